Source: an optimization exercise on an open RTL-to-GDS flow (aim: small area). Production flows keep margins and buffers that such runs may drop.
Where RTL was checked, it was by simulation tests only, not by an equivalence proof against the original.
The runs stand in the order in which they began. Some may have run side by side, so a run need not build on the results above it, and the first need not be the original design.
Some runs may be left out. An edit can pass the tests and still lose a function that they never use.
For runs 1 and 2, only the layout was checked, not whether the RTL still works.
Power figures rest on the tool's default switching activity, not on a simulated workload. The flow treats the clock pin as an ideal source, which a real chip does not have.

`design/flow/config.mk`:
```
export PLATFORM = sky130hd
export DESIGN_NAME = tpuv1
export DESIGN_NICKNAME = tpuv1
export VERILOG_FILES = /design/flow/design.v
export SDC_FILE = /design/flow/constraint.sdc
export NUM_CORES = 4
export LEC_CHECK = 0
export CAP_MARGIN = 20
export CORE_MARGIN = 2
export CORE_UTILIZATION = 35
export PLACE_DENSITY = 0.45
export SLEW_MARGIN = 30
```
`design/flow/constraint.sdc`:
```
create_clock -name core_clock -period 10.0 [get_ports {clk}]
set_input_delay 2.0000 -clock core_clock [delete_from_list [all_inputs] [get_ports {clk}]]
set_output_delay 2.0000 -clock core_clock [all_outputs]
set_load 0.01 [all_outputs]
```
`design/flow/design.v`:
```
module tpuv1
  (
    input clk, rst_n, r_w,  
    input [63:0] dataIn,
    output [63:0] dataOut,
    input [15:0] addr
  );
wire wrA   = r_w & (addr[15:6] == 10'h004);             
wire wrB   = r_w & (addr[15:6] == 10'h008);             
wire wrCl  = r_w & (addr[15:7] == 9'h006) & ~addr[3];  
wire wrCh  = r_w & (addr[15:7] == 9'h006) &  addr[3];  
wire start = r_w & (addr == 16'h0400);
reg        busy;
reg  [2:0] row;
reg  [1:0] step;
wire last = busy & (row == 3'd7) & (step == 2'd2);
always @(posedge clk) begin
  if (!rst_n) begin
    busy <= 1'b0;
    row  <= 3'd0;
    step <= 2'd0;
  end else if (busy) begin
    if (step == 2'd2) begin
      step <= 2'd0;
      row  <= row + 3'd1;
      if (row == 3'd7) busy <= 1'b0;
    end else
      step <= step + 2'd1;
  end else if (start) begin
    busy <= 1'b1;
    row  <= 3'd0;
    step <= 2'd0;
  end
end
wire [63:0] din = (rst_n & ~busy) ? dataIn : 64'd0;
reg [63:0] A [0:7];
integer ia;
always @(posedge clk)
  for (ia = 0; ia < 8; ia = ia + 1)
    if (!rst_n || last || (wrA && addr[5:3] == ia[2:0]))
      A[ia] <= din;
reg [63:0] B [0:7];
reg [7:0]  bval;
integer ib;
always @(posedge clk)
  if (wrB) begin
    for (ib = 0; ib < 7; ib = ib + 1)
      B[ib] <= B[ib+1];
    B[7] <= dataIn;
  end
always @(posedge clk)
  if (!rst_n || last) bval <= 8'd0;
  else if (wrB)       bval <= {1'b1, bval[7:1]};
reg [63:0] Cin_lo;
always @(posedge clk)
  if (!rst_n || wrCl) Cin_lo <= din;
reg  [127:0] C [0:7];
wire [2:0]   crow = busy ? row : addr[6:4];
wire [127:0] Crd  = C[crow];
assign dataOut = addr[3] ? Crd[127:64] : Crd[63:0];
wire [63:0] Arow = A[row];
reg  [63:0] Bcol [0:2];
reg  [15:0] Cel  [0:2];
integer u, m;
always @* begin
  for (u = 0; u < 3; u = u + 1) begin
    for (m = 0; m < 8; m = m + 1)
      Bcol[u][8*m +: 8] = bval[m] ? B[m][8*(3*step+u) +: 8] : 8'd0;
    Cel[u] = Crd[16*(3*step+u) +: 16];
  end
end
reg [15:0] res [0:2];
reg signed [15:0] pa, pb;
integer k;
always @* begin
  for (u = 0; u < 3; u = u + 1) begin
    res[u] = Cel[u];
    for (k = 0; k < 8; k = k + 1) begin
      pa = {{8{Arow[8*k+7]}}, Arow[8*k +: 8]};
      pb = {{8{Bcol[u][8*k+7]}}, Bcol[u][8*k +: 8]};
      res[u] = res[u] + pa * pb;
    end
  end
end
wire [127:0] wdata = rst_n ? {din, Cin_lo} : 128'd0;
integer ic, jc;
always @(posedge clk)
  for (ic = 0; ic < 8; ic = ic + 1)
    for (jc = 0; jc < 8; jc = jc + 1)
      if (!rst_n || (wrCh && addr[6:4] == ic[2:0]))
        C[ic][16*jc +: 16] <= wdata[16*jc +: 16];
      else if (busy && row == ic[2:0] && step == jc / 3)
        C[ic][16*jc +: 16] <= res[jc % 3];
endmodule
```
`design/flow/run.sh`:
```
#!/bin/bash
# synth_recipe.tcl (not shown) runs the flow's synth.tcl, then flattens the netlist and writes it again
# the make line also repeats each setting of config.mk as NAME=value (left out here)
make -C /OpenROAD-flow-scripts/flow DESIGN_CONFIG=/design/flow/config.mk WORK_HOME=/design/flow/orfs CLKGATE_MAP_FILE= SYNTH_SCRIPT=/design/flow/synth_recipe.tcl finish
```
==> metrics.yaml, run 1 <==
clockBufferDepth: 4
clock_skew_ns: 0.153
drt_iter0_drc: 14900
pin_count: 147
vias: 122000
num-fill-cells: 42800
crit_path_max_fanout: 8
dpl.hpwl_mm: 567
grt_pass1_vias: 121000
cpMostUsedCell: "fa_1"
start_kind: "flop"
grt_max_degree: 198
hold_path_class: "reg2reg"
required_ns: 10.68
worstSkewPairLatency_ns: 1.05
synth_cells: 14700
port_buffers: 146
end_kind: "flop"
antenna_found_initial: 49
final-setup-viol-count: 358
htree_levels: 4
final_nets: 18700
max_cap_viol_count: 0
cts_buffers: 240
regArea_um2: 63700
crit_slowest_cell: "fa_2"
die_w_um: 676
cellPowerDensity_nw_per_um2: 121
synth_ff_type: "edfxtp_1"
cts_sinks: 2126
rsz0062_at_grt: "yes"
synth_seq_cells: 2126
avgSynthCellArea_um2: 10.8
synth-edff-count: 2112
grt_pass1_wl_mm: 1010
drc: 0
yosysSeqAreaShare_pct: 40.3
track_usage_pct: 32.2
ys_async_sr_fraction_pct: 0
p_leak_uw: 0.0801
grt_overflow: 0
multi_input_area_um2: 86200
tns_ns: -46.79
start_util_pct: 35.2
netlist_area_um2: 158000
area_delta_synth_final_pct: 23.0
antenna_left: 0
ir_worst_vdd_uv: 168
yosys_warnings: 7
die_h_um: 676
setup_slack_ns: -0.349
slew_viol_final: 0
drt_first_pass_iters: 8
max_slew_margin_pct: 21.2
path_clk_slew_ns: 0.08
vias_per_cell: 5.47
die-area_um2: 456000
path_delay_family: "adder cells"
cts_root_buf: "clkbuf_16"
rows: 246
finalCritPeriodShare_pct: 103
worstMarginPinSlew_ns: 1.18
crit_buf_inv: 13
cts_tree: "built"
place_congestion: 0.997
final-hold-violation-count: 0
drive_above_1_share_pct: 19.9
crit_type: "reg2reg"
check.faults: "negative setup slack"
fmax_mhz: 96.6
core_area_um2: 449000
outcome: "finished with violations"
wire_per_inst_um: 33.2
dp_slack_ns: -2.33
routed_wl_mm: 741
min_period_ns: 10.35
power_uw: 23600
slowest_delay_ns: 0.68
crit_arrival_ns: 11.03
synth.distinct_cells: 84
cells in the final DEF (no fill, tap or decap), types with 249 or more instances in the layout:
cell type / Yosys / routed
nand3_1: 348 / 338
clkbuf_16: 0 / 249
edfxtp_1: 2112 / 2112
nor2_1: 1347 / 1297
a21oi_1: 678 / 642
ha_1: 591 / 550
buf_4: 29 / 1576
o21ai_0: 666 / 567
buf_12: 0 / 313
nand2_1: 2221 / 2191
inv_1: 2023 / 1953
fa_1: 1873 / 1783
state kept, by name, indices dropped and copies added, names as in the netlist:
name and count:
row 3, bval 8, B 512, A 512
C 1024, busy 1, Cin_lo 64, step 2
where the power goes:
part	switching (uW)	internal, uW	leakage [uW]
sequential	232	10400	0.0207
combinational	2600	1430	0.0556
clock	4000	4900	0.00370
total	6830	16700	0.0801
Yosys cell counts (36+ instances only):
library cell | count | area [um^2]
mux2i_1 | 144 | 1440
a21oi_1 | 678 | 3390
nor2_1 | 1347 | 5060
nand3_1 | 348 | 1740
ha_1 | 591 | 7390
o22ai_1 | 50 | 313
xnor2_1 | 198 | 1730
nor3_1 | 45 | 225
buf_1 | 109 | 409
a211oi_1 | 69 | 518
nor2b_1 | 48 | 300
a222oi_1 | 65 | 651
nand4_1 | 45 | 282
fa_1 | 1873 | 37500
o211ai_1 | 51 | 383
edfxtp_1 | 2112 | 63400
a22oi_1 | 128 | 961
o22a_1 | 36 | 315
mux2_2 | 158 | 1780
o21ai_0 | 666 | 3330
inv_1 | 2023 | 7590
clkbuf_1 | 655 | 2460
mux4_2 | 58 | 1310
and2_1 | 162 | 1010
o21a_1 | 89 | 668
or2_2 | 49 | 307
o21ai_1 | 38 | 190
buf_2 | 95 | 475
a31oi_1 | 49 | 307
nand2b_1 | 52 | 325
a221oi_1 | 53 | 464
nand2_1 | 2221 | 8340
per-stage QoR:
stage	instances	hold slack (ns)	cell area (um^2)	utilization (%)
2_1_floorplan	14700	0.417	159000	-
3_3_place_gp	21700	0.428	181000	40.4
3_5_place_dp	21700	0.429	182000	40.4
4_1_cts	22300	0.422	192000	42.8
5_1_grt	22300	0.430	194000	43.2
6_report	22300	0.418	194000	43.2
area by class of cell:
cell class                      count  share of cell area (%)
Inverter                         2029                    3.94
Sequential cell                  2126                    32.8
Antenna cell                       27                  0.0348
Clock inverter                    142                   0.672
Multi-Input combinational cell   9599                    44.4
Clock buffer                      296                    3.24
Tap cell                         5952                    3.84
Timing Repair Buffer             2164                    11.1
cells by family (layout without fill, tap and decap cells):
kind of cell | after synthesis | in the layout | synth area share (%)
AO/OA/AOI/OAI | 2148 | 2148 | 8.29
XOR/XNOR | 241 | 241 | 1.42
adder cells (fa/ha/maj) | 2464 | 2464 | 28.4
buffers and inverters | 2938 | 4631 | 7.15
flip-flops | 2126 | 2126 | 40.3
multiplexers | 365 | 365 | 2.93
other | 0 | 27 | 0
AND/OR/NAND/NOR | 4381 | 4381 | 11.4
what timing repair did:
action | CTS | global route
setup endpoints to repair | 680 | 612
resized for setup | 349 | 348
setup buffers | 143 | 55
hold buffers | 0 | 0
pin swaps | 154 | 170
cloned | 11 | 6
metal layers:
layer / vias up / GRT usage, % / share of wire (%)
met1: 62800 / 41.7 / 39
met2: 6310 / 50.3 / 45
met3: 1539 / 5.16 / 8.1
met5: - / 0 / 0.010
met4: 12 / 20.4 / 7.9
li1: 51400 / - / -
worst paths after layout:
check	from	endpoint	slack [ns]	depth (start not counted)
max	row[0]$_SDFFE_PN0P_	C[7][45]$_DFFE_PP_	-0.35	38
min	B[6][28]$_DFFE_PP_	B[5][28]$_DFFE_PP_	0.42	0
max reg2reg	row[0]$_SDFFE_PN0P_	C[7][45]$_DFFE_PP_	-0.35	38
min reg2reg	B[6][28]$_DFFE_PP_	B[5][28]$_DFFE_PP_	0.42	0
==> run 2, diff against run 1 <==
==> design/flow/design.v (replaced) <==
module dot8 (input [63:0] a, input [63:0] b, input [15:0] c, output [15:0] r);
wire pp1;
wire pp2;
wire pp3;
wire pp4;
wire pp5;
wire pp6;
wire pp7;
wire pp8;
wire pp9;
wire pp10;
wire pp11;
wire pp12;
wire pp13;
wire pp14;
wire pp15;
wire pp16;
wire pp17;
wire pp18;
wire pp19;
wire pp20;
wire pp21;
wire pp22;
wire pp23;
wire pp24;
wire pp25;
wire pp26;
wire pp27;
wire pp28;
wire pp29;
wire pp30;
wire pp31;
wire pp32;
wire pp33;
wire pp34;
wire pp35;
wire pp36;
wire pp37;
wire pp38;
wire pp39;
wire pp40;
wire pp41;
wire pp42;
wire pp43;
wire pp44;
wire pp45;
wire pp46;
wire pp47;
wire pp48;
wire pp49;
wire pp50;
wire pp51;
wire pp52;
wire pp53;
wire pp54;
wire pp55;
wire pp56;
wire pp57;
wire pp58;
wire pp59;
wire pp60;
wire pp61;
wire pp62;
wire pp63;
wire pp64;
wire pp65;
wire pp66;
wire pp67;
wire pp68;
wire pp69;
wire pp70;
wire pp71;
wire pp72;
wire pp73;
wire pp74;
wire pp75;
wire pp76;
wire pp77;
wire pp78;
wire pp79;
wire pp80;
wire pp81;
wire pp82;
wire pp83;
wire pp84;
wire pp85;
wire pp86;
wire pp87;
wire pp88;
wire pp89;
wire pp90;
wire pp91;
wire pp92;
wire pp93;
wire pp94;
wire pp95;
wire pp96;
wire pp97;
wire pp98;
wire pp99;
wire pp100;
wire pp101;
wire pp102;
wire pp103;
wire pp104;
wire pp105;
wire pp106;
wire pp107;
wire pp108;
wire pp109;
wire pp110;
wire pp111;
wire pp112;
wire pp113;
wire pp114;
wire pp115;
wire pp116;
wire pp117;
wire pp118;
wire pp119;
wire pp120;
wire pp121;
wire pp122;
wire pp123;
wire pp124;
wire pp125;
wire pp126;
wire pp127;
wire pp128;
wire pp129;
wire pp130;
wire pp131;
wire pp132;
wire pp133;
wire pp134;
wire pp135;
wire pp136;
wire pp137;
wire pp138;
wire pp139;
wire pp140;
wire pp141;
wire pp142;
wire pp143;
wire pp144;
wire pp145;
wire pp146;
wire pp147;
wire pp148;
wire pp149;
wire pp150;
wire pp151;
wire pp152;
wire pp153;
wire pp154;
wire pp155;
wire pp156;
wire pp157;
wire pp158;
wire pp159;
wire pp160;
wire pp161;
wire pp162;
wire pp163;
wire pp164;
wire pp165;
wire pp166;
wire pp167;
wire pp168;
wire pp169;
wire pp170;
wire pp171;
wire pp172;
wire pp173;
wire pp174;
wire pp175;
wire pp176;
wire pp177;
wire pp178;
wire pp179;
wire pp180;
wire pp181;
wire pp182;
wire pp183;
wire pp184;
wire pp185;
wire pp186;
wire pp187;
wire pp188;
wire pp189;
wire pp190;
wire pp191;
wire pp192;
wire pp193;
wire pp194;
wire pp195;
wire pp196;
wire pp197;
wire pp198;
wire pp199;
wire pp200;
wire pp201;
wire pp202;
wire pp203;
wire pp204;
wire pp205;
wire pp206;
wire pp207;
wire pp208;
wire pp209;
wire pp210;
wire pp211;
wire pp212;
wire pp213;
wire pp214;
wire pp215;
wire pp216;
wire pp217;
wire pp218;
wire pp219;
wire pp220;
wire pp221;
wire pp222;
wire pp223;
wire pp224;
wire pp225;
wire pp226;
wire pp227;
wire pp228;
wire pp229;
wire pp230;
wire pp231;
wire pp232;
wire pp233;
wire pp234;
wire pp235;
wire pp236;
wire pp237;
wire pp238;
wire pp239;
wire pp240;
wire pp241;
wire pp242;
wire pp243;
wire pp244;
wire pp245;
wire pp246;
wire pp247;
wire pp248;
wire pp249;
wire pp250;
wire pp251;
wire pp252;
wire pp253;
wire pp254;
wire pp255;
wire pp256;
wire pp257;
wire pp258;
wire pp259;
wire pp260;
wire pp261;
wire pp262;
wire pp263;
wire pp264;
wire pp265;
wire pp266;
wire pp267;
wire pp268;
wire pp269;
wire pp270;
wire pp271;
wire pp272;
wire pp273;
wire pp274;
wire pp275;
wire pp276;
wire pp277;
wire pp278;
wire pp279;
wire pp280;
wire pp281;
wire pp282;
wire pp283;
wire pp284;
wire pp285;
wire pp286;
wire pp287;
wire pp288;
wire pp289;
wire pp290;
wire pp291;
wire pp292;
wire pp293;
wire pp294;
wire pp295;
wire pp296;
wire pp297;
wire pp298;
wire pp299;
wire pp300;
wire pp301;
wire pp302;
wire pp303;
wire pp304;
wire pp305;
wire pp306;
wire pp307;
wire pp308;
wire pp309;
wire pp310;
wire pp311;
wire pp312;
wire pp313;
wire pp314;
wire pp315;
wire pp316;
wire pp317;
wire pp318;
wire pp319;
wire pp320;
wire pp321;
wire pp322;
wire pp323;
wire pp324;
wire pp325;
wire pp326;
wire pp327;
wire pp328;
wire pp329;
wire pp330;
wire pp331;
wire pp332;
wire pp333;
wire pp334;
wire pp335;
wire pp336;
wire pp337;
wire pp338;
wire pp339;
wire pp340;
wire pp341;
wire pp342;
wire pp343;
wire pp344;
wire pp345;
wire pp346;
wire pp347;
wire pp348;
wire pp349;
wire pp350;
wire pp351;
wire pp352;
wire pp353;
wire pp354;
wire pp355;
wire pp356;
wire pp357;
wire pp358;
wire pp359;
wire pp360;
wire pp361;
wire pp362;
wire pp363;
wire pp364;
wire pp365;
wire pp366;
wire pp367;
wire pp368;
wire pp369;
wire pp370;
wire pp371;
wire pp372;
wire pp373;
wire pp374;
wire pp375;
wire pp376;
wire pp377;
wire pp378;
wire pp379;
wire pp380;
wire pp381;
wire pp382;
wire pp383;
wire pp384;
wire pp385;
wire pp386;
wire pp387;
wire pp388;
wire pp389;
wire pp390;
wire pp391;
wire pp392;
wire pp393;
wire pp394;
wire pp395;
wire pp396;
wire pp397;
wire pp398;
wire pp399;
wire pp400;
wire pp401;
wire pp402;
wire pp403;
wire pp404;
wire pp405;
wire pp406;
wire pp407;
wire pp408;
wire pp409;
wire pp410;
wire pp411;
wire pp412;
wire pp413;
wire pp414;
wire pp415;
wire pp416;
wire pp417;
wire pp418;
wire pp419;
wire pp420;
wire pp421;
wire pp422;
wire pp423;
wire pp424;
wire pp425;
wire pp426;
wire pp427;
wire pp428;
wire pp429;
wire pp430;
wire pp431;
wire pp432;
wire pp433;
wire pp434;
wire pp435;
wire pp436;
wire pp437;
wire pp438;
wire pp439;
wire pp440;
wire pp441;
wire pp442;
wire pp443;
wire pp444;
wire pp445;
wire pp446;
wire pp447;
wire pp448;
wire pp449;
wire pp450;
wire pp451;
wire pp452;
wire pp453;
wire pp454;
wire pp455;
wire pp456;
wire pp457;
wire pp458;
wire pp459;
wire pp460;
wire pp461;
wire pp462;
wire pp463;
wire pp464;
wire pp465;
wire pp466;
wire pp467;
wire pp468;
wire pp469;
wire pp470;
wire pp471;
wire pp472;
wire pp473;
wire pp474;
wire pp475;
wire pp476;
wire pp477;
wire pp478;
wire pp479;
wire pp480;
wire pp481;
wire pp482;
wire pp483;
wire pp484;
wire pp485;
wire pp486;
wire pp487;
wire pp488;
wire pp489;
wire pp490;
wire pp491;
wire pp492;
wire pp493;
wire pp494;
wire pp495;
wire pp496;
wire pp497;
wire pp498;
wire pp499;
wire pp500;
wire pp501;
wire pp502;
wire pp503;
wire pp504;
wire pp505;
wire pp506;
wire pp507;
wire pp508;
wire pp509;
wire pp510;
wire pp511;
wire pp512;
wire s513;
wire co514;
wire s515;
wire co516;
wire s517;
wire co518;
wire s519;
wire co520;
wire s521;
wire co522;
wire s523;
wire co524;
wire s525;
wire co526;
wire s527;
wire co528;
wire s529;
wire co530;
wire s531;
wire co532;
wire s533;
wire co534;
wire s535;
wire co536;
wire s537;
wire co538;
wire s539;
wire co540;
wire s541;
wire co542;
wire s543;
wire co544;
wire s545;
wire co546;
wire s547;
wire co548;
wire s549;
wire co550;
wire s551;
wire co552;
wire s553;
wire co554;
wire s555;
wire co556;
wire s557;
wire co558;
wire s559;
wire co560;
wire s561;
wire co562;
wire s563;
wire co564;
wire s565;
wire co566;
wire s567;
wire co568;
wire s569;
wire co570;
wire s571;
wire co572;
wire s573;
wire co574;
wire s575;
wire co576;
wire s577;
wire co578;
wire s579;
wire co580;
wire s581;
wire co582;
wire s583;
wire co584;
wire s585;
wire co586;
wire s587;
wire co588;
wire s589;
wire co590;
wire s591;
wire co592;
wire s593;
wire co594;
wire s595;
wire co596;
wire s597;
wire co598;
wire s599;
wire co600;
wire s601;
wire co602;
wire s603;
wire co604;
wire s605;
wire co606;
wire s607;
wire co608;
wire s609;
wire co610;
wire s611;
wire co612;
wire s613;
wire co614;
wire s615;
wire co616;
wire s617;
wire co618;
wire s619;
wire co620;
wire s621;
wire co622;
wire s623;
wire co624;
wire s625;
wire co626;
wire s627;
wire co628;
wire s629;
wire co630;
wire s631;
wire co632;
wire s633;
wire co634;
wire s635;
wire co636;
wire s637;
wire co638;
wire s639;
wire co640;
wire s641;
wire co642;
wire s643;
wire co644;
wire s645;
wire co646;
wire s647;
wire co648;
wire s649;
wire co650;
wire s651;
wire co652;
wire s653;
wire co654;
wire s655;
wire co656;
wire s657;
wire co658;
wire s659;
wire co660;
wire s661;
wire co662;
wire s663;
wire co664;
wire s665;
wire co666;
wire s667;
wire co668;
wire s669;
wire co670;
wire s671;
wire co672;
wire s673;
wire co674;
wire s675;
wire co676;
wire s677;
wire co678;
wire s679;
wire co680;
wire s681;
wire co682;
wire s683;
wire co684;
wire s685;
wire co686;
wire s687;
wire co688;
wire s689;
wire co690;
wire s691;
wire co692;
wire s693;
wire co694;
wire s695;
wire co696;
wire s697;
wire co698;
wire s699;
wire co700;
wire s701;
wire co702;
wire s703;
wire co704;
wire s705;
wire co706;
wire s707;
wire co708;
wire s709;
wire co710;
wire s711;
wire co712;
wire s713;
wire co714;
wire s715;
wire co716;
wire s717;
wire co718;
wire s719;
wire co720;
wire s721;
wire co722;
wire s723;
wire co724;
wire s725;
wire co726;
wire s727;
wire co728;
wire s729;
wire co730;
wire s731;
wire co732;
wire s733;
wire co734;
wire s735;
wire co736;
wire s737;
wire co738;
wire s739;
wire co740;
wire s741;
wire co742;
wire s743;
wire co744;
wire s745;
wire co746;
wire s747;
wire co748;
wire s749;
wire co750;
wire s751;
wire co752;
wire s753;
wire co754;
wire s755;
wire co756;
wire s757;
wire co758;
wire s759;
wire co760;
wire s761;
wire co762;
wire s763;
wire co764;
wire s765;
wire co766;
wire s767;
wire co768;
wire s769;
wire co770;
wire s771;
wire co772;
wire s773;
wire co774;
wire s775;
wire co776;
wire s777;
wire co778;
wire s779;
wire co780;
wire s781;
wire co782;
wire s783;
wire co784;
wire s785;
wire co786;
wire s787;
wire co788;
wire s789;
wire co790;
wire s791;
wire co792;
wire s793;
wire co794;
wire s795;
wire co796;
wire s797;
wire co798;
wire s799;
wire co800;
wire s801;
wire co802;
wire s803;
wire co804;
wire s805;
wire co806;
wire s807;
wire co808;
wire s809;
wire co810;
wire s811;
wire co812;
wire s813;
wire co814;
wire s815;
wire co816;
wire s817;
wire co818;
wire s819;
wire co820;
wire s821;
wire co822;
wire s823;
wire co824;
wire s825;
wire co826;
wire s827;
wire co828;
wire s829;
wire co830;
wire s831;
wire co832;
wire s833;
wire co834;
wire s835;
wire co836;
wire s837;
wire co838;
wire s839;
wire co840;
wire s841;
wire co842;
wire s843;
wire co844;
wire s845;
wire co846;
wire s847;
wire co848;
wire s849;
wire co850;
wire s851;
wire co852;
wire s853;
wire co854;
wire s855;
wire co856;
wire s857;
wire co858;
wire s859;
wire co860;
wire s861;
wire co862;
wire s863;
wire co864;
wire s865;
wire co866;
wire s867;
wire co868;
wire s869;
wire co870;
wire s871;
wire co872;
wire s873;
wire co874;
wire s875;
wire co876;
wire s877;
wire co878;
wire s879;
wire co880;
wire s881;
wire co882;
wire s883;
wire co884;
wire s885;
wire co886;
wire s887;
wire co888;
wire s889;
wire co890;
wire s891;
wire co892;
wire s893;
wire co894;
wire s895;
wire co896;
wire s897;
wire co898;
wire s899;
wire co900;
wire s901;
wire co902;
wire s903;
wire co904;
wire s905;
wire co906;
wire s907;
wire co908;
wire s909;
wire co910;
wire s911;
wire co912;
wire s913;
wire co914;
wire s915;
wire co916;
wire s917;
wire co918;
wire s919;
wire co920;
wire s921;
wire co922;
wire s923;
wire co924;
wire s925;
wire co926;
wire s927;
wire co928;
wire s929;
wire co930;
wire s931;
wire co932;
wire s933;
wire co934;
wire s935;
wire co936;
wire s937;
wire co938;
wire s939;
wire co940;
wire s941;
wire co942;
wire s943;
wire co944;
wire s945;
wire co946;
wire s947;
wire co948;
wire s949;
wire co950;
wire s951;
wire co952;
wire s953;
wire co954;
wire s955;
wire co956;
wire s957;
wire co958;
wire s959;
wire co960;
wire s961;
wire co962;
wire s963;
wire co964;
wire s965;
wire co966;
wire s967;
wire co968;
wire s969;
wire co970;
wire s971;
wire co972;
wire s973;
wire co974;
wire s975;
wire co976;
wire s977;
wire co978;
wire s979;
wire co980;
wire s981;
wire co982;
wire s983;
wire co984;
wire s985;
wire co986;
wire s987;
wire co988;
wire s989;
wire co990;
wire s991;
wire co992;
wire s993;
wire co994;
wire s995;
wire co996;
wire s997;
wire co998;
wire s999;
wire co1000;
wire s1001;
wire co1002;
wire s1003;
wire co1004;
wire s1005;
wire co1006;
wire s1007;
wire co1008;
wire s1009;
wire co1010;
wire s1011;
wire co1012;
wire s1013;
wire co1014;
wire s1015;
wire co1016;
wire s1017;
wire co1018;
wire s1019;
wire co1020;
wire s1021;
wire co1022;
wire s1023;
wire co1024;
wire s1025;
wire co1026;
wire s1027;
wire co1028;
wire s1029;
wire co1030;
wire s1031;
wire co1032;
wire s1033;
wire co1034;
wire s1035;
wire co1036;
wire s1037;
wire co1038;
wire s1039;
wire co1040;
wire s1041;
wire co1042;
wire s1043;
wire co1044;
wire s1045;
wire co1046;
wire s1047;
wire co1048;
wire s1049;
wire co1050;
wire s1051;
wire co1052;
wire s1053;
wire co1054;
wire s1055;
wire co1056;
wire s1057;
wire co1058;
wire s1059;
wire co1060;
wire s1061;
wire co1062;
wire s1063;
wire co1064;
wire s1065;
wire co1066;
wire s1067;
wire co1068;
wire s1069;
wire co1070;
wire s1071;
wire co1072;
wire s1073;
wire co1074;
wire s1075;
wire co1076;
wire s1077;
wire co1078;
wire s1079;
wire co1080;
wire s1081;
wire co1082;
wire s1083;
wire co1084;
wire s1085;
wire co1086;
wire s1087;
wire co1088;
wire s1089;
wire co1090;
wire s1091;
wire co1092;
wire s1093;
wire co1094;
wire s1095;
wire co1096;
wire s1097;
wire co1098;
wire s1099;
wire co1100;
wire s1101;
wire co1102;
wire s1103;
wire co1104;
wire s1105;
wire co1106;
wire s1107;
wire co1108;
wire s1109;
wire co1110;
wire s1111;
wire co1112;
wire s1113;
wire co1114;
wire s1115;
wire co1116;
wire s1117;
wire co1118;
wire s1119;
wire co1120;
wire s1121;
wire co1122;
wire s1123;
wire co1124;
wire s1125;
wire co1126;
wire s1127;
wire co1128;
wire s1129;
wire co1130;
wire s1131;
wire co1132;
wire s1133;
wire co1134;
wire s1135;
wire co1136;
wire s1137;
wire co1138;
wire s1139;
wire co1140;
wire s1141;
wire co1142;
wire s1143;
wire co1144;
wire s1145;
wire co1146;
wire s1147;
wire co1148;
wire s1149;
wire co1150;
wire s1151;
wire co1152;
wire s1153;
wire co1154;
wire s1155;
wire co1156;
wire s1157;
wire co1158;
wire s1159;
wire co1160;
wire s1161;
wire co1162;
wire s1163;
wire co1164;
wire s1165;
wire co1166;
wire s1167;
wire co1168;
wire s1169;
wire co1170;
wire s1171;
wire co1172;
wire s1173;
wire co1174;
wire s1175;
wire co1176;
wire s1177;
wire co1178;
wire s1179;
wire co1180;
wire s1181;
wire co1182;
wire s1183;
wire co1184;
wire s1185;
wire co1186;
wire s1187;
wire co1188;
wire s1189;
wire co1190;
wire s1191;
wire co1192;
wire s1193;
wire co1194;
wire s1195;
wire co1196;
wire s1197;
wire co1198;
wire s1199;
wire co1200;
wire s1201;
wire co1202;
wire s1203;
wire co1204;
wire s1205;
wire co1206;
wire s1207;
wire co1208;
wire s1209;
wire co1210;
wire s1211;
wire co1212;
wire s1213;
wire co1214;
wire s1215;
wire co1216;
wire s1217;
wire co1218;
wire s1219;
wire co1220;
wire s1221;
wire co1222;
wire s1223;
wire co1224;
wire s1225;
wire co1226;
wire s1227;
wire co1228;
wire s1229;
wire co1230;
wire s1231;
wire co1232;
wire s1233;
wire co1234;
wire s1235;
wire co1236;
wire s1237;
wire co1238;
wire s1239;
wire co1240;
wire s1241;
wire co1242;
wire s1243;
wire co1244;
wire s1245;
wire co1246;
wire s1247;
wire co1248;
wire s1249;
wire co1250;
wire s1251;
wire co1252;
wire s1253;
wire co1254;
wire s1255;
wire co1256;
wire s1257;
wire co1258;
wire s1259;
wire co1260;
wire s1261;
wire co1262;
wire s1263;
wire co1264;
wire s1265;
wire co1266;
wire s1267;
wire co1268;
wire s1269;
wire co1270;
wire s1271;
wire co1272;
wire s1273;
wire co1274;
wire s1275;
wire co1276;
wire s1277;
wire co1278;
wire s1279;
wire co1280;
wire s1281;
wire co1282;
wire s1283;
wire co1284;
wire s1285;
wire co1286;
wire s1287;
wire co1288;
wire s1289;
wire co1290;
wire s1291;
wire co1292;
wire s1293;
wire co1294;
wire s1295;
wire co1296;
wire s1297;
wire co1298;
wire s1299;
wire co1300;
wire s1301;
wire co1302;
wire s1303;
wire co1304;
wire s1305;
wire co1306;
wire s1307;
wire co1308;
wire s1309;
wire co1310;
wire s1311;
wire co1312;
wire s1313;
wire co1314;
wire s1315;
wire co1316;
wire s1317;
wire co1318;
wire s1319;
wire co1320;
wire s1321;
wire co1322;
wire s1323;
wire co1324;
wire s1325;
wire co1326;
wire s1327;
wire co1328;
wire s1329;
wire co1330;
wire s1331;
wire co1332;
wire s1333;
wire co1334;
wire s1335;
wire co1336;
wire s1337;
wire co1338;
wire s1339;
wire co1340;
wire s1341;
wire co1342;
wire s1343;
wire co1344;
wire s1345;
wire co1346;
wire s1347;
wire co1348;
wire s1349;
wire co1350;
wire s1351;
wire co1352;
wire s1353;
wire co1354;
wire s1355;
wire co1356;
wire s1357;
wire co1358;
wire s1359;
wire co1360;
wire s1361;
wire co1362;
wire s1363;
wire co1364;
wire s1365;
wire co1366;
wire s1367;
wire co1368;
wire s1369;
wire co1370;
wire s1371;
wire co1372;
wire s1373;
wire co1374;
wire s1375;
wire co1376;
wire s1377;
wire co1378;
wire s1379;
wire co1380;
wire s1381;
wire co1382;
wire s1383;
wire co1384;
wire s1385;
wire co1386;
wire s1387;
wire co1388;
wire s1389;
wire co1390;
wire s1391;
wire co1392;
wire s1393;
wire co1394;
wire s1395;
wire co1396;
wire s1397;
wire co1398;
wire s1399;
wire co1400;
wire s1401;
wire co1402;
wire s1403;
wire co1404;
wire s1405;
wire co1406;
wire s1407;
wire co1408;
wire s1409;
wire co1410;
wire s1411;
wire co1412;
wire s1413;
wire co1414;
wire s1415;
wire co1416;
wire s1417;
wire co1418;
wire s1419;
wire co1420;
wire s1421;
wire co1422;
wire s1423;
wire co1424;
wire s1425;
wire co1426;
wire s1427;
wire co1428;
wire s1429;
wire co1430;
wire s1431;
wire co1432;
wire s1433;
wire co1434;
wire s1435;
wire co1436;
wire s1437;
wire co1438;
wire s1439;
wire co1440;
wire s1441;
wire co1442;
wire s1443;
wire co1444;
wire s1445;
wire co1446;
wire s1447;
wire co1448;
wire s1449;
wire co1450;
wire s1451;
wire co1452;
wire s1453;
wire co1454;
wire s1455;
wire co1456;
wire s1457;
wire co1458;
wire s1459;
wire co1460;
wire s1461;
wire co1462;
wire s1463;
wire co1464;
wire s1465;
wire co1466;
wire s1467;
wire co1468;
wire s1469;
wire co1470;
wire s1471;
wire co1472;
wire s1473;
wire co1474;
wire s1475;
wire co1476;
wire s1477;
wire co1478;
wire s1479;
wire co1480;
wire s1481;
wire co1482;
wire s1483;
wire co1484;
wire s1485;
wire co1486;
wire s1487;
wire co1488;
wire s1489;
wire co1490;
wire s1491;
wire co1492;
wire s1493;
wire co1494;
wire s1495;
wire co1496;
wire s1497;
wire co1498;
wire s1499;
wire co1500;
wire s1501;
wire co1502;
wire s1503;
wire co1504;
wire s1505;
wire co1506;
wire s1507;
wire co1508;
wire s1509;
wire co1510;
wire s1511;
wire co1512;
wire s1513;
wire co1514;
wire s1515;
wire co1516;
wire s1517;
wire co1518;
wire s1519;
wire co1520;
wire s1521;
wire co1522;
wire s1523;
wire co1524;
wire s1525;
wire co1526;
assign pp1 = ~(a[0] & b[0]);
assign pp2 = ~(a[0] & b[1]);
assign pp3 = ~(a[0] & b[2]);
assign pp4 = ~(a[0] & b[3]);
assign pp5 = ~(a[0] & b[4]);
assign pp6 = ~(a[0] & b[5]);
assign pp7 = ~(a[0] & b[6]);
assign pp8 = a[0] & b[7];
assign pp9 = ~(a[1] & b[0]);
assign pp10 = ~(a[1] & b[1]);
assign pp11 = ~(a[1] & b[2]);
assign pp12 = ~(a[1] & b[3]);
assign pp13 = ~(a[1] & b[4]);
assign pp14 = ~(a[1] & b[5]);
assign pp15 = ~(a[1] & b[6]);
assign pp16 = a[1] & b[7];
assign pp17 = ~(a[2] & b[0]);
assign pp18 = ~(a[2] & b[1]);
assign pp19 = ~(a[2] & b[2]);
assign pp20 = ~(a[2] & b[3]);
assign pp21 = ~(a[2] & b[4]);
assign pp22 = ~(a[2] & b[5]);
assign pp23 = ~(a[2] & b[6]);
assign pp24 = a[2] & b[7];
assign pp25 = ~(a[3] & b[0]);
assign pp26 = ~(a[3] & b[1]);
assign pp27 = ~(a[3] & b[2]);
assign pp28 = ~(a[3] & b[3]);
assign pp29 = ~(a[3] & b[4]);
assign pp30 = ~(a[3] & b[5]);
assign pp31 = ~(a[3] & b[6]);
assign pp32 = a[3] & b[7];
assign pp33 = ~(a[4] & b[0]);
assign pp34 = ~(a[4] & b[1]);
assign pp35 = ~(a[4] & b[2]);
assign pp36 = ~(a[4] & b[3]);
assign pp37 = ~(a[4] & b[4]);
assign pp38 = ~(a[4] & b[5]);
assign pp39 = ~(a[4] & b[6]);
assign pp40 = a[4] & b[7];
assign pp41 = ~(a[5] & b[0]);
assign pp42 = ~(a[5] & b[1]);
assign pp43 = ~(a[5] & b[2]);
assign pp44 = ~(a[5] & b[3]);
assign pp45 = ~(a[5] & b[4]);
assign pp46 = ~(a[5] & b[5]);
assign pp47 = ~(a[5] & b[6]);
assign pp48 = a[5] & b[7];
assign pp49 = ~(a[6] & b[0]);
assign pp50 = ~(a[6] & b[1]);
assign pp51 = ~(a[6] & b[2]);
assign pp52 = ~(a[6] & b[3]);
assign pp53 = ~(a[6] & b[4]);
assign pp54 = ~(a[6] & b[5]);
assign pp55 = ~(a[6] & b[6]);
assign pp56 = a[6] & b[7];
assign pp57 = a[7] & b[0];
assign pp58 = a[7] & b[1];
assign pp59 = a[7] & b[2];
assign pp60 = a[7] & b[3];
assign pp61 = a[7] & b[4];
assign pp62 = a[7] & b[5];
assign pp63 = a[7] & b[6];
assign pp64 = ~(a[7] & b[7]);
assign pp65 = ~(a[8] & b[8]);
assign pp66 = ~(a[8] & b[9]);
assign pp67 = ~(a[8] & b[10]);
assign pp68 = ~(a[8] & b[11]);
assign pp69 = ~(a[8] & b[12]);
assign pp70 = ~(a[8] & b[13]);
assign pp71 = ~(a[8] & b[14]);
assign pp72 = a[8] & b[15];
assign pp73 = ~(a[9] & b[8]);
assign pp74 = ~(a[9] & b[9]);
assign pp75 = ~(a[9] & b[10]);
assign pp76 = ~(a[9] & b[11]);
assign pp77 = ~(a[9] & b[12]);
assign pp78 = ~(a[9] & b[13]);
assign pp79 = ~(a[9] & b[14]);
assign pp80 = a[9] & b[15];
assign pp81 = ~(a[10] & b[8]);
assign pp82 = ~(a[10] & b[9]);
assign pp83 = ~(a[10] & b[10]);
assign pp84 = ~(a[10] & b[11]);
assign pp85 = ~(a[10] & b[12]);
assign pp86 = ~(a[10] & b[13]);
assign pp87 = ~(a[10] & b[14]);
assign pp88 = a[10] & b[15];
assign pp89 = ~(a[11] & b[8]);
assign pp90 = ~(a[11] & b[9]);
assign pp91 = ~(a[11] & b[10]);
assign pp92 = ~(a[11] & b[11]);
assign pp93 = ~(a[11] & b[12]);
assign pp94 = ~(a[11] & b[13]);
assign pp95 = ~(a[11] & b[14]);
assign pp96 = a[11] & b[15];
assign pp97 = ~(a[12] & b[8]);
assign pp98 = ~(a[12] & b[9]);
assign pp99 = ~(a[12] & b[10]);
assign pp100 = ~(a[12] & b[11]);
assign pp101 = ~(a[12] & b[12]);
assign pp102 = ~(a[12] & b[13]);
assign pp103 = ~(a[12] & b[14]);
assign pp104 = a[12] & b[15];
assign pp105 = ~(a[13] & b[8]);
assign pp106 = ~(a[13] & b[9]);
assign pp107 = ~(a[13] & b[10]);
assign pp108 = ~(a[13] & b[11]);
assign pp109 = ~(a[13] & b[12]);
assign pp110 = ~(a[13] & b[13]);
assign pp111 = ~(a[13] & b[14]);
assign pp112 = a[13] & b[15];
assign pp113 = ~(a[14] & b[8]);
assign pp114 = ~(a[14] & b[9]);
assign pp115 = ~(a[14] & b[10]);
assign pp116 = ~(a[14] & b[11]);
assign pp117 = ~(a[14] & b[12]);
assign pp118 = ~(a[14] & b[13]);
assign pp119 = ~(a[14] & b[14]);
assign pp120 = a[14] & b[15];
assign pp121 = a[15] & b[8];
assign pp122 = a[15] & b[9];
assign pp123 = a[15] & b[10];
assign pp124 = a[15] & b[11];
assign pp125 = a[15] & b[12];
assign pp126 = a[15] & b[13];
assign pp127 = a[15] & b[14];
assign pp128 = ~(a[15] & b[15]);
assign pp129 = ~(a[16] & b[16]);
assign pp130 = ~(a[16] & b[17]);
assign pp131 = ~(a[16] & b[18]);
assign pp132 = ~(a[16] & b[19]);
assign pp133 = ~(a[16] & b[20]);
assign pp134 = ~(a[16] & b[21]);
assign pp135 = ~(a[16] & b[22]);
assign pp136 = a[16] & b[23];
assign pp137 = ~(a[17] & b[16]);
assign pp138 = ~(a[17] & b[17]);
assign pp139 = ~(a[17] & b[18]);
assign pp140 = ~(a[17] & b[19]);
assign pp141 = ~(a[17] & b[20]);
assign pp142 = ~(a[17] & b[21]);
assign pp143 = ~(a[17] & b[22]);
assign pp144 = a[17] & b[23];
assign pp145 = ~(a[18] & b[16]);
assign pp146 = ~(a[18] & b[17]);
assign pp147 = ~(a[18] & b[18]);
assign pp148 = ~(a[18] & b[19]);
assign pp149 = ~(a[18] & b[20]);
assign pp150 = ~(a[18] & b[21]);
assign pp151 = ~(a[18] & b[22]);
assign pp152 = a[18] & b[23];
assign pp153 = ~(a[19] & b[16]);
assign pp154 = ~(a[19] & b[17]);
assign pp155 = ~(a[19] & b[18]);
assign pp156 = ~(a[19] & b[19]);
assign pp157 = ~(a[19] & b[20]);
assign pp158 = ~(a[19] & b[21]);
assign pp159 = ~(a[19] & b[22]);
assign pp160 = a[19] & b[23];
assign pp161 = ~(a[20] & b[16]);
assign pp162 = ~(a[20] & b[17]);
assign pp163 = ~(a[20] & b[18]);
assign pp164 = ~(a[20] & b[19]);
assign pp165 = ~(a[20] & b[20]);
assign pp166 = ~(a[20] & b[21]);
assign pp167 = ~(a[20] & b[22]);
assign pp168 = a[20] & b[23];
assign pp169 = ~(a[21] & b[16]);
assign pp170 = ~(a[21] & b[17]);
assign pp171 = ~(a[21] & b[18]);
assign pp172 = ~(a[21] & b[19]);
assign pp173 = ~(a[21] & b[20]);
assign pp174 = ~(a[21] & b[21]);
assign pp175 = ~(a[21] & b[22]);
assign pp176 = a[21] & b[23];
assign pp177 = ~(a[22] & b[16]);
assign pp178 = ~(a[22] & b[17]);
assign pp179 = ~(a[22] & b[18]);
assign pp180 = ~(a[22] & b[19]);
assign pp181 = ~(a[22] & b[20]);
assign pp182 = ~(a[22] & b[21]);
assign pp183 = ~(a[22] & b[22]);
assign pp184 = a[22] & b[23];
assign pp185 = a[23] & b[16];
assign pp186 = a[23] & b[17];
assign pp187 = a[23] & b[18];
assign pp188 = a[23] & b[19];
assign pp189 = a[23] & b[20];
assign pp190 = a[23] & b[21];
assign pp191 = a[23] & b[22];
assign pp192 = ~(a[23] & b[23]);
assign pp193 = ~(a[24] & b[24]);
assign pp194 = ~(a[24] & b[25]);
assign pp195 = ~(a[24] & b[26]);
assign pp196 = ~(a[24] & b[27]);
assign pp197 = ~(a[24] & b[28]);
assign pp198 = ~(a[24] & b[29]);
assign pp199 = ~(a[24] & b[30]);
assign pp200 = a[24] & b[31];
assign pp201 = ~(a[25] & b[24]);
assign pp202 = ~(a[25] & b[25]);
assign pp203 = ~(a[25] & b[26]);
assign pp204 = ~(a[25] & b[27]);
assign pp205 = ~(a[25] & b[28]);
assign pp206 = ~(a[25] & b[29]);
assign pp207 = ~(a[25] & b[30]);
assign pp208 = a[25] & b[31];
assign pp209 = ~(a[26] & b[24]);
assign pp210 = ~(a[26] & b[25]);
assign pp211 = ~(a[26] & b[26]);
assign pp212 = ~(a[26] & b[27]);
assign pp213 = ~(a[26] & b[28]);
assign pp214 = ~(a[26] & b[29]);
assign pp215 = ~(a[26] & b[30]);
assign pp216 = a[26] & b[31];
assign pp217 = ~(a[27] & b[24]);
assign pp218 = ~(a[27] & b[25]);
assign pp219 = ~(a[27] & b[26]);
assign pp220 = ~(a[27] & b[27]);
assign pp221 = ~(a[27] & b[28]);
assign pp222 = ~(a[27] & b[29]);
assign pp223 = ~(a[27] & b[30]);
assign pp224 = a[27] & b[31];
assign pp225 = ~(a[28] & b[24]);
assign pp226 = ~(a[28] & b[25]);
assign pp227 = ~(a[28] & b[26]);
assign pp228 = ~(a[28] & b[27]);
assign pp229 = ~(a[28] & b[28]);
assign pp230 = ~(a[28] & b[29]);
assign pp231 = ~(a[28] & b[30]);
assign pp232 = a[28] & b[31];
assign pp233 = ~(a[29] & b[24]);
assign pp234 = ~(a[29] & b[25]);
assign pp235 = ~(a[29] & b[26]);
assign pp236 = ~(a[29] & b[27]);
assign pp237 = ~(a[29] & b[28]);
assign pp238 = ~(a[29] & b[29]);
assign pp239 = ~(a[29] & b[30]);
assign pp240 = a[29] & b[31];
assign pp241 = ~(a[30] & b[24]);
assign pp242 = ~(a[30] & b[25]);
assign pp243 = ~(a[30] & b[26]);
assign pp244 = ~(a[30] & b[27]);
assign pp245 = ~(a[30] & b[28]);
assign pp246 = ~(a[30] & b[29]);
assign pp247 = ~(a[30] & b[30]);
assign pp248 = a[30] & b[31];
assign pp249 = a[31] & b[24];
assign pp250 = a[31] & b[25];
assign pp251 = a[31] & b[26];
assign pp252 = a[31] & b[27];
assign pp253 = a[31] & b[28];
assign pp254 = a[31] & b[29];
assign pp255 = a[31] & b[30];
assign pp256 = ~(a[31] & b[31]);
assign pp257 = ~(a[32] & b[32]);
assign pp258 = ~(a[32] & b[33]);
assign pp259 = ~(a[32] & b[34]);
assign pp260 = ~(a[32] & b[35]);
assign pp261 = ~(a[32] & b[36]);
assign pp262 = ~(a[32] & b[37]);
assign pp263 = ~(a[32] & b[38]);
assign pp264 = a[32] & b[39];
assign pp265 = ~(a[33] & b[32]);
assign pp266 = ~(a[33] & b[33]);
assign pp267 = ~(a[33] & b[34]);
assign pp268 = ~(a[33] & b[35]);
assign pp269 = ~(a[33] & b[36]);
assign pp270 = ~(a[33] & b[37]);
assign pp271 = ~(a[33] & b[38]);
assign pp272 = a[33] & b[39];
assign pp273 = ~(a[34] & b[32]);
assign pp274 = ~(a[34] & b[33]);
assign pp275 = ~(a[34] & b[34]);
assign pp276 = ~(a[34] & b[35]);
assign pp277 = ~(a[34] & b[36]);
assign pp278 = ~(a[34] & b[37]);
assign pp279 = ~(a[34] & b[38]);
assign pp280 = a[34] & b[39];
assign pp281 = ~(a[35] & b[32]);
assign pp282 = ~(a[35] & b[33]);
assign pp283 = ~(a[35] & b[34]);
assign pp284 = ~(a[35] & b[35]);
assign pp285 = ~(a[35] & b[36]);
assign pp286 = ~(a[35] & b[37]);
assign pp287 = ~(a[35] & b[38]);
assign pp288 = a[35] & b[39];
assign pp289 = ~(a[36] & b[32]);
assign pp290 = ~(a[36] & b[33]);
assign pp291 = ~(a[36] & b[34]);
assign pp292 = ~(a[36] & b[35]);
assign pp293 = ~(a[36] & b[36]);
assign pp294 = ~(a[36] & b[37]);
assign pp295 = ~(a[36] & b[38]);
assign pp296 = a[36] & b[39];
assign pp297 = ~(a[37] & b[32]);
assign pp298 = ~(a[37] & b[33]);
assign pp299 = ~(a[37] & b[34]);
assign pp300 = ~(a[37] & b[35]);
assign pp301 = ~(a[37] & b[36]);
assign pp302 = ~(a[37] & b[37]);
assign pp303 = ~(a[37] & b[38]);
assign pp304 = a[37] & b[39];
assign pp305 = ~(a[38] & b[32]);
assign pp306 = ~(a[38] & b[33]);
assign pp307 = ~(a[38] & b[34]);
assign pp308 = ~(a[38] & b[35]);
assign pp309 = ~(a[38] & b[36]);
assign pp310 = ~(a[38] & b[37]);
assign pp311 = ~(a[38] & b[38]);
assign pp312 = a[38] & b[39];
assign pp313 = a[39] & b[32];
assign pp314 = a[39] & b[33];
assign pp315 = a[39] & b[34];
assign pp316 = a[39] & b[35];
assign pp317 = a[39] & b[36];
assign pp318 = a[39] & b[37];
assign pp319 = a[39] & b[38];
assign pp320 = ~(a[39] & b[39]);
assign pp321 = ~(a[40] & b[40]);
assign pp322 = ~(a[40] & b[41]);
assign pp323 = ~(a[40] & b[42]);
assign pp324 = ~(a[40] & b[43]);
assign pp325 = ~(a[40] & b[44]);
assign pp326 = ~(a[40] & b[45]);
assign pp327 = ~(a[40] & b[46]);
assign pp328 = a[40] & b[47];
assign pp329 = ~(a[41] & b[40]);
assign pp330 = ~(a[41] & b[41]);
assign pp331 = ~(a[41] & b[42]);
assign pp332 = ~(a[41] & b[43]);
assign pp333 = ~(a[41] & b[44]);
assign pp334 = ~(a[41] & b[45]);
assign pp335 = ~(a[41] & b[46]);
assign pp336 = a[41] & b[47];
assign pp337 = ~(a[42] & b[40]);
assign pp338 = ~(a[42] & b[41]);
assign pp339 = ~(a[42] & b[42]);
assign pp340 = ~(a[42] & b[43]);
assign pp341 = ~(a[42] & b[44]);
assign pp342 = ~(a[42] & b[45]);
assign pp343 = ~(a[42] & b[46]);
assign pp344 = a[42] & b[47];
assign pp345 = ~(a[43] & b[40]);
assign pp346 = ~(a[43] & b[41]);
assign pp347 = ~(a[43] & b[42]);
assign pp348 = ~(a[43] & b[43]);
assign pp349 = ~(a[43] & b[44]);
assign pp350 = ~(a[43] & b[45]);
assign pp351 = ~(a[43] & b[46]);
assign pp352 = a[43] & b[47];
assign pp353 = ~(a[44] & b[40]);
assign pp354 = ~(a[44] & b[41]);
assign pp355 = ~(a[44] & b[42]);
assign pp356 = ~(a[44] & b[43]);
assign pp357 = ~(a[44] & b[44]);
assign pp358 = ~(a[44] & b[45]);
assign pp359 = ~(a[44] & b[46]);
assign pp360 = a[44] & b[47];
assign pp361 = ~(a[45] & b[40]);
assign pp362 = ~(a[45] & b[41]);
assign pp363 = ~(a[45] & b[42]);
assign pp364 = ~(a[45] & b[43]);
assign pp365 = ~(a[45] & b[44]);
assign pp366 = ~(a[45] & b[45]);
assign pp367 = ~(a[45] & b[46]);
assign pp368 = a[45] & b[47];
assign pp369 = ~(a[46] & b[40]);
assign pp370 = ~(a[46] & b[41]);
assign pp371 = ~(a[46] & b[42]);
assign pp372 = ~(a[46] & b[43]);
assign pp373 = ~(a[46] & b[44]);
assign pp374 = ~(a[46] & b[45]);
assign pp375 = ~(a[46] & b[46]);
assign pp376 = a[46] & b[47];
assign pp377 = a[47] & b[40];
assign pp378 = a[47] & b[41];
assign pp379 = a[47] & b[42];
assign pp380 = a[47] & b[43];
assign pp381 = a[47] & b[44];
assign pp382 = a[47] & b[45];
assign pp383 = a[47] & b[46];
assign pp384 = ~(a[47] & b[47]);
assign pp385 = ~(a[48] & b[48]);
assign pp386 = ~(a[48] & b[49]);
assign pp387 = ~(a[48] & b[50]);
assign pp388 = ~(a[48] & b[51]);
assign pp389 = ~(a[48] & b[52]);
assign pp390 = ~(a[48] & b[53]);
assign pp391 = ~(a[48] & b[54]);
assign pp392 = a[48] & b[55];
assign pp393 = ~(a[49] & b[48]);
assign pp394 = ~(a[49] & b[49]);
assign pp395 = ~(a[49] & b[50]);
assign pp396 = ~(a[49] & b[51]);
assign pp397 = ~(a[49] & b[52]);
assign pp398 = ~(a[49] & b[53]);
assign pp399 = ~(a[49] & b[54]);
assign pp400 = a[49] & b[55];
assign pp401 = ~(a[50] & b[48]);
assign pp402 = ~(a[50] & b[49]);
assign pp403 = ~(a[50] & b[50]);
assign pp404 = ~(a[50] & b[51]);
assign pp405 = ~(a[50] & b[52]);
assign pp406 = ~(a[50] & b[53]);
assign pp407 = ~(a[50] & b[54]);
assign pp408 = a[50] & b[55];
assign pp409 = ~(a[51] & b[48]);
assign pp410 = ~(a[51] & b[49]);
assign pp411 = ~(a[51] & b[50]);
assign pp412 = ~(a[51] & b[51]);
assign pp413 = ~(a[51] & b[52]);
assign pp414 = ~(a[51] & b[53]);
assign pp415 = ~(a[51] & b[54]);
assign pp416 = a[51] & b[55];
assign pp417 = ~(a[52] & b[48]);
assign pp418 = ~(a[52] & b[49]);
assign pp419 = ~(a[52] & b[50]);
assign pp420 = ~(a[52] & b[51]);
assign pp421 = ~(a[52] & b[52]);
assign pp422 = ~(a[52] & b[53]);
assign pp423 = ~(a[52] & b[54]);
assign pp424 = a[52] & b[55];
assign pp425 = ~(a[53] & b[48]);
assign pp426 = ~(a[53] & b[49]);
assign pp427 = ~(a[53] & b[50]);
assign pp428 = ~(a[53] & b[51]);
assign pp429 = ~(a[53] & b[52]);
assign pp430 = ~(a[53] & b[53]);
assign pp431 = ~(a[53] & b[54]);
assign pp432 = a[53] & b[55];
assign pp433 = ~(a[54] & b[48]);
assign pp434 = ~(a[54] & b[49]);
assign pp435 = ~(a[54] & b[50]);
assign pp436 = ~(a[54] & b[51]);
assign pp437 = ~(a[54] & b[52]);
assign pp438 = ~(a[54] & b[53]);
assign pp439 = ~(a[54] & b[54]);
assign pp440 = a[54] & b[55];
assign pp441 = a[55] & b[48];
assign pp442 = a[55] & b[49];
assign pp443 = a[55] & b[50];
assign pp444 = a[55] & b[51];
assign pp445 = a[55] & b[52];
assign pp446 = a[55] & b[53];
assign pp447 = a[55] & b[54];
assign pp448 = ~(a[55] & b[55]);
assign pp449 = ~(a[56] & b[56]);
assign pp450 = ~(a[56] & b[57]);
assign pp451 = ~(a[56] & b[58]);
assign pp452 = ~(a[56] & b[59]);
assign pp453 = ~(a[56] & b[60]);
assign pp454 = ~(a[56] & b[61]);
assign pp455 = ~(a[56] & b[62]);
assign pp456 = a[56] & b[63];
assign pp457 = ~(a[57] & b[56]);
assign pp458 = ~(a[57] & b[57]);
assign pp459 = ~(a[57] & b[58]);
assign pp460 = ~(a[57] & b[59]);
assign pp461 = ~(a[57] & b[60]);
assign pp462 = ~(a[57] & b[61]);
assign pp463 = ~(a[57] & b[62]);
assign pp464 = a[57] & b[63];
assign pp465 = ~(a[58] & b[56]);
assign pp466 = ~(a[58] & b[57]);
assign pp467 = ~(a[58] & b[58]);
assign pp468 = ~(a[58] & b[59]);
assign pp469 = ~(a[58] & b[60]);
assign pp470 = ~(a[58] & b[61]);
assign pp471 = ~(a[58] & b[62]);
assign pp472 = a[58] & b[63];
assign pp473 = ~(a[59] & b[56]);
assign pp474 = ~(a[59] & b[57]);
assign pp475 = ~(a[59] & b[58]);
assign pp476 = ~(a[59] & b[59]);
assign pp477 = ~(a[59] & b[60]);
assign pp478 = ~(a[59] & b[61]);
assign pp479 = ~(a[59] & b[62]);
assign pp480 = a[59] & b[63];
assign pp481 = ~(a[60] & b[56]);
assign pp482 = ~(a[60] & b[57]);
assign pp483 = ~(a[60] & b[58]);
assign pp484 = ~(a[60] & b[59]);
assign pp485 = ~(a[60] & b[60]);
assign pp486 = ~(a[60] & b[61]);
assign pp487 = ~(a[60] & b[62]);
assign pp488 = a[60] & b[63];
assign pp489 = ~(a[61] & b[56]);
assign pp490 = ~(a[61] & b[57]);
assign pp491 = ~(a[61] & b[58]);
assign pp492 = ~(a[61] & b[59]);
assign pp493 = ~(a[61] & b[60]);
assign pp494 = ~(a[61] & b[61]);
assign pp495 = ~(a[61] & b[62]);
assign pp496 = a[61] & b[63];
assign pp497 = ~(a[62] & b[56]);
assign pp498 = ~(a[62] & b[57]);
assign pp499 = ~(a[62] & b[58]);
assign pp500 = ~(a[62] & b[59]);
assign pp501 = ~(a[62] & b[60]);
assign pp502 = ~(a[62] & b[61]);
assign pp503 = ~(a[62] & b[62]);
assign pp504 = a[62] & b[63];
assign pp505 = a[63] & b[56];
assign pp506 = a[63] & b[57];
assign pp507 = a[63] & b[58];
assign pp508 = a[63] & b[59];
assign pp509 = a[63] & b[60];
assign pp510 = a[63] & b[61];
assign pp511 = a[63] & b[62];
assign pp512 = ~(a[63] & b[63]);
fa1 us513 (.a(pp8), .b(pp15), .c(pp22), .s(s513), .co(co514));
fa1 us515 (.a(pp6), .b(pp13), .c(pp20), .s(s515), .co(co516));
fa1 us517 (.a(pp27), .b(pp34), .c(pp41), .s(s517), .co(co518));
fa1 us519 (.a(pp70), .b(pp77), .c(pp84), .s(s519), .co(co520));
assign s521 = ~(pp91 ^ pp98);
assign co522 = pp91 | pp98;
fa1 us523 (.a(pp7), .b(pp14), .c(pp21), .s(s523), .co(co524));
fa1 us525 (.a(pp28), .b(pp35), .c(pp42), .s(s525), .co(co526));
fa1 us527 (.a(pp49), .b(pp71), .c(pp78), .s(s527), .co(co528));
fa1 us529 (.a(pp85), .b(pp92), .c(pp99), .s(s529), .co(co530));
fa1 us531 (.a(pp106), .b(pp113), .c(pp135), .s(s531), .co(co532));
fa1 us533 (.a(pp142), .b(pp149), .c(pp156), .s(s533), .co(co534));
fa1 us535 (.a(pp163), .b(pp170), .c(pp177), .s(s535), .co(co536));
fa1 us537 (.a(pp199), .b(pp206), .c(pp213), .s(s537), .co(co538));
fa1 us539 (.a(pp220), .b(pp227), .c(pp234), .s(s539), .co(co540));
assign s541 = ~(pp241 ^ pp263);
assign co542 = pp241 | pp263;
fa1 us543 (.a(pp29), .b(pp36), .c(pp43), .s(s543), .co(co544));
fa1 us545 (.a(pp50), .b(pp57), .c(pp72), .s(s545), .co(co546));
fa1 us547 (.a(pp79), .b(pp86), .c(pp93), .s(s547), .co(co548));
fa1 us549 (.a(pp100), .b(pp107), .c(pp114), .s(s549), .co(co550));
fa1 us551 (.a(pp121), .b(pp136), .c(pp143), .s(s551), .co(co552));
fa1 us553 (.a(pp150), .b(pp157), .c(pp164), .s(s553), .co(co554));
fa1 us555 (.a(pp171), .b(pp178), .c(pp185), .s(s555), .co(co556));
fa1 us557 (.a(pp200), .b(pp207), .c(pp214), .s(s557), .co(co558));
fa1 us559 (.a(pp221), .b(pp228), .c(pp235), .s(s559), .co(co560));
fa1 us561 (.a(pp242), .b(pp249), .c(pp264), .s(s561), .co(co562));
fa1 us563 (.a(pp271), .b(pp278), .c(pp285), .s(s563), .co(co564));
fa1 us565 (.a(pp292), .b(pp299), .c(pp306), .s(s565), .co(co566));
fa1 us567 (.a(pp313), .b(pp328), .c(pp335), .s(s567), .co(co568));
fa1 us569 (.a(pp342), .b(pp349), .c(pp356), .s(s569), .co(co570));
fa1 us571 (.a(pp363), .b(pp370), .c(pp377), .s(s571), .co(co572));
assign s573 = ~(pp392 ^ pp399);
assign co574 = pp392 | pp399;
fa1 us575 (.a(pp16), .b(pp23), .c(pp30), .s(s575), .co(co576));
fa1 us577 (.a(pp37), .b(pp44), .c(pp51), .s(s577), .co(co578));
fa1 us579 (.a(pp58), .b(pp80), .c(pp87), .s(s579), .co(co580));
fa1 us581 (.a(pp94), .b(pp101), .c(pp108), .s(s581), .co(co582));
fa1 us583 (.a(pp115), .b(pp122), .c(pp144), .s(s583), .co(co584));
fa1 us585 (.a(pp151), .b(pp158), .c(pp165), .s(s585), .co(co586));
fa1 us587 (.a(pp172), .b(pp179), .c(pp186), .s(s587), .co(co588));
fa1 us589 (.a(pp208), .b(pp215), .c(pp222), .s(s589), .co(co590));
fa1 us591 (.a(pp229), .b(pp236), .c(pp243), .s(s591), .co(co592));
fa1 us593 (.a(pp250), .b(pp272), .c(pp279), .s(s593), .co(co594));
fa1 us595 (.a(pp286), .b(pp293), .c(pp300), .s(s595), .co(co596));
fa1 us597 (.a(pp307), .b(pp314), .c(pp336), .s(s597), .co(co598));
fa1 us599 (.a(pp343), .b(pp350), .c(pp357), .s(s599), .co(co600));
fa1 us601 (.a(pp364), .b(pp371), .c(pp378), .s(s601), .co(co602));
fa1 us603 (.a(pp400), .b(pp407), .c(pp414), .s(s603), .co(co604));
fa1 us605 (.a(pp421), .b(pp428), .c(pp435), .s(s605), .co(co606));
fa1 us607 (.a(pp24), .b(pp31), .c(pp38), .s(s607), .co(co608));
fa1 us609 (.a(pp45), .b(pp52), .c(pp59), .s(s609), .co(co610));
fa1 us611 (.a(pp88), .b(pp95), .c(pp102), .s(s611), .co(co612));
fa1 us613 (.a(pp109), .b(pp116), .c(pp123), .s(s613), .co(co614));
fa1 us615 (.a(pp152), .b(pp159), .c(pp166), .s(s615), .co(co616));
fa1 us617 (.a(pp173), .b(pp180), .c(pp187), .s(s617), .co(co618));
fa1 us619 (.a(pp216), .b(pp223), .c(pp230), .s(s619), .co(co620));
fa1 us621 (.a(pp237), .b(pp244), .c(pp251), .s(s621), .co(co622));
fa1 us623 (.a(pp280), .b(pp287), .c(pp294), .s(s623), .co(co624));
fa1 us625 (.a(pp301), .b(pp308), .c(pp315), .s(s625), .co(co626));
fa1 us627 (.a(pp344), .b(pp351), .c(pp358), .s(s627), .co(co628));
assign s629 = ~(pp365 ^ pp372);
assign co630 = pp365 | pp372;
fa1 us631 (.a(pp32), .b(pp39), .c(pp46), .s(s631), .co(co632));
fa1 us633 (.a(pp53), .b(pp60), .c(pp96), .s(s633), .co(co634));
fa1 us635 (.a(pp103), .b(pp110), .c(pp117), .s(s635), .co(co636));
fa1 us637 (.a(pp124), .b(pp160), .c(pp167), .s(s637), .co(co638));
fa1 us639 (.a(pp174), .b(pp181), .c(pp188), .s(s639), .co(co640));
assign s641 = ~(pp224 ^ pp231);
assign co642 = pp224 | pp231;
fa1 us643 (.a(pp4), .b(pp11), .c(pp18), .s(s643), .co(co644));
fa1 us645 (.a(pp25), .b(pp68), .c(pp75), .s(s645), .co(co646));
assign s647 = ~(pp82 ^ pp89);
assign co648 = pp82 | pp89;
fa1 us649 (.a(pp5), .b(pp12), .c(pp19), .s(s649), .co(co650));
fa1 us651 (.a(pp26), .b(pp33), .c(pp69), .s(s651), .co(co652));
fa1 us653 (.a(pp76), .b(pp83), .c(pp90), .s(s653), .co(co654));
fa1 us655 (.a(pp97), .b(pp133), .c(pp140), .s(s655), .co(co656));
fa1 us657 (.a(pp147), .b(pp154), .c(pp161), .s(s657), .co(co658));
fa1 us659 (.a(pp197), .b(pp204), .c(pp211), .s(s659), .co(co660));
fa1 us661 (.a(pp218), .b(pp225), .c(pp261), .s(s661), .co(co662));
fa1 us663 (.a(pp268), .b(pp275), .c(pp282), .s(s663), .co(co664));
fa1 us665 (.a(pp105), .b(pp134), .c(pp141), .s(s665), .co(co666));
fa1 us667 (.a(pp148), .b(pp155), .c(pp162), .s(s667), .co(co668));
fa1 us669 (.a(pp169), .b(pp198), .c(pp205), .s(s669), .co(co670));
fa1 us671 (.a(pp212), .b(pp219), .c(pp226), .s(s671), .co(co672));
fa1 us673 (.a(pp233), .b(pp262), .c(pp269), .s(s673), .co(co674));
fa1 us675 (.a(pp276), .b(pp283), .c(pp290), .s(s675), .co(co676));
fa1 us677 (.a(pp297), .b(pp326), .c(pp333), .s(s677), .co(co678));
fa1 us679 (.a(pp340), .b(pp347), .c(pp354), .s(s679), .co(co680));
fa1 us681 (.a(pp361), .b(pp390), .c(pp397), .s(s681), .co(co682));
fa1 us683 (.a(pp404), .b(pp411), .c(pp418), .s(s683), .co(co684));
fa1 us685 (.a(pp425), .b(pp454), .c(pp461), .s(s685), .co(co686));
fa1 us687 (.a(pp270), .b(pp277), .c(pp284), .s(s687), .co(co688));
fa1 us689 (.a(pp291), .b(pp298), .c(pp305), .s(s689), .co(co690));
fa1 us691 (.a(pp327), .b(pp334), .c(pp341), .s(s691), .co(co692));
fa1 us693 (.a(pp348), .b(pp355), .c(pp362), .s(s693), .co(co694));
fa1 us695 (.a(pp369), .b(pp391), .c(pp398), .s(s695), .co(co696));
fa1 us697 (.a(pp405), .b(pp412), .c(pp419), .s(s697), .co(co698));
fa1 us699 (.a(pp426), .b(pp433), .c(pp455), .s(s699), .co(co700));
fa1 us701 (.a(pp462), .b(pp469), .c(pp476), .s(s701), .co(co702));
fa1 us703 (.a(pp483), .b(pp490), .c(pp497), .s(s703), .co(co704));
fa1 us705 (.a(~c[6]), .b(co522), .c(s541), .s(s705), .co(co706));
fa1 us707 (.a(co516), .b(co518), .c(co520), .s(s707), .co(co708));
fa1 us709 (.a(s523), .b(s525), .c(s527), .s(s709), .co(co710));
assign s711 = ~(s529 ^ s531);
assign co712 = s529 | s531;
fa1 us713 (.a(pp406), .b(pp413), .c(pp420), .s(s713), .co(co714));
fa1 us715 (.a(pp427), .b(pp434), .c(pp441), .s(s715), .co(co716));
fa1 us717 (.a(pp456), .b(pp463), .c(pp470), .s(s717), .co(co718));
fa1 us719 (.a(pp477), .b(pp484), .c(pp491), .s(s719), .co(co720));
fa1 us721 (.a(pp498), .b(pp505), .c(~c[7]), .s(s721), .co(co722));
fa1 us723 (.a(co542), .b(s573), .c(co524), .s(s723), .co(co724));
fa1 us725 (.a(co526), .b(co528), .c(co530), .s(s725), .co(co726));
fa1 us727 (.a(co532), .b(co534), .c(co536), .s(s727), .co(co728));
fa1 us729 (.a(co538), .b(co540), .c(s543), .s(s729), .co(co730));
fa1 us731 (.a(s545), .b(s547), .c(s549), .s(s731), .co(co732));
fa1 us733 (.a(s551), .b(s553), .c(s555), .s(s733), .co(co734));
fa1 us735 (.a(s557), .b(s559), .c(s561), .s(s735), .co(co736));
fa1 us737 (.a(s563), .b(s565), .c(s567), .s(s737), .co(co738));
assign s739 = ~(s569 ^ s571);
assign co740 = s569 | s571;
fa1 us741 (.a(pp442), .b(pp464), .c(pp471), .s(s741), .co(co742));
fa1 us743 (.a(pp478), .b(pp485), .c(pp492), .s(s743), .co(co744));
fa1 us745 (.a(pp499), .b(pp506), .c(~c[8]), .s(s745), .co(co746));
fa1 us747 (.a(co574), .b(co544), .c(co546), .s(s747), .co(co748));
fa1 us749 (.a(co548), .b(co550), .c(co552), .s(s749), .co(co750));
fa1 us751 (.a(co554), .b(co556), .c(co558), .s(s751), .co(co752));
fa1 us753 (.a(co560), .b(co562), .c(co564), .s(s753), .co(co754));
fa1 us755 (.a(co566), .b(co568), .c(co570), .s(s755), .co(co756));
fa1 us757 (.a(co572), .b(s575), .c(s577), .s(s757), .co(co758));
fa1 us759 (.a(s579), .b(s581), .c(s583), .s(s759), .co(co760));
fa1 us761 (.a(s585), .b(s587), .c(s589), .s(s761), .co(co762));
fa1 us763 (.a(s591), .b(s593), .c(s595), .s(s763), .co(co764));
fa1 us765 (.a(s597), .b(s599), .c(s601), .s(s765), .co(co766));
fa1 us767 (.a(s603), .b(s605), .c(co514), .s(s767), .co(co768));
fa1 us769 (.a(pp379), .b(pp408), .c(pp415), .s(s769), .co(co770));
fa1 us771 (.a(pp422), .b(pp429), .c(pp436), .s(s771), .co(co772));
fa1 us773 (.a(pp443), .b(pp472), .c(pp479), .s(s773), .co(co774));
fa1 us775 (.a(pp486), .b(pp493), .c(pp500), .s(s775), .co(co776));
fa1 us777 (.a(pp507), .b(~c[9]), .c(s629), .s(s777), .co(co778));
fa1 us779 (.a(co576), .b(co578), .c(co580), .s(s779), .co(co780));
fa1 us781 (.a(co582), .b(co584), .c(co586), .s(s781), .co(co782));
fa1 us783 (.a(co588), .b(co590), .c(co592), .s(s783), .co(co784));
fa1 us785 (.a(co594), .b(co596), .c(co598), .s(s785), .co(co786));
fa1 us787 (.a(co600), .b(co602), .c(co604), .s(s787), .co(co788));
fa1 us789 (.a(co606), .b(s607), .c(s609), .s(s789), .co(co790));
fa1 us791 (.a(s611), .b(s613), .c(s615), .s(s791), .co(co792));
fa1 us793 (.a(s617), .b(s619), .c(s621), .s(s793), .co(co794));
fa1 us795 (.a(s623), .b(s625), .c(s627), .s(s795), .co(co796));
fa1 us797 (.a(pp238), .b(pp245), .c(pp252), .s(s797), .co(co798));
fa1 us799 (.a(pp288), .b(pp295), .c(pp302), .s(s799), .co(co800));
fa1 us801 (.a(pp309), .b(pp316), .c(pp352), .s(s801), .co(co802));
fa1 us803 (.a(pp359), .b(pp366), .c(pp373), .s(s803), .co(co804));
fa1 us805 (.a(pp380), .b(pp416), .c(pp423), .s(s805), .co(co806));
fa1 us807 (.a(pp430), .b(pp437), .c(pp444), .s(s807), .co(co808));
fa1 us809 (.a(pp480), .b(pp487), .c(pp494), .s(s809), .co(co810));
fa1 us811 (.a(pp501), .b(pp508), .c(~c[10]), .s(s811), .co(co812));
fa1 us813 (.a(co630), .b(s641), .c(co608), .s(s813), .co(co814));
fa1 us815 (.a(co610), .b(co612), .c(co614), .s(s815), .co(co816));
fa1 us817 (.a(co616), .b(co618), .c(co620), .s(s817), .co(co818));
fa1 us819 (.a(co622), .b(co624), .c(co626), .s(s819), .co(co820));
fa1 us821 (.a(co628), .b(s631), .c(s633), .s(s821), .co(co822));
fa1 us823 (.a(s635), .b(s637), .c(s639), .s(s823), .co(co824));
fa1 us825 (.a(1'b0), .b(pp40), .c(pp47), .s(s825), .co(co826));
fa1 us827 (.a(pp54), .b(pp61), .c(pp104), .s(s827), .co(co828));
fa1 us829 (.a(pp111), .b(pp118), .c(pp125), .s(s829), .co(co830));
fa1 us831 (.a(pp168), .b(pp175), .c(pp182), .s(s831), .co(co832));
fa1 us833 (.a(pp189), .b(pp232), .c(pp239), .s(s833), .co(co834));
fa1 us835 (.a(pp246), .b(pp253), .c(pp296), .s(s835), .co(co836));
fa1 us837 (.a(pp303), .b(pp310), .c(pp317), .s(s837), .co(co838));
fa1 us839 (.a(pp360), .b(pp367), .c(pp374), .s(s839), .co(co840));
fa1 us841 (.a(pp381), .b(pp424), .c(pp431), .s(s841), .co(co842));
fa1 us843 (.a(pp438), .b(pp445), .c(pp488), .s(s843), .co(co844));
fa1 us845 (.a(pp495), .b(pp502), .c(pp509), .s(s845), .co(co846));
fa1 us847 (.a(~c[11]), .b(co642), .c(co632), .s(s847), .co(co848));
fa1 us849 (.a(co634), .b(co636), .c(co638), .s(s849), .co(co850));
fa1 us851 (.a(pp48), .b(pp55), .c(pp62), .s(s851), .co(co852));
fa1 us853 (.a(pp112), .b(pp119), .c(pp126), .s(s853), .co(co854));
fa1 us855 (.a(pp176), .b(pp183), .c(pp190), .s(s855), .co(co856));
fa1 us857 (.a(pp240), .b(pp247), .c(pp254), .s(s857), .co(co858));
fa1 us859 (.a(pp304), .b(pp311), .c(pp318), .s(s859), .co(co860));
fa1 us861 (.a(pp3), .b(pp10), .c(pp17), .s(s861), .co(co862));
fa1 us863 (.a(pp67), .b(pp74), .c(pp81), .s(s863), .co(co864));
fa1 us865 (.a(pp131), .b(pp138), .c(pp145), .s(s865), .co(co866));
fa1 us867 (.a(pp132), .b(pp139), .c(pp146), .s(s867), .co(co868));
fa1 us869 (.a(pp153), .b(pp196), .c(pp203), .s(s869), .co(co870));
fa1 us871 (.a(pp210), .b(pp217), .c(pp260), .s(s871), .co(co872));
fa1 us873 (.a(pp267), .b(pp274), .c(pp281), .s(s873), .co(co874));
fa1 us875 (.a(pp324), .b(pp331), .c(pp338), .s(s875), .co(co876));
fa1 us877 (.a(pp345), .b(pp388), .c(pp395), .s(s877), .co(co878));
fa1 us879 (.a(pp289), .b(pp325), .c(pp332), .s(s879), .co(co880));
fa1 us881 (.a(pp339), .b(pp346), .c(pp353), .s(s881), .co(co882));
fa1 us883 (.a(pp389), .b(pp396), .c(pp403), .s(s883), .co(co884));
fa1 us885 (.a(pp410), .b(pp417), .c(pp453), .s(s885), .co(co886));
fa1 us887 (.a(pp460), .b(pp467), .c(pp474), .s(s887), .co(co888));
fa1 us889 (.a(pp481), .b(~c[4]), .c(co648), .s(s889), .co(co890));
fa1 us891 (.a(co644), .b(co646), .c(s649), .s(s891), .co(co892));
assign s893 = ~(s651 ^ s653);
assign co894 = s651 | s653;
fa1 us895 (.a(pp468), .b(pp475), .c(pp482), .s(s895), .co(co896));
fa1 us897 (.a(pp489), .b(~c[5]), .c(s521), .s(s897), .co(co898));
fa1 us899 (.a(co650), .b(co652), .c(co654), .s(s899), .co(co900));
fa1 us901 (.a(co656), .b(co658), .c(co660), .s(s901), .co(co902));
fa1 us903 (.a(co662), .b(co664), .c(s665), .s(s903), .co(co904));
fa1 us905 (.a(s667), .b(s669), .c(s671), .s(s905), .co(co906));
fa1 us907 (.a(s673), .b(s675), .c(s677), .s(s907), .co(co908));
fa1 us909 (.a(s679), .b(s681), .c(s683), .s(s909), .co(co910));
assign s911 = ~(s685 ^ s515);
assign co912 = s685 | s515;
fa1 us913 (.a(co666), .b(co668), .c(co670), .s(s913), .co(co914));
fa1 us915 (.a(co672), .b(co674), .c(co676), .s(s915), .co(co916));
fa1 us917 (.a(co678), .b(co680), .c(co682), .s(s917), .co(co918));
fa1 us919 (.a(co684), .b(co686), .c(s687), .s(s919), .co(co920));
fa1 us921 (.a(s689), .b(s691), .c(s693), .s(s921), .co(co922));
fa1 us923 (.a(s695), .b(s697), .c(s699), .s(s923), .co(co924));
fa1 us925 (.a(s701), .b(s703), .c(s533), .s(s925), .co(co926));
fa1 us927 (.a(s535), .b(s537), .c(s539), .s(s927), .co(co928));
fa1 us929 (.a(s705), .b(s711), .c(s707), .s(s929), .co(co930));
fa1 us931 (.a(co688), .b(co690), .c(co692), .s(s931), .co(co932));
fa1 us933 (.a(co694), .b(co696), .c(co698), .s(s933), .co(co934));
fa1 us935 (.a(co700), .b(co702), .c(co704), .s(s935), .co(co936));
fa1 us937 (.a(s713), .b(s715), .c(s717), .s(s937), .co(co938));
fa1 us939 (.a(s719), .b(s513), .c(s721), .s(s939), .co(co940));
fa1 us941 (.a(co706), .b(co712), .c(s739), .s(s941), .co(co942));
fa1 us943 (.a(co708), .b(co710), .c(s723), .s(s943), .co(co944));
fa1 us945 (.a(s725), .b(s727), .c(s729), .s(s945), .co(co946));
fa1 us947 (.a(s731), .b(s733), .c(s735), .s(s947), .co(co948));
fa1 us949 (.a(co714), .b(co716), .c(co718), .s(s949), .co(co950));
fa1 us951 (.a(co720), .b(s741), .c(s743), .s(s951), .co(co952));
fa1 us953 (.a(co722), .b(s745), .c(co740), .s(s953), .co(co954));
fa1 us955 (.a(co724), .b(co726), .c(co728), .s(s955), .co(co956));
fa1 us957 (.a(co730), .b(co732), .c(co734), .s(s957), .co(co958));
fa1 us959 (.a(co736), .b(co738), .c(s747), .s(s959), .co(co960));
fa1 us961 (.a(s749), .b(s751), .c(s753), .s(s961), .co(co962));
fa1 us963 (.a(s755), .b(s757), .c(s759), .s(s963), .co(co964));
fa1 us965 (.a(s761), .b(s763), .c(s765), .s(s965), .co(co966));
fa1 us967 (.a(co742), .b(co744), .c(s769), .s(s967), .co(co968));
fa1 us969 (.a(s771), .b(s773), .c(s775), .s(s969), .co(co970));
fa1 us971 (.a(co746), .b(s777), .c(co748), .s(s971), .co(co972));
fa1 us973 (.a(co750), .b(co752), .c(co754), .s(s973), .co(co974));
fa1 us975 (.a(co756), .b(co758), .c(co760), .s(s975), .co(co976));
fa1 us977 (.a(co762), .b(co764), .c(co766), .s(s977), .co(co978));
fa1 us979 (.a(co768), .b(s779), .c(s781), .s(s979), .co(co980));
fa1 us981 (.a(s783), .b(s785), .c(s787), .s(s981), .co(co982));
fa1 us983 (.a(s789), .b(s791), .c(s793), .s(s983), .co(co984));
fa1 us985 (.a(co770), .b(co772), .c(co774), .s(s985), .co(co986));
fa1 us987 (.a(co776), .b(s797), .c(s799), .s(s987), .co(co988));
fa1 us989 (.a(s801), .b(s803), .c(s805), .s(s989), .co(co990));
fa1 us991 (.a(s807), .b(s809), .c(s811), .s(s991), .co(co992));
fa1 us993 (.a(co778), .b(co780), .c(co782), .s(s993), .co(co994));
fa1 us995 (.a(co784), .b(co786), .c(co788), .s(s995), .co(co996));
fa1 us997 (.a(co790), .b(co792), .c(co794), .s(s997), .co(co998));
fa1 us999 (.a(co796), .b(s813), .c(s815), .s(s999), .co(co1000));
fa1 us1001 (.a(s817), .b(s819), .c(s821), .s(s1001), .co(co1002));
fa1 us1003 (.a(co798), .b(co800), .c(co802), .s(s1003), .co(co1004));
fa1 us1005 (.a(co804), .b(co806), .c(co808), .s(s1005), .co(co1006));
fa1 us1007 (.a(co810), .b(s825), .c(s827), .s(s1007), .co(co1008));
fa1 us1009 (.a(s829), .b(s831), .c(s833), .s(s1009), .co(co1010));
fa1 us1011 (.a(s835), .b(s837), .c(s839), .s(s1011), .co(co1012));
fa1 us1013 (.a(s841), .b(s843), .c(s845), .s(s1013), .co(co1014));
fa1 us1015 (.a(co640), .b(co812), .c(co814), .s(s1015), .co(co1016));
fa1 us1017 (.a(co816), .b(co818), .c(co820), .s(s1017), .co(co1018));
fa1 us1019 (.a(co822), .b(co824), .c(s847), .s(s1019), .co(co1020));
fa1 us1021 (.a(pp368), .b(pp375), .c(pp382), .s(s1021), .co(co1022));
fa1 us1023 (.a(pp432), .b(pp439), .c(pp446), .s(s1023), .co(co1024));
fa1 us1025 (.a(pp496), .b(pp503), .c(pp510), .s(s1025), .co(co1026));
fa1 us1027 (.a(~c[12]), .b(co826), .c(co828), .s(s1027), .co(co1028));
fa1 us1029 (.a(co830), .b(co832), .c(co834), .s(s1029), .co(co1030));
fa1 us1031 (.a(co836), .b(co838), .c(co840), .s(s1031), .co(co1032));
fa1 us1033 (.a(co842), .b(co844), .c(co846), .s(s1033), .co(co1034));
fa1 us1035 (.a(s851), .b(s853), .c(s855), .s(s1035), .co(co1036));
fa1 us1037 (.a(s857), .b(s859), .c(co848), .s(s1037), .co(co1038));
fa1 us1039 (.a(pp56), .b(pp63), .c(pp120), .s(s1039), .co(co1040));
fa1 us1041 (.a(pp127), .b(pp184), .c(pp191), .s(s1041), .co(co1042));
fa1 us1043 (.a(pp248), .b(pp255), .c(pp312), .s(s1043), .co(co1044));
fa1 us1045 (.a(pp319), .b(pp376), .c(pp383), .s(s1045), .co(co1046));
fa1 us1047 (.a(pp440), .b(pp447), .c(pp504), .s(s1047), .co(co1048));
fa1 us1049 (.a(pp511), .b(~c[13]), .c(co852), .s(s1049), .co(co1050));
fa1 us1051 (.a(pp2), .b(pp9), .c(pp66), .s(s1051), .co(co1052));
fa1 us1053 (.a(pp73), .b(pp130), .c(pp137), .s(s1053), .co(co1054));
fa1 us1055 (.a(pp195), .b(pp202), .c(pp209), .s(s1055), .co(co1056));
fa1 us1057 (.a(pp259), .b(pp266), .c(pp273), .s(s1057), .co(co1058));
fa1 us1059 (.a(pp323), .b(pp330), .c(pp337), .s(s1059), .co(co1060));
fa1 us1061 (.a(pp387), .b(pp394), .c(pp401), .s(s1061), .co(co1062));
fa1 us1063 (.a(pp402), .b(pp409), .c(pp452), .s(s1063), .co(co1064));
fa1 us1065 (.a(pp459), .b(pp466), .c(pp473), .s(s1065), .co(co1066));
fa1 us1067 (.a(~c[3]), .b(s647), .c(co862), .s(s1067), .co(co1068));
fa1 us1069 (.a(co864), .b(co866), .c(s867), .s(s1069), .co(co1070));
fa1 us1071 (.a(s869), .b(s871), .c(s873), .s(s1071), .co(co1072));
fa1 us1073 (.a(co868), .b(co870), .c(co872), .s(s1073), .co(co1074));
fa1 us1075 (.a(co874), .b(co876), .c(co878), .s(s1075), .co(co1076));
fa1 us1077 (.a(s879), .b(s881), .c(s883), .s(s1077), .co(co1078));
fa1 us1079 (.a(s885), .b(s887), .c(s655), .s(s1079), .co(co1080));
fa1 us1081 (.a(s657), .b(s659), .c(s661), .s(s1081), .co(co1082));
assign s1083 = ~(s663 ^ s889);
assign co1084 = s663 | s889;
fa1 us1085 (.a(co880), .b(co882), .c(co884), .s(s1085), .co(co1086));
fa1 us1087 (.a(co886), .b(co888), .c(s895), .s(s1087), .co(co1088));
fa1 us1089 (.a(s517), .b(s519), .c(co890), .s(s1089), .co(co1090));
fa1 us1091 (.a(co894), .b(s897), .c(s911), .s(s1091), .co(co1092));
fa1 us1093 (.a(co892), .b(s899), .c(s901), .s(s1093), .co(co1094));
fa1 us1095 (.a(s903), .b(s905), .c(s907), .s(s1095), .co(co1096));
fa1 us1097 (.a(co896), .b(co898), .c(co912), .s(s1097), .co(co1098));
fa1 us1099 (.a(co900), .b(co902), .c(co904), .s(s1099), .co(co1100));
fa1 us1101 (.a(co906), .b(co908), .c(co910), .s(s1101), .co(co1102));
fa1 us1103 (.a(s913), .b(s915), .c(s917), .s(s1103), .co(co1104));
fa1 us1105 (.a(s919), .b(s921), .c(s923), .s(s1105), .co(co1106));
fa1 us1107 (.a(s925), .b(s927), .c(s709), .s(s1107), .co(co1108));
fa1 us1109 (.a(co914), .b(co916), .c(co918), .s(s1109), .co(co1110));
fa1 us1111 (.a(co920), .b(co922), .c(co924), .s(s1111), .co(co1112));
fa1 us1113 (.a(co926), .b(co928), .c(s931), .s(s1113), .co(co1114));
fa1 us1115 (.a(s933), .b(s935), .c(s937), .s(s1115), .co(co1116));
fa1 us1117 (.a(s737), .b(s939), .c(s941), .s(s1117), .co(co1118));
fa1 us1119 (.a(co930), .b(s943), .c(s945), .s(s1119), .co(co1120));
fa1 us1121 (.a(co932), .b(co934), .c(co936), .s(s1121), .co(co1122));
fa1 us1123 (.a(co938), .b(s949), .c(s951), .s(s1123), .co(co1124));
fa1 us1125 (.a(s767), .b(co940), .c(co942), .s(s1125), .co(co1126));
fa1 us1127 (.a(s953), .b(co944), .c(co946), .s(s1127), .co(co1128));
fa1 us1129 (.a(co948), .b(s955), .c(s957), .s(s1129), .co(co1130));
fa1 us1131 (.a(s959), .b(s961), .c(s963), .s(s1131), .co(co1132));
fa1 us1133 (.a(co950), .b(co952), .c(s967), .s(s1133), .co(co1134));
fa1 us1135 (.a(s969), .b(s795), .c(co954), .s(s1135), .co(co1136));
fa1 us1137 (.a(co956), .b(co958), .c(co960), .s(s1137), .co(co1138));
fa1 us1139 (.a(co962), .b(co964), .c(co966), .s(s1139), .co(co1140));
fa1 us1141 (.a(s971), .b(s973), .c(s975), .s(s1141), .co(co1142));
fa1 us1143 (.a(s977), .b(s979), .c(s981), .s(s1143), .co(co1144));
fa1 us1145 (.a(co968), .b(co970), .c(s985), .s(s1145), .co(co1146));
fa1 us1147 (.a(s987), .b(s989), .c(s823), .s(s1147), .co(co1148));
fa1 us1149 (.a(s991), .b(co972), .c(co974), .s(s1149), .co(co1150));
fa1 us1151 (.a(co976), .b(co978), .c(co980), .s(s1151), .co(co1152));
fa1 us1153 (.a(co982), .b(co984), .c(s993), .s(s1153), .co(co1154));
fa1 us1155 (.a(s995), .b(s997), .c(s999), .s(s1155), .co(co1156));
fa1 us1157 (.a(co986), .b(co988), .c(co990), .s(s1157), .co(co1158));
fa1 us1159 (.a(s1003), .b(s1005), .c(s1007), .s(s1159), .co(co1160));
fa1 us1161 (.a(s1009), .b(s1011), .c(s1013), .s(s1161), .co(co1162));
fa1 us1163 (.a(s849), .b(co992), .c(co994), .s(s1163), .co(co1164));
fa1 us1165 (.a(co996), .b(co998), .c(co1000), .s(s1165), .co(co1166));
fa1 us1167 (.a(co1002), .b(s1015), .c(s1017), .s(s1167), .co(co1168));
fa1 us1169 (.a(s1021), .b(s1023), .c(s1025), .s(s1169), .co(co1170));
fa1 us1171 (.a(co1004), .b(co1006), .c(co1008), .s(s1171), .co(co1172));
fa1 us1173 (.a(co1010), .b(co1012), .c(co1014), .s(s1173), .co(co1174));
fa1 us1175 (.a(s1027), .b(s1029), .c(s1031), .s(s1175), .co(co1176));
fa1 us1177 (.a(s1033), .b(s1035), .c(co850), .s(s1177), .co(co1178));
fa1 us1179 (.a(co1016), .b(co1018), .c(co1020), .s(s1179), .co(co1180));
fa1 us1181 (.a(co1022), .b(co1024), .c(co1026), .s(s1181), .co(co1182));
fa1 us1183 (.a(s1039), .b(s1041), .c(s1043), .s(s1183), .co(co1184));
fa1 us1185 (.a(s1045), .b(s1047), .c(co854), .s(s1185), .co(co1186));
fa1 us1187 (.a(co856), .b(co858), .c(co860), .s(s1187), .co(co1188));
fa1 us1189 (.a(co1028), .b(co1030), .c(co1032), .s(s1189), .co(co1190));
fa1 us1191 (.a(co1034), .b(co1036), .c(s1049), .s(s1191), .co(co1192));
fa1 us1193 (.a(pp64), .b(pp128), .c(pp192), .s(s1193), .co(co1194));
fa1 us1195 (.a(pp256), .b(pp320), .c(pp384), .s(s1195), .co(co1196));
fa1 us1197 (.a(pp448), .b(pp512), .c(~c[14]), .s(s1197), .co(co1198));
fa1 us1199 (.a(co1040), .b(co1042), .c(co1044), .s(s1199), .co(co1200));
fa1 us1201 (.a(pp194), .b(pp201), .c(pp258), .s(s1201), .co(co1202));
fa1 us1203 (.a(pp265), .b(pp322), .c(pp329), .s(s1203), .co(co1204));
fa1 us1205 (.a(pp451), .b(pp458), .c(pp465), .s(s1205), .co(co1206));
fa1 us1207 (.a(~c[2]), .b(co1052), .c(co1054), .s(s1207), .co(co1208));
fa1 us1209 (.a(s1055), .b(s1057), .c(s1059), .s(s1209), .co(co1210));
fa1 us1211 (.a(co1056), .b(co1058), .c(co1060), .s(s1211), .co(co1212));
fa1 us1213 (.a(co1062), .b(s1063), .c(s1065), .s(s1213), .co(co1214));
fa1 us1215 (.a(s875), .b(s877), .c(s643), .s(s1215), .co(co1216));
assign s1217 = ~(s645 ^ s1067);
assign co1218 = s645 | s1067;
fa1 us1219 (.a(co1064), .b(co1066), .c(s893), .s(s1219), .co(co1220));
fa1 us1221 (.a(co1068), .b(co1070), .c(co1072), .s(s1221), .co(co1222));
fa1 us1223 (.a(s1073), .b(s1075), .c(s1077), .s(s1223), .co(co1224));
fa1 us1225 (.a(s1079), .b(s1081), .c(s891), .s(s1225), .co(co1226));
fa1 us1227 (.a(co1074), .b(co1076), .c(co1078), .s(s1227), .co(co1228));
fa1 us1229 (.a(co1080), .b(co1082), .c(s1085), .s(s1229), .co(co1230));
fa1 us1231 (.a(s1087), .b(s909), .c(co1084), .s(s1231), .co(co1232));
fa1 us1233 (.a(s1089), .b(s1091), .c(s1093), .s(s1233), .co(co1234));
fa1 us1235 (.a(co1086), .b(co1088), .c(co1090), .s(s1235), .co(co1236));
fa1 us1237 (.a(co1092), .b(s1097), .c(co1094), .s(s1237), .co(co1238));
fa1 us1239 (.a(co1096), .b(s1099), .c(s1101), .s(s1239), .co(co1240));
fa1 us1241 (.a(s1103), .b(s1105), .c(s1107), .s(s1241), .co(co1242));
fa1 us1243 (.a(co1098), .b(co1100), .c(co1102), .s(s1243), .co(co1244));
fa1 us1245 (.a(co1104), .b(co1106), .c(co1108), .s(s1245), .co(co1246));
fa1 us1247 (.a(s1109), .b(s1111), .c(s1113), .s(s1247), .co(co1248));
fa1 us1249 (.a(s1115), .b(s947), .c(s1117), .s(s1249), .co(co1250));
fa1 us1251 (.a(co1110), .b(co1112), .c(co1114), .s(s1251), .co(co1252));
fa1 us1253 (.a(co1116), .b(s1121), .c(s1123), .s(s1253), .co(co1254));
fa1 us1255 (.a(s965), .b(co1118), .c(s1125), .s(s1255), .co(co1256));
fa1 us1257 (.a(co1120), .b(s1127), .c(s1129), .s(s1257), .co(co1258));
fa1 us1259 (.a(co1122), .b(co1124), .c(s1133), .s(s1259), .co(co1260));
fa1 us1261 (.a(s983), .b(co1126), .c(s1135), .s(s1261), .co(co1262));
fa1 us1263 (.a(co1128), .b(co1130), .c(co1132), .s(s1263), .co(co1264));
fa1 us1265 (.a(s1137), .b(s1139), .c(s1141), .s(s1265), .co(co1266));
fa1 us1267 (.a(co1134), .b(s1145), .c(s1147), .s(s1267), .co(co1268));
fa1 us1269 (.a(s1001), .b(co1136), .c(co1138), .s(s1269), .co(co1270));
fa1 us1271 (.a(co1140), .b(co1142), .c(co1144), .s(s1271), .co(co1272));
fa1 us1273 (.a(s1149), .b(s1151), .c(s1153), .s(s1273), .co(co1274));
fa1 us1275 (.a(co1146), .b(co1148), .c(s1157), .s(s1275), .co(co1276));
fa1 us1277 (.a(s1159), .b(s1161), .c(s1019), .s(s1277), .co(co1278));
fa1 us1279 (.a(co1150), .b(co1152), .c(co1154), .s(s1279), .co(co1280));
fa1 us1281 (.a(co1156), .b(s1163), .c(s1165), .s(s1281), .co(co1282));
fa1 us1283 (.a(s1169), .b(co1158), .c(co1160), .s(s1283), .co(co1284));
fa1 us1285 (.a(co1162), .b(s1171), .c(s1173), .s(s1285), .co(co1286));
fa1 us1287 (.a(s1175), .b(s1177), .c(s1037), .s(s1287), .co(co1288));
fa1 us1289 (.a(co1164), .b(co1166), .c(co1168), .s(s1289), .co(co1290));
fa1 us1291 (.a(co1170), .b(s1181), .c(s1183), .s(s1291), .co(co1292));
fa1 us1293 (.a(s1185), .b(s1187), .c(co1172), .s(s1293), .co(co1294));
fa1 us1295 (.a(co1174), .b(co1176), .c(co1178), .s(s1295), .co(co1296));
fa1 us1297 (.a(s1189), .b(s1191), .c(co1038), .s(s1297), .co(co1298));
fa1 us1299 (.a(s1193), .b(s1195), .c(co1046), .s(s1299), .co(co1300));
fa1 us1301 (.a(co1048), .b(s1197), .c(co1182), .s(s1301), .co(co1302));
fa1 us1303 (.a(co1184), .b(co1186), .c(co1188), .s(s1303), .co(co1304));
fa1 us1305 (.a(s1199), .b(co1050), .c(co1190), .s(s1305), .co(co1306));
fa1 us1307 (.a(pp1), .b(pp65), .c(pp129), .s(s1307), .co(co1308));
assign s1309 = ~(pp193 ^ pp257);
assign co1310 = pp193 | pp257;
fa1 us1311 (.a(pp386), .b(pp393), .c(pp450), .s(s1311), .co(co1312));
fa1 us1313 (.a(pp457), .b(~c[1]), .c(s1201), .s(s1313), .co(co1314));
assign s1315 = ~(s1203 ^ s1051);
assign co1316 = s1203 | s1051;
fa1 us1317 (.a(co1202), .b(co1204), .c(s1205), .s(s1317), .co(co1318));
fa1 us1319 (.a(s1061), .b(s861), .c(s863), .s(s1319), .co(co1320));
fa1 us1321 (.a(s865), .b(s1207), .c(s1209), .s(s1321), .co(co1322));
fa1 us1323 (.a(co1206), .b(co1208), .c(co1210), .s(s1323), .co(co1324));
fa1 us1325 (.a(s1211), .b(s1213), .c(s1215), .s(s1325), .co(co1326));
fa1 us1327 (.a(s1069), .b(s1071), .c(s1217), .s(s1327), .co(co1328));
fa1 us1329 (.a(co1212), .b(co1214), .c(co1216), .s(s1329), .co(co1330));
fa1 us1331 (.a(s1083), .b(co1218), .c(s1219), .s(s1331), .co(co1332));
fa1 us1333 (.a(s1221), .b(s1223), .c(s1225), .s(s1333), .co(co1334));
fa1 us1335 (.a(co1220), .b(co1222), .c(co1224), .s(s1335), .co(co1336));
fa1 us1337 (.a(co1226), .b(s1227), .c(s1229), .s(s1337), .co(co1338));
fa1 us1339 (.a(s1095), .b(s1231), .c(s1233), .s(s1339), .co(co1340));
fa1 us1341 (.a(co1228), .b(co1230), .c(s929), .s(s1341), .co(co1342));
fa1 us1343 (.a(co1232), .b(s1235), .c(co1234), .s(s1343), .co(co1344));
fa1 us1345 (.a(s1237), .b(s1239), .c(s1241), .s(s1345), .co(co1346));
fa1 us1347 (.a(co1236), .b(co1238), .c(co1240), .s(s1347), .co(co1348));
fa1 us1349 (.a(co1242), .b(s1243), .c(s1245), .s(s1349), .co(co1350));
fa1 us1351 (.a(s1247), .b(s1119), .c(s1249), .s(s1351), .co(co1352));
fa1 us1353 (.a(co1244), .b(co1246), .c(co1248), .s(s1353), .co(co1354));
fa1 us1355 (.a(s1251), .b(s1253), .c(s1131), .s(s1355), .co(co1356));
fa1 us1357 (.a(co1250), .b(s1255), .c(s1257), .s(s1357), .co(co1358));
fa1 us1359 (.a(co1252), .b(co1254), .c(s1259), .s(s1359), .co(co1360));
fa1 us1361 (.a(s1143), .b(co1256), .c(s1261), .s(s1361), .co(co1362));
fa1 us1363 (.a(co1258), .b(s1263), .c(s1265), .s(s1363), .co(co1364));
fa1 us1365 (.a(co1260), .b(s1267), .c(s1155), .s(s1365), .co(co1366));
fa1 us1367 (.a(co1262), .b(co1264), .c(co1266), .s(s1367), .co(co1368));
fa1 us1369 (.a(s1269), .b(s1271), .c(s1273), .s(s1369), .co(co1370));
fa1 us1371 (.a(co1268), .b(s1275), .c(s1277), .s(s1371), .co(co1372));
fa1 us1373 (.a(s1167), .b(co1270), .c(co1272), .s(s1373), .co(co1374));
fa1 us1375 (.a(co1274), .b(s1279), .c(s1281), .s(s1375), .co(co1376));
fa1 us1377 (.a(co1276), .b(co1278), .c(s1283), .s(s1377), .co(co1378));
fa1 us1379 (.a(s1285), .b(s1287), .c(s1179), .s(s1379), .co(co1380));
fa1 us1381 (.a(co1280), .b(co1282), .c(s1289), .s(s1381), .co(co1382));
fa1 us1383 (.a(s1291), .b(co1284), .c(co1286), .s(s1383), .co(co1384));
fa1 us1385 (.a(co1288), .b(s1293), .c(s1295), .s(s1385), .co(co1386));
fa1 us1387 (.a(s1297), .b(co1180), .c(co1290), .s(s1387), .co(co1388));
fa1 us1389 (.a(s1299), .b(co1292), .c(s1301), .s(s1389), .co(co1390));
fa1 us1391 (.a(s1303), .b(co1192), .c(co1294), .s(s1391), .co(co1392));
fa1 us1393 (.a(co1296), .b(co1298), .c(s1305), .s(s1393), .co(co1394));
fa1 us1395 (.a(~c[15]), .b(co1194), .c(co1196), .s(s1395), .co(co1396));
fa1 us1397 (.a(co1198), .b(co1300), .c(co1200), .s(s1397), .co(co1398));
fa1 us1399 (.a(co1302), .b(co1304), .c(co1306), .s(s1399), .co(co1400));
fa1 us1401 (.a(pp321), .b(pp385), .c(pp449), .s(s1401), .co(co1402));
fa1 us1403 (.a(co1310), .b(co1308), .c(s1311), .s(s1403), .co(co1404));
assign s1405 = ~(s1053 ^ s1315);
assign co1406 = s1053 | s1315;
fa1 us1407 (.a(co1312), .b(co1316), .c(co1314), .s(s1407), .co(co1408));
fa1 us1409 (.a(s1317), .b(s1319), .c(s1321), .s(s1409), .co(co1410));
fa1 us1411 (.a(co1318), .b(co1320), .c(co1322), .s(s1411), .co(co1412));
fa1 us1413 (.a(s1323), .b(s1325), .c(s1327), .s(s1413), .co(co1414));
fa1 us1415 (.a(co1324), .b(co1326), .c(s1329), .s(s1415), .co(co1416));
fa1 us1417 (.a(co1328), .b(s1331), .c(s1333), .s(s1417), .co(co1418));
fa1 us1419 (.a(co1330), .b(co1332), .c(co1334), .s(s1419), .co(co1420));
fa1 us1421 (.a(s1335), .b(s1337), .c(s1339), .s(s1421), .co(co1422));
fa1 us1423 (.a(co1336), .b(co1338), .c(s1341), .s(s1423), .co(co1424));
fa1 us1425 (.a(co1340), .b(s1343), .c(s1345), .s(s1425), .co(co1426));
fa1 us1427 (.a(co1342), .b(co1344), .c(co1346), .s(s1427), .co(co1428));
fa1 us1429 (.a(s1347), .b(s1349), .c(s1351), .s(s1429), .co(co1430));
fa1 us1431 (.a(co1348), .b(co1350), .c(s1353), .s(s1431), .co(co1432));
fa1 us1433 (.a(s1355), .b(co1352), .c(s1357), .s(s1433), .co(co1434));
fa1 us1435 (.a(co1354), .b(co1356), .c(s1359), .s(s1435), .co(co1436));
fa1 us1437 (.a(s1361), .b(co1358), .c(s1363), .s(s1437), .co(co1438));
fa1 us1439 (.a(co1360), .b(s1365), .c(co1362), .s(s1439), .co(co1440));
fa1 us1441 (.a(co1364), .b(s1367), .c(s1369), .s(s1441), .co(co1442));
fa1 us1443 (.a(co1366), .b(s1371), .c(co1368), .s(s1443), .co(co1444));
fa1 us1445 (.a(co1370), .b(s1373), .c(s1375), .s(s1445), .co(co1446));
fa1 us1447 (.a(co1372), .b(s1377), .c(s1379), .s(s1447), .co(co1448));
fa1 us1449 (.a(co1374), .b(co1376), .c(s1381), .s(s1449), .co(co1450));
fa1 us1451 (.a(co1378), .b(co1380), .c(s1383), .s(s1451), .co(co1452));
fa1 us1453 (.a(s1385), .b(co1382), .c(s1387), .s(s1453), .co(co1454));
fa1 us1455 (.a(s1389), .b(co1384), .c(co1386), .s(s1455), .co(co1456));
fa1 us1457 (.a(s1391), .b(s1393), .c(co1388), .s(s1457), .co(co1458));
fa1 us1459 (.a(s1395), .b(s1397), .c(co1390), .s(s1459), .co(co1460));
fa1 us1461 (.a(co1392), .b(co1394), .c(s1399), .s(s1461), .co(co1462));
assign s1463 = ~(~c[0] ^ s1309);
assign co1464 = ~c[0] | s1309;
fa1 us1465 (.a(co1402), .b(s1403), .c(s1313), .s(s1465), .co(co1466));
fa1 us1467 (.a(co1404), .b(co1406), .c(s1407), .s(s1467), .co(co1468));
fa1 us1469 (.a(co1408), .b(co1410), .c(s1411), .s(s1469), .co(co1470));
fa1 us1471 (.a(co1412), .b(s1415), .c(co1414), .s(s1471), .co(co1472));
fa1 us1473 (.a(co1416), .b(co1418), .c(s1419), .s(s1473), .co(co1474));
fa1 us1475 (.a(co1420), .b(s1423), .c(co1422), .s(s1475), .co(co1476));
fa1 us1477 (.a(co1424), .b(co1426), .c(s1427), .s(s1477), .co(co1478));
fa1 us1479 (.a(co1428), .b(s1431), .c(co1430), .s(s1479), .co(co1480));
fa1 us1481 (.a(co1432), .b(s1435), .c(co1434), .s(s1481), .co(co1482));
fa1 us1483 (.a(co1436), .b(s1439), .c(co1438), .s(s1483), .co(co1484));
fa1 us1485 (.a(co1440), .b(co1442), .c(s1443), .s(s1485), .co(co1486));
fa1 us1487 (.a(s1447), .b(co1444), .c(co1446), .s(s1487), .co(co1488));
fa1 us1489 (.a(co1448), .b(s1451), .c(co1450), .s(s1489), .co(co1490));
fa1 us1491 (.a(co1452), .b(s1455), .c(co1454), .s(s1491), .co(co1492));
fa1 us1493 (.a(s1459), .b(co1456), .c(s1461), .s(s1493), .co(co1494));
assign s1495 = ~(s1401 ^ s1307);
assign co1496 = s1401 | s1307;
fa1 us1497 (.a(co1464), .b(s1405), .c(s1465), .s(s1497), .co(co1498));
fa1 us1499 (.a(co1466), .b(s1467), .c(s1409), .s(s1499), .co(co1500));
fa1 us1501 (.a(co1468), .b(s1413), .c(s1469), .s(s1501), .co(co1502));
fa1 us1503 (.a(co1470), .b(s1417), .c(s1471), .s(s1503), .co(co1504));
fa1 us1505 (.a(co1472), .b(s1473), .c(s1421), .s(s1505), .co(co1506));
fa1 us1507 (.a(co1474), .b(s1425), .c(s1475), .s(s1507), .co(co1508));
fa1 us1509 (.a(s1429), .b(co1476), .c(s1477), .s(s1509), .co(co1510));
fa1 us1511 (.a(co1478), .b(s1433), .c(s1479), .s(s1511), .co(co1512));
fa1 us1513 (.a(s1437), .b(co1480), .c(s1481), .s(s1513), .co(co1514));
fa1 us1515 (.a(s1441), .b(co1482), .c(s1483), .s(s1515), .co(co1516));
fa1 us1517 (.a(s1445), .b(co1484), .c(s1485), .s(s1517), .co(co1518));
fa1 us1519 (.a(s1449), .b(co1486), .c(s1487), .s(s1519), .co(co1520));
fa1 us1521 (.a(s1453), .b(co1488), .c(s1489), .s(s1521), .co(co1522));
fa1 us1523 (.a(s1457), .b(co1490), .c(s1491), .s(s1523), .co(co1524));
fa1 us1525 (.a(s1493), .b(co1458), .c(co1492), .s(s1525), .co(co1526));
assign r = ~({co1524, co1522, co1520, co1518, co1516, co1514, co1512, co1510, co1508, co1506, co1504, co1502, co1500, co1498, co1496, s1495} + {s1525, s1523, s1521, s1519, s1517, s1515, s1513, s1511, s1509, s1507, s1505, s1503, s1501, s1499, s1497, s1463} + 16'd1);
endmodule
module fa1 (input a, input b, input c, output s, output co);
assign s = a ^ b ^ c;
assign co = (a & b) | (a & c) | (b & c);
endmodule
module tpuv1
  (
    input clk, rst_n, r_w,  
    input [63:0] dataIn,
    output [63:0] dataOut,
    input [15:0] addr
  );
wire wrA   = r_w & (addr[15:6] == 10'h004);             
wire wrB   = r_w & (addr[15:6] == 10'h008);             
wire wrCl  = r_w & (addr[15:7] == 9'h006) & ~addr[3];  
wire wrCh  = r_w & (addr[15:7] == 9'h006) &  addr[3];  
wire start = r_w & (addr == 16'h0400);
reg        busy;
reg  [2:0] row;
reg  [1:0] step;
wire last = busy & (row == 3'd7) & (step == 2'd2);
wire [2:0] nrow  = busy ? row + {2'd0, step == 2'd2} : 3'd0;
wire [1:0] nstep = (busy && step != 2'd2) ? step + 2'd1 : 2'd0;
always @(posedge clk) begin
  if (!rst_n) begin
    busy <= 1'b0;
    row  <= 3'd0;
    step <= 2'd0;
  end else if (busy) begin
    if (step == 2'd2) begin
      step <= 2'd0;
      row  <= row + 3'd1;
      if (row == 3'd7) busy <= 1'b0;
    end else
      step <= step + 2'd1;
  end else if (start) begin
    busy <= 1'b1;
    row  <= 3'd0;
    step <= 2'd0;
  end
end
wire [63:0] din = (rst_n & ~busy) ? dataIn : 64'd0;
reg [63:0] A [0:7];
integer ia;
always @(posedge clk)
  for (ia = 0; ia < 8; ia = ia + 1)
    if (!rst_n || last || (wrA && addr[5:3] == ia[2:0]))
      A[ia] <= din;
reg [63:0] B [0:7];
reg [7:0]  bval;
integer ib;
always @(posedge clk)
  if (wrB) begin
    for (ib = 0; ib < 7; ib = ib + 1)
      B[ib] <= B[ib+1];
    B[7] <= dataIn;
  end
always @(posedge clk)
  if (!rst_n || last) bval <= 8'd0;
  else if (wrB)       bval <= {1'b1, bval[7:1]};
reg [63:0] Cin_lo;
always @(posedge clk)
  if (!rst_n || wrCl) Cin_lo <= din;
reg  [127:0] C [0:7];
wire [2:0]   crow = busy ? nrow : addr[6:4];
wire [127:0] Crd  = C[crow];
assign dataOut = addr[3] ? Crd[127:64] : Crd[63:0];
reg  [63:0] Arow;
reg  [15:0] Cel [0:2];
wire [2:0]  nst = {nstep == 2'd2, nstep == 2'd1, nstep == 2'd0};
reg  [15:0] Cnx [0:2];
integer u, m, q;
always @* begin
  for (u = 0; u < 3; u = u + 1) begin
    Cnx[u] = 16'd0;
    for (q = 0; q < 3; q = q + 1)
      if (3*q+u < 8)
        Cnx[u] = Cnx[u] | ({16{nst[q]}} & Crd[16*(3*q+u) +: 16]);
  end
end
always @(posedge clk) begin
  Arow <= A[nrow];
  for (u = 0; u < 3; u = u + 1)
    Cel[u] <= Cnx[u];
end
wire [2:0]  st = {step == 2'd2, step == 2'd1, step == 2'd0};
reg  [63:0] Bcol [0:2];
always @* begin
  for (u = 0; u < 3; u = u + 1) begin
    Bcol[u] = 64'd0;
    for (q = 0; q < 3; q = q + 1)
      if (3*q+u < 8)
        for (m = 0; m < 8; m = m + 1)
          Bcol[u][8*m +: 8] = Bcol[u][8*m +: 8] |
                              ({8{st[q] & bval[m]}} & B[m][8*(3*q+u) +: 8]);
  end
end
wire [15:0] res [0:2];
genvar gu;
generate
  for (gu = 0; gu < 3; gu = gu + 1) begin : g_dot
    dot8 u_dot (.a(Arow), .b(Bcol[gu]), .c(Cel[gu]), .r(res[gu]));
  end
endgenerate
wire [127:0] wdata = {din, Cin_lo};
reg  [127:0] cbus;
integer ic, jc;
always @*
  for (jc = 0; jc < 8; jc = jc + 1)
    cbus[16*jc +: 16] = !rst_n ? 16'd0 : busy ? res[jc % 3] : wdata[16*jc +: 16];
always @(posedge clk)
  for (ic = 0; ic < 8; ic = ic + 1)
    for (jc = 0; jc < 8; jc = jc + 1)
      if (!rst_n || (wrCh && addr[6:4] == ic[2:0]) ||
          (busy && row == ic[2:0] && step == jc / 3))
        C[ic][16*jc +: 16] <= cbus[16*jc +: 16];
endmodule
--- a/design/flow/config.mk
+++ b/design/flow/config.mk
@@ -11,2 +11,3 @@
 export PLACE_DENSITY = 0.45
 export SLEW_MARGIN = 30
+export SYNTH_HIERARCHICAL = 1
==> run 2 against run 1 <==
  * The run now finishes clean
  * Final cell count shrank 34%
  * Cell area shrank 25%
  * Die area shrank 20%
  * Area after synthesis shrank 20%
  * Fmax grew 5.8%
  * Clock skew shrank 0.051 ns
  * Flip-flop and latch count grew 112
  * Register-to-register slack gained 0.57 ns
  * Setup slack gained 0.57 ns
  * Sequential power grew 4%
  * Critical endpoint is now C[3][76]$_DFFE_PP_
  * Largest cell class is now registers
==> metrics.yaml, run 2 <==
crit_type: "reg2reg"
cts_buffers: 268
required_ns: 10.61
final-setup-viol-count: 0
rows: 220
yosysSeqAreaShare_pct: 52.1
min_period_ns: 9.78
outcome: "finished clean"
yosysTopAreaCell: "edfxtp_1"
rsz0062_at_grt: "yes"
start_kind: "flop"
layout_commonest_cell: "edfxtp_1"
synth_cells: 9404
antenna_left: 0
synth_ff_type: "edfxtp_1"
port_buffers: 146
start_util_pct: 35.2
stdcell_count: 14700
cts_tree: "built"
crit_path_max_fanout: 15
final-hold-violation-count: 0
largest-register: "C"
drt_first_pass_iters: 8
reg_top3: "C: 1024 flops, A: 512 flops, B: 512 flops"
path_clk_slew_ns: 0.06
grt_max_degree: 167
synth_area_leaders: "edfxtp_1 (50%), fa_1 (23%), nand2_1 (6.0%)"
pin_count: 147
yosys_warnings: 19
largest_register_ffs: 1024
drive_above_1_share_pct: 10.8
final_area_um2: 145000
worstMarginPinSlew_ns: 1.12
hold_path_class: "reg2reg"
area_delta_synth_final_pct: 14.8
routed_wl_mm: 571
htree_levels: 5
netlist_top_cells_count: "edfxtp_1 (2,112), nand2_1 (2,009), fa_1 (1,473)"
synth.distinct_cells: 86
final_nets: 11400
avgSynthCellArea_um2: 13.5
die_w_um: 605
cts_hold_buf: 0
ir_worst_vdd_uv: 170
end_kind: "flop"
grt_pass1_wl_mm: 772
cts_root_buf: "clkbuf_16"
cts_sinks: 2238
ys_async_sr_fraction_pct: 0
crit_arrival_ns: 10.39
vias_per_cell: 5.86
antenna_found_initial: 57
netlist_area_um2: 127000
clockBufferDepth: 4
synth-edff-count: 2112
synth_seq_cells: 2238
wire_per_inst_um: 38.7
place_congestion: 0.963
place_inst: 14200
drc: 0
post-route-util_pct: 40.4
grt_pass1_vias: 86500
final_cell_mix: "edfxtp_1 (2,112), nand2_1 (2,002), fa_1 (1,473)"
track_usage_pct: 31.1
num-fill-cells: 33500
synth.most_common_cell: "edfxtp_1"
clock_skew_ns: 0.102
drt_iter0_drc: 11400
power_uw: 25900
die_h_um: 605
dpl.hpwl_mm: 416
tns_ns: 0
cellPowerDensity_nw_per_um2: 179
slew_viol_final: 0
grt_overflow: 0
p_leak_uw: 0.0474
core_area_um2: 359000
die-area_um2: 366000
fmax_mhz: 102
max_cap_viol_count: 0
worstSkewPairLatency_ns: 0.96
max_slew_margin_pct: 25.2
synth_top_area_share_pct: 50.1
dpl-instance-area_um2: 136000
finalCritPeriodShare_pct: 97.8
vias: 86300
==> run 2: cell count changes in the layout (fill, tap and decap cells not counted), moves of 310 or more <==
cell / delta
buf_4: -1149
o21ai_0: -386
fa_1: -310
inv_1: -1725
ha_1: -440
nor2_1: -1205
==> run 2: path summary, 6_finish.rpt <==
check                                          start                 end  slack [ns]  cells past startpoint
worst max-delay path            step[0]$_SDFFE_PN0P_  C[3][76]$_DFFE_PP_        0.22                     24
worst min-delay path              B[4][53]$_DFFE_PP_  B[3][53]$_DFFE_PP_        0.43                      0
worst max register to register  step[0]$_SDFFE_PN0P_  C[3][76]$_DFFE_PP_        0.22                     24
worst min register to register    B[4][53]$_DFFE_PP_  B[3][53]$_DFFE_PP_        0.43                      0
==> run 2: layout make-up <==
class                   count  area [um^2]  area share [%]
diodes                     31         77.6          0.0534
clock buffers             344         7260            5.00
clock inverters           144         1730            1.19
inverters                 231          877           0.604
multi-input cells        6373        58000            39.9
flip-flops and latches   2238        66000            45.4
well taps                4773         5970            4.11
repair buffers            607         5320            3.66
==> run 2: kinds of logic (layout without fill, tap and decap cells) <==
| logic type | Yosys count | in the layout | synth area share [%] |
|---|---|---|---|
| simple gates | 2822 | 2822 | 9.70 |
| flops | 2238 | 2238 | 52.1 |
| compound gates | 1661 | 1661 | 8.73 |
| fa+ha+maj | 1585 | 1585 | 24.4 |
| buf+inv | 793 | 1326 | 2.50 |
| mux | 259 | 259 | 2.19 |
| xor+xnor | 43 | 43 | 0.330 |
| other cells | 3 | 34 | 0.00890 |
==> run 2: routing by layer <==
layer	track usage, %	part of all wire (%)
met1	42.6	41
met2	46.2	44
met3	7.33	9.6
met4	15.9	6.1
met5	0	0.011
==> run 2: power by group <==
part           internal [uW]  switching (uW)
Combinational           1560            3180
Sequential             10700             284
Clock                   5920            4230
Total                  18200            7700
==> run 2: worst max-delay path: stages (launching register included) <==
cell	delay (ns)
dfxtp_1	0.40
inv_1	0.26
ha_1	0.63
and2_1	0.24
buf_4	0.25
a22oi_1	0.10
nand2_1	0.40
nand2_1	0.17
fa_1	0.63
fa_1	0.54
fa_1	0.47
fa_1	0.52
fa_1	0.44
fa_1	0.58
fa_1	0.44
fa_1	0.51
fa_1	0.43
ha_1	0.31
a21o_1	0.23
a31o_2	0.22
a21oi_1	0.20
o21ai_0	0.12
nor3_1	0.25
nand2_1	0.26
a21oi_1	0.84
==> run 2: stage by stage <==
step | hold slack, ns | setup WS [ns]
floorplan | 0.426 | 0.406
global placement | 0.431 | 0.245
detailed placement | 0.435 | 0.0871
CTS | 0.433 | 0.0463
global route | 0.451 | -0.0376
finish | 0.434 | 0.220
==> run 2: what timing repair did <==
item,CTS,global route
endpoints found under the setup margin,0,144
setup buffers,0,0
gates resized for setup,0,11
==> run 2: Yosys stat by module (local to each module, per instance) <==
module / flops+latches / times used
dot8: 0 / 3
tpuv1: 2238 / 1
fa1: 0 / 1470
==> run 3, diff against run 2 <==
==> design/flow/design.v (replaced) <==
module dot8 (input [31:0] one, input [31:0] two, input [31:0] neg, input [63:0] b, input [15:0] c, output [15:0] r);
wire pp1;
wire pp2;
wire pp3;
wire pp4;
wire pp5;
wire pp6;
wire pp7;
wire pp8;
wire pp9;
wire pp10;
wire pp11;
wire pp12;
wire pp13;
wire pp14;
wire pp15;
wire pp16;
wire pp17;
wire pp18;
wire pp19;
wire pp20;
wire pp21;
wire pp22;
wire pp23;
wire pp24;
wire pp25;
wire pp26;
wire pp27;
wire pp28;
wire pp29;
wire pp30;
wire pp31;
wire pp32;
wire pp33;
wire pp34;
wire pp35;
wire pp36;
wire pp37;
wire pp38;
wire pp39;
wire pp40;
wire pp41;
wire pp42;
wire pp43;
wire pp44;
wire pp45;
wire pp46;
wire pp47;
wire pp48;
wire pp49;
wire pp50;
wire pp51;
wire pp52;
wire pp53;
wire pp54;
wire pp55;
wire pp56;
wire pp57;
wire pp58;
wire pp59;
wire pp60;
wire pp61;
wire pp62;
wire pp63;
wire pp64;
wire pp65;
wire pp66;
wire pp67;
wire pp68;
wire pp69;
wire pp70;
wire pp71;
wire pp72;
wire pp73;
wire pp74;
wire pp75;
wire pp76;
wire pp77;
wire pp78;
wire pp79;
wire pp80;
wire pp81;
wire pp82;
wire pp83;
wire pp84;
wire pp85;
wire pp86;
wire pp87;
wire pp88;
wire pp89;
wire pp90;
wire pp91;
wire pp92;
wire pp93;
wire pp94;
wire pp95;
wire pp96;
wire pp97;
wire pp98;
wire pp99;
wire pp100;
wire pp101;
wire pp102;
wire pp103;
wire pp104;
wire pp105;
wire pp106;
wire pp107;
wire pp108;
wire pp109;
wire pp110;
wire pp111;
wire pp112;
wire pp113;
wire pp114;
wire pp115;
wire pp116;
wire pp117;
wire pp118;
wire pp119;
wire pp120;
wire pp121;
wire pp122;
wire pp123;
wire pp124;
wire pp125;
wire pp126;
wire pp127;
wire pp128;
wire pp129;
wire pp130;
wire pp131;
wire pp132;
wire pp133;
wire pp134;
wire pp135;
wire pp136;
wire pp137;
wire pp138;
wire pp139;
wire pp140;
wire pp141;
wire pp142;
wire pp143;
wire pp144;
wire pp145;
wire pp146;
wire pp147;
wire pp148;
wire pp149;
wire pp150;
wire pp151;
wire pp152;
wire pp153;
wire pp154;
wire pp155;
wire pp156;
wire pp157;
wire pp158;
wire pp159;
wire pp160;
wire pp161;
wire pp162;
wire pp163;
wire pp164;
wire pp165;
wire pp166;
wire pp167;
wire pp168;
wire pp169;
wire pp170;
wire pp171;
wire pp172;
wire pp173;
wire pp174;
wire pp175;
wire pp176;
wire pp177;
wire pp178;
wire pp179;
wire pp180;
wire pp181;
wire pp182;
wire pp183;
wire pp184;
wire pp185;
wire pp186;
wire pp187;
wire pp188;
wire pp189;
wire pp190;
wire pp191;
wire pp192;
wire pp193;
wire pp194;
wire pp195;
wire pp196;
wire pp197;
wire pp198;
wire pp199;
wire pp200;
wire pp201;
wire pp202;
wire pp203;
wire pp204;
wire pp205;
wire pp206;
wire pp207;
wire pp208;
wire pp209;
wire pp210;
wire pp211;
wire pp212;
wire pp213;
wire pp214;
wire pp215;
wire pp216;
wire pp217;
wire pp218;
wire pp219;
wire pp220;
wire pp221;
wire pp222;
wire pp223;
wire pp224;
wire pp225;
wire pp226;
wire pp227;
wire pp228;
wire pp229;
wire pp230;
wire pp231;
wire pp232;
wire pp233;
wire pp234;
wire pp235;
wire pp236;
wire pp237;
wire pp238;
wire pp239;
wire pp240;
wire pp241;
wire pp242;
wire pp243;
wire pp244;
wire pp245;
wire pp246;
wire pp247;
wire pp248;
wire pp249;
wire pp250;
wire pp251;
wire pp252;
wire pp253;
wire pp254;
wire pp255;
wire pp256;
wire pp257;
wire pp258;
wire pp259;
wire pp260;
wire pp261;
wire pp262;
wire pp263;
wire pp264;
wire pp265;
wire pp266;
wire pp267;
wire pp268;
wire pp269;
wire pp270;
wire pp271;
wire pp272;
wire pp273;
wire pp274;
wire pp275;
wire pp276;
wire pp277;
wire pp278;
wire pp279;
wire pp280;
wire pp281;
wire pp282;
wire pp283;
wire pp284;
wire pp285;
wire pp286;
wire pp287;
wire pp288;
wire s289;
wire co290;
wire s291;
wire co292;
wire s293;
wire co294;
wire s295;
wire co296;
wire s297;
wire co298;
wire s299;
wire co300;
wire s301;
wire co302;
wire s303;
wire co304;
wire s305;
wire co306;
wire s307;
wire co308;
wire s309;
wire co310;
wire s311;
wire co312;
wire s313;
wire co314;
wire s315;
wire co316;
wire s317;
wire co318;
wire s319;
wire co320;
wire s321;
wire co322;
wire s323;
wire co324;
wire s325;
wire co326;
wire s327;
wire co328;
wire s329;
wire co330;
wire s331;
wire co332;
wire s333;
wire co334;
wire s335;
wire co336;
wire s337;
wire co338;
wire s339;
wire co340;
wire s341;
wire co342;
wire s343;
wire co344;
wire s345;
wire co346;
wire s347;
wire co348;
wire s349;
wire co350;
wire s351;
wire co352;
wire s353;
wire co354;
wire s355;
wire co356;
wire s357;
wire co358;
wire s359;
wire co360;
wire s361;
wire co362;
wire s363;
wire co364;
wire s365;
wire co366;
wire s367;
wire co368;
wire s369;
wire co370;
wire s371;
wire co372;
wire s373;
wire co374;
wire s375;
wire co376;
wire s377;
wire co378;
wire s379;
wire co380;
wire s381;
wire co382;
wire s383;
wire co384;
wire s385;
wire co386;
wire s387;
wire co388;
wire s389;
wire co390;
wire s391;
wire co392;
wire s393;
wire co394;
wire s395;
wire co396;
wire s397;
wire co398;
wire s399;
wire co400;
wire s401;
wire co402;
wire s403;
wire co404;
wire s405;
wire co406;
wire s407;
wire co408;
wire s409;
wire co410;
wire s411;
wire co412;
wire s413;
wire co414;
wire s415;
wire co416;
wire s417;
wire co418;
wire s419;
wire co420;
wire s421;
wire co422;
wire s423;
wire co424;
wire s425;
wire co426;
wire s427;
wire co428;
wire s429;
wire co430;
wire s431;
wire co432;
wire s433;
wire co434;
wire s435;
wire co436;
wire s437;
wire co438;
wire s439;
wire co440;
wire s441;
wire co442;
wire s443;
wire co444;
wire s445;
wire co446;
wire s447;
wire co448;
wire s449;
wire co450;
wire s451;
wire co452;
wire s453;
wire co454;
wire s455;
wire co456;
wire s457;
wire co458;
wire s459;
wire co460;
wire s461;
wire co462;
wire s463;
wire co464;
wire s465;
wire co466;
wire s467;
wire co468;
wire s469;
wire co470;
wire s471;
wire co472;
wire s473;
wire co474;
wire s475;
wire co476;
wire s477;
wire co478;
wire s479;
wire co480;
wire s481;
wire co482;
wire s483;
wire co484;
wire s485;
wire co486;
wire s487;
wire co488;
wire s489;
wire co490;
wire s491;
wire co492;
wire s493;
wire co494;
wire s495;
wire co496;
wire s497;
wire co498;
wire s499;
wire co500;
wire s501;
wire co502;
wire s503;
wire co504;
wire s505;
wire co506;
wire s507;
wire co508;
wire s509;
wire co510;
wire s511;
wire co512;
wire s513;
wire co514;
wire s515;
wire co516;
wire s517;
wire co518;
wire s519;
wire co520;
wire s521;
wire co522;
wire s523;
wire co524;
wire s525;
wire co526;
wire s527;
wire co528;
wire s529;
wire co530;
wire s531;
wire co532;
wire s533;
wire co534;
wire s535;
wire co536;
wire s537;
wire co538;
wire s539;
wire co540;
wire s541;
wire co542;
wire s543;
wire co544;
wire s545;
wire co546;
wire s547;
wire co548;
wire s549;
wire co550;
wire s551;
wire co552;
wire s553;
wire co554;
wire s555;
wire co556;
wire s557;
wire co558;
wire s559;
wire co560;
wire s561;
wire co562;
wire s563;
wire co564;
wire s565;
wire co566;
wire s567;
wire co568;
wire s569;
wire co570;
wire s571;
wire co572;
wire s573;
wire co574;
wire s575;
wire co576;
wire s577;
wire co578;
wire s579;
wire co580;
wire s581;
wire co582;
wire s583;
wire co584;
wire s585;
wire co586;
wire s587;
wire co588;
wire s589;
wire co590;
wire s591;
wire co592;
wire s593;
wire co594;
wire s595;
wire co596;
wire s597;
wire co598;
wire s599;
wire co600;
wire s601;
wire co602;
wire s603;
wire co604;
wire s605;
wire co606;
wire s607;
wire co608;
wire s609;
wire co610;
wire s611;
wire co612;
wire s613;
wire co614;
wire s615;
wire co616;
wire s617;
wire co618;
wire s619;
wire co620;
wire s621;
wire co622;
wire s623;
wire co624;
wire s625;
wire co626;
wire s627;
wire co628;
wire s629;
wire co630;
wire s631;
wire co632;
wire s633;
wire co634;
wire s635;
wire co636;
wire s637;
wire co638;
wire s639;
wire co640;
wire s641;
wire co642;
wire s643;
wire co644;
wire s645;
wire co646;
wire s647;
wire co648;
wire s649;
wire co650;
wire s651;
wire co652;
wire s653;
wire co654;
wire s655;
wire co656;
wire s657;
wire co658;
wire s659;
wire co660;
wire s661;
wire co662;
wire s663;
wire co664;
wire s665;
wire co666;
wire s667;
wire co668;
wire s669;
wire co670;
wire s671;
wire co672;
wire s673;
wire co674;
wire s675;
wire co676;
wire s677;
wire co678;
wire s679;
wire co680;
wire s681;
wire co682;
wire s683;
wire co684;
wire s685;
wire co686;
wire s687;
wire co688;
wire s689;
wire co690;
wire s691;
wire co692;
wire s693;
wire co694;
wire s695;
wire co696;
wire s697;
wire co698;
wire s699;
wire co700;
wire s701;
wire co702;
wire s703;
wire co704;
wire s705;
wire co706;
wire s707;
wire co708;
wire s709;
wire co710;
wire s711;
wire co712;
wire s713;
wire co714;
wire s715;
wire co716;
wire s717;
wire co718;
wire s719;
wire co720;
wire s721;
wire co722;
wire s723;
wire co724;
wire s725;
wire co726;
wire s727;
wire co728;
wire s729;
wire co730;
wire s731;
wire co732;
wire s733;
wire co734;
wire s735;
wire co736;
wire s737;
wire co738;
wire s739;
wire co740;
wire s741;
wire co742;
wire s743;
wire co744;
wire s745;
wire co746;
wire s747;
wire co748;
wire s749;
wire co750;
wire s751;
wire co752;
wire s753;
wire co754;
wire s755;
wire co756;
wire s757;
wire co758;
wire s759;
wire co760;
wire s761;
wire co762;
wire s763;
wire co764;
wire s765;
wire co766;
wire s767;
wire co768;
wire s769;
wire co770;
wire s771;
wire co772;
wire s773;
wire co774;
wire s775;
wire co776;
wire s777;
wire co778;
wire s779;
wire co780;
wire s781;
wire co782;
wire s783;
wire co784;
wire s785;
wire co786;
wire s787;
wire co788;
wire s789;
wire co790;
wire s791;
wire co792;
wire s793;
wire co794;
wire s795;
wire co796;
wire s797;
wire co798;
wire s799;
wire co800;
wire s801;
wire co802;
wire s803;
wire co804;
wire s805;
wire co806;
wire s807;
wire co808;
wire s809;
wire co810;
wire s811;
wire co812;
wire s813;
wire co814;
wire s815;
wire co816;
wire s817;
wire co818;
wire s819;
wire co820;
wire s821;
wire co822;
wire s823;
wire co824;
wire s825;
wire co826;
wire s827;
wire co828;
wire s829;
wire co830;
wire s831;
wire co832;
wire s833;
wire co834;
wire s835;
wire co836;
wire s837;
wire co838;
wire s839;
wire co840;
wire s841;
wire co842;
wire s843;
wire co844;
wire s845;
wire co846;
wire s847;
wire co848;
wire s849;
wire co850;
wire s851;
wire co852;
wire s853;
wire co854;
wire s855;
wire co856;
wire s857;
wire co858;
wire s859;
wire co860;
wire s861;
wire co862;
wire s863;
wire co864;
wire s865;
wire co866;
wire s867;
wire co868;
wire s869;
wire co870;
wire s871;
wire co872;
wire s873;
wire co874;
wire s875;
wire co876;
wire s877;
wire co878;
wire s879;
wire co880;
wire s881;
wire co882;
wire s883;
wire co884;
wire s885;
wire co886;
wire s887;
wire co888;
wire s889;
wire co890;
wire s891;
wire co892;
wire s893;
wire co894;
wire s895;
wire co896;
wire s897;
wire co898;
wire s899;
wire co900;
wire s901;
wire co902;
wire s903;
wire co904;
wire s905;
wire co906;
wire s907;
wire co908;
wire s909;
wire co910;
wire s911;
wire co912;
wire s913;
wire co914;
wire s915;
wire co916;
wire s917;
wire co918;
wire s919;
wire co920;
wire s921;
wire co922;
wire s923;
wire co924;
wire s925;
wire co926;
assign pp1 = ((one[0] & b[0])) ^ neg[0];
assign pp2 = ((one[0] & b[1]) | (two[0] & b[0])) ^ neg[0];
assign pp3 = ((one[0] & b[2]) | (two[0] & b[1])) ^ neg[0];
assign pp4 = ((one[0] & b[3]) | (two[0] & b[2])) ^ neg[0];
assign pp5 = ((one[0] & b[4]) | (two[0] & b[3])) ^ neg[0];
assign pp6 = ((one[0] & b[5]) | (two[0] & b[4])) ^ neg[0];
assign pp7 = ((one[0] & b[6]) | (two[0] & b[5])) ^ neg[0];
assign pp8 = ((one[0] & b[7]) | (two[0] & b[6])) ^ neg[0];
assign pp9 = ~(((one[0] & b[7]) | (two[0] & b[7])) ^ neg[0]);
assign pp10 = ((one[1] & b[0])) ^ neg[1];
assign pp11 = ((one[1] & b[1]) | (two[1] & b[0])) ^ neg[1];
assign pp12 = ((one[1] & b[2]) | (two[1] & b[1])) ^ neg[1];
assign pp13 = ((one[1] & b[3]) | (two[1] & b[2])) ^ neg[1];
assign pp14 = ((one[1] & b[4]) | (two[1] & b[3])) ^ neg[1];
assign pp15 = ((one[1] & b[5]) | (two[1] & b[4])) ^ neg[1];
assign pp16 = ((one[1] & b[6]) | (two[1] & b[5])) ^ neg[1];
assign pp17 = ((one[1] & b[7]) | (two[1] & b[6])) ^ neg[1];
assign pp18 = ~(((one[1] & b[7]) | (two[1] & b[7])) ^ neg[1]);
assign pp19 = ((one[2] & b[0])) ^ neg[2];
assign pp20 = ((one[2] & b[1]) | (two[2] & b[0])) ^ neg[2];
assign pp21 = ((one[2] & b[2]) | (two[2] & b[1])) ^ neg[2];
assign pp22 = ((one[2] & b[3]) | (two[2] & b[2])) ^ neg[2];
assign pp23 = ((one[2] & b[4]) | (two[2] & b[3])) ^ neg[2];
assign pp24 = ((one[2] & b[5]) | (two[2] & b[4])) ^ neg[2];
assign pp25 = ((one[2] & b[6]) | (two[2] & b[5])) ^ neg[2];
assign pp26 = ((one[2] & b[7]) | (two[2] & b[6])) ^ neg[2];
assign pp27 = ~(((one[2] & b[7]) | (two[2] & b[7])) ^ neg[2]);
assign pp28 = ((one[3] & b[0])) ^ neg[3];
assign pp29 = ((one[3] & b[1]) | (two[3] & b[0])) ^ neg[3];
assign pp30 = ((one[3] & b[2]) | (two[3] & b[1])) ^ neg[3];
assign pp31 = ((one[3] & b[3]) | (two[3] & b[2])) ^ neg[3];
assign pp32 = ((one[3] & b[4]) | (two[3] & b[3])) ^ neg[3];
assign pp33 = ((one[3] & b[5]) | (two[3] & b[4])) ^ neg[3];
assign pp34 = ((one[3] & b[6]) | (two[3] & b[5])) ^ neg[3];
assign pp35 = ((one[3] & b[7]) | (two[3] & b[6])) ^ neg[3];
assign pp36 = ~(((one[3] & b[7]) | (two[3] & b[7])) ^ neg[3]);
assign pp37 = ((one[4] & b[8])) ^ neg[4];
assign pp38 = ((one[4] & b[9]) | (two[4] & b[8])) ^ neg[4];
assign pp39 = ((one[4] & b[10]) | (two[4] & b[9])) ^ neg[4];
assign pp40 = ((one[4] & b[11]) | (two[4] & b[10])) ^ neg[4];
assign pp41 = ((one[4] & b[12]) | (two[4] & b[11])) ^ neg[4];
assign pp42 = ((one[4] & b[13]) | (two[4] & b[12])) ^ neg[4];
assign pp43 = ((one[4] & b[14]) | (two[4] & b[13])) ^ neg[4];
assign pp44 = ((one[4] & b[15]) | (two[4] & b[14])) ^ neg[4];
assign pp45 = ~(((one[4] & b[15]) | (two[4] & b[15])) ^ neg[4]);
assign pp46 = ((one[5] & b[8])) ^ neg[5];
assign pp47 = ((one[5] & b[9]) | (two[5] & b[8])) ^ neg[5];
assign pp48 = ((one[5] & b[10]) | (two[5] & b[9])) ^ neg[5];
assign pp49 = ((one[5] & b[11]) | (two[5] & b[10])) ^ neg[5];
assign pp50 = ((one[5] & b[12]) | (two[5] & b[11])) ^ neg[5];
assign pp51 = ((one[5] & b[13]) | (two[5] & b[12])) ^ neg[5];
assign pp52 = ((one[5] & b[14]) | (two[5] & b[13])) ^ neg[5];
assign pp53 = ((one[5] & b[15]) | (two[5] & b[14])) ^ neg[5];
assign pp54 = ~(((one[5] & b[15]) | (two[5] & b[15])) ^ neg[5]);
assign pp55 = ((one[6] & b[8])) ^ neg[6];
assign pp56 = ((one[6] & b[9]) | (two[6] & b[8])) ^ neg[6];
assign pp57 = ((one[6] & b[10]) | (two[6] & b[9])) ^ neg[6];
assign pp58 = ((one[6] & b[11]) | (two[6] & b[10])) ^ neg[6];
assign pp59 = ((one[6] & b[12]) | (two[6] & b[11])) ^ neg[6];
assign pp60 = ((one[6] & b[13]) | (two[6] & b[12])) ^ neg[6];
assign pp61 = ((one[6] & b[14]) | (two[6] & b[13])) ^ neg[6];
assign pp62 = ((one[6] & b[15]) | (two[6] & b[14])) ^ neg[6];
assign pp63 = ~(((one[6] & b[15]) | (two[6] & b[15])) ^ neg[6]);
assign pp64 = ((one[7] & b[8])) ^ neg[7];
assign pp65 = ((one[7] & b[9]) | (two[7] & b[8])) ^ neg[7];
assign pp66 = ((one[7] & b[10]) | (two[7] & b[9])) ^ neg[7];
assign pp67 = ((one[7] & b[11]) | (two[7] & b[10])) ^ neg[7];
assign pp68 = ((one[7] & b[12]) | (two[7] & b[11])) ^ neg[7];
assign pp69 = ((one[7] & b[13]) | (two[7] & b[12])) ^ neg[7];
assign pp70 = ((one[7] & b[14]) | (two[7] & b[13])) ^ neg[7];
assign pp71 = ((one[7] & b[15]) | (two[7] & b[14])) ^ neg[7];
assign pp72 = ~(((one[7] & b[15]) | (two[7] & b[15])) ^ neg[7]);
assign pp73 = ((one[8] & b[16])) ^ neg[8];
assign pp74 = ((one[8] & b[17]) | (two[8] & b[16])) ^ neg[8];
assign pp75 = ((one[8] & b[18]) | (two[8] & b[17])) ^ neg[8];
assign pp76 = ((one[8] & b[19]) | (two[8] & b[18])) ^ neg[8];
assign pp77 = ((one[8] & b[20]) | (two[8] & b[19])) ^ neg[8];
assign pp78 = ((one[8] & b[21]) | (two[8] & b[20])) ^ neg[8];
assign pp79 = ((one[8] & b[22]) | (two[8] & b[21])) ^ neg[8];
assign pp80 = ((one[8] & b[23]) | (two[8] & b[22])) ^ neg[8];
assign pp81 = ~(((one[8] & b[23]) | (two[8] & b[23])) ^ neg[8]);
assign pp82 = ((one[9] & b[16])) ^ neg[9];
assign pp83 = ((one[9] & b[17]) | (two[9] & b[16])) ^ neg[9];
assign pp84 = ((one[9] & b[18]) | (two[9] & b[17])) ^ neg[9];
assign pp85 = ((one[9] & b[19]) | (two[9] & b[18])) ^ neg[9];
assign pp86 = ((one[9] & b[20]) | (two[9] & b[19])) ^ neg[9];
assign pp87 = ((one[9] & b[21]) | (two[9] & b[20])) ^ neg[9];
assign pp88 = ((one[9] & b[22]) | (two[9] & b[21])) ^ neg[9];
assign pp89 = ((one[9] & b[23]) | (two[9] & b[22])) ^ neg[9];
assign pp90 = ~(((one[9] & b[23]) | (two[9] & b[23])) ^ neg[9]);
assign pp91 = ((one[10] & b[16])) ^ neg[10];
assign pp92 = ((one[10] & b[17]) | (two[10] & b[16])) ^ neg[10];
assign pp93 = ((one[10] & b[18]) | (two[10] & b[17])) ^ neg[10];
assign pp94 = ((one[10] & b[19]) | (two[10] & b[18])) ^ neg[10];
assign pp95 = ((one[10] & b[20]) | (two[10] & b[19])) ^ neg[10];
assign pp96 = ((one[10] & b[21]) | (two[10] & b[20])) ^ neg[10];
assign pp97 = ((one[10] & b[22]) | (two[10] & b[21])) ^ neg[10];
assign pp98 = ((one[10] & b[23]) | (two[10] & b[22])) ^ neg[10];
assign pp99 = ~(((one[10] & b[23]) | (two[10] & b[23])) ^ neg[10]);
assign pp100 = ((one[11] & b[16])) ^ neg[11];
assign pp101 = ((one[11] & b[17]) | (two[11] & b[16])) ^ neg[11];
assign pp102 = ((one[11] & b[18]) | (two[11] & b[17])) ^ neg[11];
assign pp103 = ((one[11] & b[19]) | (two[11] & b[18])) ^ neg[11];
assign pp104 = ((one[11] & b[20]) | (two[11] & b[19])) ^ neg[11];
assign pp105 = ((one[11] & b[21]) | (two[11] & b[20])) ^ neg[11];
assign pp106 = ((one[11] & b[22]) | (two[11] & b[21])) ^ neg[11];
assign pp107 = ((one[11] & b[23]) | (two[11] & b[22])) ^ neg[11];
assign pp108 = ~(((one[11] & b[23]) | (two[11] & b[23])) ^ neg[11]);
assign pp109 = ((one[12] & b[24])) ^ neg[12];
assign pp110 = ((one[12] & b[25]) | (two[12] & b[24])) ^ neg[12];
assign pp111 = ((one[12] & b[26]) | (two[12] & b[25])) ^ neg[12];
assign pp112 = ((one[12] & b[27]) | (two[12] & b[26])) ^ neg[12];
assign pp113 = ((one[12] & b[28]) | (two[12] & b[27])) ^ neg[12];
assign pp114 = ((one[12] & b[29]) | (two[12] & b[28])) ^ neg[12];
assign pp115 = ((one[12] & b[30]) | (two[12] & b[29])) ^ neg[12];
assign pp116 = ((one[12] & b[31]) | (two[12] & b[30])) ^ neg[12];
assign pp117 = ~(((one[12] & b[31]) | (two[12] & b[31])) ^ neg[12]);
assign pp118 = ((one[13] & b[24])) ^ neg[13];
assign pp119 = ((one[13] & b[25]) | (two[13] & b[24])) ^ neg[13];
assign pp120 = ((one[13] & b[26]) | (two[13] & b[25])) ^ neg[13];
assign pp121 = ((one[13] & b[27]) | (two[13] & b[26])) ^ neg[13];
assign pp122 = ((one[13] & b[28]) | (two[13] & b[27])) ^ neg[13];
assign pp123 = ((one[13] & b[29]) | (two[13] & b[28])) ^ neg[13];
assign pp124 = ((one[13] & b[30]) | (two[13] & b[29])) ^ neg[13];
assign pp125 = ((one[13] & b[31]) | (two[13] & b[30])) ^ neg[13];
assign pp126 = ~(((one[13] & b[31]) | (two[13] & b[31])) ^ neg[13]);
assign pp127 = ((one[14] & b[24])) ^ neg[14];
assign pp128 = ((one[14] & b[25]) | (two[14] & b[24])) ^ neg[14];
assign pp129 = ((one[14] & b[26]) | (two[14] & b[25])) ^ neg[14];
assign pp130 = ((one[14] & b[27]) | (two[14] & b[26])) ^ neg[14];
assign pp131 = ((one[14] & b[28]) | (two[14] & b[27])) ^ neg[14];
assign pp132 = ((one[14] & b[29]) | (two[14] & b[28])) ^ neg[14];
assign pp133 = ((one[14] & b[30]) | (two[14] & b[29])) ^ neg[14];
assign pp134 = ((one[14] & b[31]) | (two[14] & b[30])) ^ neg[14];
assign pp135 = ~(((one[14] & b[31]) | (two[14] & b[31])) ^ neg[14]);
assign pp136 = ((one[15] & b[24])) ^ neg[15];
assign pp137 = ((one[15] & b[25]) | (two[15] & b[24])) ^ neg[15];
assign pp138 = ((one[15] & b[26]) | (two[15] & b[25])) ^ neg[15];
assign pp139 = ((one[15] & b[27]) | (two[15] & b[26])) ^ neg[15];
assign pp140 = ((one[15] & b[28]) | (two[15] & b[27])) ^ neg[15];
assign pp141 = ((one[15] & b[29]) | (two[15] & b[28])) ^ neg[15];
assign pp142 = ((one[15] & b[30]) | (two[15] & b[29])) ^ neg[15];
assign pp143 = ((one[15] & b[31]) | (two[15] & b[30])) ^ neg[15];
assign pp144 = ~(((one[15] & b[31]) | (two[15] & b[31])) ^ neg[15]);
assign pp145 = ((one[16] & b[32])) ^ neg[16];
assign pp146 = ((one[16] & b[33]) | (two[16] & b[32])) ^ neg[16];
assign pp147 = ((one[16] & b[34]) | (two[16] & b[33])) ^ neg[16];
assign pp148 = ((one[16] & b[35]) | (two[16] & b[34])) ^ neg[16];
assign pp149 = ((one[16] & b[36]) | (two[16] & b[35])) ^ neg[16];
assign pp150 = ((one[16] & b[37]) | (two[16] & b[36])) ^ neg[16];
assign pp151 = ((one[16] & b[38]) | (two[16] & b[37])) ^ neg[16];
assign pp152 = ((one[16] & b[39]) | (two[16] & b[38])) ^ neg[16];
assign pp153 = ~(((one[16] & b[39]) | (two[16] & b[39])) ^ neg[16]);
assign pp154 = ((one[17] & b[32])) ^ neg[17];
assign pp155 = ((one[17] & b[33]) | (two[17] & b[32])) ^ neg[17];
assign pp156 = ((one[17] & b[34]) | (two[17] & b[33])) ^ neg[17];
assign pp157 = ((one[17] & b[35]) | (two[17] & b[34])) ^ neg[17];
assign pp158 = ((one[17] & b[36]) | (two[17] & b[35])) ^ neg[17];
assign pp159 = ((one[17] & b[37]) | (two[17] & b[36])) ^ neg[17];
assign pp160 = ((one[17] & b[38]) | (two[17] & b[37])) ^ neg[17];
assign pp161 = ((one[17] & b[39]) | (two[17] & b[38])) ^ neg[17];
assign pp162 = ~(((one[17] & b[39]) | (two[17] & b[39])) ^ neg[17]);
assign pp163 = ((one[18] & b[32])) ^ neg[18];
assign pp164 = ((one[18] & b[33]) | (two[18] & b[32])) ^ neg[18];
assign pp165 = ((one[18] & b[34]) | (two[18] & b[33])) ^ neg[18];
assign pp166 = ((one[18] & b[35]) | (two[18] & b[34])) ^ neg[18];
assign pp167 = ((one[18] & b[36]) | (two[18] & b[35])) ^ neg[18];
assign pp168 = ((one[18] & b[37]) | (two[18] & b[36])) ^ neg[18];
assign pp169 = ((one[18] & b[38]) | (two[18] & b[37])) ^ neg[18];
assign pp170 = ((one[18] & b[39]) | (two[18] & b[38])) ^ neg[18];
assign pp171 = ~(((one[18] & b[39]) | (two[18] & b[39])) ^ neg[18]);
assign pp172 = ((one[19] & b[32])) ^ neg[19];
assign pp173 = ((one[19] & b[33]) | (two[19] & b[32])) ^ neg[19];
assign pp174 = ((one[19] & b[34]) | (two[19] & b[33])) ^ neg[19];
assign pp175 = ((one[19] & b[35]) | (two[19] & b[34])) ^ neg[19];
assign pp176 = ((one[19] & b[36]) | (two[19] & b[35])) ^ neg[19];
assign pp177 = ((one[19] & b[37]) | (two[19] & b[36])) ^ neg[19];
assign pp178 = ((one[19] & b[38]) | (two[19] & b[37])) ^ neg[19];
assign pp179 = ((one[19] & b[39]) | (two[19] & b[38])) ^ neg[19];
assign pp180 = ~(((one[19] & b[39]) | (two[19] & b[39])) ^ neg[19]);
assign pp181 = ((one[20] & b[40])) ^ neg[20];
assign pp182 = ((one[20] & b[41]) | (two[20] & b[40])) ^ neg[20];
assign pp183 = ((one[20] & b[42]) | (two[20] & b[41])) ^ neg[20];
assign pp184 = ((one[20] & b[43]) | (two[20] & b[42])) ^ neg[20];
assign pp185 = ((one[20] & b[44]) | (two[20] & b[43])) ^ neg[20];
assign pp186 = ((one[20] & b[45]) | (two[20] & b[44])) ^ neg[20];
assign pp187 = ((one[20] & b[46]) | (two[20] & b[45])) ^ neg[20];
assign pp188 = ((one[20] & b[47]) | (two[20] & b[46])) ^ neg[20];
assign pp189 = ~(((one[20] & b[47]) | (two[20] & b[47])) ^ neg[20]);
assign pp190 = ((one[21] & b[40])) ^ neg[21];
assign pp191 = ((one[21] & b[41]) | (two[21] & b[40])) ^ neg[21];
assign pp192 = ((one[21] & b[42]) | (two[21] & b[41])) ^ neg[21];
assign pp193 = ((one[21] & b[43]) | (two[21] & b[42])) ^ neg[21];
assign pp194 = ((one[21] & b[44]) | (two[21] & b[43])) ^ neg[21];
assign pp195 = ((one[21] & b[45]) | (two[21] & b[44])) ^ neg[21];
assign pp196 = ((one[21] & b[46]) | (two[21] & b[45])) ^ neg[21];
assign pp197 = ((one[21] & b[47]) | (two[21] & b[46])) ^ neg[21];
assign pp198 = ~(((one[21] & b[47]) | (two[21] & b[47])) ^ neg[21]);
assign pp199 = ((one[22] & b[40])) ^ neg[22];
assign pp200 = ((one[22] & b[41]) | (two[22] & b[40])) ^ neg[22];
assign pp201 = ((one[22] & b[42]) | (two[22] & b[41])) ^ neg[22];
assign pp202 = ((one[22] & b[43]) | (two[22] & b[42])) ^ neg[22];
assign pp203 = ((one[22] & b[44]) | (two[22] & b[43])) ^ neg[22];
assign pp204 = ((one[22] & b[45]) | (two[22] & b[44])) ^ neg[22];
assign pp205 = ((one[22] & b[46]) | (two[22] & b[45])) ^ neg[22];
assign pp206 = ((one[22] & b[47]) | (two[22] & b[46])) ^ neg[22];
assign pp207 = ~(((one[22] & b[47]) | (two[22] & b[47])) ^ neg[22]);
assign pp208 = ((one[23] & b[40])) ^ neg[23];
assign pp209 = ((one[23] & b[41]) | (two[23] & b[40])) ^ neg[23];
assign pp210 = ((one[23] & b[42]) | (two[23] & b[41])) ^ neg[23];
assign pp211 = ((one[23] & b[43]) | (two[23] & b[42])) ^ neg[23];
assign pp212 = ((one[23] & b[44]) | (two[23] & b[43])) ^ neg[23];
assign pp213 = ((one[23] & b[45]) | (two[23] & b[44])) ^ neg[23];
assign pp214 = ((one[23] & b[46]) | (two[23] & b[45])) ^ neg[23];
assign pp215 = ((one[23] & b[47]) | (two[23] & b[46])) ^ neg[23];
assign pp216 = ~(((one[23] & b[47]) | (two[23] & b[47])) ^ neg[23]);
assign pp217 = ((one[24] & b[48])) ^ neg[24];
assign pp218 = ((one[24] & b[49]) | (two[24] & b[48])) ^ neg[24];
assign pp219 = ((one[24] & b[50]) | (two[24] & b[49])) ^ neg[24];
assign pp220 = ((one[24] & b[51]) | (two[24] & b[50])) ^ neg[24];
assign pp221 = ((one[24] & b[52]) | (two[24] & b[51])) ^ neg[24];
assign pp222 = ((one[24] & b[53]) | (two[24] & b[52])) ^ neg[24];
assign pp223 = ((one[24] & b[54]) | (two[24] & b[53])) ^ neg[24];
assign pp224 = ((one[24] & b[55]) | (two[24] & b[54])) ^ neg[24];
assign pp225 = ~(((one[24] & b[55]) | (two[24] & b[55])) ^ neg[24]);
assign pp226 = ((one[25] & b[48])) ^ neg[25];
assign pp227 = ((one[25] & b[49]) | (two[25] & b[48])) ^ neg[25];
assign pp228 = ((one[25] & b[50]) | (two[25] & b[49])) ^ neg[25];
assign pp229 = ((one[25] & b[51]) | (two[25] & b[50])) ^ neg[25];
assign pp230 = ((one[25] & b[52]) | (two[25] & b[51])) ^ neg[25];
assign pp231 = ((one[25] & b[53]) | (two[25] & b[52])) ^ neg[25];
assign pp232 = ((one[25] & b[54]) | (two[25] & b[53])) ^ neg[25];
assign pp233 = ((one[25] & b[55]) | (two[25] & b[54])) ^ neg[25];
assign pp234 = ~(((one[25] & b[55]) | (two[25] & b[55])) ^ neg[25]);
assign pp235 = ((one[26] & b[48])) ^ neg[26];
assign pp236 = ((one[26] & b[49]) | (two[26] & b[48])) ^ neg[26];
assign pp237 = ((one[26] & b[50]) | (two[26] & b[49])) ^ neg[26];
assign pp238 = ((one[26] & b[51]) | (two[26] & b[50])) ^ neg[26];
assign pp239 = ((one[26] & b[52]) | (two[26] & b[51])) ^ neg[26];
assign pp240 = ((one[26] & b[53]) | (two[26] & b[52])) ^ neg[26];
assign pp241 = ((one[26] & b[54]) | (two[26] & b[53])) ^ neg[26];
assign pp242 = ((one[26] & b[55]) | (two[26] & b[54])) ^ neg[26];
assign pp243 = ~(((one[26] & b[55]) | (two[26] & b[55])) ^ neg[26]);
assign pp244 = ((one[27] & b[48])) ^ neg[27];
assign pp245 = ((one[27] & b[49]) | (two[27] & b[48])) ^ neg[27];
assign pp246 = ((one[27] & b[50]) | (two[27] & b[49])) ^ neg[27];
assign pp247 = ((one[27] & b[51]) | (two[27] & b[50])) ^ neg[27];
assign pp248 = ((one[27] & b[52]) | (two[27] & b[51])) ^ neg[27];
assign pp249 = ((one[27] & b[53]) | (two[27] & b[52])) ^ neg[27];
assign pp250 = ((one[27] & b[54]) | (two[27] & b[53])) ^ neg[27];
assign pp251 = ((one[27] & b[55]) | (two[27] & b[54])) ^ neg[27];
assign pp252 = ~(((one[27] & b[55]) | (two[27] & b[55])) ^ neg[27]);
assign pp253 = ((one[28] & b[56])) ^ neg[28];
assign pp254 = ((one[28] & b[57]) | (two[28] & b[56])) ^ neg[28];
assign pp255 = ((one[28] & b[58]) | (two[28] & b[57])) ^ neg[28];
assign pp256 = ((one[28] & b[59]) | (two[28] & b[58])) ^ neg[28];
assign pp257 = ((one[28] & b[60]) | (two[28] & b[59])) ^ neg[28];
assign pp258 = ((one[28] & b[61]) | (two[28] & b[60])) ^ neg[28];
assign pp259 = ((one[28] & b[62]) | (two[28] & b[61])) ^ neg[28];
assign pp260 = ((one[28] & b[63]) | (two[28] & b[62])) ^ neg[28];
assign pp261 = ~(((one[28] & b[63]) | (two[28] & b[63])) ^ neg[28]);
assign pp262 = ((one[29] & b[56])) ^ neg[29];
assign pp263 = ((one[29] & b[57]) | (two[29] & b[56])) ^ neg[29];
assign pp264 = ((one[29] & b[58]) | (two[29] & b[57])) ^ neg[29];
assign pp265 = ((one[29] & b[59]) | (two[29] & b[58])) ^ neg[29];
assign pp266 = ((one[29] & b[60]) | (two[29] & b[59])) ^ neg[29];
assign pp267 = ((one[29] & b[61]) | (two[29] & b[60])) ^ neg[29];
assign pp268 = ((one[29] & b[62]) | (two[29] & b[61])) ^ neg[29];
assign pp269 = ((one[29] & b[63]) | (two[29] & b[62])) ^ neg[29];
assign pp270 = ~(((one[29] & b[63]) | (two[29] & b[63])) ^ neg[29]);
assign pp271 = ((one[30] & b[56])) ^ neg[30];
assign pp272 = ((one[30] & b[57]) | (two[30] & b[56])) ^ neg[30];
assign pp273 = ((one[30] & b[58]) | (two[30] & b[57])) ^ neg[30];
assign pp274 = ((one[30] & b[59]) | (two[30] & b[58])) ^ neg[30];
assign pp275 = ((one[30] & b[60]) | (two[30] & b[59])) ^ neg[30];
assign pp276 = ((one[30] & b[61]) | (two[30] & b[60])) ^ neg[30];
assign pp277 = ((one[30] & b[62]) | (two[30] & b[61])) ^ neg[30];
assign pp278 = ((one[30] & b[63]) | (two[30] & b[62])) ^ neg[30];
assign pp279 = ~(((one[30] & b[63]) | (two[30] & b[63])) ^ neg[30]);
assign pp280 = ((one[31] & b[56])) ^ neg[31];
assign pp281 = ((one[31] & b[57]) | (two[31] & b[56])) ^ neg[31];
assign pp282 = ((one[31] & b[58]) | (two[31] & b[57])) ^ neg[31];
assign pp283 = ((one[31] & b[59]) | (two[31] & b[58])) ^ neg[31];
assign pp284 = ((one[31] & b[60]) | (two[31] & b[59])) ^ neg[31];
assign pp285 = ((one[31] & b[61]) | (two[31] & b[60])) ^ neg[31];
assign pp286 = ((one[31] & b[62]) | (two[31] & b[61])) ^ neg[31];
assign pp287 = ((one[31] & b[63]) | (two[31] & b[62])) ^ neg[31];
assign pp288 = ~(((one[31] & b[63]) | (two[31] & b[63])) ^ neg[31]);
fa1 us289 (.a(neg[2]), .b(neg[6]), .c(neg[10]), .s(s289), .co(co290));
fa1 us291 (.a(neg[14]), .b(neg[18]), .c(neg[22]), .s(s291), .co(co292));
assign s293 = neg[26] ^ neg[30];
assign co294 = neg[26] & neg[30];
fa1 us295 (.a(neg[3]), .b(neg[7]), .c(neg[11]), .s(s295), .co(co296));
fa1 us297 (.a(neg[15]), .b(neg[19]), .c(neg[23]), .s(s297), .co(co298));
fa1 us299 (.a(neg[27]), .b(neg[31]), .c(pp7), .s(s299), .co(co300));
fa1 us301 (.a(pp14), .b(pp21), .c(pp28), .s(s301), .co(co302));
fa1 us303 (.a(pp43), .b(pp50), .c(pp57), .s(s303), .co(co304));
fa1 us305 (.a(pp64), .b(pp79), .c(pp86), .s(s305), .co(co306));
assign s307 = pp93 ^ pp100;
assign co308 = pp93 & pp100;
fa1 us309 (.a(pp8), .b(pp15), .c(pp22), .s(s309), .co(co310));
fa1 us311 (.a(pp29), .b(pp44), .c(pp51), .s(s311), .co(co312));
fa1 us313 (.a(pp58), .b(pp65), .c(pp80), .s(s313), .co(co314));
fa1 us315 (.a(pp87), .b(pp94), .c(pp101), .s(s315), .co(co316));
fa1 us317 (.a(pp116), .b(pp123), .c(pp130), .s(s317), .co(co318));
fa1 us319 (.a(pp137), .b(pp152), .c(pp159), .s(s319), .co(co320));
fa1 us321 (.a(pp9), .b(pp16), .c(pp23), .s(s321), .co(co322));
fa1 us323 (.a(pp30), .b(pp45), .c(pp52), .s(s323), .co(co324));
fa1 us325 (.a(pp59), .b(pp66), .c(pp81), .s(s325), .co(co326));
fa1 us327 (.a(pp88), .b(pp95), .c(pp102), .s(s327), .co(co328));
fa1 us329 (.a(pp117), .b(pp124), .c(pp131), .s(s329), .co(co330));
assign s331 = pp138 ^ pp153;
assign co332 = pp138 & pp153;
fa1 us333 (.a(pp17), .b(pp24), .c(pp31), .s(s333), .co(co334));
assign s335 = pp53 ^ pp60;
assign co336 = pp53 & pp60;
fa1 us337 (.a(neg[1]), .b(neg[5]), .c(neg[9]), .s(s337), .co(co338));
fa1 us339 (.a(neg[13]), .b(neg[17]), .c(neg[21]), .s(s339), .co(co340));
fa1 us341 (.a(neg[25]), .b(neg[29]), .c(pp3), .s(s341), .co(co342));
assign s343 = pp4 ^ pp11;
assign co344 = pp4 & pp11;
fa1 us345 (.a(pp5), .b(pp12), .c(pp19), .s(s345), .co(co346));
fa1 us347 (.a(pp41), .b(pp48), .c(pp55), .s(s347), .co(co348));
fa1 us349 (.a(pp77), .b(pp84), .c(pp91), .s(s349), .co(co350));
fa1 us351 (.a(pp113), .b(pp120), .c(pp127), .s(s351), .co(co352));
fa1 us353 (.a(pp149), .b(pp156), .c(pp163), .s(s353), .co(co354));
fa1 us355 (.a(pp6), .b(pp13), .c(pp20), .s(s355), .co(co356));
fa1 us357 (.a(pp42), .b(pp49), .c(pp56), .s(s357), .co(co358));
fa1 us359 (.a(pp78), .b(pp85), .c(pp92), .s(s359), .co(co360));
fa1 us361 (.a(pp114), .b(pp121), .c(pp128), .s(s361), .co(co362));
fa1 us363 (.a(pp150), .b(pp157), .c(pp164), .s(s363), .co(co364));
fa1 us365 (.a(pp186), .b(pp193), .c(pp200), .s(s365), .co(co366));
fa1 us367 (.a(pp222), .b(pp229), .c(pp236), .s(s367), .co(co368));
fa1 us369 (.a(pp115), .b(pp122), .c(pp129), .s(s369), .co(co370));
fa1 us371 (.a(pp136), .b(pp151), .c(pp158), .s(s371), .co(co372));
fa1 us373 (.a(pp165), .b(pp172), .c(pp187), .s(s373), .co(co374));
fa1 us375 (.a(pp194), .b(pp201), .c(pp208), .s(s375), .co(co376));
fa1 us377 (.a(pp223), .b(pp230), .c(pp237), .s(s377), .co(co378));
fa1 us379 (.a(pp244), .b(pp259), .c(pp266), .s(s379), .co(co380));
fa1 us381 (.a(pp273), .b(pp280), .c(c[6]), .s(s381), .co(co382));
fa1 us383 (.a(s295), .b(s297), .c(s307), .s(s383), .co(co384));
fa1 us385 (.a(pp166), .b(pp173), .c(pp188), .s(s385), .co(co386));
fa1 us387 (.a(pp195), .b(pp202), .c(pp209), .s(s387), .co(co388));
fa1 us389 (.a(pp224), .b(pp231), .c(pp238), .s(s389), .co(co390));
fa1 us391 (.a(pp245), .b(pp260), .c(pp267), .s(s391), .co(co392));
fa1 us393 (.a(pp274), .b(pp281), .c(c[7]), .s(s393), .co(co394));
fa1 us395 (.a(co296), .b(co298), .c(co308), .s(s395), .co(co396));
fa1 us397 (.a(co300), .b(co302), .c(co304), .s(s397), .co(co398));
fa1 us399 (.a(co306), .b(s309), .c(s311), .s(s399), .co(co400));
assign s401 = s313 ^ s315;
assign co402 = s313 & s315;
fa1 us403 (.a(pp160), .b(pp167), .c(pp174), .s(s403), .co(co404));
fa1 us405 (.a(pp189), .b(pp196), .c(pp203), .s(s405), .co(co406));
fa1 us407 (.a(pp210), .b(pp225), .c(pp232), .s(s407), .co(co408));
fa1 us409 (.a(pp239), .b(pp246), .c(pp261), .s(s409), .co(co410));
fa1 us411 (.a(pp268), .b(pp275), .c(pp282), .s(s411), .co(co412));
fa1 us413 (.a(c[8]), .b(s331), .c(co310), .s(s413), .co(co414));
fa1 us415 (.a(co312), .b(co314), .c(co316), .s(s415), .co(co416));
fa1 us417 (.a(co318), .b(co320), .c(s321), .s(s417), .co(co418));
fa1 us419 (.a(s323), .b(s325), .c(s327), .s(s419), .co(co420));
fa1 us421 (.a(pp67), .b(pp89), .c(pp96), .s(s421), .co(co422));
fa1 us423 (.a(pp103), .b(pp125), .c(pp132), .s(s423), .co(co424));
fa1 us425 (.a(pp139), .b(pp161), .c(pp168), .s(s425), .co(co426));
fa1 us427 (.a(pp175), .b(pp197), .c(pp204), .s(s427), .co(co428));
fa1 us429 (.a(pp211), .b(pp233), .c(pp240), .s(s429), .co(co430));
fa1 us431 (.a(pp247), .b(pp269), .c(pp276), .s(s431), .co(co432));
fa1 us433 (.a(pp283), .b(c[9]), .c(co332), .s(s433), .co(co434));
fa1 us435 (.a(s335), .b(co322), .c(co324), .s(s435), .co(co436));
fa1 us437 (.a(co326), .b(co328), .c(co330), .s(s437), .co(co438));
fa1 us439 (.a(pp18), .b(pp25), .c(pp32), .s(s439), .co(co440));
fa1 us441 (.a(pp54), .b(pp61), .c(pp68), .s(s441), .co(co442));
fa1 us443 (.a(pp90), .b(pp97), .c(pp104), .s(s443), .co(co444));
fa1 us445 (.a(pp126), .b(pp133), .c(pp140), .s(s445), .co(co446));
fa1 us447 (.a(pp162), .b(pp169), .c(pp176), .s(s447), .co(co448));
fa1 us449 (.a(pp198), .b(pp205), .c(pp212), .s(s449), .co(co450));
fa1 us451 (.a(pp234), .b(pp241), .c(pp248), .s(s451), .co(co452));
fa1 us453 (.a(pp270), .b(pp277), .c(pp284), .s(s453), .co(co454));
assign s455 = c[10] ^ co336;
assign co456 = c[10] & co336;
fa1 us457 (.a(1'b1), .b(pp26), .c(pp33), .s(s457), .co(co458));
fa1 us459 (.a(pp62), .b(pp69), .c(pp98), .s(s459), .co(co460));
fa1 us461 (.a(pp105), .b(pp134), .c(pp141), .s(s461), .co(co462));
fa1 us463 (.a(pp170), .b(pp177), .c(pp206), .s(s463), .co(co464));
fa1 us465 (.a(1'b1), .b(pp27), .c(pp34), .s(s465), .co(co466));
assign s467 = pp63 ^ pp70;
assign co468 = pp63 & pp70;
fa1 us469 (.a(neg[0]), .b(neg[4]), .c(neg[8]), .s(s469), .co(co470));
fa1 us471 (.a(neg[12]), .b(neg[16]), .c(neg[20]), .s(s471), .co(co472));
fa1 us473 (.a(pp10), .b(pp39), .c(pp46), .s(s473), .co(co474));
fa1 us475 (.a(pp75), .b(pp82), .c(pp111), .s(s475), .co(co476));
fa1 us477 (.a(pp118), .b(pp147), .c(pp154), .s(s477), .co(co478));
fa1 us479 (.a(pp40), .b(pp47), .c(pp76), .s(s479), .co(co480));
fa1 us481 (.a(pp83), .b(pp112), .c(pp119), .s(s481), .co(co482));
fa1 us483 (.a(pp148), .b(pp155), .c(pp184), .s(s483), .co(co484));
fa1 us485 (.a(pp191), .b(pp220), .c(pp227), .s(s485), .co(co486));
assign s487 = pp256 ^ pp263;
assign co488 = pp256 & pp263;
fa1 us489 (.a(pp185), .b(pp192), .c(pp199), .s(s489), .co(co490));
fa1 us491 (.a(pp221), .b(pp228), .c(pp235), .s(s491), .co(co492));
fa1 us493 (.a(pp257), .b(pp264), .c(pp271), .s(s493), .co(co494));
fa1 us495 (.a(c[4]), .b(s293), .c(s289), .s(s495), .co(co496));
fa1 us497 (.a(s291), .b(co344), .c(s345), .s(s497), .co(co498));
assign s499 = s347 ^ s349;
assign co500 = s347 & s349;
fa1 us501 (.a(pp258), .b(pp265), .c(pp272), .s(s501), .co(co502));
fa1 us503 (.a(c[5]), .b(co294), .c(co290), .s(s503), .co(co504));
fa1 us505 (.a(co292), .b(co346), .c(co348), .s(s505), .co(co506));
fa1 us507 (.a(co350), .b(co352), .c(co354), .s(s507), .co(co508));
fa1 us509 (.a(s355), .b(s357), .c(s359), .s(s509), .co(co510));
fa1 us511 (.a(s361), .b(s363), .c(s365), .s(s511), .co(co512));
fa1 us513 (.a(co356), .b(co358), .c(co360), .s(s513), .co(co514));
fa1 us515 (.a(co362), .b(co364), .c(co366), .s(s515), .co(co516));
fa1 us517 (.a(co368), .b(s369), .c(s371), .s(s517), .co(co518));
fa1 us519 (.a(s373), .b(s375), .c(s377), .s(s519), .co(co520));
fa1 us521 (.a(s379), .b(s381), .c(s299), .s(s521), .co(co522));
fa1 us523 (.a(s301), .b(s303), .c(s305), .s(s523), .co(co524));
fa1 us525 (.a(co370), .b(co372), .c(co374), .s(s525), .co(co526));
fa1 us527 (.a(co376), .b(co378), .c(co380), .s(s527), .co(co528));
fa1 us529 (.a(co382), .b(s385), .c(s387), .s(s529), .co(co530));
fa1 us531 (.a(s389), .b(s391), .c(s393), .s(s531), .co(co532));
fa1 us533 (.a(s317), .b(s319), .c(co384), .s(s533), .co(co534));
fa1 us535 (.a(s395), .b(s401), .c(s397), .s(s535), .co(co536));
fa1 us537 (.a(co386), .b(co388), .c(co390), .s(s537), .co(co538));
fa1 us539 (.a(co392), .b(co394), .c(s403), .s(s539), .co(co540));
fa1 us541 (.a(s405), .b(s407), .c(s409), .s(s541), .co(co542));
fa1 us543 (.a(s411), .b(s329), .c(co396), .s(s543), .co(co544));
fa1 us545 (.a(co402), .b(co398), .c(co400), .s(s545), .co(co546));
fa1 us547 (.a(s413), .b(s415), .c(s417), .s(s547), .co(co548));
fa1 us549 (.a(co404), .b(co406), .c(co408), .s(s549), .co(co550));
fa1 us551 (.a(co410), .b(co412), .c(s421), .s(s551), .co(co552));
fa1 us553 (.a(s423), .b(s425), .c(s427), .s(s553), .co(co554));
fa1 us555 (.a(s429), .b(s431), .c(s333), .s(s555), .co(co556));
fa1 us557 (.a(s433), .b(co414), .c(co416), .s(s557), .co(co558));
fa1 us559 (.a(co418), .b(co420), .c(s435), .s(s559), .co(co560));
fa1 us561 (.a(co422), .b(co424), .c(co426), .s(s561), .co(co562));
fa1 us563 (.a(co428), .b(co430), .c(co432), .s(s563), .co(co564));
fa1 us565 (.a(s439), .b(s441), .c(s443), .s(s565), .co(co566));
fa1 us567 (.a(s445), .b(s447), .c(s449), .s(s567), .co(co568));
fa1 us569 (.a(s451), .b(s453), .c(co334), .s(s569), .co(co570));
fa1 us571 (.a(s455), .b(co434), .c(co436), .s(s571), .co(co572));
fa1 us573 (.a(pp213), .b(pp242), .c(pp249), .s(s573), .co(co574));
fa1 us575 (.a(pp278), .b(pp285), .c(c[11]), .s(s575), .co(co576));
fa1 us577 (.a(co440), .b(co442), .c(co444), .s(s577), .co(co578));
fa1 us579 (.a(co446), .b(co448), .c(co450), .s(s579), .co(co580));
fa1 us581 (.a(co452), .b(co454), .c(s457), .s(s581), .co(co582));
fa1 us583 (.a(s459), .b(s461), .c(s463), .s(s583), .co(co584));
fa1 us585 (.a(pp99), .b(pp106), .c(pp135), .s(s585), .co(co586));
fa1 us587 (.a(pp142), .b(pp171), .c(pp178), .s(s587), .co(co588));
fa1 us589 (.a(pp207), .b(pp214), .c(pp243), .s(s589), .co(co590));
fa1 us591 (.a(pp250), .b(pp279), .c(pp286), .s(s591), .co(co592));
fa1 us593 (.a(c[12]), .b(s467), .c(co458), .s(s593), .co(co594));
fa1 us595 (.a(co460), .b(co462), .c(co464), .s(s595), .co(co596));
fa1 us597 (.a(pp35), .b(pp71), .c(pp107), .s(s597), .co(co598));
fa1 us599 (.a(pp143), .b(pp179), .c(pp215), .s(s599), .co(co600));
fa1 us601 (.a(neg[24]), .b(neg[28]), .c(pp1), .s(s601), .co(co602));
fa1 us603 (.a(pp37), .b(pp73), .c(pp109), .s(s603), .co(co604));
fa1 us605 (.a(pp2), .b(pp38), .c(pp74), .s(s605), .co(co606));
fa1 us607 (.a(pp110), .b(pp146), .c(pp182), .s(s607), .co(co608));
fa1 us609 (.a(pp183), .b(pp190), .c(pp219), .s(s609), .co(co610));
fa1 us611 (.a(pp226), .b(pp255), .c(pp262), .s(s611), .co(co612));
fa1 us613 (.a(c[2]), .b(s337), .c(s339), .s(s613), .co(co614));
fa1 us615 (.a(c[3]), .b(co338), .c(co340), .s(s615), .co(co616));
fa1 us617 (.a(s487), .b(s343), .c(co474), .s(s617), .co(co618));
fa1 us619 (.a(co476), .b(co478), .c(s479), .s(s619), .co(co620));
assign s621 = s481 ^ s483;
assign co622 = s481 & s483;
fa1 us623 (.a(co488), .b(co480), .c(co482), .s(s623), .co(co624));
fa1 us625 (.a(co484), .b(co486), .c(s489), .s(s625), .co(co626));
fa1 us627 (.a(s491), .b(s493), .c(s351), .s(s627), .co(co628));
fa1 us629 (.a(s353), .b(s495), .c(s499), .s(s629), .co(co630));
fa1 us631 (.a(co490), .b(co492), .c(co494), .s(s631), .co(co632));
fa1 us633 (.a(s501), .b(s367), .c(co496), .s(s633), .co(co634));
fa1 us635 (.a(s503), .b(co500), .c(co498), .s(s635), .co(co636));
fa1 us637 (.a(s505), .b(s507), .c(s509), .s(s637), .co(co638));
fa1 us639 (.a(co502), .b(co504), .c(s383), .s(s639), .co(co640));
fa1 us641 (.a(co506), .b(co508), .c(co510), .s(s641), .co(co642));
fa1 us643 (.a(co512), .b(s513), .c(s515), .s(s643), .co(co644));
fa1 us645 (.a(s517), .b(s519), .c(s521), .s(s645), .co(co646));
fa1 us647 (.a(co514), .b(co516), .c(co518), .s(s647), .co(co648));
fa1 us649 (.a(co520), .b(co522), .c(co524), .s(s649), .co(co650));
fa1 us651 (.a(s525), .b(s527), .c(s529), .s(s651), .co(co652));
fa1 us653 (.a(s531), .b(s399), .c(s533), .s(s653), .co(co654));
fa1 us655 (.a(co526), .b(co528), .c(co530), .s(s655), .co(co656));
fa1 us657 (.a(co532), .b(s537), .c(s539), .s(s657), .co(co658));
fa1 us659 (.a(s541), .b(s419), .c(co534), .s(s659), .co(co660));
fa1 us661 (.a(s543), .b(co536), .c(s545), .s(s661), .co(co662));
fa1 us663 (.a(co538), .b(co540), .c(co542), .s(s663), .co(co664));
fa1 us665 (.a(s549), .b(s551), .c(s553), .s(s665), .co(co666));
fa1 us667 (.a(s555), .b(s437), .c(co544), .s(s667), .co(co668));
fa1 us669 (.a(co546), .b(co548), .c(s557), .s(s669), .co(co670));
fa1 us671 (.a(co550), .b(co552), .c(co554), .s(s671), .co(co672));
fa1 us673 (.a(co556), .b(s561), .c(s563), .s(s673), .co(co674));
fa1 us675 (.a(s565), .b(s567), .c(s569), .s(s675), .co(co676));
fa1 us677 (.a(co438), .b(co558), .c(co560), .s(s677), .co(co678));
fa1 us679 (.a(s573), .b(s575), .c(co456), .s(s679), .co(co680));
fa1 us681 (.a(co562), .b(co564), .c(co566), .s(s681), .co(co682));
fa1 us683 (.a(co568), .b(co570), .c(s577), .s(s683), .co(co684));
fa1 us685 (.a(s579), .b(s581), .c(s583), .s(s685), .co(co686));
fa1 us687 (.a(co574), .b(co576), .c(s585), .s(s687), .co(co688));
fa1 us689 (.a(s587), .b(s589), .c(s591), .s(s689), .co(co690));
fa1 us691 (.a(s465), .b(co578), .c(co580), .s(s691), .co(co692));
fa1 us693 (.a(co582), .b(co584), .c(s593), .s(s693), .co(co694));
fa1 us695 (.a(pp251), .b(pp287), .c(c[13]), .s(s695), .co(co696));
fa1 us697 (.a(co468), .b(co586), .c(co588), .s(s697), .co(co698));
fa1 us699 (.a(co590), .b(co592), .c(s597), .s(s699), .co(co700));
fa1 us701 (.a(s599), .b(co466), .c(co594), .s(s701), .co(co702));
fa1 us703 (.a(1'b1), .b(pp36), .c(pp72), .s(s703), .co(co704));
fa1 us705 (.a(pp108), .b(pp144), .c(pp180), .s(s705), .co(co706));
fa1 us707 (.a(pp216), .b(pp252), .c(pp288), .s(s707), .co(co708));
assign s709 = c[14] ^ co598;
assign co710 = c[14] & co598;
fa1 us711 (.a(pp145), .b(pp181), .c(pp217), .s(s711), .co(co712));
assign s713 = pp253 ^ c[0];
assign co714 = pp253 & c[0];
fa1 us715 (.a(pp218), .b(pp254), .c(c[1]), .s(s715), .co(co716));
fa1 us717 (.a(co470), .b(co472), .c(co602), .s(s717), .co(co718));
assign s719 = co604 ^ s605;
assign co720 = co604 & s605;
fa1 us721 (.a(co606), .b(co608), .c(s609), .s(s721), .co(co722));
fa1 us723 (.a(s611), .b(s473), .c(s475), .s(s723), .co(co724));
fa1 us725 (.a(s477), .b(s341), .c(s613), .s(s725), .co(co726));
fa1 us727 (.a(co610), .b(co612), .c(s485), .s(s727), .co(co728));
fa1 us729 (.a(co342), .b(co614), .c(s615), .s(s729), .co(co730));
fa1 us731 (.a(s621), .b(s617), .c(s619), .s(s731), .co(co732));
fa1 us733 (.a(co616), .b(co622), .c(co618), .s(s733), .co(co734));
fa1 us735 (.a(co620), .b(s623), .c(s625), .s(s735), .co(co736));
fa1 us737 (.a(s627), .b(s497), .c(s629), .s(s737), .co(co738));
fa1 us739 (.a(co624), .b(co626), .c(co628), .s(s739), .co(co740));
fa1 us741 (.a(s631), .b(s511), .c(s633), .s(s741), .co(co742));
fa1 us743 (.a(co630), .b(s635), .c(s637), .s(s743), .co(co744));
fa1 us745 (.a(co632), .b(s523), .c(co634), .s(s745), .co(co746));
fa1 us747 (.a(s639), .b(co636), .c(co638), .s(s747), .co(co748));
fa1 us749 (.a(s641), .b(s643), .c(s645), .s(s749), .co(co750));
fa1 us751 (.a(co640), .b(co642), .c(co644), .s(s751), .co(co752));
fa1 us753 (.a(co646), .b(s647), .c(s649), .s(s753), .co(co754));
fa1 us755 (.a(s651), .b(s535), .c(s653), .s(s755), .co(co756));
fa1 us757 (.a(co648), .b(co650), .c(co652), .s(s757), .co(co758));
fa1 us759 (.a(s655), .b(s657), .c(s547), .s(s759), .co(co760));
fa1 us761 (.a(co654), .b(s659), .c(s661), .s(s761), .co(co762));
fa1 us763 (.a(co656), .b(co658), .c(s663), .s(s763), .co(co764));
fa1 us765 (.a(s665), .b(s559), .c(co660), .s(s765), .co(co766));
fa1 us767 (.a(s667), .b(co662), .c(s669), .s(s767), .co(co768));
fa1 us769 (.a(co664), .b(co666), .c(s671), .s(s769), .co(co770));
fa1 us771 (.a(s673), .b(s675), .c(s571), .s(s771), .co(co772));
fa1 us773 (.a(co668), .b(co670), .c(s677), .s(s773), .co(co774));
fa1 us775 (.a(s679), .b(co672), .c(co674), .s(s775), .co(co776));
fa1 us777 (.a(co676), .b(s681), .c(s683), .s(s777), .co(co778));
fa1 us779 (.a(s685), .b(co572), .c(co678), .s(s779), .co(co780));
fa1 us781 (.a(s687), .b(s689), .c(s595), .s(s781), .co(co782));
fa1 us783 (.a(co680), .b(co682), .c(co684), .s(s783), .co(co784));
fa1 us785 (.a(co686), .b(s691), .c(s693), .s(s785), .co(co786));
fa1 us787 (.a(s695), .b(co688), .c(co690), .s(s787), .co(co788));
fa1 us789 (.a(s697), .b(s699), .c(co596), .s(s789), .co(co790));
fa1 us791 (.a(co692), .b(co694), .c(s701), .s(s791), .co(co792));
fa1 us793 (.a(co696), .b(s703), .c(s705), .s(s793), .co(co794));
fa1 us795 (.a(s707), .b(co600), .c(s709), .s(s795), .co(co796));
fa1 us797 (.a(co698), .b(co700), .c(co702), .s(s797), .co(co798));
fa1 us799 (.a(c[15]), .b(co704), .c(co706), .s(s799), .co(co800));
fa1 us801 (.a(s469), .b(s471), .c(s713), .s(s801), .co(co802));
fa1 us803 (.a(co714), .b(co712), .c(s715), .s(s803), .co(co804));
assign s805 = s607 ^ s719;
assign co806 = s607 & s719;
fa1 us807 (.a(co716), .b(co720), .c(co718), .s(s807), .co(co808));
fa1 us809 (.a(s721), .b(s723), .c(s725), .s(s809), .co(co810));
fa1 us811 (.a(co722), .b(co724), .c(s727), .s(s811), .co(co812));
fa1 us813 (.a(co726), .b(s729), .c(s731), .s(s813), .co(co814));
fa1 us815 (.a(co728), .b(co730), .c(co732), .s(s815), .co(co816));
fa1 us817 (.a(s733), .b(s735), .c(s737), .s(s817), .co(co818));
fa1 us819 (.a(co734), .b(co736), .c(s739), .s(s819), .co(co820));
fa1 us821 (.a(s741), .b(co738), .c(s743), .s(s821), .co(co822));
fa1 us823 (.a(co740), .b(co742), .c(s745), .s(s823), .co(co824));
fa1 us825 (.a(co744), .b(s747), .c(s749), .s(s825), .co(co826));
fa1 us827 (.a(co746), .b(co748), .c(co750), .s(s827), .co(co828));
fa1 us829 (.a(s751), .b(s753), .c(s755), .s(s829), .co(co830));
fa1 us831 (.a(co752), .b(co754), .c(s757), .s(s831), .co(co832));
fa1 us833 (.a(s759), .b(co756), .c(s761), .s(s833), .co(co834));
fa1 us835 (.a(co758), .b(co760), .c(s763), .s(s835), .co(co836));
fa1 us837 (.a(s765), .b(co762), .c(s767), .s(s837), .co(co838));
fa1 us839 (.a(co764), .b(s769), .c(s771), .s(s839), .co(co840));
fa1 us841 (.a(co766), .b(co768), .c(s773), .s(s841), .co(co842));
fa1 us843 (.a(co770), .b(co772), .c(s775), .s(s843), .co(co844));
fa1 us845 (.a(s777), .b(co774), .c(s779), .s(s845), .co(co846));
fa1 us847 (.a(s781), .b(co776), .c(co778), .s(s847), .co(co848));
fa1 us849 (.a(s783), .b(s785), .c(co780), .s(s849), .co(co850));
fa1 us851 (.a(co782), .b(s787), .c(s789), .s(s851), .co(co852));
fa1 us853 (.a(co784), .b(co786), .c(s791), .s(s853), .co(co854));
fa1 us855 (.a(s793), .b(s795), .c(co788), .s(s855), .co(co856));
fa1 us857 (.a(co790), .b(co792), .c(s797), .s(s857), .co(co858));
fa1 us859 (.a(co708), .b(co710), .c(co794), .s(s859), .co(co860));
fa1 us861 (.a(s799), .b(co796), .c(co798), .s(s861), .co(co862));
assign s863 = s711 ^ s601;
assign co864 = s711 & s601;
fa1 us865 (.a(co802), .b(s803), .c(s717), .s(s865), .co(co866));
fa1 us867 (.a(co804), .b(co806), .c(s807), .s(s867), .co(co868));
fa1 us869 (.a(co808), .b(s811), .c(co810), .s(s869), .co(co870));
fa1 us871 (.a(co812), .b(co814), .c(s815), .s(s871), .co(co872));
fa1 us873 (.a(co816), .b(s819), .c(co818), .s(s873), .co(co874));
fa1 us875 (.a(co820), .b(s823), .c(co822), .s(s875), .co(co876));
fa1 us877 (.a(co824), .b(co826), .c(s827), .s(s877), .co(co878));
fa1 us879 (.a(co828), .b(s831), .c(co830), .s(s879), .co(co880));
fa1 us881 (.a(co832), .b(s835), .c(co834), .s(s881), .co(co882));
fa1 us883 (.a(co836), .b(s839), .c(co838), .s(s883), .co(co884));
fa1 us885 (.a(co840), .b(s843), .c(co842), .s(s885), .co(co886));
fa1 us887 (.a(co844), .b(s847), .c(co846), .s(s887), .co(co888));
fa1 us889 (.a(s851), .b(co848), .c(s853), .s(s889), .co(co890));
fa1 us891 (.a(co852), .b(s855), .c(co854), .s(s891), .co(co892));
fa1 us893 (.a(s859), .b(co856), .c(co858), .s(s893), .co(co894));
assign s895 = s603 ^ s863;
assign co896 = s603 & s863;
fa1 us897 (.a(co864), .b(s805), .c(s865), .s(s897), .co(co898));
fa1 us899 (.a(co866), .b(s809), .c(s867), .s(s899), .co(co900));
fa1 us901 (.a(co868), .b(s813), .c(s869), .s(s901), .co(co902));
fa1 us903 (.a(co870), .b(s817), .c(s871), .s(s903), .co(co904));
fa1 us905 (.a(co872), .b(s821), .c(s873), .s(s905), .co(co906));
fa1 us907 (.a(s825), .b(co874), .c(s875), .s(s907), .co(co908));
fa1 us909 (.a(s829), .b(co876), .c(s877), .s(s909), .co(co910));
fa1 us911 (.a(co878), .b(s833), .c(s879), .s(s911), .co(co912));
fa1 us913 (.a(s837), .b(co880), .c(s881), .s(s913), .co(co914));
fa1 us915 (.a(s841), .b(co882), .c(s883), .s(s915), .co(co916));
fa1 us917 (.a(s845), .b(co884), .c(s885), .s(s917), .co(co918));
fa1 us919 (.a(s849), .b(co886), .c(s887), .s(s919), .co(co920));
fa1 us921 (.a(s889), .b(co850), .c(co888), .s(s921), .co(co922));
fa1 us923 (.a(s857), .b(co890), .c(s891), .s(s923), .co(co924));
fa1 us925 (.a(s861), .b(co892), .c(s893), .s(s925), .co(co926));
assign r = {co924, co922, co920, co918, co916, co914, co912, co910, co908, co906, co904, co902, co900, co898, co896, s895} + {s925, s923, s921, s919, s917, s915, s913, s911, s909, s907, s905, s903, s901, s899, s897, s801};
endmodule
module boothenc (input [63:0] a, output [31:0] one, output [31:0] two, output [31:0] neg);
genvar p, r;
generate for (p = 0; p < 8; p = p + 1) begin : g_p
  for (r = 0; r < 4; r = r + 1) begin : g_r
    wire x2 = a[8*p+2*r+1], x1 = a[8*p+2*r];
    wire x0 = (r == 0) ? 1'b0 : a[8*p+2*r-1];
    assign one[4*p+r] = x1 ^ x0;
    assign two[4*p+r] = (x2 & ~x1 & ~x0) | (~x2 & x1 & x0);
    assign neg[4*p+r] = x2;
  end
end endgenerate
endmodule
module fa1 (input a, input b, input c, output s, output co);
assign s = a ^ b ^ c;
assign co = (a & b) | (a & c) | (b & c);
endmodule
module tpuv1
  (
    input clk, rst_n, r_w,  
    input [63:0] dataIn,
    output [63:0] dataOut,
    input [15:0] addr
  );
wire wrA   = r_w & (addr[15:6] == 10'h004);             
wire wrB   = r_w & (addr[15:6] == 10'h008);             
wire wrCl  = r_w & (addr[15:7] == 9'h006) & ~addr[3];  
wire wrCh  = r_w & (addr[15:7] == 9'h006) &  addr[3];  
wire start = r_w & (addr == 16'h0400);
reg        busy;
reg  [2:0] row;
reg  [2:0] st;
wire last = busy & (row == 3'd7) & st[2];
wire [2:0] nrow = busy ? row + {2'd0, st[2]} : 3'd0;
wire [2:0] nst  = busy ? {st[1:0], st[2]} : 3'b001;
always @(posedge clk) begin
  if (!rst_n) begin
    busy <= 1'b0;
    row  <= 3'd0;
    st   <= 3'b001;
  end else if (busy) begin
    st <= {st[1:0], st[2]};
    if (st[2]) begin
      row <= row + 3'd1;
      if (row == 3'd7) busy <= 1'b0;
    end
  end else if (start) begin
    busy <= 1'b1;
    row  <= 3'd0;
    st   <= 3'b001;
  end
end
wire [63:0] din = (rst_n & ~busy) ? dataIn : 64'd0;
reg [63:0] A [0:7];
integer ia;
always @(posedge clk)
  for (ia = 0; ia < 8; ia = ia + 1)
    if (!rst_n || last || (wrA && addr[5:3] == ia[2:0]))
      A[ia] <= din;
reg [63:0] B [0:7];
reg [7:0]  bval;
integer ib;
always @(posedge clk)
  if (wrB) begin
    for (ib = 0; ib < 7; ib = ib + 1)
      B[ib] <= B[ib+1];
    B[7] <= dataIn;
  end
always @(posedge clk)
  if (!rst_n || last) bval <= 8'd0;
  else if (wrB)       bval <= {1'b1, bval[7:1]};
reg [63:0] Cin_lo;
always @(posedge clk)
  if (!rst_n || wrCl) Cin_lo <= din;
reg  [127:0] C [0:7];
wire [2:0]   crow = busy ? nrow : addr[6:4];
wire [127:0] Crd  = C[crow];
assign dataOut = addr[3] ? Crd[127:64] : Crd[63:0];
reg  [63:0] Arow;
reg  [15:0] Cel [0:2];
reg  [15:0] Cnx [0:2];
integer u, m, q;
always @* begin
  for (u = 0; u < 3; u = u + 1) begin
    Cnx[u] = 16'd0;
    for (q = 0; q < 3; q = q + 1)
      if (3*q+u < 8)
        Cnx[u] = Cnx[u] | ({16{nst[q]}} & Crd[16*(3*q+u) +: 16]);
  end
end
always @(posedge clk) begin
  Arow <= A[nrow];
  for (u = 0; u < 3; u = u + 1)
    Cel[u] <= Cnx[u];
end
reg  [63:0] Bcol [0:2];
always @* begin
  for (u = 0; u < 3; u = u + 1) begin
    Bcol[u] = 64'd0;
    for (q = 0; q < 3; q = q + 1)
      if (3*q+u < 8)
        for (m = 0; m < 8; m = m + 1)
          Bcol[u][8*m +: 8] = Bcol[u][8*m +: 8] |
                              ({8{st[q] & bval[m]}} & B[m][8*(3*q+u) +: 8]);
  end
end
wire [31:0] one, two, neg;
boothenc u_enc (.a(Arow), .one(one), .two(two), .neg(neg));
wire [15:0] res [0:2];
genvar gu;
generate
  for (gu = 0; gu < 3; gu = gu + 1) begin : g_dot
    dot8 u_dot (.one(one), .two(two), .neg(neg), .b(Bcol[gu]), .c(Cel[gu]), .r(res[gu]));
  end
endgenerate
wire [127:0] wdata = {din, rst_n ? Cin_lo : 64'd0};
wire         csel  = busy & rst_n;
reg  [127:0] cbus;
integer ic, jc;
always @*
  for (jc = 0; jc < 8; jc = jc + 1)
    cbus[16*jc +: 16] = csel ? res[jc % 3] : wdata[16*jc +: 16];
always @(posedge clk)
  for (ic = 0; ic < 8; ic = ic + 1)
    for (jc = 0; jc < 8; jc = jc + 1)
      if (!rst_n || (wrCh && addr[6:4] == ic[2:0]) ||
          (busy && row == ic[2:0] && st[jc / 3]))
        C[ic][16*jc +: 16] <= cbus[16*jc +: 16];
endmodule
==> design/flow/config.mk (replaced) <==
export PLATFORM = sky130hd
export DESIGN_NAME = tpuv1
export DESIGN_NICKNAME = tpuv1
export VERILOG_FILES = /design/flow/design.v
export SDC_FILE = /design/flow/constraint.sdc
export NUM_CORES = 4
export LEC_CHECK = 0
export CAP_MARGIN = 10
export CORE_MARGIN = 2
export CORE_UTILIZATION = 45
export CTS_BUF_LIST = sky130_fd_sc_hd__clkbuf_8
export CTS_CLUSTER_DIAMETER = 45
export CTS_CLUSTER_SIZE = 16
export PLACE_DENSITY = 0.55
export SLEW_MARGIN = 10
export SYNTH_HIERARCHICAL = 1
==> run 3 against run 2 <==
  * Critical path depth decreased by 3
  * Die area down 25%
  * Area after synthesis decreased by 3.7%
==> metrics.yaml, run 3 <==
outcome: "finished clean"
crit_chain: "and2_1, buf_4, a22oi_1, nand2_1, a22oi_1, xnor2_1, fa_1, fa_1, fa_1, fa_1, fa_1, fa_1, fa_1, fa_1, ha_1, a21oi_1, mux2i_1, o311ai_0, a311oi_1, nand2_1, a21oi_1"
synth_seq_cells: 2239
ys_async_sr_fraction_pct: 0
start_kind: "flop"
crit_buf_inv: 1
track_usage_pct: 35.8
routed_wl_mm: 498
final-setup-viol-count: 0
clock_skew_ns: 0.135
synth.distinct_cells: 106
worstMarginPinSlew_ns: 1.32
cts_root_buf: "clkbuf_8"
clockBufferDepth: 4
pin_count: 147
crit_path_max_fanout: 17
stdcell_count: 12700
yosys_warnings: 19
slowest_delay_ns: 0.93
synth_area_leaders: "edfxtp_1 (52%), fa_1 (15%), a22oi_1 (6.0%)"
tns_ns: 0
worstSkewPairLatency_ns: 1.08
synth-edff-count: 2112
yosysSeqAreaShare_pct: 54.1
path_clk_slew_ns: 0.10
vias: 82500
multi_input_area_um2: 52900
finalCritPeriodShare_pct: 93.9
final_area_um2: 135000
grt_pass1_wl_mm: 680
cts_tree: "built"
start_util_pct: 45.1
final-hold-violation-count: 0
die-area_um2: 275000
crit_type: "reg2reg"
slew_viol_final: 0
synth_cells: 8895
cts_setup_buffers: 0
ctsResizeCount: 0
cpMostUsedCell: "fa_1"
fmax_mhz: 106
grt_pass1_vias: 80500
htree_levels: 5
drive_above_1_share_pct: 12.0
wire_per_inst_um: 39.3
regArea_um2: 66000
cts_hold_buf: 0
max_slew_margin_pct: 9.85
max_cap_viol_count: 0
synth_top_area_share_pct: 52.0
num-fill-cells: 23300
die_h_um: 524
crit_slowest_cell: "dfxtp_1"
netlist_area_um2: 122000
dpl-instance-area_um2: 128000
synth_ff_type: "edfxtp_1"
dpl.hpwl_mm: 362
die_w_um: 524
grt_max_degree: 171
largest_register_ffs: 1024
drc: 0
drt_first_pass_iters: 7
vias_per_cell: 6.51
path_delay_family: "adder cells"
hold_path_class: "reg2reg"
min_period_ns: 9.39
end_kind: "flop"
largest-register: "C"
hold_slack_ns: 0.381
antenna_found_initial: 46
core_area_um2: 270000
required_ns: 10.80
reg_top3: "C: 1024 flops, A: 512 flops, B: 512 flops"
drt_iter0_drc: 12200
rsz0062_at_grt: "no"
grt_overflow: 0
cts_buffers: 297
area_delta_synth_final_pct: 10.4
crit_arrival_ns: 10.19
avgSynthCellArea_um2: 13.7
final_nets: 9913
final_cell_mix: "edfxtp_1 (2,112), a22oi_1 (973), fa_1 (909)"
rows: 191
place_inst: 12100
place_congestion: 0.996
layout_commonest_cell: "edfxtp_1"
synth.most_common_cell: "edfxtp_1"
antenna_left: 0
yosysTopAreaCell: "edfxtp_1"
port_buffers: 146
netlist_top_cells_count: "edfxtp_1 (2,112), a22oi_1 (973), fa_1 (909)"
cts_sinks: 2239
## run 3: cell types whose count changed after synthesis, moves of 65 or more
cell      delta
and2_1     -359
inv_1      -204
xnor2_1    +771
a22oi_1    +779
clkbuf_1   +223
a21oi_1    -223
buf_4       +68
nand2_1   -1185
xor2_1     +117
fa_1       -564
o21ai_0     +69
o211ai_1    -83
a222oi_1    +65
## run 3: routing by layer
metal | GRT usage (%) | vias up | routed length [um]
met5 | 0 | - | 168
met4 | 19.8 | 26 | 32900
met3 | 9.71 | 1161 | 55500
met2 | 53.4 | 5527 | 219000
met1 | 47.4 | 42700 | 190000
li1 | - | 33000 | -
## run 3: cells by family (layout without fill, tap and decap cells)
group	after synthesis	count (layout)	synth area share [%]
compound gates	2272	2272	13.3
xor+xnor	929	929	6.70
fa+ha+maj	1013	1013	16.0
buf+inv	895	1060	3.19
flops	2239	2239	54.1
mux	196	196	1.66
other cells	3	34	0.00924
simple gates	1348	1348	5.02
## run 3: path summary, 6_finish.rpt
check / start / end / slack (ns) / depth (start not counted)
hold / removal: B[6][16]$_DFFE_PP_ / B[5][16]$_DFFE_PP_ / 0.38 / 0
setup / recovery: st[0]$_SDFFE_PN1P_ / C[6][124]$_DFFE_PP_ / 0.61 / 21
setup reg to reg: st[0]$_SDFFE_PN1P_ / C[6][124]$_DFFE_PP_ / 0.61 / 21
hold reg to reg: B[6][16]$_DFFE_PP_ / B[5][16]$_DFFE_PP_ / 0.38 / 0
## run 3: modules after synthesis, one instance, submodules excluded
module / times used / flip-flops and latches
fa1: 906 / 0
boothenc: 1 / 0
tpuv1: 1 / 2239
dot8: 3 / 0
## run 3: worst reg2reg max path: stages, from the launching register on
cell      delay [ns]
dfxtp_1         0.93
and2_1          0.77
buf_4           0.32
a22oi_1         0.11
nand2_1         0.25
a22oi_1         0.16
xnor2_1         0.19
fa_1            0.56
fa_1            0.47
fa_1            0.45
fa_1            0.54
fa_1            0.45
fa_1            0.41
fa_1            0.52
fa_1            0.48
ha_1            0.55
a21oi_1         0.37
mux2i_1         0.22
o311ai_0        0.16
a311oi_1        0.46
nand2_1         0.30
a21oi_1         0.50
## run 3: per-stage QoR
step / worst slack (ns) / util (%)
floorplan: 0.225 / -
global placement: 1.02 / 47.3
CTS: 0.912 / 49.8
detailed placement: 0.902 / 47.3
finish: 0.606 / 49.8
global route: 0.443 / 49.8
## run 3: layout make-up
cell class / instances / share of cell area, %
flip-flops and latches: 2239 / 49.1
diodes: 25 / 0.0465
well taps: 3570 / 3.32
clock inverters: 237 / 1.91
repair buffers: 483 / 3.06
clock buffers: 311 / 3.18
multi-input cells: 5767 / 39.3
inverters: 29 / 0.0865
Power of run 3 is not shown: the default activity estimate is doubtful for this run.
==> run 4, diff against run 3 <==
--- a/design/flow/config.mk
+++ b/design/flow/config.mk
@@ -9,7 +9,7 @@
 export CORE_MARGIN = 2
 export CORE_UTILIZATION = 45
-export CTS_BUF_LIST = sky130_fd_sc_hd__clkbuf_8
-export CTS_CLUSTER_DIAMETER = 45
-export CTS_CLUSTER_SIZE = 16
+export CTS_BUF_LIST = sky130_fd_sc_hd__clkbuf_16
+export CTS_CLUSTER_DIAMETER = 60
+export CTS_CLUSTER_SIZE = 30
 export PLACE_DENSITY = 0.55
 export SLEW_MARGIN = 10
==> run 4 against run 3 <==
  * Still clean on timing, DRC and antenna
  * Register-to-register slack got worse by 0.02 ns
  * Synthesized cell count did not move
  * Final cell count fell by 1.8%
  * Clock-buffer cell count fell by 138
  * Global-route usage fell by 0.24 points
  * Fmax fell by 0.20%
  * Hold slack improved by 0.075 ns
==> metrics.yaml, run 4 <==
grt_max_degree: 171
antenna_left: 0
cts_setup_buffers: 0
layout_commonest_cell: "edfxtp_1"
netlist_area_um2: 122000
ys_async_sr_fraction_pct: 0
pin_count: 147
yosysTopAreaCell: "edfxtp_1"
netlist_top_cells_count: "edfxtp_1 (2,112), a22oi_1 (973), fa_1 (909)"
rows: 191
rsz0062_at_grt: "no"
path_clk_slew_ns: 0.09
synth_cells: 8895
synth_seq_cells: 2239
place_congestion: 0.996
die-area_um2: 275000
worstSkewPairLatency_ns: 0.93
synth_top_family_by_area: "adder cells"
final-hold-violation-count: 0
area_delta_synth_final_pct: 9.89
crit_type: "reg2reg"
ctsResizeCount: 0
final_area_um2: 134000
die_w_um: 524
slew_viol_final: 0
slowest_delay_ns: 0.89
port_buffers: 146
largest-register: "C"
final-setup-viol-count: 0
wire_per_inst_um: 39.8
cts_root_buf: "clkbuf_16"
die_h_um: 524
grt_overflow: 0
cts_buffers: 170
core_area_um2: 270000
cpMostUsedCell: "fa_1"
antenna_found_initial: 49
cts_sinks: 2239
final_nets: 9786
clockBufferDepth: 4
synth_xor_area_share_pct: 6.70
cts_tree: "built"
crit_slowest_cell: "dfxtp_1"
final_cell_mix: "edfxtp_1 (2,112), a22oi_1 (973), fa_1 (909)"
synth.most_common_cell: "edfxtp_1"
num-fill-cells: 23300
ff2ff_setup_slack_ns: 0.59
start_kind: "flop"
path_delay_family: "adder cells"
reg_top3: "C: 1024 flops, A: 512 flops, B: 512 flops"
drc: 0
largest_register_ffs: 1024
min_period_ns: 9.41
synth_fa_ha_area_share_pct: 16.0
drt_first_pass_iters: 8
dpl-instance-area_um2: 128000
outcome: "finished clean"
max_cap_viol_count: 0
synth_area_leaders: "edfxtp_1 (52%), fa_1 (15%), a22oi_1 (6.0%)"
finalCritPeriodShare_pct: 94.1
max_slew_margin_pct: 14.2
dpl.hpwl_mm: 362
start_util_pct: 45.1
htree_levels: 4
drive_above_1_share_pct: 10.0
synthSimpleGateAreaFrac_pct: 5.02
vias: 81500
synth_compound_area_share_pct: 13.3
hold_slack_ns: 0.457
tns_ns: 0
clock_skew_ns: 0.117
crit_path_max_fanout: 17
crit_chain: "and2_1, buf_4, a22oi_1, nand2_1, a22oi_1, xnor2_1, fa_1, fa_1, fa_1, fa_1, fa_1, fa_1, fa_1, fa_1, ha_1, a21oi_1, mux2i_1, o311ai_0, a311oi_1, nand2_1, a21oi_1"
track_usage_pct: 35.5
end_kind: "flop"
synth_ff_type: "edfxtp_1"
avgSynthCellArea_um2: 13.7
grt_pass1_vias: 78900
muxShareOfSynthArea_pct: 1.66
cts_hold_buf: 0
drt_iter0_drc: 12500
synth.distinct_cells: 106
synth_top_area_share_pct: 52.0
required_ns: 10.61
yosys_warnings: 19
grt_pass1_wl_mm: 676
vias_per_cell: 6.56
crit_buf_inv: 1
crit_arrival_ns: 10.02
yosysSeqAreaShare_pct: 54.1
hold_path_class: "reg2reg"
worstMarginPinSlew_ns: 1.27
synth-edff-count: 2112
routed_wl_mm: 495
fmax_mhz: 106
## run 4: cell counts after synthesis
Identical to the previous run, type by type.
## run 4: area by class of cell
class / count / area (um^2) / share of cell area [%]
Sequential cell: 2239 / 66000 / 49.3
Clock buffer: 173 / 4330 / 3.23
Antenna cell: 36 / 90.1 / 0.0673
Inverter: 29 / 116 / 0.0869
Clock inverter: 138 / 1880 / 1.40
Multi-Input combinational cell: 5767 / 52900 / 39.5
Timing Repair Buffer: 483 / 4120 / 3.08
Tap cell: 3570 / 4470 / 3.33
## run 4: worst paths after layout
kind / startpoint / end / depth (start not counted)
setup / recovery: st[0]$_SDFFE_PN1P_ / C[5][124]$_DFFE_PP_ / 21
hold / removal: B[1][6]$_DFFE_PP_ / B[0][6]$_DFFE_PP_ / 0
setup reg to reg: st[0]$_SDFFE_PN1P_ / C[5][124]$_DFFE_PP_ / 21
hold reg to reg: B[1][6]$_DFFE_PP_ / B[0][6]$_DFFE_PP_ / 0
## run 4: kinds of logic after synthesis
group	Yosys count
mux	196
fa+ha+maj	1013
flops	2239
other cells	3
compound gates	2272
xor+xnor	929
buf+inv	895
simple gates	1348
## run 4: per-stage QoR
stage	setup slack [ns]	util, %	cells
after floorplan	0.225	-	8901
after global placement	1.02	47.3	12100
after detailed placement	0.902	47.3	12100
after global routing	0.402	49.6	12400
after CTS	0.866	49.6	12400
final	0.587	49.6	12400
## run 4: worst register-to-register path, cell delays in order, from the launching register on
cell and delay (ns):
dfxtp_1 0.89, and2_1 0.77, buf_4 0.32, a22oi_1 0.12, nand2_1 0.25, a22oi_1 0.16, xnor2_1 0.19, fa_1 0.56
fa_1 0.47, fa_1 0.46, fa_1 0.54, fa_1 0.45, fa_1 0.42, fa_1 0.52, fa_1 0.48, ha_1 0.53
a21oi_1 0.36, mux2i_1 0.22, o311ai_0 0.15, a311oi_1 0.47, nand2_1 0.31, a21oi_1 0.49
## run 4: per-module statistics from Yosys (local to each module, per instance)
module	area [um^2]	times used	cells	flops+latches
boothenc	1010	1	144	0
dot8	6080	3	843	0
fa1	20.0	906	1	0
tpuv1	84500	1	5316	2239
## run 4: per-layer routing
layer	vias to the layer above	global-route usage (%)	wire, um
li1	32700	-	-
met1	42400	47.5	190000
met2	5361	53.6	220000
met3	1007	8.96	54100
met4	32	18.7	31100
met5	-	0	201
Power of run 4 is not shown: the default activity estimate is doubtful for this run.
==> run 5, diff against run 4 <==
==> design/flow/flow/run.sh (new file) <==
#!/bin/bash
# The standard layout (standard.sh, the ORFS flow with flow/config.mk's
# settings), with two changes passed to ORFS through its own variables:
#  - clock tree synthesis without dummy loads (clkbuf_16, clusters of 30);
#  - the port buffers are buf_1 cells.
set -euo pipefail
export CTS_ARGS="-sink_clustering_enable -repair_clock_nets -sink_clustering_size 30 -sink_clustering_max_diameter 60 -buf_list sky130_fd_sc_hd__clkbuf_16 -dont_use_dummy_load"
export BUFFER_PORTS_ARGS="-buffer_cell sky130_fd_sc_hd__buf_1"
bash standard.sh > standard.log 2>&1
==> design/flow/standard.sh (new file) <==
#!/bin/bash
# synth_recipe.tcl (not shown) runs the flow's synth.tcl, then flattens the netlist and writes it again
# the make line also repeats each setting of config.mk as NAME=value (left out here)
make -C /OpenROAD-flow-scripts/flow DESIGN_CONFIG=/design/flow/config.mk WORK_HOME=/design/flow/orfs CLKGATE_MAP_FILE= SYNTH_SCRIPT=/design/flow/synth_recipe.tcl "${@:-finish}"
removed: design/flow/run.sh
==> run 5 against run 4 <==
  * Still clean on timing, DRC and antenna
  * Flip-flop and latch count did not move
  * Global-route usage down 0.28 points
  * Non-clock buffer count is 6 lower
  * Clock-buffer cell count down 15
  * Sequential share of layout area increased by 1.2 points
  * Highest routed layer unchanged
==> metrics.yaml, run 5 <==
ff2ff_setup_slack_ns: 0.55
clockBufferDepth: 4
htree_levels: 4
area_delta_synth_final_pct: 7.34
hold_path_class: "reg2reg"
synth-edff-count: 2112
pin_count: 147
final_nets: 9768
critPathCapture: "C[3][126]$_DFFE_PP_"
die-area_um2: 275000
netlist_area_um2: 122000
netlist_top_cells_count: "edfxtp_1 (2,112), a22oi_1 (973), fa_1 (909)"
crit_arrival_ns: 10.04
crit_path_max_fanout: 14
routed_wl_mm: 492
drt_first_pass_iters: 10
tns_ns: 0
clock_skew_ns: 0.161
outcome: "finished clean"
finalCritPeriodShare_pct: 94.5
dpl.hpwl_mm: 354
cts_tree: "built"
final-hold-violation-count: 0
use_met1_pct: 47.3
rows: 191
reg2reg_from: "st[0]$_SDFFE_PN1P_"
num-fill-cells: 23500
cts_setup_buffers: 0
grt_max_degree: 181
synth_seq_cells: 2239
drc: 0
crit_start: "st[0]$_SDFFE_PN1P_"
slew_viol_final: 0
cts_hold_buf: 0
synth.most_common_cell: "edfxtp_1"
grt_pass1_vias: 78500
die_h_um: 524
start_util_pct: 45.1
reg2regPathDepth: 22
antenna_found_initial: 63
worstSkewPairLatency_ns: 0.93
wire_per_inst_um: 40.0
largest-register: "C"
hold_slack_ns: 0.407
met3_usage_pct: 8.93
r2r_end: "C[3][126]$_DFFE_PP_"
final-setup-viol-count: 0
synth_cells: 8895
core_area_um2: 270000
cts_root_buf: "clkbuf_16"
start_kind: "flop"
max_cap_viol_count: 0
worstMarginPinSlew_ns: 1.30
yosysSeqAreaShare_pct: 54.1
hold_depth: 0
vias_per_cell: 6.65
place_congestion: 0.974
layout_commonest_cell: "edfxtp_1"
avgSynthCellArea_um2: 13.7
largest_register_ffs: 1024
fmax_mhz: 106
ctsResizeCount: 0
grt.busiest_layer: "met2"
synth.distinct_cells: 106
yosysTopAreaCell: "edfxtp_1"
post-route-util_pct: 48.5
path_clk_slew_ns: 0.07
end_kind: "flop"
track_usage_pct: 35.3
reg_top3: "C: 1024 flops, A: 512 flops, B: 512 flops"
grt_pass1_wl_mm: 670
met2_usage_pct: 52.6
ys_async_sr_fraction_pct: 0
synth_area_leaders: "edfxtp_1 (52%), fa_1 (15%), a22oi_1 (6.0%)"
antenna_left: 0
cts_buffers: 158
synth_ff_type: "edfxtp_1"
grt_overflow: 0
max_slew_margin_pct: 12.9
synth_top_area_share_pct: 52.0
rsz0062_at_grt: "no"
drive_above_1_share_pct: 8.45
cts_sinks: 2239
vias: 81600
drt_iter0_drc: 12500
port_buffers: 146
yosys_warnings: 19
required_ns: 10.58
die_w_um: 524
final_cell_mix: "edfxtp_1 (2,112), a22oi_1 (973), fa_1 (909)"
crit_type: "reg2reg"
min_period_ns: 9.45
-- run 5: cell counts after synthesis --
No cell type changed its count.
-- run 5: Yosys stat by module, one instance, submodules excluded --
module / times used / area (um^2)
fa1: 906 / 20.0
dot8: 3 / 6080
boothenc: 1 / 1010
tpuv1: 1 / 84500
-- run 5: metrics by stage --
stage	std cells	area [um^2]	setup WS [ns]
3_5_place_dp	12100	127000	0.944
3_3_place_gp	12100	127000	1.06
6_report	12300	131000	0.547
5_1_grt	12200	131000	0.377
2_1_floorplan	8901	122000	0.225
4_1_cts	12200	131000	0.882
-- run 5: worst min-delay path by stage --
stage / from / end
6_report: B[3][7]$_DFFE_PP_ / B[2][7]$_DFFE_PP_
5_1_grt: B[5][8]$_DFFE_PP_ / B[4][8]$_DFFE_PP_
4_1_cts: B[5][8]$_DFFE_PP_ / B[4][8]$_DFFE_PP_
3_5_place_dp: B[1][50]$_DFFE_PP_ / B[0][50]$_DFFE_PP_
3_3_place_gp: B[7][22]$_DFFE_PP_ / B[6][22]$_DFFE_PP_
2_1_floorplan: B[1][24]$_DFFE_PP_ / B[0][24]$_DFFE_PP_
-- run 5: worst max-delay path: stages, from the launching register on --
cell and delay, ns:
dfxtp_1 0.87, and2_1 0.63, buf_4 0.29, a22oi_1 0.10
nand2_1 0.31, a22oi_1 0.16, xnor2_1 0.19, fa_1 0.63
fa_1 0.46, fa_1 0.41, fa_1 0.54, fa_1 0.47
fa_1 0.42, fa_1 0.58, fa_1 0.54, ha_1 0.58
and3_1 0.32, a221oi_2 0.08, o21ai_1 0.18, a211oi_2 0.06
xnor2_1 0.59, nand2_1 0.26, a21oi_1 0.51
-- run 5: cells by family after synthesis --
logic type	after synthesis	synth area share [%]
compound gates	2272	13.3
xor+xnor	929	6.70
fa+ha+maj	1013	16.0
buf+inv	895	3.19
flops	2239	54.1
mux	196	1.66
other cells	3	0.00924
simple gates	1348	5.02
-- run 5: cell type report --
class	instances	area (um^2)	area share [%]
flip-flops and latches	2239	66000	50.4
multi-input cells	5767	53000	40.5
repair buffers	477	3210	2.46
diodes	42	105	0.0803
clock buffers	158	3950	3.02
well taps	3570	4470	3.41
inverters	29	116	0.0889
-- run 5: per-layer routing --
layer | part of all wire [%] | wire (um) | vias up
li1 | - | - | 32500
met5 | 0.048 | 235 | -
met2 | 44 | 216000 | 5733
met1 | 38 | 188000 | 42300
met3 | 11 | 56100 | 1054
met4 | 6.5 | 31800 | 34
Power of run 5 is not shown: the default activity estimate is doubtful for this run.
==> run 6, diff against run 5 <==
==> design/flow/flow/run.sh (replaced) <==
#!/bin/bash
# The standard layout (standard.sh, the ORFS flow with flow/config.mk's
# settings), with two changes passed to ORFS through its own variables:
#  - clock tree synthesis without dummy loads (clkbuf_16, clusters of up to 30 within 100 um);
#  - the port buffers are buf_1 cells.
set -euo pipefail
export CTS_ARGS="-sink_clustering_enable -repair_clock_nets -sink_clustering_size 30 -sink_clustering_max_diameter 100 -buf_list sky130_fd_sc_hd__clkbuf_16 -dont_use_dummy_load"
export BUFFER_PORTS_ARGS="-buffer_cell sky130_fd_sc_hd__buf_1"
bash standard.sh > standard.log 2>&1
==> design/flow/config.mk (replaced) <==
export PLATFORM = sky130hd
export DESIGN_NAME = tpuv1
export DESIGN_NICKNAME = tpuv1
export VERILOG_FILES = /design/flow/design.v
export SDC_FILE = /design/flow/constraint.sdc
export NUM_CORES = 4
export LEC_CHECK = 0
export CAP_MARGIN = 0
export CORE_MARGIN = 2
export CORE_UTILIZATION = 45
export CTS_BUF_LIST = sky130_fd_sc_hd__clkbuf_16
export CTS_CLUSTER_DIAMETER = 100
export CTS_CLUSTER_SIZE = 30
export PLACE_DENSITY = 0.6
export SLEW_MARGIN = 0
export SYNTH_HIERARCHICAL = 1
==> run 6 against run 5 <==
  * Utilization decreased by 0.61 points
  * Setup slack improved by 0.073 ns
  * Synthesized cell count unchanged
  * Global-route usage decreased by 1.1 points
  * Clock-buffer cell count decreased by 63
  * Largest cell class unchanged
  * Via count decreased by 0.28%
==> metrics.yaml, run 6 <==
outcome: "finished clean"
drt_iter0_drc: 12500
synth_cells: 8895
grt_pass1_vias: 78800
antenna_left: 0
cts_buffers: 95
fmax_mhz: 107
area_delta_synth_final_pct: 6.00
yosys_warnings: 19
finalCritPeriodShare_pct: 93.8
synth.distinct_cells: 106
antenna_found_initial: 49
track_usage_pct: 34.1
crit_path_max_fanout: 17
hold_path_class: "reg2reg"
rsz0062_at_grt: "no"
path_clk_slew_ns: 0.11
synth_area_leaders: "edfxtp_1 (52%), fa_1 (15%), a22oi_1 (6.0%)"
synth_ff_type: "edfxtp_1"
vias_per_cell: 6.66
rows: 191
yosysTopAreaCell: "edfxtp_1"
reg2regPathDepth: 21
slew_viol_final: 0
drt_first_pass_iters: 6
htree_levels: 3
required_ns: 10.52
crit_type: "reg2reg"
crit_arrival_ns: 9.90
clock_skew_ns: 0.154
grt_pass1_wl_mm: 654
start_kind: "flop"
pin_count: 147
final_cell_mix: "edfxtp_1 (2,112), a22oi_1 (973), fa_1 (909)"
tns_ns: 0
drc: 0
max_cap_viol_count: 0
cts_sinks: 2239
final-setup-viol-count: 0
final-hold-violation-count: 0
die_w_um: 524
synth_top_area_share_pct: 52.0
synth_seq_cells: 2239
vias: 81400
ctsResizeCount: 0
die_h_um: 524
port_buffers: 146
synth.most_common_cell: "edfxtp_1"
yosysSeqAreaShare_pct: 54.1
ys_async_sr_fraction_pct: 0
max_slew_margin_pct: 8.00
grt_overflow: 0
cts_setup_buffers: 0
netlist_top_cells_count: "edfxtp_1 (2,112), a22oi_1 (973), fa_1 (909)"
routed_wl_mm: 475
min_period_ns: 9.38
netlist_area_um2: 122000
layout_commonest_cell: "edfxtp_1"
num-fill-cells: 23500
largest_register_ffs: 1024
wire_per_inst_um: 38.9
place_congestion: 1.04
worstMarginPinSlew_ns: 1.37
drive_above_1_share_pct: 7.82
cts_root_buf: "clkbuf_16"
post-route-util_pct: 47.8
worstSkewPairLatency_ns: 0.84
die-area_um2: 275000
final_nets: 9707
reg_top3: "C: 1024 flops, A: 512 flops, B: 512 flops"
clockBufferDepth: 3
cts_tree: "built"
largest-register: "C"
cts_hold_buf: 0
grt_max_degree: 185
dpl.hpwl_mm: 344
hold_depth: 0
core_area_um2: 270000
start_util_pct: 45.1
synth-edff-count: 2112
avgSynthCellArea_um2: 13.7
end_kind: "flop"
## run 6: cell families after synthesis
| logic type | after synthesis | synth area share, % |
|---|---|---|
| flops | 2239 | 54.1 |
| xor+xnor | 929 | 6.70 |
| fa+ha+maj | 1013 | 16.0 |
| other cells | 3 | 0.00924 |
| simple gates | 1348 | 5.02 |
| compound gates | 2272 | 13.3 |
| mux | 196 | 1.66 |
| buf+inv | 895 | 3.19 |
## run 6: final cells by class
type | instances | area (um^2) | area share (%)
Sequential cell | 2239 | 66000 | 51.1
Inverter | 29 | 118 | 0.0910
Antenna cell | 40 | 100 | 0.0775
Multi-Input combinational cell | 5767 | 52900 | 41.0
Clock buffer | 95 | 2380 | 1.84
Tap cell | 3570 | 4470 | 3.46
Timing Repair Buffer | 479 | 3220 | 2.49
## run 6: worst max-delay path, cell delays in order (launching register included)
cell and delay [ns]:
dfxtp_1 0.85, and2_1 0.76, a22oi_1 0.23, nand2_1 0.27
o21ai_0 0.16, xor2_1 0.21, fa_1 0.66, fa_1 0.48
fa_1 0.41, fa_1 0.54, fa_1 0.47, fa_1 0.41
fa_1 0.50, fa_1 0.52, ha_1 0.56, nand2_1 0.11
o31ai_1 0.26, a31oi_1 0.12, a31oi_2 0.18, xor2_1 0.62
nand2_1 0.31, a21oi_1 0.49
## run 6: routing by layer
metal  GRT usage [%]  up-vias  part of all wire [%]
met5               0        -                 0.037
met4            21.8       26                   7.7
met3            9.36     1113                    12
met2            51.7     5737                    44
met1            43.4    42200                    36
li1                -    32300                     -
## run 6: Yosys stat by module, one instance, submodules excluded
module	times used	cells inside
boothenc	1	144
dot8	3	843
fa1	906	1
tpuv1	1	5316
## run 6: final timing paths
path                       from                 end  slack, ns
min reg2reg  B[2][42]$_DFFE_PP_  B[1][42]$_DFFE_PP_       0.39
min          B[2][42]$_DFFE_PP_  B[1][42]$_DFFE_PP_       0.39
max          st[0]$_SDFFE_PN1P_  C[5][61]$_DFFE_PP_       0.62
max reg2reg  st[0]$_SDFFE_PN1P_  C[5][61]$_DFFE_PP_       0.62
## run 6: metrics by stage
stage / hold slack, ns / area, um^2 / cells / worst slack [ns]
2_1_floorplan: 0.426 / 122000 / 8901 / 0.225
3_3_place_gp: 0.432 / 127000 / 12100 / 0.948
3_5_place_dp: 0.434 / 127000 / 12100 / 0.896
4_1_cts: 0.394 / 129000 / 12200 / 0.875
5_1_grt: 0.386 / 129000 / 12200 / 0.277
6_report: 0.390 / 129000 / 12200 / 0.620
Power of run 6 is not shown: the default activity estimate is doubtful for this run.
==> run 7, diff against run 6 <==
==> design/flow/flow/run.sh (replaced) <==
#!/bin/bash
# The standard layout (standard.sh, the ORFS flow with flow/config.mk's
# settings), with two changes passed to ORFS through its own variables:
#  - clock tree synthesis without dummy loads (clkbuf_16, clusters of 30);
#  - the port buffers are buf_1 cells.
set -euo pipefail
export CTS_ARGS="-sink_clustering_enable -repair_clock_nets -sink_clustering_size 30 -sink_clustering_max_diameter 60 -buf_list sky130_fd_sc_hd__clkbuf_16 -dont_use_dummy_load"
export BUFFER_PORTS_ARGS="-buffer_cell sky130_fd_sc_hd__buf_1"
bash standard.sh > standard.log 2>&1
--- a/design/flow/config.mk
+++ b/design/flow/config.mk
@@ -8,7 +8,7 @@
 export CAP_MARGIN = 0
 export CORE_MARGIN = 2
-export CORE_UTILIZATION = 45
+export CORE_UTILIZATION = 50
 export CTS_BUF_LIST = sky130_fd_sc_hd__clkbuf_16
-export CTS_CLUSTER_DIAMETER = 100
+export CTS_CLUSTER_DIAMETER = 60
 export CTS_CLUSTER_SIZE = 30
 export PLACE_DENSITY = 0.6
==> run 7 against run 6 <==
  * Still clean on timing, DRC and antenna
  * Sequential share of layout area is 0.42 points lower
  * Global-route usage is 4.1 points higher
  * Via count is 0.27% higher
  * Cell area is 0.84% higher
  * Flip-flop and latch count stayed put
  * Critical path depth is 1 higher
  * Critical endpoint is now C[7][109]$_DFFE_PP_
==> metrics.yaml, run 7 <==
largest-register: "C"
crit_path_max_fanout: 18
crit_type: "reg2reg"
largest_register_ffs: 1024
place_congestion: 1.01
final-setup-viol-count: 0
final-hold-violation-count: 0
start_kind: "flop"
synth.distinct_cells: 106
track_usage_pct: 38.2
synth.most_common_cell: "edfxtp_1"
ff2ff_setup_slack_ns: 0.62
cts_hold_buf: 0
reg2regPathDepth: 22
vias: 81600
min_period_ns: 9.38
clockBufferDepth: 3
start_util_pct: 50.2
synth_ff_type: "edfxtp_1"
end_kind: "flop"
r2r_end: "C[7][109]$_DFFE_PP_"
synth_seq_cells: 2239
clock_skew_ns: 0.125
hold_path_class: "reg2reg"
core_area_um2: 243000
cts_setup_buffers: 0
outcome: "finished clean"
hold_slack_ns: 0.406
dp_slack_ns: 0.835
htree_levels: 4
cts_buffers: 151
rows: 181
grt_overflow: 0
drt_iter0_drc: 12400
synth-edff-count: 2112
area_delta_synth_final_pct: 6.89
synth_cells: 8895
ys_async_sr_fraction_pct: 0
cts_tree: "built"
final_nets: 9773
layout_commonest_cell: "edfxtp_1"
drive_above_1_share_pct: 8.46
setup_slack_ns: 0.620
routed_wl_mm: 477
yosysSeqAreaShare_pct: 54.1
dpl.hpwl_mm: 346
die-area_um2: 248000
min_from: "B[5][39]$_DFFE_PP_"
die_h_um: 498
wire_per_inst_um: 40.0
antenna_found_initial: 62
max_cap_viol_count: 0
crit_arrival_ns: 9.93
cts_sinks: 2239
post-route-util_pct: 53.7
rsz0062_at_grt: "no"
final_cell_mix: "edfxtp_1 (2,112), a22oi_1 (973), fa_1 (909)"
vias_per_cell: 6.85
worstSkewPairLatency_ns: 0.90
ctsResizeCount: 0
yosys_warnings: 19
fmax_mhz: 107
netlist_area_um2: 122000
worstMarginPinSlew_ns: 1.44
synth_area_leaders: "edfxtp_1 (52%), fa_1 (15%), a22oi_1 (6.0%)"
slew_viol_final: 0
avgSynthCellArea_um2: 13.7
reg2reg_from: "st[1]$_SDFFE_PN0P_"
path_clk_slew_ns: 0.08
drc: 0
drt_first_pass_iters: 13
antenna_left: 0
hold_depth: 0
worstHoldEndpoint: "B[4][39]$_DFFE_PP_"
yosysTopAreaCell: "edfxtp_1"
required_ns: 10.55
tns_ns: 0
synth_top_area_share_pct: 52.0
grt_pass1_vias: 78900
port_buffers: 146
pin_count: 147
reg_top3: "C: 1024 flops, A: 512 flops, B: 512 flops"
grt_max_degree: 167
max_slew_margin_pct: 4.14
grt_pass1_wl_mm: 654
cts_root_buf: "clkbuf_16"
finalCritPeriodShare_pct: 93.8
die_w_um: 498
netlist_top_cells_count: "edfxtp_1 (2,112), a22oi_1 (973), fa_1 (909)"
-- run 7: changes by cell type in the layout (fill, tap and decap cells not counted), moves of 5 or more --
cell and delta:
clkbuf_16 +56, buf_4 +12, xor2_2 -7, xor2_4 +7, o21ai_2 -5, o21ai_4 +5
-- run 7: cell type report --
class	count	area, um^2
Antenna cell	38	95.1
Clock buffer	151	3780
Fill cell	19900	112000
Timing Repair Buffer	489	3270
Sequential cell	2239	66000
Tap cell	3202	4010
Multi-Input combinational cell	5767	53000
Inverter	29	116
-- run 7: how the worst max path moves through the flow --
stage                             from              endpoint  slack (ns)
floorplan                     addr[12]  bval[0]$_SDFFE_PP0P_        0.23
global placement    st[1]$_SDFFE_PN0P_   C[6][109]$_DFFE_PP_        0.98
detailed placement  st[1]$_SDFFE_PN0P_   C[3][109]$_DFFE_PP_        0.84
CTS                 st[1]$_SDFFE_PN0P_   C[7][109]$_DFFE_PP_        0.79
global route        st[1]$_SDFFE_PN0P_   C[7][109]$_DFFE_PP_        0.32
finish              st[1]$_SDFFE_PN0P_   C[7][109]$_DFFE_PP_        0.62
-- run 7: critical path, cell delays in order, from the launching register on --
cell     delay (ns)
dfxtp_1        0.86
and2_1         0.85
buf_4          0.26
nand2_1        0.05
nand2_1        0.23
a22oi_1        0.15
xnor2_1        0.18
fa_1           0.46
fa_1           0.53
fa_1           0.44
fa_1           0.55
fa_1           0.45
fa_1           0.44
fa_1           0.51
fa_1           0.51
ha_1           0.58
nand2_1        0.12
o31ai_1        0.29
a31oi_1        0.13
a31oi_2        0.21
xor2_1         0.46
nand2_1        0.29
a21oi_1        0.53
-- run 7: through the flow --
step | instances | instance area [um^2]
after floorplan | 8901 | 122000
after global placement | 11700 | 126000
after detailed placement | 11700 | 126000
after CTS | 11900 | 130000
after global routing | 11900 | 130000
final | 11900 | 130000
-- run 7: routing by layer --
layer | track usage [%] | wire [um]
met5 | 0 | 273
met4 | 21.7 | 32300
met3 | 12.9 | 64500
met2 | 55.7 | 206000
met1 | 50.1 | 174000
-- run 7: Yosys stat by module (local to each module, per instance) --
module / area [um^2] / flip-flops and latches / cells / copies in the design
fa1: 20.0 / 0 / 1 / 906
boothenc: 1010 / 0 / 144 / 1
dot8: 6080 / 0 / 843 / 3
tpuv1: 84500 / 2239 / 5316 / 1
-- run 7: cells by family (layout without fill, tap and decap cells) --
logic type / after synthesis / in the layout / share of synthesized area (%)
mux: 196 / 196 / 1.66
fa+ha+maj: 1013 / 1013 / 16.0
compound gates: 2272 / 2272 / 13.3
flops: 2239 / 2239 / 54.1
xor+xnor: 929 / 929 / 6.70
simple gates: 1348 / 1348 / 5.02
buf+inv: 895 / 669 / 3.19
other cells: 3 / 47 / 0.00924
Power of run 7 is not shown: the default activity estimate is doubtful for this run.
==> run 8, diff against run 7 <==
==> design/flow/flow/run.sh (replaced) <==
#!/bin/bash
# The standard layout (standard.sh, the ORFS flow with flow/config.mk's
# settings), with two changes passed to ORFS through its own variables:
#  - clock tree synthesis without dummy loads (clkbuf_16, clusters of up to 30 within 100 um);
#  - the port buffers are buf_1 cells.
set -euo pipefail
export CTS_ARGS="-sink_clustering_enable -repair_clock_nets -sink_clustering_size 30 -sink_clustering_max_diameter 100 -buf_list sky130_fd_sc_hd__clkbuf_16 -dont_use_dummy_load"
export BUFFER_PORTS_ARGS="-buffer_cell sky130_fd_sc_hd__buf_1"
bash standard.sh > standard.log 2>&1
--- a/design/flow/config.mk
+++ b/design/flow/config.mk
@@ -8,9 +8,9 @@
 export CAP_MARGIN = 0
 export CORE_MARGIN = 2
-export CORE_UTILIZATION = 50
+export CORE_UTILIZATION = 55
 export CTS_BUF_LIST = sky130_fd_sc_hd__clkbuf_16
-export CTS_CLUSTER_DIAMETER = 60
+export CTS_CLUSTER_DIAMETER = 100
 export CTS_CLUSTER_SIZE = 30
-export PLACE_DENSITY = 0.6
+export PLACE_DENSITY = 0.7
 export SLEW_MARGIN = 0
 export SYNTH_HIERARCHICAL = 1
==> run 8 against run 7 <==
  * The layout now fails its checks (max-capacitance violations, max-slew violations)
  * Fmax shrank 1.7%
  * Clock skew grew 0.026 ns
  * Setup slack lost 0.16 ns
  * Die area fell by 9.0%
  * Clock-buffer cell count fell by 60
  * Synthesized cell count unchanged
  * First-iteration DRC count rose by 17%
  * Sequential share of layout area rose by 0.79 points
  * Utilization is 4.7 points higher
  * Global-route usage up 2.9 points
  * Hold slack improved by 0.032 ns
  * Register-to-register slack worse by 0.16 ns
  * Critical endpoint is now C[5][29]$_DFFE_PP_
  * Largest cell class unchanged
==> metrics.yaml, run 8 <==
yosysSeqAreaShare_pct: 54.1
die-area_um2: 225000
use_met1_pct: 53.1
clock_skew_ns: 0.151
min_period_ns: 9.54
max_cap_viol_count: 2
die_h_um: 475
cts_tree: "built"
yosysTopAreaCell: "edfxtp_1"
start_kind: "flop"
final-hold-violation-count: 0
regArea_um2: 66000
track_usage_pct: 41.1
fmax_mhz: 105
layout_commonest_cell: "edfxtp_1"
hold_path_class: "reg2reg"
wire_per_inst_um: 39.8
synth_area_leaders: "edfxtp_1 (52%), fa_1 (15%), a22oi_1 (6.0%)"
num-fill-cells: 17300
multi_input_area_um2: 52900
crit_type: "reg2reg"
vias_per_cell: 7.10
rsz0062_at_grt: "no"
grt_overflow: 0
ctsResizeCount: 0
max_slew_margin_pct: -12.6
start_util_pct: 55.4
met2_usage_pct: 59.0
antenna_left: 0
dpl.hpwl_mm: 332
pin_count: 147
required_ns: 10.46
synth_seq_cells: 2239
path_clk_slew_ns: 0.11
drive_above_1_share_pct: 7.63
synth.most_common_cell: "edfxtp_1"
cts_buffers: 91
worstSkewPairLatency_ns: 0.83
netlist_area_um2: 122000
slowest_delay_ns: 0.92
die_w_um: 475
core_area_um2: 220000
finalCritPeriodShare_pct: 95.4
cpMostUsedCell: "fa_1"
drt_iter0_drc: 14500
end_kind: "flop"
area_delta_synth_final_pct: 5.26
cts_hold_buf: 0
crit_path_max_fanout: 17
antenna_found_initial: 42
synth_top_area_share_pct: 52.0
yosys_warnings: 19
cts_root_buf: "clkbuf_16"
port_buffers: 146
worstMarginPinSlew_ns: 1.69
final-setup-viol-count: 0
drt_first_pass_iters: 9
rows: 172
tns_ns: 0
ys_async_sr_fraction_pct: 0
cts_setup_buffers: 0
final_nets: 9699
clockBufferDepth: 3
avgSynthCellArea_um2: 13.7
grt.busiest_layer: "met2"
synth-edff-count: 2112
netlist_top_cells_count: "edfxtp_1 (2,112), a22oi_1 (973), fa_1 (909)"
synth_cells: 8895
place_congestion: 1.04
routed_wl_mm: 462
met3_usage_pct: 15.3
largest_register_ffs: 1024
crit_chain: "and2_1, buf_4, nand2_1, nand2_1, o21ai_0, xor2_1, fa_1, fa_1, fa_1, fa_1, fa_1, fa_1, fa_1, ha_1, nand2_1, o31ai_1, a31oi_1, a31oi_2, xor2_1, buf_4, nand2_1, a21oi_1"
largest-register: "C"
slew_viol_final: 5
grt_pass1_vias: 79100
final_cell_mix: "edfxtp_1 (2,112), a22oi_1 (973), fa_1 (909)"
grt_max_degree: 179
drc: 0
check.faults: "max-capacitance violations, max-slew violations"
outcome: "finished with violations"
grt_pass1_wl_mm: 638
htree_levels: 3
synth.distinct_cells: 106
crit_slowest_cell: "dfxtp_1"
reg_top3: "C: 1024 flops, A: 512 flops, B: 512 flops"
crit_arrival_ns: 10.01
cts_sinks: 2239
synth_ff_type: "edfxtp_1"
vias: 82300
-- run 8: cell counts after synthesis --
Identical to the previous run, type by type.
-- run 8: cell type report --
| class | instances | share of cell area, % |
|---|---|---|
| clock buffer | 91 | 1.77 |
| multi-input combinational | 5767 | 41.3 |
| antenna | 36 | 0.0702 |
| tap | 2958 | 2.88 |
| inverter | 29 | 0.0917 |
| sequential | 2239 | 51.4 |
| timing repair buffer | 475 | 2.48 |
-- run 8: kinds of logic after synthesis --
group | synth area share [%]
compound gates | 13.3
flops | 54.1
simple gates | 5.02
fa+ha+maj | 16.0
xor+xnor | 6.70
buf+inv | 3.19
mux | 1.66
other cells | 0.00924
-- run 8: worst paths after layout --
path	start	depth (start not counted)	slack (ns)	end
worst min-delay path	B[3][41]$_DFFE_PP_	0	0.44	B[2][41]$_DFFE_PP_
worst min register to register	B[3][41]$_DFFE_PP_	0	0.44	B[2][41]$_DFFE_PP_
worst max register to register	st[1]$_SDFFE_PN0P_	22	0.46	C[5][29]$_DFFE_PP_
worst max-delay path	st[1]$_SDFFE_PN0P_	22	0.46	C[5][29]$_DFFE_PP_
-- run 8: through the flow --
step	worst slack, ns	cell area [um^2]	std cells	utilization [%]	hold slack [ns]
finish	0.456	128000	11600	58.3	0.438
global route	0.290	128000	11600	58.3	0.458
CTS	0.814	128000	11600	58.3	0.441
detailed placement	0.872	126000	11500	57.2	0.438
global placement	0.931	126000	11500	57.2	0.433
floorplan	0.225	122000	8901	-	0.426
-- run 8: worst max-delay path: cells and delay by family, from the launching register on --
family          cells  cell delay (ns)
fa+ha+maj           8             4.23
flops               1             0.92
buf+inv             2             0.51
simple gates        5             1.46
xor+xnor            2             0.48
compound gates      5             1.62
-- run 8: modules after synthesis, one instance, submodules excluded --
module    cells  area [um^2]  copies in the design  flip-flops and latches
dot8        843         6080                     3                       0
boothenc    144         1010                     1                       0
fa1           1         20.0                   906                       0
tpuv1      5316        84500                     1                    2239
-- run 8: layer usage --
metal / part of all wire, % / vias up / wire [um]
met5: 0.072 / - / 332
met4: 7.8 / 33 / 36000
met3: 15 / 1385 / 69400
met2: 42 / 6977 / 196000
met1: 35 / 41600 / 160000
li1: - / 32300 / -
Power of run 8 is not shown: the default activity estimate is doubtful for this run.
==> run 9, diff against run 8 <==
--- a/design/flow/design.v
+++ b/design/flow/design.v
@@ -1626,33 +1626,35 @@
   if (!rst_n || wrCl) Cin_lo <= din;
 reg  [127:0] C [0:7];
-wire [2:0]   crow = busy ? nrow : addr[6:4];
-wire [127:0] Crd  = C[crow];
-assign dataOut = addr[3] ? Crd[127:64] : Crd[63:0];
-reg  [63:0] Arow;
-reg  [15:0] Cel [0:2];
-reg  [15:0] Cnx [0:2];
-integer u, m, q;
+wire [3:0]  chalf = busy ? {nrow, ~nst[0]} : addr[6:3];
+reg  [63:0] Crd;
+integer k;
 always @* begin
-  for (u = 0; u < 3; u = u + 1) begin
-    Cnx[u] = 16'd0;
-    for (q = 0; q < 3; q = q + 1)
-      if (3*q+u < 8)
-        Cnx[u] = Cnx[u] | ({16{nst[q]}} & Crd[16*(3*q+u) +: 16]);
-  end
+  Crd = 64'd0;
+  for (k = 0; k < 16; k = k + 1)
+    Crd = Crd | ({64{chalf == k[3:0]}} & C[k / 2][64 * (k % 2) +: 64]);
 end
+assign dataOut = Crd;
+reg  [63:0] Arow;
+reg  [15:0] Cel [0:2];
+reg  [15:0] X3;
+integer u, m;
 always @(posedge clk) begin
-  Arow <= A[nrow];
-  for (u = 0; u < 3; u = u + 1)
-    Cel[u] <= Cnx[u];
+  Arow   <= A[nrow];
+  Cel[0] <= nst[2] ? X3 : Crd[15:0];
+  Cel[1] <= nst[2] ? Crd[63:48] : Crd[31:16];
+  Cel[2] <= Crd[47:32];
+  if (nst[0]) X3 <= Crd[63:48];
 end
 reg  [63:0] Bcol [0:2];
 always @* begin
-  for (u = 0; u < 3; u = u + 1) begin
-    Bcol[u] = 64'd0;
-    for (q = 0; q < 3; q = q + 1)
-      if (3*q+u < 8)
-        for (m = 0; m < 8; m = m + 1)
-          Bcol[u][8*m +: 8] = Bcol[u][8*m +: 8] |
-                              ({8{st[q] & bval[m]}} & B[m][8*(3*q+u) +: 8]);
+  for (m = 0; m < 8; m = m + 1) begin
+    Bcol[0][8*m +: 8] = {8{bval[m]}} & (({8{st[0]}} & B[m][8*0 +: 8]) |
+                                        ({8{st[1]}} & B[m][8*4 +: 8]) |
+                                        ({8{st[2]}} & B[m][8*3 +: 8]));
+    Bcol[1][8*m +: 8] = {8{bval[m]}} & (({8{st[0]}} & B[m][8*1 +: 8]) |
+                                        ({8{st[1]}} & B[m][8*5 +: 8]) |
+                                        ({8{st[2]}} & B[m][8*7 +: 8]));
+    Bcol[2][8*m +: 8] = {8{bval[m]}} & (({8{st[0]}} & B[m][8*2 +: 8]) |
+                                        ({8{st[1]}} & B[m][8*6 +: 8]));
   end
 end
@@ -1666,4 +1668,10 @@
   end
 endgenerate
+function automatic integer ucol(input integer j);
+  ucol = (j == 3) ? 0 : (j == 7) ? 1 : j % 4;
+endfunction
+function automatic integer scol(input integer j);
+  scol = (j == 3 || j == 7) ? 2 : j / 4;
+endfunction
 wire [127:0] wdata = {din, rst_n ? Cin_lo : 64'd0};
 wire         csel  = busy & rst_n;
@@ -1672,10 +1680,10 @@
 always @*
   for (jc = 0; jc < 8; jc = jc + 1)
-    cbus[16*jc +: 16] = csel ? res[jc % 3] : wdata[16*jc +: 16];
+    cbus[16*jc +: 16] = csel ? res[ucol(jc)] : wdata[16*jc +: 16];
 always @(posedge clk)
   for (ic = 0; ic < 8; ic = ic + 1)
     for (jc = 0; jc < 8; jc = jc + 1)
       if (!rst_n || (wrCh && addr[6:4] == ic[2:0]) ||
-          (busy && row == ic[2:0] && st[jc / 3]))
+          (busy && row == ic[2:0] && st[scol(jc)]))
         C[ic][16*jc +: 16] <= cbus[16*jc +: 16];
 endmodule
--- a/design/flow/config.mk
+++ b/design/flow/config.mk
@@ -8,9 +8,9 @@
 export CAP_MARGIN = 0
 export CORE_MARGIN = 2
-export CORE_UTILIZATION = 55
+export CORE_UTILIZATION = 45
 export CTS_BUF_LIST = sky130_fd_sc_hd__clkbuf_16
 export CTS_CLUSTER_DIAMETER = 100
 export CTS_CLUSTER_SIZE = 30
-export PLACE_DENSITY = 0.7
+export PLACE_DENSITY = 0.6
 export SLEW_MARGIN = 0
 export SYNTH_HIERARCHICAL = 1
==> run 9 against run 8 <==
  * The run now finishes clean
  * First-iteration DRC count shrank 14%
  * Utilization shrank 9.9 points
  * Register-to-register slack gained 0.05 ns
  * Cell area is essentially flat
  * Non-clock buffer count grew 86
  * Clock-buffer cell count grew 6
  * Synthesized cell count shrank 6.1%
  * Flip-flop and latch count grew 16
  * Wire length shrank 8.8%
==> metrics.yaml, run 9 <==
outcome: "finished clean"
synth_fa_ha_area_share_pct: 16.3
start_util_pct: 45.2
max_cap_viol_count: 0
muxShareOfSynthArea_pct: 0.469
worstSkewPairLatency_ns: 0.85
yosys_warnings: 17
cts_buffers: 97
yosysTopAreaCell: "edfxtp_1"
dpl.hpwl_mm: 299
min_period_ns: 9.49
met2_usage_pct: 46.8
antenna_found_initial: 35
vias_per_cell: 6.48
num-fill-cells: 22700
clock_skew_ns: 0.153
final_nets: 9298
cts_hold_buf: 0
start_kind: "flop"
required_ns: 10.43
cts_tree: "built"
area_delta_synth_final_pct: 7.04
yosysSeqAreaShare_pct: 55.4
layout_commonest_cell: "edfxtp_1"
cts_root_buf: "clkbuf_16"
setup_slack_ns: 0.507
synth_top_area_share_pct: 53.3
grt_overflow: 0
drt_iter0_drc: 12400
rsz0062_at_grt: "no"
avgSynthCellArea_um2: 14.4
netlist_top_cells_count: "edfxtp_1 (2,128), a22oi_1 (1,272), fa_1 (909)"
path_clk_slew_ns: 0.12
r2r_end: "C[7][28]$_DFFE_PP_"
synthSimpleGateAreaFrac_pct: 4.94
htree_levels: 3
clockBufferDepth: 3
crit_type: "reg2reg"
crit_arrival_ns: 9.92
final-setup-viol-count: 0
rows: 189
dp_slack_ns: 0.668
ctsResizeCount: 0
die_h_um: 520
synth.distinct_cells: 70
pin_count: 147
min_from: "B[5][35]$_DFFE_PP_"
hold_path_class: "reg2reg"
met3_usage_pct: 7.90
hold_depth: 0
grt_pass1_wl_mm: 586
grt.busiest_layer: "met2"
synth_seq_cells: 2255
die-area_um2: 271000
fmax_mhz: 105
reg2reg_from: "st[2]$_SDFFE_PN0P_"
synth.most_common_cell: "edfxtp_1"
grt_pass1_vias: 73900
drc: 0
synth_ff_type: "edfxtp_1"
finalCritPeriodShare_pct: 94.9
die_w_um: 520
largest-register: "C"
vias: 76200
crit_path_max_fanout: 44
tns_ns: 0
port_buffers: 146
synth_top_family_by_area: "adder cells"
final_cell_mix: "edfxtp_1 (2,128), a22oi_1 (1,272), fa_1 (909)"
cts_sinks: 2255
end_kind: "flop"
synth_area_leaders: "edfxtp_1 (53%), fa_1 (15%), a22oi_1 (8.0%)"
reg2regPathDepth: 21
max_slew_margin_pct: 6.39
ff2ff_setup_slack_ns: 0.51
synth-edff-count: 2128
wire_per_inst_um: 35.8
drive_above_1_share_pct: 8.83
cts_setup_buffers: 0
synth_cells: 8350
final-hold-violation-count: 0
track_usage_pct: 30.7
use_met1_pct: 42.9
core_area_um2: 265000
slew_viol_final: 0
netlist_area_um2: 120000
place_congestion: 1.02
grt_max_degree: 167
reg_top3: "C: 1024 flops, A: 512 flops, B: 512 flops"
worstMarginPinSlew_ns: 1.39
post-route-util_pct: 48.4
antenna_left: 0
synth_xor_area_share_pct: 6.79
ys_async_sr_fraction_pct: 0
worstHoldEndpoint: "B[4][35]$_DFFE_PP_"
synth_compound_area_share_pct: 13.3
drt_first_pass_iters: 8
routed_wl_mm: 421
largest_register_ffs: 1024
run 9: changes by cell type in the layout (fill, tap and decap cells not counted), sizes merged, moves of 74 or more:
cell / delta
and3: -74
buf: +88
a222oi: +137
nor2b: +199
nand2: -397
a22oi: +297
mux2i: -143
a21boi: +125
nor2: -80
nand2b: +123
o21ai: -112
o22ai: -97
a21oi: -121
run 9: metal layers:
| layer | share of wire (%) | wire length [um] | up-vias |
|---|---|---|---|
| li1 | - | - | 30900 |
| met1 | 39 | 166000 | 39700 |
| met2 | 45 | 190000 | 4975 |
| met3 | 12 | 49400 | 732 |
| met4 | 3.9 | 16300 | 12 |
| met5 | 0.019 | 79 | - |
run 9: area by class of cell:
class | count | area [um^2] | share of cell area [%]
diodes | 29 | 72.6 | 0.0566
flip-flops and latches | 2255 | 66500 | 51.8
multi-input cells | 5281 | 51000 | 39.8
well taps | 3533 | 4420 | 3.44
inverters | 6 | 26.3 | 0.0205
clock buffers | 97 | 2430 | 1.89
repair buffers | 561 | 3870 | 3.01
run 9: critical path, stage by stage (launching register included):
cell and delay, ns:
dfxtp_4 0.81, buf_4 0.55, a222oi_1 0.15, nor2b_1 0.52, a22oi_1 0.16, xnor2_1 0.21
fa_1 0.60, fa_1 0.45, fa_1 0.41, fa_1 0.65, fa_1 0.50, fa_1 0.43
fa_1 0.43, fa_1 0.51, ha_1 0.40, a21oi_1 0.26, mux2i_1 0.21, o311ai_0 0.16
a311oi_1 0.49, buf_4 0.21, nand2_1 0.09, a21boi_0 0.95
run 9: worst max-delay path by stage:
stage                         end                from  slack, ns  cells past startpoint
3_3_place_gp   C[1][28]$_DFFE_PP_  st[1]$_SDFFE_PN0P_       0.88                     21
4_1_cts        C[7][28]$_DFFE_PP_  st[1]$_SDFFE_PN0P_       0.62                     21
5_1_grt        C[7][28]$_DFFE_PP_  st[2]$_SDFFE_PN0P_       0.12                     21
6_report       C[7][28]$_DFFE_PP_  st[2]$_SDFFE_PN0P_       0.51                     21
2_1_floorplan   B[0][0]$_DFFE_PP_                 r_w      -0.59                      5
3_5_place_dp   C[1][28]$_DFFE_PP_  st[2]$_SDFFE_PN0P_       0.67                     21
run 9: through the flow:
step           hold slack [ns]  instances  area (um^2)
3_3_place_gp             0.432      11600       126000
3_5_place_dp             0.434      11600       126000
6_report                 0.389      11800       128000
5_1_grt                  0.400      11700       128000
2_1_floorplan            0.424       8356       120000
4_1_cts                  0.386      11700       128000
run 9: modules after synthesis (local to each module, per instance):
module / flip-flops and latches / area, um^2
tpuv1: 2255 / 82600
dot8: 0 / 6050
boothenc: 0 / 1010
fa1: 0 / 20.0
run 9: kinds of logic (layout without fill, tap and decap cells):
| kind of cell | count (synthesis) | after routing |
|---|---|---|
| AO/OA/AOI/OAI | 2156 | 2156 |
| XOR/XNOR | 929 | 929 |
| adder cells (fa/ha/maj) | 1013 | 1013 |
| buffers and inverters | 820 | 664 |
| flip-flops | 2255 | 2255 |
| multiplexers | 52 | 52 |
| other | 3 | 38 |
| AND/OR/NAND/NOR | 1122 | 1122 |
Power of run 9 is left out: the tool's default activity adds up to more than one toggle a clock period on the data nets, which glitch-free logic cannot reach.
==> run 10, diff against run 9 <==
--- a/design/flow/config.mk
+++ b/design/flow/config.mk
@@ -6,5 +6,5 @@
 export NUM_CORES = 4
 export LEC_CHECK = 0
-export CAP_MARGIN = 0
+export CAP_MARGIN = 10
 export CORE_MARGIN = 2
 export CORE_UTILIZATION = 45
@@ -13,4 +13,4 @@
 export CTS_CLUSTER_SIZE = 30
 export PLACE_DENSITY = 0.6
-export SLEW_MARGIN = 0
+export SLEW_MARGIN = 10
 export SYNTH_HIERARCHICAL = 1
==> run 10 against run 9 <==
  * Sequential share of layout area hardly changed
  * Register-to-register slack is essentially flat
  * Clock skew down 0.026 ns
  * Critical path depth is 1 higher
  * Via count hardly changed
  * Global-route usage is essentially flat
  * Final cell count is essentially flat
  * Hold slack better by 0.033 ns
  * Cell area about the same
  * Setup slack improved by 0.013 ns
  * Clock-buffer cell count stayed put
==> metrics.yaml, run 10 <==
rsz0062_at_grt: "no"
dpl-instance-area_um2: 126000
yosys_warnings: 17
antenna_left: 0
port_buffers: 146
clockBufferDepth: 3
crit_chain: "buf_4, nand3b_1, o21ai_2, buf_4, a22oi_1, xnor2_1, fa_1, fa_1, fa_1, fa_1, fa_1, fa_1, fa_1, fa_1, ha_1, a21oi_1, mux2i_1, o311ai_0, a311oi_1, buf_4, nand2_1, a21boi_0"
fmax_mhz: 105
drt_first_pass_iters: 10
setup_slack_ns: 0.520
ys_async_sr_fraction_pct: 0
die-area_um2: 271000
synth_area_leaders: "edfxtp_1 (53%), fa_1 (15%), a22oi_1 (8.0%)"
crit_path_max_fanout: 19
drt_iter0_drc: 12900
grt_overflow: 0
reg_top3: "C: 1024 flops, A: 512 flops, B: 512 flops"
dpl.hpwl_mm: 299
num-fill-cells: 22700
largest-register: "C"
hold_slack_ns: 0.422
cts_root_buf: "clkbuf_16"
tns_ns: 0
netlist_top_cells_count: "edfxtp_1 (2,128), a22oi_1 (1,272), fa_1 (909)"
synth_cells: 8350
hold_path_class: "reg2reg"
pin_count: 147
clock_skew_ns: 0.127
rows: 189
max_cap_viol_count: 0
slew_viol_final: 0
drive_above_1_share_pct: 8.82
dp_slack_ns: 0.665
synth_ff_type: "edfxtp_1"
antenna_found_initial: 30
synth.most_common_cell: "edfxtp_1"
final-setup-viol-count: 0
outcome: "finished clean"
worstMarginPinSlew_ns: 1.30
required_ns: 10.43
core_area_um2: 265000
path_clk_slew_ns: 0.11
track_usage_pct: 30.7
htree_levels: 3
start_kind: "flop"
synth.distinct_cells: 70
largest_register_ffs: 1024
cpMostUsedCell: "fa_1"
yosysSeqAreaShare_pct: 55.4
slowest_delay_ns: 0.95
end_kind: "flop"
final_nets: 9296
crit_slowest_cell: "a21boi_0"
drc: 0
finalCritPeriodShare_pct: 94.8
crit_arrival_ns: 9.91
cts_tree: "built"
worstSkewPairLatency_ns: 0.84
yosysTopAreaCell: "edfxtp_1"
path_delay_family: "adder cells"
vias: 76200
layout_commonest_cell: "edfxtp_1"
max_slew_margin_pct: 12.3
wire_per_inst_um: 35.8
area_delta_synth_final_pct: 7.05
routed_wl_mm: 421
vias_per_cell: 6.48
min_period_ns: 9.48
netlist_area_um2: 120000
crit_buf_inv: 3
avgSynthCellArea_um2: 14.4
die_w_um: 520
grt_max_degree: 167
cts_setup_buffers: 0
start_util_pct: 45.2
grt_pass1_wl_mm: 586
final_area_um2: 128000
synth-edff-count: 2128
cts_buffers: 97
grt_pass1_vias: 74000
die_h_um: 520
place_congestion: 1.02
cts_sinks: 2255
crit_type: "reg2reg"
synth_seq_cells: 2255
cts_hold_buf: 0
synth_top_area_share_pct: 53.3
ctsResizeCount: 0
final-hold-violation-count: 0
final_cell_mix: "edfxtp_1 (2,128), a22oi_1 (1,272), fa_1 (909)"
run 10: cell counts after synthesis:
No cell type changed its count.
run 10: worst reg2reg max path, stage by stage (launching register included):
cell	delay, ns
dfxtp_2	0.92
buf_4	0.52
nand3b_1	0.18
o21ai_2	0.26
buf_4	0.32
a22oi_1	0.20
xnor2_1	0.12
fa_1	0.52
fa_1	0.42
fa_1	0.45
fa_1	0.56
fa_1	0.47
fa_1	0.43
fa_1	0.52
fa_1	0.46
ha_1	0.40
a21oi_1	0.26
mux2i_1	0.20
o311ai_0	0.16
a311oi_1	0.48
buf_4	0.21
nand2_1	0.09
a21boi_0	0.95
run 10: worst paths after layout:
check / from / to / slack [ns] / depth (start not counted)
setup / recovery: Arow[19]$_DFF_P_ / C[3][28]$_DFFE_PP_ / 0.52 / 22
hold / removal: B[1][61]$_DFFE_PP_ / B[0][61]$_DFFE_PP_ / 0.42 / 0
setup reg to reg: Arow[19]$_DFF_P_ / C[3][28]$_DFFE_PP_ / 0.52 / 22
hold reg to reg: B[1][61]$_DFFE_PP_ / B[0][61]$_DFFE_PP_ / 0.42 / 0
run 10: metal layers:
| metal | wire length [um] | track usage [%] |
|---|---|---|
| met5 | 52 | 0 |
| met3 | 50500 | 8.02 |
| met2 | 190000 | 47.0 |
| met4 | 16100 | 9.60 |
| met1 | 165000 | 42.9 |
run 10: layout make-up:
| class | instances | area (um^2) | share of cell area [%] |
|---|---|---|---|
| Tap cell | 3533 | 4420 | 3.44 |
| Timing Repair Buffer | 559 | 3850 | 3.00 |
| Sequential cell | 2255 | 66500 | 51.8 |
| Antenna cell | 34 | 85.1 | 0.0663 |
| Multi-Input combinational cell | 5281 | 51000 | 39.8 |
| Clock buffer | 97 | 2430 | 1.89 |
| Inverter | 6 | 26.3 | 0.0205 |
run 10: kinds of logic (layout without fill, tap and decap cells):
kind of cell | Yosys count | after routing | share of synthesized area [%]
DFF | 2255 | 2255 | 55.4
muxes | 52 | 52 | 0.469
adders and majority gates | 1013 | 1013 | 16.3
buffers and inverters | 820 | 662 | 2.81
xor gates and xnor gates | 929 | 929 | 6.79
other | 3 | 43 | 0.00939
AOI/OAI and AO/OA | 2156 | 2156 | 13.3
and+or+nand+nor | 1122 | 1122 | 4.95
run 10: per-module statistics from Yosys (local to each module, per instance):
module / cells inside / times used / area [um^2] / flops+latches
dot8: 846 / 3 / 6050 / 0
tpuv1: 4762 / 1 / 82600 / 2255
fa1: 1 / 906 / 20.0 / 0
boothenc: 144 / 1 / 1010 / 0
run 10: through the flow:
step,utilization (%),cells
floorplan,-,8356
global placement,47.5,11600
detailed placement,47.5,11600
CTS,48.4,11700
global route,48.4,11700
finish,48.4,11800
Power of run 10 is left out for the same reason.
==> run 11, diff against run 10 <==
--- a/design/flow/config.mk
+++ b/design/flow/config.mk
@@ -8,9 +8,9 @@
 export CAP_MARGIN = 10
 export CORE_MARGIN = 2
-export CORE_UTILIZATION = 45
+export CORE_UTILIZATION = 50
 export CTS_BUF_LIST = sky130_fd_sc_hd__clkbuf_16
 export CTS_CLUSTER_DIAMETER = 100
 export CTS_CLUSTER_SIZE = 30
-export PLACE_DENSITY = 0.6
+export PLACE_DENSITY = 0.65
 export SLEW_MARGIN = 10
 export SYNTH_HIERARCHICAL = 1
==> run 11 against run 10 <==
  * Still clean on timing, DRC and antenna
  * Via count down 0.13%
  * Critical path depth fell by 1
  * Fmax grew 1.4%
  * Flip-flop and latch count stayed put
  * Global-route usage grew 2.5 points
  * Final cell count is 3.5% lower
  * Register-to-register slack improved by 0.13 ns
  * Clock skew up 0.029 ns
  * Non-clock buffer count is 40 lower
  * Setup slack better by 0.13 ns
  * Area after synthesis did not move
  * Cell area fell by 0.64%
==> metrics.yaml, run 11 <==
min_period_ns: 9.35
required_ns: 10.42
dpl-instance-area_um2: 125000
cts_sinks: 2255
grt_pass1_wl_mm: 573
synth_seq_cells: 2255
cts_root_buf: "clkbuf_16"
vias: 76100
final_area_um2: 128000
htree_levels: 3
slew_viol_final: 0
largest-register: "C"
rsz0062_at_grt: "no"
cts_setup_buffers: 0
crit_path_max_fanout: 32
worstSkewPairLatency_ns: 0.82
ctsResizeCount: 0
area_delta_synth_final_pct: 6.37
synth.most_common_cell: "edfxtp_1"
netlist_area_um2: 120000
synth_cells: 8350
final-setup-viol-count: 0
grt_pass1_vias: 74200
crit_type: "reg2reg"
crit_chain: "buf_4, a222oi_1, nor2b_1, a22oi_1, xnor2_1, fa_1, fa_1, fa_1, fa_1, fa_1, fa_1, fa_1, fa_1, ha_1, and3_1, a221oi_2, o21ai_1, a211oi_2, xnor2_1, nand2_1, a21boi_0"
core_area_um2: 238000
drt_iter0_drc: 11900
pin_count: 147
yosysTopAreaCell: "edfxtp_1"
path_clk_slew_ns: 0.11
antenna_found_initial: 42
avgSynthCellArea_um2: 14.4
slowest_delay_ns: 1.06
setup_slack_ns: 0.655
place_congestion: 1.00
yosys_warnings: 17
die_h_um: 494
drc: 0
grt_max_degree: 173
largest_register_ffs: 1024
ys_async_sr_fraction_pct: 0
vias_per_cell: 6.70
synth_ff_type: "edfxtp_1"
reg_top3: "C: 1024 flops, A: 512 flops, B: 512 flops"
drt_first_pass_iters: 8
clockBufferDepth: 3
finalCritPeriodShare_pct: 93.5
synth.distinct_cells: 70
outcome: "finished clean"
port_buffers: 146
cpMostUsedCell: "fa_1"
start_kind: "flop"
crit_slowest_cell: "a21boi_0"
routed_wl_mm: 408
cts_buffers: 94
crit_arrival_ns: 9.77
worstMarginPinSlew_ns: 1.32
rows: 179
die-area_um2: 244000
cts_tree: "built"
end_kind: "flop"
netlist_top_cells_count: "edfxtp_1 (2,128), a22oi_1 (1,272), fa_1 (909)"
grt_overflow: 0
drive_above_1_share_pct: 8.34
antenna_left: 0
synth_area_leaders: "edfxtp_1 (53%), fa_1 (15%), a22oi_1 (8.0%)"
synth_top_area_share_pct: 53.3
final_cell_mix: "edfxtp_1 (2,128), a22oi_1 (1,272), fa_1 (909)"
clock_skew_ns: 0.156
dp_slack_ns: 0.544
max_cap_viol_count: 0
synth-edff-count: 2128
layout_commonest_cell: "edfxtp_1"
final_nets: 9253
cts_hold_buf: 0
final-hold-violation-count: 0
max_slew_margin_pct: 11.5
die_w_um: 494
yosysSeqAreaShare_pct: 55.4
start_util_pct: 50.4
wire_per_inst_um: 36.0
track_usage_pct: 33.2
dpl.hpwl_mm: 292
hold_path_class: "reg2reg"
fmax_mhz: 107
run 11: cell counts after synthesis:
No cell type changed its count.
run 11: critical path: cells and delay by family (launching register included):
kind | cells | cell delay, ns
AO/OA/AOI/OAI | 6 | 2.02
flip-flops | 1 | 0.73
adder cells (fa/ha/maj) | 9 | 4.34
XOR/XNOR | 2 | 0.39
AND/OR/NAND/NOR | 3 | 1.07
buffers and inverters | 1 | 0.34
run 11: worst paths after layout:
| kind | from | to | slack, ns | cells past startpoint |
|---|---|---|---|---|
| setup reg to reg | st[1]$_SDFFE_PN0P_ | C[3][14]$_DFFE_PP_ | 0.65 | 21 |
| setup / recovery | st[1]$_SDFFE_PN0P_ | C[3][14]$_DFFE_PP_ | 0.65 | 21 |
| hold / removal | B[2][45]$_DFFE_PP_ | B[1][45]$_DFFE_PP_ | 0.39 | 0 |
| hold reg to reg | B[2][45]$_DFFE_PP_ | B[1][45]$_DFFE_PP_ | 0.39 | 0 |
run 11: logic make-up (layout without fill, tap and decap cells):
group	count (synthesis)	in the layout	synth area share (%)
flops	2255	2255	55.4
compound gates	2156	2156	13.3
simple gates	1122	1122	4.95
fa+ha+maj	1013	1013	16.3
xor+xnor	929	929	6.79
buf+inv	820	619	2.81
mux	52	52	0.469
other cells	3	41	0.00939
run 11: cell type report:
| cell class | instances | area (um^2) |
|---|---|---|
| Fill cell | 19200 | 111000 |
| Sequential cell | 2255 | 66500 |
| Clock buffer | 94 | 2350 |
| Antenna cell | 32 | 80.1 |
| Timing Repair Buffer | 519 | 3600 |
| Tap cell | 3167 | 3960 |
| Multi-Input combinational cell | 5281 | 51000 |
| Inverter | 6 | 26.3 |
run 11: metrics by stage:
stage	TNS (ns)	instances	hold WS (ns)	utilization (%)
after floorplan	-304.59	8356	0.424	-
after global placement	0	11200	0.432	52.5
after detailed placement	0	11200	0.433	52.5
after CTS	0	11300	0.394	53.5
after global routing	0	11300	0.400	53.5
final	0	11400	0.390	53.6
run 11: layer usage:
layer,share of wire [%],global-route usage [%]
met1,39,46.9
met2,44,49.2
met3,13,10.4
met4,3.8,10.5
met5,0.083,0.783
run 11: Yosys stat by module (local to each module, per instance):
module | cells inside | times used
dot8 | 846 | 3
fa1 | 1 | 906
boothenc | 144 | 1
tpuv1 | 4762 | 1
Power of run 11 is left out for the same reason.
==> run 12, diff against run 11 <==
--- a/design/flow/config.mk
+++ b/design/flow/config.mk
@@ -8,9 +8,10 @@
 export CAP_MARGIN = 10
 export CORE_MARGIN = 2
-export CORE_UTILIZATION = 50
+export CORE_UTILIZATION = 45
 export CTS_BUF_LIST = sky130_fd_sc_hd__clkbuf_16
 export CTS_CLUSTER_DIAMETER = 100
 export CTS_CLUSTER_SIZE = 30
-export PLACE_DENSITY = 0.65
+export GPL_ROUTABILITY_DRIVEN = 0
+export PLACE_DENSITY = 0.6
 export SLEW_MARGIN = 10
 export SYNTH_HIERARCHICAL = 1
==> run 12 against run 11 <==
  * Utilization shrank 5.2 points
  * Clock skew shrank 0.013 ns
  * Wire length grew 3.2%
  * Die area grew 11%
  * Fmax shrank 0.21%
  * Critical path depth grew 1
  * Synthesized cell count is the same
  * Critical path type unchanged
  * Non-clock buffer count grew 31
  * Final cell count grew 3.5%
  * Hold slack gained 0.0040 ns
  * Cell area grew 0.59%
==> metrics.yaml, run 12 <==
yosys_warnings: 17
synth_seq_cells: 2255
ys_async_sr_fraction_pct: 0
netlist_area_um2: 120000
area_delta_synth_final_pct: 6.99
place_inst: 11600
cts_sinks: 2255
start_kind: "flop"
ctsResizeCount: 0
vias: 76700
port_buffers: 146
use_met1_pct: 42.3
reg2reg_from: "st[1]$_SDFFE_PN0P_"
max_slew_margin_pct: 10.8
synth_ff_type: "edfxtp_1"
wire_per_inst_um: 35.9
layout_commonest_cell: "edfxtp_1"
drive_above_1_share_pct: 8.73
final_cell_mix: "edfxtp_1 (2,128), a22oi_1 (1,272), fa_1 (909)"
met2_usage_pct: 46.2
crit_arrival_ns: 9.86
pin_count: 147
cts_setup_buffers: 0
grt_overflow: 0
synth_area_leaders: "edfxtp_1 (53%), fa_1 (15%), a22oi_1 (8.0%)"
yosysTopAreaCell: "edfxtp_1"
synth_top_area_share_pct: 53.3
rows: 189
htree_levels: 3
largest-register: "C"
track_usage_pct: 30.7
antenna_found_initial: 40
min_from: "B[1][39]$_DFFE_PP_"
yosysSeqAreaShare_pct: 55.4
stdcell_count: 11700
slew_viol_final: 0
outcome: "finished clean"
cts_hold_buf: 0
avgSynthCellArea_um2: 14.4
synth.most_common_cell: "edfxtp_1"
synth.distinct_cells: 70
required_ns: 10.49
drt_iter0_drc: 12900
clock_skew_ns: 0.143
finalCritPeriodShare_pct: 93.7
antenna_left: 0
routed_wl_mm: 421
max_cap_viol_count: 0
drc: 0
start_util_pct: 45.2
vias_per_cell: 6.53
cts_tree: "built"
fmax_mhz: 107
path_clk_slew_ns: 0.11
met3_usage_pct: 9.49
grt_max_degree: 184
end_kind: "flop"
drt_first_pass_iters: 10
num-fill-cells: 22600
die_w_um: 520
core_area_um2: 265000
grt_pass1_wl_mm: 588
cts_root_buf: "clkbuf_16"
worstSkewPairLatency_ns: 0.84
clockBufferDepth: 3
largest_register_ffs: 1024
crit_type: "reg2reg"
min_period_ns: 9.37
worstMarginPinSlew_ns: 1.33
synth_cells: 8350
die_h_um: 520
dpl.hpwl_mm: 300
hold_path_class: "reg2reg"
final-setup-viol-count: 0
cts_buffers: 98
grt.busiest_layer: "met2"
crit_start: "st[1]$_SDFFE_PN0P_"
netlist_top_cells_count: "edfxtp_1 (2,128), a22oi_1 (1,272), fa_1 (909)"
grt_pass1_vias: 74800
final_nets: 9288
final-hold-violation-count: 0
synth-edff-count: 2128
die-area_um2: 271000
crit_path_max_fanout: 38
reg_top3: "C: 1024 flops, A: 512 flops, B: 512 flops"
rsz0062_at_grt: "no"
==> run 12: cell counts after synthesis <==
No cell type changed its count.
==> run 12: Yosys stat by module, one instance, submodules excluded <==
module	flip-flops and latches	area (um^2)	times used
dot8	0	6050	3
fa1	0	20.0	906
boothenc	0	1010	1
tpuv1	2255	82600	1
==> run 12: cells by family (layout without fill, tap and decap cells) <==
kind of cell | count (synthesis) | after routing | synth area share, %
buffers and inverters | 820 | 654 | 2.81
and+or+nand+nor | 1122 | 1122 | 4.95
DFF | 2255 | 2255 | 55.4
xor gates and xnor gates | 929 | 929 | 6.79
AOI/OAI and AO/OA | 2156 | 2156 | 13.3
muxes | 52 | 52 | 0.469
adders and majority gates | 1013 | 1013 | 16.3
other | 3 | 34 | 0.00939
==> run 12: through the flow <==
step	utilization (%)	setup TNS (ns)	hold WS (ns)	instance area (um^2)	setup slack (ns)
floorplan	-	-304.59	0.424	120000	-0.595
detailed placement	47.4	0	0.434	126000	0.870
global route	48.4	0	0.396	128000	0.399
finish	48.4	0	0.394	128000	0.635
global placement	47.4	0	0.429	126000	0.931
CTS	48.4	0	0.389	128000	0.868
==> run 12: critical path, cell delays in order, from the launching register on <==
cell and delay, ns:
dfxtp_4 0.77, buf_4 0.53, buf_4 0.28, a222oi_1 0.11
nor2b_1 0.64, a22oi_1 0.18, xnor2_1 0.34, fa_1 0.48
fa_1 0.63, fa_1 0.68, fa_1 0.46, fa_1 0.40
fa_1 0.42, fa_1 0.47, ha_1 0.47, a21oi_1 0.26
o21ai_0 0.17, a21oi_1 0.18, o211ai_1 0.14, xnor2_1 0.51
buf_4 0.20, nand2_1 0.08, a21boi_0 0.67
==> run 12: final timing paths <==
path              slack (ns)  cells past startpoint                   to
setup reg to reg        0.63                     22  C[3][127]$_DFFE_PP_
setup / recovery        0.63                     22  C[3][127]$_DFFE_PP_
hold reg to reg         0.39                      0   B[0][39]$_DFFE_PP_
hold / removal          0.39                      0   B[0][39]$_DFFE_PP_
==> run 12: layout make-up <==
class	instances	area [um^2]	share of cell area, %
timing repair buffer	550	3780	2.95
tap	3533	4420	3.45
antenna	25	62.6	0.0488
sequential	2255	66500	51.8
multi-input combinational	5281	51000	39.8
inverter	6	26.3	0.0205
clock buffer	98	2450	1.91
==> run 12: per-layer routing <==
metal	vias to the layer above	wire [um]
met1	39800	162000
met4	18	17300
met2	5273	187000
li1	30800	-
met3	749	54800
met5	-	121
Power of run 12 is left out for the same reason.
==> run 13, diff against run 12 <==
--- a/design/flow/config.mk
+++ b/design/flow/config.mk
@@ -8,10 +8,9 @@
 export CAP_MARGIN = 10
 export CORE_MARGIN = 2
-export CORE_UTILIZATION = 45
+export CORE_UTILIZATION = 55
 export CTS_BUF_LIST = sky130_fd_sc_hd__clkbuf_16
 export CTS_CLUSTER_DIAMETER = 100
 export CTS_CLUSTER_SIZE = 30
-export GPL_ROUTABILITY_DRIVEN = 0
-export PLACE_DENSITY = 0.6
+export PLACE_DENSITY = 0.7
 export SLEW_MARGIN = 10
 export SYNTH_HIERARCHICAL = 1
==> run 13 against run 12 <==
  * Register-to-register slack gained 0.19 ns
  * Sequential share of layout area grew 0.35 points
  * Critical path depth is the same
  * Setup slack gained 0.19 ns
  * Via count shrank 0.21%
  * Hold slack gained 0.024 ns
  * Cell area shrank 0.67%
  * Non-clock buffer count grew 30
  * Clock skew grew 0.0047 ns
  * Die area shrank 18%
  * Critical endpoint is now C[0][105]$_DFFE_PP_
==> metrics.yaml, run 13 <==
outcome: "finished clean"
final-setup-viol-count: 0
wire_per_inst_um: 36.8
synth_area_leaders: "edfxtp_1 (53%), fa_1 (15%), a22oi_1 (8.0%)"
worstMarginPinSlew_ns: 1.26
end_kind: "flop"
largest_register_ffs: 1024
antenna_left: 0
layout_commonest_cell: "edfxtp_1"
area_delta_synth_final_pct: 6.28
max_cap_viol_count: 0
vias_per_cell: 6.90
crit_buf_inv: 3
reg_top3: "C: 1024 flops, A: 512 flops, B: 512 flops"
yosysTopAreaCell: "edfxtp_1"
tns_ns: 0
path_delay_family: "adder cells"
final-hold-violation-count: 0
synth_top_area_share_pct: 53.3
grt_pass1_wl_mm: 573
track_usage_pct: 36.6
rows: 171
crit_type: "reg2reg"
yosysSeqAreaShare_pct: 55.4
place_congestion: 0.998
hold_path_class: "reg2reg"
dpl.hpwl_mm: 295
drt_iter0_drc: 11500
synth_top_family_by_area: "adder cells"
crit_slowest_cell: "a21boi_0"
start_kind: "flop"
required_ns: 10.43
synth_fa_ha_area_share_pct: 16.3
synth.most_common_cell: "edfxtp_1"
drive_above_1_share_pct: 8.90
netlist_area_um2: 120000
synth_compound_area_share_pct: 13.3
crit_path_max_fanout: 39
dp_slack_ns: 1.07
ys_async_sr_fraction_pct: 0
cts_buffers: 90
finalCritPeriodShare_pct: 91.8
drt_first_pass_iters: 14
cts_hold_buf: 0
crit_chain: "buf_12, buf_12, buf_4, a22oi_1, nor2b_1, a22oi_1, xnor2_1, fa_1, fa_1, fa_1, fa_1, fa_1, fa_1, fa_1, ha_1, nand3_1, nor3_1, a211oi_1, nor3_1, xor2_1, nand2_1, a21boi_0"
synth_cells: 8350
avgSynthCellArea_um2: 14.4
vias: 76500
setup_slack_ns: 0.824
port_buffers: 146
slew_viol_final: 0
drc: 0
die_h_um: 471
grt_overflow: 0
start_util_pct: 55.3
ctsResizeCount: 0
synth_xor_area_share_pct: 6.79
worstSkewPairLatency_ns: 0.83
clockBufferDepth: 3
final_nets: 9310
cts_sinks: 2255
synth_ff_type: "edfxtp_1"
clock_skew_ns: 0.147
slowest_delay_ns: 0.94
cts_setup_buffers: 0
cts_root_buf: "clkbuf_16"
pin_count: 147
stdcell_count: 11100
max_slew_margin_pct: 15.5
cpMostUsedCell: "fa_1"
rsz0062_at_grt: "no"
synth.distinct_cells: 70
die-area_um2: 222000
synthSimpleGateAreaFrac_pct: 4.94
antenna_found_initial: 35
crit_arrival_ns: 9.60
die_w_um: 471
place_inst: 11000
grt_pass1_vias: 74500
final_cell_mix: "edfxtp_1 (2,128), a22oi_1 (1,272), fa_1 (909)"
min_period_ns: 9.18
routed_wl_mm: 408
yosys_warnings: 17
htree_levels: 3
hold_slack_ns: 0.418
fmax_mhz: 109
netlist_top_cells_count: "edfxtp_1 (2,128), a22oi_1 (1,272), fa_1 (909)"
synth_seq_cells: 2255
grt_max_degree: 183
synth-edff-count: 2128
path_clk_slew_ns: 0.11
largest-register: "C"
core_area_um2: 217000
cts_tree: "built"
muxShareOfSynthArea_pct: 0.469
-- run 13: through the flow --
stage / area (um^2) / util [%]
finish: 127000 / 58.7
global route: 127000 / 58.7
CTS: 127000 / 58.7
detailed placement: 125000 / 57.6
global placement: 125000 / 57.6
floorplan: 120000 / -
-- run 13: per-module statistics from Yosys (local to each module, per instance) --
module | copies in the design | flops+latches | cells inside | area, um^2
fa1 | 906 | 0 | 1 | 20.0
tpuv1 | 1 | 2255 | 4762 | 82600
boothenc | 1 | 0 | 144 | 1010
dot8 | 3 | 0 | 846 | 6050
-- run 13: area by class of cell --
class                      instances  area [um^2]
fill                           16700        89500
antenna                           24         60.1
sequential                      2255        66500
timing repair buffer             580         4010
multi-input combinational       5281        51000
tap                             2854         3570
inverter                           6         26.3
clock buffer                      90         2250
-- run 13: path summary, 6_finish.rpt --
path / start / to / slack [ns] / cells past startpoint
max: st[0]$_SDFFE_PN1P_ / C[0][105]$_DFFE_PP_ / 0.82 / 22
max reg2reg: st[0]$_SDFFE_PN1P_ / C[0][105]$_DFFE_PP_ / 0.82 / 22
min: B[5][13]$_DFFE_PP_ / B[4][13]$_DFFE_PP_ / 0.42 / 0
min reg2reg: B[5][13]$_DFFE_PP_ / B[4][13]$_DFFE_PP_ / 0.42 / 0
-- run 13: metal layers --
layer / track usage (%) / wire length [um]
met5: 0.606 / 333
met4: 15.1 / 20400
met3: 12.0 / 58800
met2: 53.4 / 178000
met1: 50.6 / 151000
-- run 13: logic make-up after synthesis --
kind of cell,Yosys count
flip-flops,2255
multiplexers,52
adder cells (fa/ha/maj),1013
buffers and inverters,820
AO/OA/AOI/OAI,2156
XOR/XNOR,929
AND/OR/NAND/NOR,1122
other,3
Power of run 13 is left out for the same reason.

==> port drivers added, routing unchanged <==
Ports are ideal in the flow. The routed layouts listed here were re-timed in OpenROAD.
Step 1, drivers: a clkbuf_16 drives clk and a buf_2 each remaining input, both assumed.
Step 2, shift: input delay + t, output delay - t, t = (earliest + latest rising clock arrival at the registers) / 2. This alone moves slack from input paths to output paths.
a / b / c = ideal / step 1 / step 2; a / b = the first two.
| run | t, ns | slack for setup (ns) | worst hold slack (ns) | worst setup path at the end | latest minus earliest clock arrival (ns) |
|---|---|---|---|---|---|
| run 1 | 1.091 | -0.349 / -0.349 / -1.293 | 0.418 / 0.418 / 0.418 | input to register | 0.157 / 0.157 |
| run 2 | 1.015 | 0.220 / 0.220 / 0.220 | 0.434 / 0.434 / 0.434 | register to register | 0.103 / 0.102 |
| run 3 | 1.127 | 0.606 / 0.606 / 0.606 | 0.381 / 0.381 / 0.381 | register to register | 0.145 / 0.145 |
| run 4 | 0.983 | 0.587 / 0.587 / 0.587 | 0.457 / 0.457 / 0.457 | register to register | 0.119 / 0.119 |
| run 5 | 0.950 | 0.547 / 0.547 / 0.547 | 0.407 / 0.407 / 0.407 | register to register | 0.160 / 0.161 |
| run 6 | 0.869 | 0.620 / 0.620 / 0.620 | 0.390 / 0.390 / 0.390 | register to register | 0.155 / 0.155 |
| run 7 | 0.925 | 0.620 / 0.620 / 0.620 | 0.406 / 0.406 / 0.406 | register to register | 0.152 / 0.152 |
| run 8 | 0.859 | 0.456 / 0.456 / 0.456 | 0.438 / 0.438 / 0.438 | register to register | 0.151 / 0.151 |
| run 9 | 0.874 | 0.507 / 0.507 / 0.507 | 0.389 / 0.389 / 0.389 | register to register | 0.153 / 0.152 |
| run 10 | 0.868 | 0.520 / 0.520 / 0.520 | 0.422 / 0.422 / 0.422 | register to register | 0.126 / 0.126 |
| run 11 | 0.845 | 0.655 / 0.655 / 0.655 | 0.390 / 0.390 / 0.390 | register to register | 0.159 / 0.159 |
| run 12 | 0.867 | 0.635 / 0.635 / 0.635 | 0.394 / 0.394 / 0.394 | register to register | 0.143 / 0.143 |
| run 13 | 0.851 | 0.824 / 0.824 / 0.824 | 0.418 / 0.418 / 0.418 | register to register | 0.149 / 0.149 |
For run 1, which loses most, drivers alone change the setup slack by 0.000 ns; drivers and shift together by -0.944 ns.
